Context: an optimization exercise on an open-source flow, tuned for small area and a short achievable clock period. The choices shown serve that exercise and are no tape-out recipe.
At most, simulation tests tie the RTL to the original design; equivalence was not proved.
Runs are listed by start time; runs that overlapped did not see each other's results, and the first one shown may already differ from the original design.
Not every run is shown, and edits may drop behaviour that the tests do not exercise.
The RTL of runs 5, 6, 8, 10 to 12 and 20 was laid out without a check of its function.

--- design/flow/config.mk ---
export PLATFORM = sky130hd
export DESIGN_NAME = chipInterface
export DESIGN_NICKNAME = chipInterface
export VERILOG_FILES = /design/flow/design.v
export SDC_FILE = /design/flow/constraint.sdc
export NUM_CORES = 4
export LEC_CHECK = 0
export CAP_MARGIN = 20
export CORE_MARGIN = 2
export CORE_UTILIZATION = 40
export SLEW_MARGIN = 20
--- design/flow/constraint.sdc ---
create_clock -name core_clock -period 20.0 [get_ports {CLOCK_50}]
set_input_delay 4.0000 -clock core_clock [delete_from_list [all_inputs] [get_ports {CLOCK_50}]]
set_output_delay 4.0000 -clock core_clock [all_outputs]
set_load 0.01 [all_outputs]
--- design/flow/run.sh ---
#!/bin/bash
# synth_recipe.tcl (not shown) runs the flow's synth.tcl, then flattens the netlist and writes it again
# the make line also repeats each setting of config.mk as NAME=value (left out here)
make -C /OpenROAD-flow-scripts/flow DESIGN_CONFIG=/design/flow/config.mk WORK_HOME=/design/flow/orfs CLKGATE_MAP_FILE= SYNTH_SCRIPT=/design/flow/synth_recipe.tcl finish
--- design/flow/design.v ---
typedef enum logic [23:0] {
    RED      = {8'hFF, 8'h00, 8'h00},
    GREEN    = {8'h00, 8'hFF, 8'h00},
    BLUE     = {8'h00, 8'h00, 8'hFF},
    CYAN     = {8'h00, 8'hFF, 8'hCC},
    PURPLE   = {8'h99, 8'h00, 8'hFF},
    YELLOW   = {8'hFF, 8'hFF, 8'h00},
    BLACK    = {8'h00, 8'h00, 8'h00},
    WHITE    = {8'hFF, 8'hFF, 8'hFF}
} color_t;
typedef enum logic [2:0] {
    LEFTTOP  = 3'b001,   
    WALL     = 3'b010,   
    RIGHTTOP = 3'b011,   
    EQUAL    = 3'b100,   
    RIGHTBOT = 3'b101,   
    LEFTBOT  = 3'b110    
} shape_t;
module mastermindVGA (
    input  logic        CLOCK_50,
    output logic [7:0]  VGA_R, VGA_G, VGA_B,
    output logic        VGA_BLANK_N, VGA_SYNC_N,
    output logic        VGA_VS, VGA_HS,
    input  logic [3:0]  numGames,
    input  logic        loadNumGames,
    input  logic [3:0]  roundNumber,
    input  logic [11:0] guess,
    input  logic        loadGuess,
    input  logic [3:0]  znarly, zood,
    input  logic        loadZnarlyZood,
    input  logic        clearGame,
    input  logic [11:0] masterPattern,
    input  logic        displayMasterPattern,
    input  logic        reset
    );
    logic [7:0][3:0][2:0] memGuess;
    logic [7:0][3:0]      memZnarly;
    logic [7:0][3:0]      memZood;
    logic [3:0]           memNumGames;
    logic [3:0][2:0]      master;
    logic [9:0]           x, y;
    logic                 blank;
    logic [2:0]           shapeSel;
    logic [3:0]           numValue;
    logic [1:0]           masterIdx, guessIdxX;
    logic [2:0]           guessIdxY;
    logic [3:0]           gIdxX, gIdxY;
    logic                 inGameZoneX, inGameZoneY;
    logic                 isNum, isCredit, isRound;
    logic                 isMaster, isZZ, isShape;
    color_t               zzColor, shapeColor;
    color_t               color;
    integer               i, j;
    logic                 clk;
    localparam X0 = 10'd169;
    localparam X1 = 10'd481;
    localparam Y0 = 10'd10;
    localparam Y1 = 10'd468;
    localparam GSIDE = 10'd52;     
    localparam ZZ_X = 10'd429;     
    localparam MASTER_Y = 10'd426;  
    assign clk = CLOCK_50;
    assign master = masterPattern;
    vga vgaCounter (
            .row        (y),
            .col        (x),
            .HS         (VGA_HS),
            .VS         (VGA_VS),
            .*);
    assign VGA_BLANK_N           = ~blank;
    assign VGA_SYNC_N            = 1'b0;
    assign {VGA_R, VGA_G, VGA_B} = color;
    registerAZ #(4) numGamesReg (
            .Q      (memNumGames),
            .D      (numGames),
            .clr    (1'b0),
            .en     (loadNumGames),
            .*);
    always_ff @(posedge clk, posedge reset) begin
        if (reset)
            memGuess <= 96'b0;
        else if (clearGame)
            memGuess <= 96'b0;
        else if (loadGuess)
            for (i = 0; i < 8; i = i + 1)
                if (roundNumber == i)
                    memGuess[i] <= guess;
    end
    always_ff @(posedge clk, posedge reset) begin
        if (reset) begin
            memZnarly <= 32'b0;
            memZood <= 32'b0;
        end
        else if (clearGame) begin
            memZnarly <= 32'b0;
            memZood <= 32'b0;
        end
        else if (loadZnarlyZood) begin
            for (j = 0; j < 8; j = j + 1)
                if (roundNumber == j) begin
                    memZood[j]   <= zood;
                    memZnarly[j] <= znarly;
                end
        end
    end
    range_check gameFieldX (
            .val        (x),
            .low        (X0),
            .high       (X1),
            .is_between (inGameZoneX)
            );
    range_check gameFieldY (
            .val        (y),
            .low        (Y0),
            .high       (Y1),
            .is_between (inGameZoneY)
            );
    always_comb begin
        color = BLACK;
        if (inGameZoneX & inGameZoneY) begin
            if (isRound & isNum)
                color = WHITE;
            else if (isCredit & isNum)
                color = CYAN;
            else if (isZZ)
                color = zzColor;
            else if (isMaster & displayMasterPattern)
                color = shapeColor;
            else if (isShape)
                color = shapeColor;
        end
    end
    assign gIdxX     = (inGameZoneX ? ((x - X0) / GSIDE) : 4'b1111);
    assign gIdxY     = (inGameZoneY ? ((y - Y0) / GSIDE) : 4'b1111);
    assign isRound   = ((gIdxX == 4'd0) & (gIdxY < 4'd8));
    assign isZZ      = ((gIdxX == 4'd5) & (gIdxY < 4'd8));
    assign isCredit  = ((gIdxX == 4'd5) & (gIdxY == 4'd8));
    assign isMaster  = ((gIdxX > 4'd0) & (gIdxX < 4'd5) & (gIdxY == 4'd8));
    assign isShape   = ((gIdxX > 4'd0) & (gIdxX < 4'd5) & (gIdxY < 4'd8));
    assign numValue  = (isCredit ? memNumGames : gIdxY);
    assign shapeSel  = (isMaster ? master[masterIdx] : memGuess[guessIdxY][guessIdxX]);
    assign masterIdx = (isMaster ? ~(gIdxX - 1'b1) : 2'b0);
    assign guessIdxX = (isShape  ? ~(gIdxX - 1'b1) : 2'b0);
    assign guessIdxY = (isShape  ? gIdxY : 4'b0);
    drawNumber numDrawer (
            .inNum  (isNum),
            .x      (x),
            .y      (y),
            .posX   (X0 + (gIdxX * GSIDE)),
            .posY   (Y0 + (gIdxY * GSIDE)),
            .value  (numValue)
            );
    drawShape shapeDrawer (
            .color  (shapeColor),
            .x      (x),
            .y      (y),
            .posX   (X0 + (gIdxX * GSIDE)),
            .posY   (Y0 + (gIdxY * GSIDE)),
            .shape  (shapeSel)
            );
    drawZnarlyZood zzDrawer (
            .color  (zzColor),
            .znarly (memZnarly[gIdxY]),
            .zood   (memZood[gIdxY]),
            .x      (x),
            .y      (y),
            .posX   (ZZ_X),
            .posY   (Y0 + (gIdxY * GSIDE))
            );
endmodule
module drawNumber
    #(parameter LINEWIDTH = 10'd4, PADDING = 10'd10, SIDE = 10'd42) (
    output logic        inNum,
    input  logic [9:0]  x, y,
    input  logic [9:0]  posX, posY,
    input  logic [2:0]  value
    );
    logic   [6:0] isSegX, isSegY, isSeg;
    assign isSeg = (isSegX & isSegY);
    always_comb begin
        inNum = 1'b0;
        case (value)
            3'd0: begin
                if (isSeg[5:0])
                    inNum = 1'b1;
            end
            3'd1: begin
                if (isSeg[2:1])
                    inNum = 1'b1;
            end
            3'd2: begin
                if (isSeg[0] | isSeg[1] | isSeg[6] | isSeg[4] | isSeg[3])
                    inNum = 1'b1;
            end
            3'd3: begin
                if (isSeg[3:0] || isSeg[6])
                    inNum = 1'b1;
            end
            3'd4: begin
                if (isSeg[6:5] || isSeg[2:1])
                    inNum = 1'b1;
            end
            3'd5: begin
                if (isSeg[6:5] || isSeg[3:2] || isSeg[0])
                    inNum = 1'b1;
            end
            3'd6: begin
                if (isSeg[6:2] || isSeg[0])
                    inNum = 1'b1;
            end
            3'd7: begin
                if (isSeg[2:0])
                    inNum = 1'b1;
            end
        endcase
    end
    offset_check #(10) segCheckX0 (
            .val        (x),
            .low        (posX + PADDING),
            .delta      (SIDE - (2*PADDING)),
            .is_between (isSegX[0]));
    offset_check #(10) segCheckY0 (
            .val        (y),
            .low        (posY + PADDING),
            .delta      (LINEWIDTH),
            .is_between (isSegY[0]));
    offset_check #(10) segCheckX1 (
            .val        (x),
            .low        (posX + (SIDE - PADDING) - LINEWIDTH),
            .delta      (LINEWIDTH),
            .is_between (isSegX[1]));
    offset_check #(10) segCheckY1 (
            .val        (y),
            .low        (posY + PADDING),
            .delta      ((SIDE - (PADDING*2))/2),
            .is_between (isSegY[1]));
    offset_check #(10) segCheckX2 (
            .val        (x),
            .low        (posX + (SIDE - PADDING) - LINEWIDTH),
            .delta      (LINEWIDTH),
            .is_between (isSegX[2]));
    offset_check #(10) segCheckY2 (
            .val        (y),
            .low        (posY + PADDING + ((SIDE - (2*PADDING))/2)),
            .delta      ((SIDE - (PADDING*2))/2),
            .is_between (isSegY[2]));
    offset_check #(10) segCheckX3 (
            .val        (x),
            .low        (posX + PADDING),
            .delta      (SIDE - (2*PADDING)),
            .is_between (isSegX[3]));
    offset_check #(10) segCheckY3 (
            .val        (y),
            .low        (posY + (SIDE - PADDING) - LINEWIDTH),
            .delta      (LINEWIDTH),
            .is_between (isSegY[3]));
    offset_check #(10) segCheckX4 (
            .val        (x),
            .low        (posX + PADDING),
            .delta      (LINEWIDTH),
            .is_between (isSegX[4]));
    offset_check #(10) segCheckY4 (
            .val        (y),
            .low        (posY + PADDING + ((SIDE - (2*PADDING))/2)),
            .delta      ((SIDE - (PADDING*2))/2),
            .is_between (isSegY[4]));
    offset_check #(10) segCheckX5 (
            .val        (x),
            .low        (posX + PADDING),
            .delta      (LINEWIDTH),
            .is_between (isSegX[5]));
    offset_check #(10) segCheckY5 (
            .val        (y),
            .low        (posY + PADDING),
            .delta      ((SIDE - (PADDING*2))/2),
            .is_between (isSegY[5]));
    offset_check #(10) segCheckX6 (
            .val        (x),
            .low        (posX + PADDING),
            .delta      (SIDE - (2*PADDING)),
            .is_between (isSegX[6]));
    offset_check #(10) segCheckY6 (
            .val        (y),
            .low        (posY + (SIDE/2) - LINEWIDTH/2),
            .delta      (LINEWIDTH),
            .is_between (isSegY[6]));
endmodule
module drawZnarlyZood
    #(parameter WIDTH = 10'd26, PADDING = 10'd16) (
    output color_t        color,
    input  logic   [3:0]  znarly, zood,
    input  logic   [9:0]  x, y,
    input  logic   [9:0]  posX, posY
    );
    logic   [3:0] inBoxX, inBoxY;
    offset_check #(10) squareCheckX0 (
            .val        (x),
            .low        (posX),
            .delta      (PADDING),
            .is_between (inBoxX[0]));
    offset_check #(10) squareCheckY0 (
            .val        (y),
            .low        (posY),
            .delta      (PADDING),
            .is_between (inBoxY[0]));
    offset_check #(10) squareCheckX1 (
            .val        (x),
            .low        (posX + WIDTH),
            .delta      (PADDING),
            .is_between (inBoxX[1]));
    offset_check #(10) squareCheckY1 (
            .val        (y),
            .low        (posY),
            .delta      (PADDING),
            .is_between (inBoxY[1]));
    offset_check #(10) squareCheckX2 (
            .val        (x),
            .low        (posX),
            .delta      (PADDING),
            .is_between (inBoxX[2]));
    offset_check #(10) squareCheckY2 (
            .val        (y),
            .low        (posY + WIDTH),
            .delta      (PADDING),
            .is_between (inBoxY[2]));
    offset_check #(10) squareCheckX3 (
            .val        (x),
            .low        (posX + WIDTH),
            .delta      (PADDING),
            .is_between (inBoxX[3]));
    offset_check #(10) squareCheckY3 (
            .val        (y),
            .low        (posY + WIDTH),
            .delta      (PADDING),
            .is_between (inBoxY[3]));
    always_comb begin
        color = BLACK;
        if (inBoxX[0] & inBoxY[0]) begin
            if (znarly > 3'd0)
                color = RED;
            else if (zood > 3'd3)
                color = WHITE;
        end
        else if (inBoxX[1] & inBoxY[1]) begin
            if (znarly > 3'd1)
                color = RED;
            else if (zood > 3'd2)
                color = WHITE;
        end
        else if (inBoxX[2] & inBoxY[2]) begin
            if (znarly > 3'd2)
                color = RED;
            else if (zood > 3'd1)
                color = WHITE;
        end
        else if (inBoxX[3] & inBoxY[3]) begin
            if (znarly > 3'd3)
                color = RED;
            else if (zood > 3'd0)
                color = WHITE;
        end
    end
endmodule
module drawShape
    #(parameter LINEWIDTH = 10'd15, SIDE = 10'd42) (
    output color_t        color,
    input  logic   [9:0]  x, y,
    input  logic   [9:0]  posX, posY,
    input  logic   [2:0]  shape
    );
    color_t shapeColor;
    shape_t shapeType;
    logic   inBoxX, inBoxY;
    logic   inTopStick, inBottomStick, inLeftStick, inRightStick;
    offset_check #(10) squareCheckX (
            .val        (x),
            .low        (posX),
            .delta      (SIDE),
            .is_between (inBoxX));
    offset_check #(10) squareCheckY (
            .val        (y),
            .low        (posY),
            .delta      (SIDE),
            .is_between (inBoxY));
    offset_check #(10) topStick (
            .val        (y),
            .low        (posY),
            .delta      (LINEWIDTH),
            .is_between (inTopStick));
    offset_check #(10) bottomStick (
            .val        (y),
            .low        (posY + SIDE - LINEWIDTH),
            .delta      (LINEWIDTH),
            .is_between (inBottomStick));
    offset_check #(10) leftStick (
            .val        (x),
            .low        (posX),
            .delta      (LINEWIDTH),
            .is_between (inLeftStick));
    offset_check #(10) rightStick (
            .val        (x),
            .low        (posX + SIDE - LINEWIDTH),
            .delta      (LINEWIDTH),
            .is_between (inRightStick));
    assign color = shapeColor;
    assign shapeType = shape_t'(shape);
    always_comb begin
        shapeColor = BLACK;
        if (inBoxX & inBoxY) begin
            if ((shapeType == WALL) & (inLeftStick | inRightStick)) begin
                shapeColor = RED;
            end
            else if ((shapeType == LEFTTOP) & (inLeftStick | inTopStick)) begin
                shapeColor = BLUE;
            end
            else if ((shapeType == RIGHTTOP) & (inRightStick | inTopStick)) begin
                shapeColor = CYAN;
            end
            else if ((shapeType == RIGHTBOT) & (inRightStick | inBottomStick)) begin
                shapeColor = GREEN;
            end
            else if ((shapeType == LEFTBOT) & (inLeftStick | inBottomStick)) begin
                shapeColor = YELLOW;
            end
            else if ((shapeType == EQUAL) & (inBottomStick | inTopStick)) begin
                shapeColor = PURPLE;
            end
        end
    end
endmodule
module vga (
    output logic [9:0] row, col,
    output logic       HS, VS, blank,
    input  logic       CLOCK_50, reset
    );
    logic [10:0] col_count;
    logic        col_clear, col_enable;
    logic [9:0]  row_count;
    logic        row_clear, row_enable;
    logic        h_blank, v_blank;
    simple_counter #(10) row_counter(
            .Q      (row_count), 
            .en     (row_enable), 
            .clr    (row_clear),
            .clk    (CLOCK_50),
            .reset  (reset)
            );
    assign row        = row_count;
    assign row_clear  = (row_count >= 10'd520);
    assign row_enable = (col_count == 11'd1599);
    assign VS         = (row_count < 10'd490) | (row_count > 10'd491);
    assign v_blank    = (row_count >= 10'd480);
    simple_counter #(11) col_counter(
            .Q      (col_count), 
            .en     (col_enable), 
            .clr    (col_clear),
            .clk    (CLOCK_50),
            .reset  (reset)
            );
    assign col        = col_count[10:1];
    assign col_clear  = (col_count >= 11'd1599);
    assign col_enable = 1'b1;
    assign HS         = (col_count < 11'd1312) | (col_count > 11'd1503);
    assign h_blank    = col_count > 11'd1279;
    assign blank      = h_blank | v_blank;
endmodule
module range_check
    #(parameter WIDTH = 4'd10) (
    input  logic [WIDTH-1:0] val, low, high,
    output logic             is_between
    );
    assign is_between = (val >= low) & (val <= high);
endmodule
module offset_check
    #(parameter WIDTH = 4'd10) (
    input  logic [WIDTH-1:0] val, low, delta,
    output logic             is_between
    );
    assign is_between = ((val >= low) & (val < (low+delta)));
endmodule
module simple_counter
    #(parameter WIDTH = 4'd8) (
    output logic [WIDTH-1:0] Q,
    input  logic             clk, en, clr, reset
    );
    always_ff @(posedge clk, posedge reset)
        if (reset)
            Q <= 'b0;
        else if (clr)
            Q <= 'b0;
        else if (en)
            Q <= (Q + 1'b1);
endmodule
module registerAZ
    #(parameter WIDTH = 4'd8) (
    output logic [WIDTH-1:0] Q,
    input  logic [WIDTH-1:0] D,
    input  logic             clk, en, clr, reset
    );
    always_ff @(posedge clk, posedge reset) begin
        if (reset)
            Q <= 'b0;
        else if (clr)
            Q <= 'b0;
        else if (en)
            Q <= D;
    end
endmodule
module comparator
  #(parameter   WIDTH = 8)
  (output logic             AltB, AeqB, AgtB,
   input  logic [WIDTH-1:0] A, B);
  assign AeqB = (A == B);
  assign AltB = (A <  B);
  assign AgtB = (A >  B);
endmodule
module adder
  #(parameter WIDTH=8)
  (input  logic [WIDTH-1:0] A, B,
   input  logic             Cin,
   output logic [WIDTH-1:0] Sum,
   output logic             Cout);
   assign {Cout, Sum} = A + B + Cin;
endmodule
module decoder
  #(parameter WIDTH=8)
  (input  logic [$clog2(WIDTH)-1:0] I,
   input  logic                     en,
   output logic [WIDTH-1:0]         D);
  always_comb begin
    D = 0;
    if (en)
      D = 1'b1 << I;
  end
endmodule
module register
  #(parameter WIDTH=8)
  (input  logic [WIDTH-1:0] D,
   input  logic             en, clr, clk,
   output logic [WIDTH-1:0] Q,
   input  logic             reset);
  always_ff @(posedge clk, posedge reset)
    if (reset)
      Q <= 0;
    else if (en)
      Q <= D;
    else if (clr)
      Q <= 0;
endmodule
`default_nettype none
module topCoinAccept(
	input logic [1:0] CoinValue,
	input logic CoinInserted, reset, CLOCK_50, startGameNow, masterLoaded, gamePlaying,
	output logic ready,
	output logic [3:0] NumGames
	);
	logic drop, gt, lt, adderIn, en_reg;
	logic [3:0] numGamesIn;
	assign en_reg = startGameNow | drop;
	assign ready = gt&masterLoaded&(~gamePlaying);  
	assign numGamesIn = (startGameNow) ? NumGames - 1 : (drop & lt) ? NumGames + 1 : NumGames;
	coinAccept ca(.*);
	register #(4) r1(numGamesIn, en_reg, reset, CLOCK_50, NumGames, reset);
	comparator #(4) c1(, , gt, NumGames, 0);
	comparator #(4) c2(lt,,, NumGames, 7);
endmodule
module coinAccept(
    input logic reset, CoinInserted, CLOCK_50,
	 input logic [1:0] CoinValue,
	 output logic drop
	 );
	 logic [1:0] coin;
	 logic prevCoinInserted, prevPrevCoinInserted, goNow;
	 assign coin = CoinValue;
   enum logic [2:0] {d0ch0 = 3'd0, d0ch1 = 3'd1, d0ch2 = 3'd2, d0ch3 = 3'd3, 
                     d1ch0 = 3'd4, d1ch1 = 3'd5, d1ch2 = 3'd6, d1ch3 = 3'd7}
                     currState, nextState;
    always_comb
        case(currState)
            d0ch0, d1ch0: unique case(coin)
                2'd0: nextState = d0ch0;
                2'd1: nextState = goNow ? d0ch1 : d0ch0;
                2'd2: nextState = goNow ? d0ch3 : d0ch0;
                2'd3: nextState = goNow ? d1ch1 : d0ch0;
                endcase
            d0ch1, d1ch1: unique case(coin)
                2'd0: nextState = d0ch1; 
                2'd1: nextState = goNow ? d0ch2 : d0ch1;
                2'd2: nextState = goNow ? d1ch0 : d0ch1;
                2'd3: nextState = goNow ? d1ch2 : d0ch1;
                endcase
            d0ch2, d1ch2: unique case(coin)
                2'd0: nextState = d0ch2;
                2'd1: nextState = goNow ? d0ch3 : d0ch2;
                2'd2: nextState = goNow ? d1ch1 : d0ch2;
                2'd3: nextState = goNow ? d1ch3 : d0ch2;
                endcase
            d0ch3, d1ch3: unique case(coin)
                2'd0: nextState = d0ch3;
                2'd1: nextState = goNow ? d1ch0 : d0ch3;
                2'd2: nextState = goNow ? d1ch2 : d0ch3;
                2'd3: nextState = goNow ? d1ch0 : d0ch3;
                endcase
            default: nextState = d0ch0;
        endcase
    always_comb
        case(currState)
            d0ch0, d0ch1, d0ch2, d0ch3: drop = 0;
            d1ch0, d1ch1, d1ch2, d1ch3: drop = 1;
            default: drop = 0;
        endcase
    always_ff @(posedge CLOCK_50, posedge reset) begin
       if (reset == 1) begin
         currState <= d0ch0;
         prevCoinInserted <= 0;
         prevPrevCoinInserted <= 0;
         goNow <= 0;
       end
       else begin
         currState <= nextState;
			prevCoinInserted <= CoinInserted;
			prevPrevCoinInserted <= prevCoinInserted;
			goNow <= prevCoinInserted & ~prevPrevCoinInserted;
		end
	end
endmodule
`default_nettype none
module loadMaster(
	input logic [2:0] LoadShape,
	input logic [1:0] ShapeLocation,
	input logic LoadShapeNow, reset, CLOCK_50, gamePlaying, resetMaster,
	output logic [2:0] master0, master1, master2, master3,
	output logic masterLoaded, clearMaster
	);
	logic [3:0] decOut;
	logic load0, load1, load2, load3, timeToLoad, resetM, prevPrevReset, prevReset;
	assign resetM = clearMaster | resetMaster;
	assign timeToLoad = LSN & ~gamePlaying;
	assign load0 = timeToLoad&decOut[0]&(master0 == 3'd0);
	assign load1 = timeToLoad&decOut[1]&(master1 == 3'd0);
	assign load2 = timeToLoad&decOut[2]&(master2 == 3'd0);
	assign load3 = timeToLoad&decOut[3]&(master3 == 3'd0);
	assign masterLoaded = (master0 != 3'd0) & (master1 != 3'd0) & (master2 != 3'd0) & (master3 != 3'd0);
	register #(3) m0(LoadShape, load0, resetM, CLOCK_50, master0, reset);
	register #(3) m1(LoadShape, load1, resetM, CLOCK_50, master1, reset);
	register #(3) m2(LoadShape, load2, resetM, CLOCK_50, master2, reset);
	register #(3) m3(LoadShape, load3, resetM, CLOCK_50, master3, reset);
	decoder  #(4) d1(ShapeLocation, 1, decOut);
	logic prevLSN, prevPrevLSN, LSN;
	always_ff @(posedge CLOCK_50, posedge reset)
       if (reset) begin
         prevReset <= 1;
         prevPrevReset <= 0;
         clearMaster <= 0;
         prevLSN <= 0;
         prevPrevLSN <= 0;
         LSN <= 0;
       end
       else begin
			prevReset <= 0;
			prevPrevReset<= prevReset;
			clearMaster <= prevReset & ~prevPrevReset;
			prevLSN <= LoadShapeNow;
			prevPrevLSN <= prevLSN;
			LSN <= prevLSN & ~prevPrevLSN;
		end
endmodule
module GradeZnarly(
	input logic GradeZnarlyNow, CLOCK_50, reset, gamePlaying,
	input logic [2:0] guess0, guess1, guess2, guess3,
	input logic [2:0] master0, master1, master2, master3,
	input logic [3:0] RoundNumber,
	output logic [3:0] Znarly,
	output logic GameWonOut,
	output logic [3:0] seenOutZnarly
	);
	logic [3:0] rsrl, seen;
	logic eq0, eq1, eq2, eq3, eqgw;
	assign seen = {eq3, eq2, eq1, eq0};
	assign rsrl = (gamePlaying) ? eq0+eq1+eq2+eq3 : 0;
	comparator #(4) gm0(, eq0, , guess0, master0);
	comparator #(4) gm1(, eq1, , guess1, master1);
	comparator #(4) gm2(, eq2, , guess2, master2);
	comparator #(4) gm3(, eq3, , guess3, master3);
	comparator #(4) gw(, eqgw, , rsrl, 4);
	always @(posedge CLOCK_50, posedge reset) 
		if (reset)begin
			Znarly <= 0;
			GameWonOut <= 0;
			seenOutZnarly <= 0;
		end
		else if (GradeZnarlyNow)begin
			Znarly <= rsrl;
			GameWonOut <= eqgw;
			seenOutZnarly <= seen;
		end
		else if (~gamePlaying)begin
			Znarly <= 0;
			GameWonOut <= eqgw;
			seenOutZnarly <= 0;
		end
endmodule
module GradeZood(
	input logic GradeZoodNow, CLOCK_50, reset, clearMaster,
	input logic [2:0] master0, master1, master2, master3,
	input logic [2:0] guess0, guess1, guess2, guess3,
	input logic [3:0] seenOutZnarly,
	output logic [3:0] seenOutZood,
	output logic zoodDone
	);
	logic [3:0] seenOutZoodReg, zoodFinal;
	logic [2:0] guessAtIndex;
	logic [1:0] index;
	logic indexDone, gradeZoodIndexNow, changeSOZ, resetSeenOutZoodReg;
	GradeZoodIndex idg(.*);
	enum logic [2:0] {waiting = 3'd0, changeZ = 3'd5, done=3'd6,  check0 = 3'd1, check1 = 3'd2, check2 = 3'd3, check3 = 3'd4} currentState, nextState;
	always_comb
		case (currentState)
			waiting: nextState = (~GradeZoodNow) ? waiting : (seenOutZnarly[0] == 0) ? check0 : (seenOutZnarly[1] == 0) ? check1 : (seenOutZnarly[2] == 0) ? check2 : (seenOutZnarly[3] == 0) ? check3 : changeZ;
			check0: nextState = (~indexDone) ? check0 : (seenOutZnarly[1] == 0) ? check1 : (seenOutZnarly[2] == 0) ? check2 : (seenOutZnarly[3] == 0) ? check3 : changeZ;
			check1: nextState = (~indexDone) ? check1 : (seenOutZnarly[2] == 0) ? check2 : (seenOutZnarly[3] == 0) ? check3 : changeZ;
			check2: nextState = (~indexDone) ? check2 : (seenOutZnarly[3] == 0) ? check3 : changeZ;
			check3: nextState = (~indexDone) ? check3 : changeZ;
			changeZ: nextState = done;
			done: nextState = waiting;
			default: nextState = waiting;
		endcase
	always_comb begin
			changeSOZ = 0;
			index = 0;
			zoodDone = 0;
			gradeZoodIndexNow = 1;
			guessAtIndex = 0;
			resetSeenOutZoodReg = 0;
			case (currentState)
				waiting: begin
					resetSeenOutZoodReg = 1;
					index = 0;
					gradeZoodIndexNow = 0;
					end
				check0: begin 
					index = 0;
					guessAtIndex = guess0;
					end
				check1: begin 
					index = 1;
					guessAtIndex = guess1;
					end
				check2: begin 
					index = 2;
					guessAtIndex = guess2;
					end
				check3: begin 
					index = 3;
					guessAtIndex = guess3;
					end
				changeZ: begin
					changeSOZ = 1;
					gradeZoodIndexNow = 0;
					end
				done: begin 
					zoodDone = 1;
					gradeZoodIndexNow = 0;
					end
			endcase
		end
		always_ff @(posedge CLOCK_50, posedge reset)
        if (reset) begin
            currentState <= waiting;
            seenOutZood <= 0;
            zoodFinal <= 0;
        end
        else  begin 
		      if (changeSOZ) begin
					seenOutZood <= zoodFinal;
				end
				else if (resetSeenOutZoodReg)
					zoodFinal <= 0;
				currentState <= nextState;
				zoodFinal <= seenOutZoodReg;
		  end
endmodule
module GradeZoodIndex(
	input logic gradeZoodIndexNow, CLOCK_50, reset, clearMaster, resetSeenOutZoodReg,
	input logic [2:0] guessAtIndex,
	input logic [2:0] master0, master1, master2, master3,
	input logic [1:0] index,
	input logic [3:0] seenOutZood, zoodFinal, seenOutZnarly,
	output logic [3:0] seenOutZoodReg,
	output logic indexDone
	);
	logic seenMatch, seenMatchReg;  
	logic  resetZGT, timeToLoad;
	logic [1:0] updateIndex;
	logic [3:0] seenInternal;
	enum logic [2:0] {waiting = 3'd0, done=3'd5,  check0 = 3'd1, check1 = 3'd2, check2 = 3'd3, check3 = 3'd4} currentState, nextState;
	zoodGradeTracker zgt(.*);
	always_comb
		case (currentState)
			waiting: nextState = (~gradeZoodIndexNow) ? waiting : (index == 0 | zoodFinal[0]) ? check1 : check0;
			check0: nextState = (index == 1 | zoodFinal[1]) ? check2 : check1;
			check1: nextState = (index == 2 | zoodFinal[2]) ? check3 : check2;
			check2: nextState = (index == 3 | zoodFinal[3]) ? done : check3;
			check3: nextState = done;
			done: nextState = waiting;
			default: nextState = waiting;
		endcase
	always_comb begin
		seenMatch = 0;
		indexDone = 0;
		resetZGT = 0;
		updateIndex = 0;
		timeToLoad = 1;
		case (currentState)
			waiting: begin
				resetZGT = 1;
				timeToLoad = 0;
				end
			check0: begin 
				seenMatch = ((~seenMatchReg & (guessAtIndex == master0) & ~seenOutZnarly[0]) | seenOutZoodReg[0]) ? 1 : 0;
				updateIndex = 0;
				end
			check1: begin 
				seenMatch = ((~seenMatchReg & (guessAtIndex == master1) & ~seenOutZnarly[1]) | seenOutZoodReg[1]) ? 1 : 0;
				updateIndex = 1;
				end
			check2: begin 
				seenMatch = ((~seenMatchReg & (guessAtIndex == master2) & ~seenOutZnarly[2]) | seenOutZoodReg[2]) ? 1 : 0;
				updateIndex = 2;
				end
			check3: begin
				seenMatch = ((~seenMatchReg & (guessAtIndex == master3) & ~seenOutZnarly[3]) | seenOutZoodReg[3]) ? 1 : 0;
				updateIndex = 3;
				end
			done: begin 
				indexDone = 1;
				timeToLoad = 0;
				end
	   endcase
	end
		always_ff @(posedge CLOCK_50, posedge reset)
        if (reset) begin
            currentState <= waiting;
				seenMatchReg <= 0;
				end
        else begin 
				currentState <= nextState;
				if (resetZGT)
					seenMatchReg <= 0;
				else if (seenMatchReg == 0)
					seenMatchReg <= seenMatch;
		end
endmodule
module zoodGradeTracker(
	input logic CLOCK_50, reset, seenMatch, timeToLoad, resetSeenOutZoodReg, clearMaster,
	input logic [1:0] updateIndex,
	output logic [3:0] seenOutZoodReg);
	logic [3:0] decOut;
	logic l0, l1, l2, l3, so0, so1, so2, so3, resetM;
	assign resetM = clearMaster | resetSeenOutZoodReg;
	assign l0 = timeToLoad&decOut[0];
	assign l1 = timeToLoad&decOut[1];
	assign l2 = timeToLoad&decOut[2];
	assign l3 = timeToLoad&decOut[3];
	assign seenOutZoodReg = {so3, so2, so1, so0};
	register #(1) m0(seenMatch, l0, resetM, CLOCK_50, so0, reset);
	register #(1) m1(seenMatch, l1, resetM, CLOCK_50, so1, reset);
	register #(1) m2(seenMatch, l2, resetM, CLOCK_50, so2, reset);
	register #(1) m3(seenMatch, l3, resetM, CLOCK_50, so3, reset);
	decoder  #(4) d1(updateIndex, 1, decOut);
endmodule
module GradeGuessTop(
	input logic [11:0] Guess,
	input logic [2:0] master0, master1, master2, master3,
	input logic CLOCK_50, reset, GradeIt, gamePlaying, resetMaster, clearMaster,
	output logic [3:0] Znarly, Zood, RoundNumber,
	output logic GameWonOut, GameOver,
	output logic [3:0] seenOutZood,
	output logic [6:0] HEX7, HEX6, HEX5, HEX4
	);
	logic GradeZnarlyNow, GradeZoodNow, loadGuessNow, zoodDone, clr;
	logic [2:0] guess0, guess1, guess2, guess3;
	logic [3:0] seenOutZnarly, resetRegister;
	logic zn0, zn1, zn2, zn3, IncRoundNumber;
	logic [3:0] SOZood, sum;
	assign {zn3, zn2, zn1, zn0} = seenOutZood;
	assign SOZood = zn3+zn2+zn1+zn0;
	assign Zood = (gamePlaying) ? SOZood : 0;
	assign clr = clearMaster | resetMaster;
	BCDtoSevenSegment wtf234234(HEX6, seenOutZood);
	BCDtoSevenSegment fuckinA(HEX5, seenOutZnarly);
   BCDtoSevenSegment wtf2(HEX4, 0);
	BCDtoSevenSegment wtf3(HEX7, 0);
	GradeZnarly     gzn(.*);
	GradeZood       gz0(.*);
	guessControlFsm gcfsm(.*);
	loadGuess       lg(.*);
	register #(4)   rn(sum, IncRoundNumber, clr, CLOCK_50, RoundNumber, reset);
	adder #(4)      ad(1, RoundNumber, 0, sum, );
	assign GameOver = GameWonOut | (RoundNumber == 8);
endmodule
module guessControlFsm(
	input logic GradeIt, CLOCK_50, reset, gamePlaying, zoodDone,
	output logic loadGuessNow, GradeZnarlyNow, GradeZoodNow, IncRoundNumber
	);
	enum logic [2:0] {waitingS = 3'd0, loadGuessS = 3'd1, gradeZnarlyS = 3'd2, gradeZoodS = 3'd3, doneS = 3'd4}
                     currState, nextState;
	 logic prevGradeIt, prevPrevGradeIt, GradeItNow;
    always_comb begin
		  IncRoundNumber = 0;
        case(currState)
            waitingS: begin 
					nextState = (GradeItNow) ? loadGuessS : waitingS;
					loadGuessNow = 0;
					GradeZnarlyNow = 0;
					GradeZoodNow = 0;
					IncRoundNumber = 0;
				end
				loadGuessS: begin
					nextState = gradeZnarlyS;
					loadGuessNow = 1;
					GradeZnarlyNow = 0;
					GradeZoodNow = 0;
					IncRoundNumber = 0;
				end
				gradeZnarlyS: begin
					nextState = gradeZoodS;
					loadGuessNow = 0;
					GradeZnarlyNow = 1;
					GradeZoodNow = 0;
					IncRoundNumber = 0;
				end
				gradeZoodS: begin
					nextState = zoodDone ? doneS : gradeZoodS;
					loadGuessNow = 0;
					GradeZnarlyNow = 0;
					GradeZoodNow = 1;
					IncRoundNumber = 0;
				end
				doneS: begin
					nextState = waitingS;
					loadGuessNow = 0;
					GradeZnarlyNow = 0;
					GradeZoodNow = 0;
					IncRoundNumber = 1;
				end
				default: begin
					nextState = waitingS;
					loadGuessNow = 0;
					GradeZnarlyNow = 0;
					GradeZoodNow = 0;
					IncRoundNumber = 0;
				end
        endcase
	 end
    always_ff @(posedge CLOCK_50, posedge reset)
        if (reset) begin
            currState <= waitingS;
            prevGradeIt <= 0;
            prevPrevGradeIt <= 0;
            GradeItNow <= 0;
        end
        else begin
            currState <= nextState;
				prevGradeIt <= GradeIt;
				prevPrevGradeIt <= prevGradeIt;
				GradeItNow <= prevGradeIt & ~prevPrevGradeIt & gamePlaying;
			end
endmodule
module loadGuess(
	input logic [11:0] Guess,
	input logic loadGuessNow, clearMaster, CLOCK_50, resetMaster, reset,
	output logic [2:0] guess0, guess1, guess2, guess3
	);
	logic resetG;
	assign resetG = clearMaster | resetMaster;
	register #(3) g0(Guess[2:0],  loadGuessNow, resetG, CLOCK_50, guess0, reset);
	register #(3) g1(Guess[5:3],  loadGuessNow, resetG, CLOCK_50, guess1, reset);
	register #(3) g2(Guess[8:6],  loadGuessNow, resetG, CLOCK_50, guess2, reset);
	register #(3) g3(Guess[11:9], loadGuessNow, resetG, CLOCK_50, guess3, reset);
endmodule
`default_nettype none
module game_playing(
	input logic ready, StartGame, GameOver, CLOCK_50, reset, GameWonOut,
	output logic startGameNow, gamePlaying, resetMaster, GameWon
	);
	enum logic [1:0] {waitingtoplay = 2'd0, ingame = 2'd1, backtowaiting = 2'd2}
                     currState, nextState;
	 logic GameWonInt;
    always_comb
        case(currState)
            waitingtoplay: nextState = (startGameNow) ? ingame : waitingtoplay;
				ingame: nextState = (GameOver) ? backtowaiting : ingame;
				backtowaiting: nextState = waitingtoplay;
            default: nextState = waitingtoplay;
        endcase
    always_comb begin
        case(currState)
				waitingtoplay: begin gamePlaying = 0; resetMaster = 0; GameWonInt = GameWon; end
				ingame: begin gamePlaying = 1; resetMaster = 0; GameWonInt = 0; end
				backtowaiting: begin gamePlaying = 0; resetMaster = 1; GameWonInt = GameWonOut; end
            default: begin gamePlaying = 0; resetMaster = 0; GameWonInt = 0; end
        endcase
    end
	 logic prevstartGame, prevprevstartGame;
    always_ff @(posedge CLOCK_50, posedge reset) begin
       if (reset == 1) begin
         GameWon <= 0;
			currState <= waitingtoplay;
			prevstartGame <= 0;
			prevprevstartGame <= 0;
			startGameNow <= 0;
			end
       else begin
			GameWon <= GameWonInt;
         currState <= nextState;
			prevstartGame <= StartGame;
			prevprevstartGame <= prevstartGame;
			startGameNow <= prevstartGame & ~prevprevstartGame & ready;
		end
	end
endmodule
`default_nettype none
module chipInterface(
	input logic [17:0] SW,
	input logic [3:1] KEY,
	input logic KEY0,
	input logic CLOCK_50,
	output logic [6:0] HEX0, HEX1, HEX2, HEX3, HEX4, HEX5, HEX6, HEX7,
	output logic [7:0] LEDG,
	output logic [7:0] VGA_R, VGA_G, VGA_B,
	output logic VGA_BLANK_N, VGA_SYNC_N,
	output logic VGA_VS, VGA_HS
);
	logic CoinInserted, StartGame, GradeIt, LoadShapeNow, GameWon, reset, debug;
	logic LoadNumGames, LoadGuess, LoadZnarlyZood, clearGame, displayMasterPattern;
	logic [1:0] CoinValue, ShapeLocation;
	logic [2:0] LoadShape;
	logic [3:0] NumGames, RoundNumber, Znarly, Zood, seenOutZood;
	logic [11:0] Guess, masterPattern;
	logic masterLoaded, ready, GameOver, gamePlaying, startGameNow, resetMaster, clearMaster, GameWonOut;
	logic [2:0] master0, master1, master2, master3;
	assign CoinValue = SW[17:16];
	assign CoinInserted = ~KEY[1];
	assign StartGame = ~KEY[2];
	assign Guess = SW[11:0];
	assign GradeIt = ~KEY[3];
	assign LoadShape = SW[2:0];
	assign ShapeLocation = SW[4:3];
	assign LoadShapeNow = ~KEY[3];
	assign debug = SW[15];
	assign reset = ~KEY0;
	assign LEDG[0] = GameWon;
	assign LEDG[1] = GameOver;
	assign LEDG[2] = gamePlaying;
	assign LEDG[7:3] = 5'b0;
	assign LoadNumGames = 1;
	assign LoadGuess = gamePlaying;
	assign LoadZnarlyZood = gamePlaying;
	assign clearGame = resetMaster;
	assign masterPattern = {master3, master2, master1, master0};
	assign displayMasterPattern = debug;
	BCDtoSevenSegment zn(HEX3, Znarly);
	BCDtoSevenSegment zo(HEX2, Zood);
	BCDtoSevenSegment rn(HEX1, RoundNumber);
	BCDtoSevenSegment ng(HEX0, NumGames);
	topCoinAccept  tca(.*);
	loadMaster     lms(.*);
	GradeGuessTop  ggt(.*);
	game_playing   igp(.*);
	mastermindVGA mm(CLOCK_50, VGA_R, VGA_G, VGA_B, VGA_BLANK_N,
							VGA_SYNC_N, VGA_VS, VGA_HS,
							NumGames, LoadNumGames, RoundNumber, Guess,
							LoadGuess, Znarly, Zood, LoadZnarlyZood, 
							clearGame, masterPattern, displayMasterPattern, reset);
endmodule
module BCDtoSevenSegment
(output logic [6:0] segment,
input logic [3:0] bcd);
	logic w, x, y, z;
	assign {w, x, y, z} = bcd;
	assign segment[6] = ~w&~x&~y | ~w&x&y&z;
	assign segment[5] = w&x | y&z | w&y |  ~x&y | ~w&~x&z;
	assign segment[4] = z | w&y | x&~y;
	assign segment[3] = z&w | w&y | x&y&z | x&~y&~z | ~y&z&~x;
	assign segment[2] = w&x | w&y | ~x&y&~z;
	assign segment[1] = w&x | w&y | x&~y&z | x&y&~z;
	assign segment[0] = w&x | w&y | x&~y&~z | ~w&~x&~y&z;
endmodule
==> out/results.md, run 1 <==
* status: complete, no violations
* count of different cell masters after synthesis: 121
* count of endpoints failing setup in the final report: 0
* max incr delay on CP: 0.81 ns
* number of buffers on the longest clock path: 3
* total via count in the routed design: 23.11k
* Root Driver: sky130_fd_sc_hd__clkbuf_16
* antenna violations before repair: 2
* class of the tightest hold or removal check: flop to flop
* Max Fanout on Critical Path: 47
* share of the synthesized area in the top cell type: 0.2480
* total routed wirelength: 80.78 mm
* Post-CTS Setup Inserts: 0
* top-count cell post-synth: sky130_fd_sc_hd__nand2_1
* measured slew at the worst slew-check pin: 1.090 ns
* depth of the worst hold-timing path: 0
* synthesis warning total: 39
* final net count: 3319
* Layout Cell Area excl Fill: 27510 um^2
* sequential cell area fraction in the yosys report: 0.2491
* CP required: 16.00 ns
* hold path start: tca.ca.prevCoinInserted$_DFF_PN0_
* number of top-level pins: 115
* site row count: 91
* CTS tree: yes
* cells on worst reg2reg path: 8
* largest net degree at the start of global routing: 157
* Crit Path Class: flop to output port
* Num CTS Buffers: 34
* largest area contributor in the netlist: sky130_fd_sc_hd__dfrtp_1
* global-route wire length before repair: 128.2 mm
* area of the die: 64570 um^2
* average routed wire per standard cell: 20.70 um
* TNS Setup: 0 ns
* weighted congestion at the end of routability-driven global placement: 0.9481
* final worst clock skew: 0.02010 ns
* number of enable-type register cells in the synthesized netlist: 0
* number of iterations in the first detailed-routing pass: 5
* unrepaired setup endpoints after global routing: no
* fraction of the cycle the final worst path needs: 0.8438
* Die Span Y: 254.1 um
* via count of the first global-routing pass: 22.42k
* Worst R2R Start: mm.vgaCounter.col_counter.Q[4]$_DFF_PN0_
* clock transition at the registers of the reported paths: 0.05 ns
* die width: 254.1 um
* startpoint type of the worst setup path: flop
* cts hold-fix bufs: 0
* Synth async-reset ratio: 1.000
* number of clock sinks seen by CTS: 249
* H-Tree Level Count: 2
* Final min period: 16.88 ns
* count of port buffers added during placement: 91
* placement-stage cell area: 26400 um^2
* worst slew slack as a fraction of its limit: 0.2656
* number of design-rule violations left by the first detailed-router iteration: 1898
* Core Box Area: 61830 um^2
* Critical R2R Capture: mm.vgaCounter.row_counter.Q[7]$_DFFE_PN0P_
* total inserted antenna cells: 0
* Area growth, synth to finish: 9.956%
* critical path arrival: 12.88 ns
* initial cell density of the core: 0.4047
* Overflow after GRT: 0
* Detail Route Antenna Nets: 0
* DP Wirelength: 57.85 mm
* crit path capture type: output port
* # resized after CTS: 0
* Vias/cell: 5.923
* mean instance size in the synthesized netlist: 8.180 um^2
* Hold Violations, Final: 0
* worst hold endpoint: tca.ca.prevPrevCoinInserted$_DFF_PN0_
* top_reg_cell synth: sky130_fd_sc_hd__dfrtp_1
* Worst path slowest cell: sky130_fd_sc_hd__ha_2
* count of state elements after synthesis: 249
* minimum setup slack among reg-to-reg paths: 16.89 ns
* final max-slew violation count: 0
* source-to-sink clock delay at the later pin of the worst-skew pair: 0.55 ns
* share of post-route cells with drive strength above 1: 0.07047
* commonest cells in the synthesized netlist: sky130_fd_sc_hd__nand2_1 (358), sky130_fd_sc_hd__o21ai_0 (278), sky130_fd_sc_hd__dfrtp_1 (248)
* combined global-route utilization of all metal layers: 0.2499
* maximum achievable frequency: 59.26 MHz
* most prevalent standard cell on the critical path: sky130_fd_sc_hd__buf_4
* instance count of the mapped netlist: 3059
* mapped cell area: 25020 um^2
* top post-synthesis cells by area: sky130_fd_sc_hd__dfrtp_1 (25%), sky130_fd_sc_hd__ha_1 (12%), sky130_fd_sc_hd__o21ai_0 (5.6%), sky130_fd_sc_hd__nand2_1 (5.4%), sky130_fd_sc_hd__xnor2_1 (4.2%)
* max capacitance violation total: 0
* final worst hold slack: 0.3711 ns
* drc violations: 0
-- worst max-delay path, delay by kind of cell (launching register included) --
kind            cells  cell delay [ns]
buf+inv             7             2.78
simple gates        9             1.94
fa+ha+maj           4             1.69
flops               1             0.55
compound gates     14             4.80
mux                 2             0.49
-- flip-flops by register name, indices dropped and copies added (netlist names), 4 cells and up --
| name | cells |
|---|---|
| mm.memGuess | 96 |
| mm.memZnarly | 24 |
| mm.memZood | 24 |
| mm.vgaCounter.col_counter.Q | 11 |
| mm.vgaCounter.row_counter.Q | 10 |
| ggt.gz0.seenOutZood | 4 |
| ggt.gz0.zoodFinal | 4 |
| ggt.gzn.seenOutZnarly | 4 |
| ggt.rn.Q | 4 |
| tca.r1.Q | 4 |
-- cells by family (layout without fill, tap and decap cells) --
family,after synthesis,after routing,synth area share
and+or+nand+nor,1024,1024,0.1970
AOI/OAI and AO/OA,895,895,0.2419
buffers and inverters,331,318,0.06036
adders and majority gates,253,253,0.1285
DFF,249,249,0.2491
xor gates and xnor gates,199,199,0.07161
muxes,106,106,0.05130
other,2,21,0.0003001
-- placed cells by master, fill, tap and decap left out, types with 15 or more instances in the layout --
cell type,instances
sky130_fd_sc_hd__inv_1,116
sky130_fd_sc_hd__mux4_2,15
sky130_fd_sc_hd__a211oi_1,39
sky130_fd_sc_hd__o21ai_0,278
sky130_fd_sc_hd__or3_1,26
sky130_fd_sc_hd__xnor2_1,120
sky130_fd_sc_hd__a21oi_1,147
sky130_fd_sc_hd__mux2_2,24
sky130_fd_sc_hd__a21o_1,69
sky130_fd_sc_hd__nor2b_1,48
sky130_fd_sc_hd__nand2b_1,51
sky130_fd_sc_hd__xor2_1,74
sky130_fd_sc_hd__mux2i_1,63
sky130_fd_sc_hd__nor2_1,200
sky130_fd_sc_hd__o31ai_1,22
sky130_fd_sc_hd__nand4_1,23
sky130_fd_sc_hd__nor4_1,23
sky130_fd_sc_hd__conb_1,21
sky130_fd_sc_hd__nand3_1,81
sky130_fd_sc_hd__a31oi_1,23
sky130_fd_sc_hd__o21a_1,35
sky130_fd_sc_hd__o21ai_1,17
sky130_fd_sc_hd__o211ai_1,25
sky130_fd_sc_hd__nand2_1,357
sky130_fd_sc_hd__and3_1,21
sky130_fd_sc_hd__clkbuf_16,34
sky130_fd_sc_hd__clkdlybuf4s50_1,90
sky130_fd_sc_hd__nor3_1,100
sky130_fd_sc_hd__dfrtp_1,248
sky130_fd_sc_hd__a211o_1,21
sky130_fd_sc_hd__ha_1,244
sky130_fd_sc_hd__buf_4,47
sky130_fd_sc_hd__and2_1,15
-- worst max path at each step --
stage / from / end / slack, ns
after detailed placement: mm.vgaCounter.row_counter.Q[1]$_DFFE_PN0P_ / VGA_G[7] / 3.71
after global placement: mm.vgaCounter.row_counter.Q[1]$_DFFE_PN0P_ / VGA_G[0] / 3.94
after floorplan: mm.vgaCounter.row_counter.Q[1]$_DFFE_PN0P_ / VGA_G[1] / 6.15
after CTS: mm.vgaCounter.row_counter.Q[1]$_DFFE_PN0P_ / VGA_G[7] / 3.09
after global routing: mm.vgaCounter.row_counter.Q[1]$_DFFE_PN0P_ / VGA_G[4] / 2.09
final: mm.vgaCounter.col_counter.Q[2]$_DFF_PN0_ / VGA_R[0] / 3.12
-- per-layer routing --
metal	vias up	track usage	routed length, um
li1	11009	-	-
met1	11166	0.3466	36710
met2	791	0.4021	36630
met3	144	0.03278	5071
met4	0	0.08017	2362
met5	-	0	0
-- per-stage QoR --
stage                     cells  worst slack, ns  utilization
after floorplan            3078            6.153            -
after global placement     3845            3.942       0.4271
after detailed placement   3845            3.712       0.4271
after CTS                  3902            3.087       0.4448
after global routing       3902            2.091       0.4450
final                      3902            3.124       0.4450
-- layout make-up --
| type | count | area, um^2 |
|---|---|---|
| repair buffers | 139 | 1289 |
| inverters | 122 | 457.9 |
| fillers | 6129 | 34310 |
| well taps | 837 | 1047 |
| flip-flops and latches | 249 | 6232 |
| clock buffers | 45 | 952.2 |
| clock inverters | 12 | 147.6 |
| multi-input cells | 2498 | 17390 |
Power of run 1 is not shown: the default activity estimate is doubtful for this run.
==> inputs of run 2 (changes only) <==
==> design/flow/design.v (replaced) <==
`default_nettype none
module GradeZood(
	input logic GradeZoodNow, CLOCK_50, reset,
	input logic [2:0] master0, master1, master2, master3,
	input logic [2:0] guess0, guess1, guess2, guess3,
	input logic [3:0] seenOutZnarly,
	output logic [3:0] seenOutZood,
	output logic zoodDone
	);
	logic [3:0] seenOutZoodReg, zoodFinal;
	logic [2:0] guessAtIndex;
	logic [1:0] index;
	logic indexDone, gradeZoodIndexNow, changeSOZ, resetSeenOutZoodReg;
	GradeZoodIndex idg(.*);
	localparam logic [2:0] waiting = 3'd0, changeZ = 3'd5, done = 3'd6, check0 = 3'd1, check1 = 3'd2, check2 = 3'd3, check3 = 3'd4;
	logic [2:0] currentState, nextState;
	always_comb
		case (currentState)
			waiting: nextState = (~GradeZoodNow) ? waiting : (seenOutZnarly[0] == 0) ? check0 : (seenOutZnarly[1] == 0) ? check1 : (seenOutZnarly[2] == 0) ? check2 : (seenOutZnarly[3] == 0) ? check3 : changeZ;
			check0: nextState = (~indexDone) ? check0 : (seenOutZnarly[1] == 0) ? check1 : (seenOutZnarly[2] == 0) ? check2 : (seenOutZnarly[3] == 0) ? check3 : changeZ;
			check1: nextState = (~indexDone) ? check1 : (seenOutZnarly[2] == 0) ? check2 : (seenOutZnarly[3] == 0) ? check3 : changeZ;
			check2: nextState = (~indexDone) ? check2 : (seenOutZnarly[3] == 0) ? check3 : changeZ;
			check3: nextState = (~indexDone) ? check3 : changeZ;
			changeZ: nextState = done;
			done: nextState = waiting;
			default: nextState = waiting;
		endcase
	always_comb begin
		changeSOZ = 0;
		index = 0;
		zoodDone = 0;
		gradeZoodIndexNow = 1;
		guessAtIndex = 0;
		resetSeenOutZoodReg = 0;
		case (currentState)
			waiting: begin
				resetSeenOutZoodReg = 1;
				gradeZoodIndexNow = 0;
			end
			check0: begin index = 0; guessAtIndex = guess0; end
			check1: begin index = 1; guessAtIndex = guess1; end
			check2: begin index = 2; guessAtIndex = guess2; end
			check3: begin index = 3; guessAtIndex = guess3; end
			changeZ: begin changeSOZ = 1; gradeZoodIndexNow = 0; end
			done: begin zoodDone = 1; gradeZoodIndexNow = 0; end
			default: ;
		endcase
	end
	always_ff @(posedge CLOCK_50, posedge reset)
		if (reset) begin
			currentState <= waiting;
			seenOutZood <= 0;
			zoodFinal <= 0;
		end
		else begin
			if (changeSOZ)
				seenOutZood <= zoodFinal;
			currentState <= nextState;
			zoodFinal <= seenOutZoodReg;
		end
endmodule
module GradeZoodIndex(
	input logic gradeZoodIndexNow, CLOCK_50, reset, resetSeenOutZoodReg,
	input logic [2:0] guessAtIndex,
	input logic [2:0] master0, master1, master2, master3,
	input logic [1:0] index,
	input logic [3:0] zoodFinal, seenOutZnarly,
	output logic [3:0] seenOutZoodReg,
	output logic indexDone
	);
	logic seenMatch, seenMatchReg;
	logic resetZGT, timeToLoad;
	logic [1:0] updateIndex;
	localparam logic [2:0] waiting = 3'd0, done = 3'd5, check0 = 3'd1, check1 = 3'd2, check2 = 3'd3, check3 = 3'd4;
	logic [2:0] currentState, nextState;
	always_comb
		case (currentState)
			waiting: nextState = (~gradeZoodIndexNow) ? waiting : (index == 0 | zoodFinal[0]) ? check1 : check0;
			check0: nextState = (index == 1 | zoodFinal[1]) ? check2 : check1;
			check1: nextState = (index == 2 | zoodFinal[2]) ? check3 : check2;
			check2: nextState = (index == 3 | zoodFinal[3]) ? done : check3;
			check3: nextState = done;
			done: nextState = waiting;
			default: nextState = waiting;
		endcase
	always_comb begin
		seenMatch = 0;
		indexDone = 0;
		resetZGT = 0;
		updateIndex = 0;
		timeToLoad = 1;
		case (currentState)
			waiting: begin resetZGT = 1; timeToLoad = 0; end
			check0: begin
				seenMatch = (~seenMatchReg & (guessAtIndex == master0) & ~seenOutZnarly[0]) | seenOutZoodReg[0];
				updateIndex = 0;
			end
			check1: begin
				seenMatch = (~seenMatchReg & (guessAtIndex == master1) & ~seenOutZnarly[1]) | seenOutZoodReg[1];
				updateIndex = 1;
			end
			check2: begin
				seenMatch = (~seenMatchReg & (guessAtIndex == master2) & ~seenOutZnarly[2]) | seenOutZoodReg[2];
				updateIndex = 2;
			end
			check3: begin
				seenMatch = (~seenMatchReg & (guessAtIndex == master3) & ~seenOutZnarly[3]) | seenOutZoodReg[3];
				updateIndex = 3;
			end
			done: begin indexDone = 1; timeToLoad = 0; end
			default: ;
		endcase
	end
	always_ff @(posedge CLOCK_50, posedge reset)
		if (reset) begin
			currentState <= waiting;
			seenMatchReg <= 0;
			seenOutZoodReg <= 0;
		end
		else begin
			currentState <= nextState;
			if (resetZGT)
				seenMatchReg <= 0;
			else if (seenMatchReg == 0)
				seenMatchReg <= seenMatch;
			for (int k = 0; k < 4; k++)
				if (timeToLoad && updateIndex == k)
					seenOutZoodReg[k] <= seenMatch;
				else if (resetSeenOutZoodReg)
					seenOutZoodReg[k] <= 1'b0;
		end
endmodule
`default_nettype none
module chipInterface(
	input logic [17:0] SW,
	input logic [3:1] KEY,
	input logic KEY0,
	input logic CLOCK_50,
	output logic [6:0] HEX0, HEX1, HEX2, HEX3, HEX4, HEX5, HEX6, HEX7,
	output logic [7:0] LEDG,
	output logic [7:0] VGA_R, VGA_G, VGA_B,
	output logic VGA_BLANK_N, VGA_SYNC_N,
	output logic VGA_VS, VGA_HS
);
	logic clk, reset;
	assign clk = CLOCK_50;
	assign reset = ~KEY0;
	function automatic logic [6:0] bcd7(input logic [3:0] bcd);
		logic w, x, y, z;
		{w, x, y, z} = bcd;
		bcd7[6] = ~w&~x&~y | ~w&x&y&z;
		bcd7[5] = w&x | y&z | w&y | ~x&y | ~w&~x&z;
		bcd7[4] = z | w&y | x&~y;
		bcd7[3] = z&w | w&y | x&y&z | x&~y&~z | ~y&z&~x;
		bcd7[2] = w&x | w&y | ~x&y&~z;
		bcd7[1] = w&x | w&y | x&~y&z | x&y&~z;
		bcd7[0] = w&x | w&y | x&~y&~z | ~w&~x&~y&z;
	endfunction
	function automatic logic [2:0] popc(input logic [3:0] v);
		popc = {2'b0, v[0]} + {2'b0, v[1]} + {2'b0, v[2]} + {2'b0, v[3]};
	endfunction
	logic c1, c2, goNow;
	logic s1, s2, startGameNow;
	logic k1, k2, LSN, GradeItNow;
	logic gamePlaying, resetMaster, GameWon, GameOver, GameWonOut, ready, masterLoaded;
	always_ff @(posedge clk, posedge reset)
		if (reset) begin
			c1 <= 0; c2 <= 0; goNow <= 0;
			s1 <= 0; s2 <= 0; startGameNow <= 0;
			k1 <= 0; k2 <= 0; LSN <= 0; GradeItNow <= 0;
		end
		else begin
			c1 <= ~KEY[1]; c2 <= c1; goNow <= c1 & ~c2;
			s1 <= ~KEY[2]; s2 <= s1; startGameNow <= s1 & ~s2 & ready;
			k1 <= ~KEY[3]; k2 <= k1; LSN <= k1 & ~k2;
			GradeItNow <= k1 & ~k2 & gamePlaying;
		end
	always_ff @(posedge clk, posedge reset)
		if (reset) begin
			gamePlaying <= 0;
			resetMaster <= 0;
			GameWon <= 0;
		end
		else begin
			gamePlaying <= (~gamePlaying & ~resetMaster & startGameNow) | (gamePlaying & ~GameOver);
			resetMaster <= gamePlaying & GameOver;
			GameWon <= (~gamePlaying & ~resetMaster & GameWon) | (resetMaster & GameWonOut);
		end
	logic [2:0] cs, csNext;
	logic [2:0] NumGames;
	logic drop;
	assign drop = cs[2];
	always_comb begin
		csNext = {1'b0, cs[1:0]};
		if (goNow)
			case ({cs[1:0], SW[17:16]})
				4'b00_01: csNext = 3'd1;
				4'b00_10: csNext = 3'd3;
				4'b00_11: csNext = 3'd5;
				4'b01_01: csNext = 3'd2;
				4'b01_10: csNext = 3'd4;
				4'b01_11: csNext = 3'd6;
				4'b10_01: csNext = 3'd3;
				4'b10_10: csNext = 3'd5;
				4'b10_11: csNext = 3'd7;
				4'b11_01: csNext = 3'd4;
				4'b11_10: csNext = 3'd6;
				4'b11_11: csNext = 3'd4;
				default: ;
			endcase
	end
	always_ff @(posedge clk, posedge reset)
		if (reset) begin
			cs <= 0;
			NumGames <= 0;
		end
		else begin
			cs <= csNext;
			if (startGameNow)
				NumGames <= NumGames - 3'd1;
			else if (drop & (NumGames != 3'd7))
				NumGames <= NumGames + 3'd1;
		end
	assign ready = (NumGames != 3'd0) & masterLoaded & ~gamePlaying;
	logic [3:0][2:0] master, masterD;
	assign masterLoaded = (master[0] != 0) & (master[1] != 0) & (master[2] != 0) & (master[3] != 0);
	always_comb
		for (int k = 0; k < 4; k++)
			if (LSN & ~gamePlaying & (SW[4:3] == k) & (master[k] == 0))
				masterD[k] = SW[2:0];
			else if (resetMaster)
				masterD[k] = 3'd0;
			else
				masterD[k] = master[k];
	always_ff @(posedge clk, posedge reset)
		if (reset) master <= 0;
		else master <= masterD;
	logic loadGuessNow, GradeZnarlyNow, GradeZoodNow, IncRoundNumber, zoodDone;
	logic [2:0] gst, gstNext;
	localparam logic [2:0] G_WAIT = 3'd0, G_LOAD = 3'd1, G_ZN = 3'd2, G_ZO = 3'd3, G_DONE = 3'd4;
	always_comb begin
		case (gst)
			G_WAIT: gstNext = GradeItNow ? G_LOAD : G_WAIT;
			G_LOAD: gstNext = G_ZN;
			G_ZN:   gstNext = G_ZO;
			G_ZO:   gstNext = zoodDone ? G_DONE : G_ZO;
			default: gstNext = G_WAIT;
		endcase
		loadGuessNow   = (gst == G_LOAD);
		GradeZnarlyNow = (gst == G_ZN);
		GradeZoodNow   = (gst == G_ZO);
		IncRoundNumber = (gst == G_DONE);
	end
	logic [3:0][2:0] guess;
	logic [3:0] RoundNumber;
	logic [2:0] Znarly;
	logic [3:0] seenOutZnarly, seenOutZood, eq;
	logic [2:0] rsrl;
	always_comb
		for (int k = 0; k < 4; k++)
			eq[k] = (guess[k] == master[k]);
	assign rsrl = gamePlaying ? popc(eq) : 3'd0;
	always_ff @(posedge clk, posedge reset)
		if (reset) begin
			gst <= G_WAIT;
			guess <= 0;
			RoundNumber <= 0;
			Znarly <= 0;
			GameWonOut <= 0;
			seenOutZnarly <= 0;
		end
		else begin
			gst <= gstNext;
			if (loadGuessNow) guess <= SW[11:0];
			else if (resetMaster) guess <= 0;
			if (IncRoundNumber) RoundNumber <= RoundNumber + 4'd1;
			else if (resetMaster) RoundNumber <= 0;
			if (GradeZnarlyNow) begin
				Znarly <= rsrl;
				GameWonOut <= (rsrl == 3'd4);
				seenOutZnarly <= eq;
			end
			else if (~gamePlaying) begin
				Znarly <= 0;
				GameWonOut <= 0;
				seenOutZnarly <= 0;
			end
		end
	assign GameOver = GameWonOut | (RoundNumber == 4'd8);
	GradeZood gz0(
		.GradeZoodNow (GradeZoodNow), .CLOCK_50 (clk), .reset (reset),
		.master0 (master[0]), .master1 (master[1]), .master2 (master[2]), .master3 (master[3]),
		.guess0 (guess[0]), .guess1 (guess[1]), .guess2 (guess[2]), .guess3 (guess[3]),
		.seenOutZnarly (seenOutZnarly), .seenOutZood (seenOutZood), .zoodDone (zoodDone));
	logic [2:0] zoodCount, Zood;
	assign zoodCount = popc(seenOutZood);
	assign Zood = gamePlaying ? zoodCount : 3'd0;
	assign HEX0 = bcd7({1'b0, NumGames});
	assign HEX1 = bcd7(RoundNumber);
	assign HEX2 = bcd7({1'b0, Zood});
	assign HEX3 = bcd7({1'b0, Znarly});
	assign HEX4 = bcd7(4'd0);
	assign HEX5 = bcd7(seenOutZnarly);
	assign HEX6 = bcd7(seenOutZood);
	assign HEX7 = bcd7(4'd0);
	assign LEDG = {5'b0, gamePlaying, GameOver, GameWon};
	mastermindVGA vga(
		.clk (clk), .reset (reset),
		.SW (SW), .gamePlaying (gamePlaying), .clearGame (resetMaster),
		.RoundNumber (RoundNumber), .Znarly (Znarly), .zoodCount (zoodCount),
		.NumGames (NumGames), .masterD (masterD),
		.VGA_R (VGA_R), .VGA_G (VGA_G), .VGA_B (VGA_B),
		.VGA_BLANK_N (VGA_BLANK_N), .VGA_SYNC_N (VGA_SYNC_N),
		.VGA_VS (VGA_VS), .VGA_HS (VGA_HS));
endmodule
module mastermindVGA(
	input logic clk, reset,
	input logic [17:0] SW,
	input logic gamePlaying, clearGame,
	input logic [3:0] RoundNumber,
	input logic [2:0] Znarly, zoodCount,
	input logic [2:0] NumGames,
	input logic [3:0][2:0] masterD,
	output logic [7:0] VGA_R, VGA_G, VGA_B,
	output logic VGA_BLANK_N, VGA_SYNC_N,
	output logic VGA_VS, VGA_HS
	);
	localparam logic [4:0] C_BLACK = 5'b00000, C_RED = 5'b11000, C_BLUE = 5'b00011,
		C_CYAN = 5'b00101, C_GREEN = 5'b00100, C_YELLOW = 5'b11100,
		C_PURPLE = 5'b01011, C_WHITE = 5'b11111;
	function automatic logic [4:0] shapeColor(input logic [2:0] shape,
		input logic top, bottom, left, right);
		shapeColor = C_BLACK;
		case (shape)
			3'd2: if (left | right) shapeColor = C_RED;
			3'd1: if (left | top) shapeColor = C_BLUE;
			3'd3: if (right | top) shapeColor = C_CYAN;
			3'd5: if (right | bottom) shapeColor = C_GREEN;
			3'd6: if (left | bottom) shapeColor = C_YELLOW;
			3'd4: if (bottom | top) shapeColor = C_PURPLE;
			default: ;
		endcase
	endfunction
	function automatic logic [3:0] zzEncode(input logic [2:0] n, z);
		logic [2:0] w;
		w = (z < 3'd4 - n) ? z : 3'd4 - n;
		case (n)
			3'd0: zzEncode = {1'b0, w};
			3'd1: zzEncode = 4'd5 + {1'b0, w};
			3'd2: zzEncode = 4'd9 + {1'b0, w};
			3'd3: zzEncode = 4'd12 + {1'b0, w};
			default: zzEncode = 4'd14;
		endcase
	endfunction
	function automatic logic [7:0] zzDecode(input logic [3:0] c);
		case (c)
			4'd0:  zzDecode = 8'b0000_0000;
			4'd1:  zzDecode = 8'b1000_0000;
			4'd2:  zzDecode = 8'b1100_0000;
			4'd3:  zzDecode = 8'b1110_0000;
			4'd4:  zzDecode = 8'b1111_0000;
			4'd5:  zzDecode = 8'b0000_0001;
			4'd6:  zzDecode = 8'b1000_0001;
			4'd7:  zzDecode = 8'b1100_0001;
			4'd8:  zzDecode = 8'b1110_0001;
			4'd9:  zzDecode = 8'b0000_0011;
			4'd10: zzDecode = 8'b1000_0011;
			4'd11: zzDecode = 8'b1100_0011;
			4'd12: zzDecode = 8'b0000_0111;
			4'd13: zzDecode = 8'b1000_0111;
			default: zzDecode = 8'b0000_1111;
		endcase
	endfunction
	logic       ph;
	logic [3:0] gx, gy;
	logic [5:0] dx, dy;
	logic       lineEnd, rowAdv;
	assign lineEnd = ph & (gx == 4'd12) & (dx == 6'd6);             
	assign rowAdv  = lineEnd | ((gy == 4'd9) & (dy == 6'd42));      
	always_ff @(posedge clk, posedge reset)
		if (reset) begin
			ph <= 1'b1; gx <= 4'd12; dx <= 6'd7;     
			gy <= 4'd9; dy <= 6'd43;                 
		end
		else begin
			ph <= ~ph;
			if (ph) begin
				if ((gx == 4'd15) & (dx == 6'd19)) begin gx <= 4'd0; dx <= 6'd0; end
				else if (dx == 6'd51) begin gx <= gx + 4'd1; dx <= 6'd0; end
				else dx <= dx + 6'd1;
			end
			if (rowAdv) begin
				if ((gy == 4'd10) & (dy == 6'd0)) begin gy <= 4'd0; dy <= 6'd0; end
				else if (dy == 6'd51) begin gy <= gy + 4'd1; dy <= 6'd0; end
				else dy <= dy + 6'd1;
			end
		end
	logic [7:0]       rowValid;
	logic [7:0][15:0] rowData;
	logic [3:0]       zzIn;
	assign zzIn = zzEncode(Znarly, zoodCount);
	always_ff @(posedge clk, posedge reset)
		if (reset) rowValid <= 8'd0;
		else if (clearGame) rowValid <= 8'd0;
		else if (gamePlaying)
			for (int r = 0; r < 8; r++)
				if (RoundNumber == r) rowValid[r] <= 1'b1;
	always_ff @(posedge clk)
		if (gamePlaying)
			for (int r = 0; r < 8; r++)
				if (RoundNumber == r) rowData[r] <= {SW[11:0], zzIn};
	logic [15:0] rowNext;
	logic [2:0]  shapeG, shapeM, numValue;
	logic [7:0]  zzSq;
	logic        zoneX, zoneY;
	logic        segXa, segXr, segXl, segY0, segYup, segYlo, segY3, segY6;
	logic [6:0]  isSeg;
	logic        isNum, inBox, top, bottom, left, right;
	logic [3:0]  boxX, boxY;
	logic [4:0]  zzColor, nmColor, msColor;
	always_comb begin
		if (clearGame) rowNext = 16'd0;
		else if (gamePlaying & (RoundNumber == gy)) rowNext = {SW[11:0], zzIn};
		else if (rowValid[gy[2:0]]) rowNext = rowData[gy[2:0]];
		else rowNext = 16'd0;
	end
	always_comb begin
		case (gx[1:0])
			2'd1: begin shapeG = rowNext[15:13]; shapeM = masterD[3]; end
			2'd2: begin shapeG = rowNext[12:10]; shapeM = masterD[2]; end
			2'd3: begin shapeG = rowNext[9:7];   shapeM = masterD[1]; end
			default: begin shapeG = rowNext[6:4]; shapeM = masterD[0]; end
		endcase
	end
	assign zoneX = (gx <= 4'd5);
	assign zoneY = (gy <= 4'd8);
	assign segXa  = (dx >= 6'd10) & (dx < 6'd32);
	assign segXr  = (dx >= 6'd28) & (dx < 6'd32);
	assign segXl  = (dx >= 6'd10) & (dx < 6'd14);
	assign segY0  = (dy >= 6'd10) & (dy < 6'd14);
	assign segYup = (dy >= 6'd10) & (dy < 6'd21);
	assign segYlo = (dy >= 6'd21) & (dy < 6'd32);
	assign segY3  = (dy >= 6'd28) & (dy < 6'd32);
	assign segY6  = (dy >= 6'd19) & (dy < 6'd23);
	assign isSeg  = {segXa & segY6, segXl & segYup, segXl & segYlo, segXa & segY3,
	                 segXr & segYlo, segXr & segYup, segXa & segY0};
	assign numValue = (gx == 4'd5) ? NumGames : gy[2:0];
	always_comb
		case (numValue)
			3'd0: isNum = |isSeg[5:0];
			3'd1: isNum = |isSeg[2:1];
			3'd2: isNum = isSeg[0] | isSeg[1] | isSeg[6] | isSeg[4] | isSeg[3];
			3'd3: isNum = (|isSeg[3:0]) | isSeg[6];
			3'd4: isNum = (|isSeg[6:5]) | (|isSeg[2:1]);
			3'd5: isNum = (|isSeg[6:5]) | (|isSeg[3:2]) | isSeg[0];
			3'd6: isNum = (|isSeg[6:2]) | isSeg[0];
			default: isNum = |isSeg[2:0];
		endcase
	assign inBox  = (dx < 6'd42) & (dy < 6'd42);
	assign top    = (dy < 6'd15);
	assign bottom = (dy >= 6'd27);
	assign left   = (dx < 6'd15);
	assign right  = (dx >= 6'd27);
	assign boxX = {dx >= 6'd26, dx < 6'd16, dx >= 6'd26, dx < 6'd16};
	assign boxY = {dy >= 6'd26, dy >= 6'd26, dy < 6'd16, dy < 6'd16};
	assign zzSq = zzDecode(rowNext[3:0]);
	always_comb begin
		zzColor = C_BLACK;
		for (int k = 3; k >= 0; k--)
			if (boxX[k] & boxY[k] & inBox)
				zzColor = zzSq[k] ? C_RED : zzSq[k+4] ? C_WHITE : C_BLACK;
	end
	always_comb begin
		nmColor = C_BLACK;
		msColor = C_BLACK;
		if (zoneX & zoneY) begin
			if (gy == 4'd8) begin
				if ((gx == 4'd5) & isNum) nmColor = C_CYAN;
				else if ((gx != 4'd0) & (gx != 4'd5) & inBox)
					msColor = shapeColor(shapeM, top, bottom, left, right);
			end
			else begin
				if (gx == 4'd0) begin
					if (isNum) nmColor = C_WHITE;
				end
				else if (gx == 4'd5) nmColor = zzColor;
				else if (inBox) nmColor = shapeColor(shapeG, top, bottom, left, right);
			end
		end
	end
	logic [4:0] nmReg, msReg, col;
	logic       hsReg, vsReg, blankReg;
	always_ff @(posedge clk, posedge reset)
		if (reset) begin
			nmReg <= 0; msReg <= 0;
			hsReg <= 1'b1; vsReg <= 1'b1; blankReg <= 1'b0;
		end
		else begin
			nmReg <= nmColor;
			msReg <= msColor;
			hsReg <= ~(((gx == 4'd9) & (dx >= 6'd19)) | (gx == 4'd10) | ((gx == 4'd11) & (dx <= 6'd10)));
			vsReg <= ~((gy == 4'd9) & ((dy == 6'd12) | (dy == 6'd13)));
			blankReg <= ((gx == 4'd9) & (dx >= 6'd3)) | (gx == 4'd10) | (gx == 4'd11) |
			            ((gx == 4'd12) & (dx <= 6'd6)) |
			            ((gy == 4'd9) & (dy >= 6'd2) & (dy <= 6'd42));
		end
	assign col = nmReg | (SW[15] ? msReg : 5'd0);
	assign VGA_R = {col[3], col[4], col[4], col[3], col[3], col[4], col[4], col[3]};
	assign VGA_G = {8{col[2]}};
	assign VGA_B = {col[0], col[0], col[1], col[1], col[0], col[0], col[1], col[1]};
	assign VGA_HS = hsReg;
	assign VGA_VS = vsReg;
	assign VGA_BLANK_N = ~blankReg;
	assign VGA_SYNC_N = 1'b0;
endmodule
==> run 2 against run 1 <==
Against the previous run:
- still clean on timing, DRC and antenna
- wire length is 58% lower
- sequential share of layout area up 21 points
- first-iteration DRC count down 54%
- flip-flop and latch count down 2
- area after synthesis down 45%
- critical path type is now primary input to output port
- highest routed layer unchanged
==> out/results.md, run 2 <==
* biggest regs: vga.rowData (128), guess (12), master (12)
* mean instance size in the synthesized netlist: 10.70 um^2
* total via count in the routed design: 9964
* critical path arrival: 5.41 ns
* combined global-route utilization of all metal layers: 0.1891
* TNS Setup: 0 ns
* final max-slew violation count: 0
* initial cell density of the core: 0.4091
* global-route wire length before repair: 53.73 mm
* fraction of the cycle the final worst path needs: 0.4705
* number of enable-type register cells in the synthesized netlist: 128
* placement-stage cell area: 14740 um^2
* die width: 189.7 um
* top_reg_cell synth: sky130_fd_sc_hd__edfxtp_1
* area of the die: 35970 um^2
* Hold Violations, Final: 0
* max capacitance violation total: 0
* number of design-rule violations left by the first detailed-router iteration: 880
* largest area contributor in the netlist: sky130_fd_sc_hd__edfxtp_1
* count of different cell masters after synthesis: 90
* Area growth, synth to finish: 14.21%
* dominant combinational cell family by area after synthesis: compound AO/OA/AOI/OAI gates
* average routed wire per standard cell: 18.83 um
* Vias/cell: 5.560
* Core Box Area: 33700 um^2
* class of the tightest hold or removal check: flop to flop
* Final min period: 9.410 ns
* instance count of the mapped netlist: 1289
* count of state elements after synthesis: 247
* multiplexer share of the synthesized area: 0.08386
* mapped cell area: 13790 um^2
* Root Driver: sky130_fd_sc_hd__clkbuf_16
* CTS tree: yes
* measured slew at the worst slew-check pin: 1.099 ns
* Crit Path Class: primary input to output port
* commonest cells in the synthesized netlist: sky130_fd_sc_hd__edfxtp_1 (128), sky130_fd_sc_hd__nand2_1 (125), sky130_fd_sc_hd__dfrtp_1 (105)
* via count of the first global-routing pass: 9594
* Top reg by flops: vga.rowData
* total routed wirelength: 33.75 mm
* Num CTS Buffers: 27
* synthesis warning total: 4
* unrepaired setup endpoints after global routing: no
* most common cell after layout, fill and taps aside: sky130_fd_sc_hd__edfxtp_1
* weighted congestion at the end of routability-driven global placement: 0.8711
* worst slew slack as a fraction of its limit: 0.2675
* top post-synthesis cells by area: sky130_fd_sc_hd__edfxtp_1 (28%), sky130_fd_sc_hd__dfrtp_1 (19%), sky130_fd_sc_hd__mux4_2 (4.4%), sky130_fd_sc_hd__nand2_1 (3.4%), sky130_fd_sc_hd__ha_1 (3.1%)
* source-to-sink clock delay at the later pin of the worst-skew pair: 0.56 ns
* share of the synthesized area in the top cell type: 0.2788
* # resized after CTS: 0
* number of buffers on the longest clock path: 3
* final net count: 1383
* CP required: 16.00 ns
* antenna violations before repair: 0
* total inserted antenna cells: 0
* crit path capture type: output port
* share of post-route cells with drive strength above 1: 0.1057
* number of clock sinks seen by CTS: 247
* most frequent cells in the layout: sky130_fd_sc_hd__edfxtp_1 (128), sky130_fd_sc_hd__nand2_1 (125), sky130_fd_sc_hd__dfrtp_1 (104), sky130_fd_sc_hd__nor2_1 (92), sky130_fd_sc_hd__clkdlybuf4s50_1 (90)
* number of flip-flops under the largest register name: 128
* Overflow after GRT: 0
* status: complete, no violations
* final worst clock skew: 0.01483 ns
* Detail Route Antenna Nets: 0
* startpoint type of the worst setup path: primary input
* number of iterations in the first detailed-routing pass: 7
* DP Wirelength: 23.01 mm
* XOR/XNOR share of the synthesized area: 0.03031
* Die Span Y: 189.7 um
* Place WS: 10.56 ns
* Final WS setup: 10.59 ns
* Max Fanout on Critical Path: 8
* maximum achievable frequency: 106.3 MHz
* top-count cell post-synth: sky130_fd_sc_hd__edfxtp_1
* Synth async-reset ratio: 0.4818
* clock transition at the registers of the reported paths: 0.06 ns
* H-Tree Level Count: 1
* count of endpoints failing setup in the final report: 0
* fraction of the mapped netlist area in compound gates: 0.1487
* sequential cell area fraction in the yosys report: 0.4961
* Post-Synth Adder-Cell Area: 0.03521
* simple-gate portion of the synthesized area: 0.1418
* drc violations: 0
* site row count: 67
* Layout Cell Area excl Fill: 15750 um^2
* largest net degree at the start of global routing: 74
* cts hold-fix bufs: 0
* count of port buffers added during placement: 91
* number of top-level pins: 115
* Post-CTS Setup Inserts: 0
## run 2: metal layers
metal | vias up | track usage | share of wire
met3 | 44 | 0.02767 | 0.056
met5 | - | 0 | 0
met1 | 4909 | 0.2673 | 0.45
met2 | 319 | 0.3091 | 0.47
li1 | 4692 | - | -
met4 | 0 | 0.04353 | 0.018
## run 2: final timing paths
kind / endpoint / depth (start not counted) / start / slack [ns]
min reg2reg: k2$_DFF_PN0_ / 0 / k1$_DFF_PN0_ / 0.37
min: k2$_DFF_PN0_ / 0 / k1$_DFF_PN0_ / 0.37
min in group asynchronous: vga.dy[4]$_DFFE_PN0P_ / 1 / KEY0 / 3.47
max: VGA_G[7] / 3 / SW[15] / 10.59
max in group asynchronous: GameWon$_DFF_PN0_ / 2 / KEY0 / 15.15
max reg2reg: vga.nmReg[4]$_DFF_PN0_ / 18 / gz0.seenOutZood[0]$_DFFE_PN0N_ / 14.74
## run 2: critical path: stages
cell and delay, ns:
sky130_fd_sc_hd__clkdlybuf4s50_1 0.57, sky130_fd_sc_hd__a21o_1 0.26, sky130_fd_sc_hd__clkdlybuf4s50_1 0.58
## run 2: metrics by stage
stage | std cells | hold WS, ns | utilization
after floorplan | 1307 | 0.3463 | -
after global placement | 1741 | 0.3536 | 0.4374
after detailed placement | 1741 | 0.3616 | 0.4374
after CTS | 1791 | 0.3760 | 0.4661
after global routing | 1792 | 0.3852 | 0.4673
final | 1792 | 0.3739 | 0.4673
## run 2: cells by family after synthesis
family / after synthesis
DFF: 247
xor gates and xnor gates: 46
muxes: 76
buffers and inverters: 173
adders and majority gates: 37
other: 2
AOI/OAI and AO/OA: 302
and+or+nand+nor: 406
## run 2: area by class of cell
type                       count  area (um^2)
tap                          448        560.5
sequential                   247         6840
multi-input combinational    887         6155
fill                        3059        17950
timing repair buffer         101         1003
inverter                      59        221.5
clock buffer                  29        683.2
clock inverter                21        282.8
Power of run 2 is not shown: the default activity estimate is doubtful for this run.
==> inputs of run 3 (changes only) <==
==> design/flow/flow/run.sh (new file) <==
#!/bin/bash
set -euo pipefail
bash standard.sh 'BUFFER_PORTS_ARGS=-buffer_cell sky130_fd_sc_hd__buf_1' finish > standard_flow.log 2>&1
==> design/flow/standard.sh (new file) <==
#!/bin/bash
# synth_recipe.tcl (not shown) runs the flow's synth.tcl, then flattens the netlist and writes it again
# the make line also repeats each setting of config.mk as NAME=value (left out here)
make -C /OpenROAD-flow-scripts/flow DESIGN_CONFIG=/design/flow/config.mk WORK_HOME=/design/flow/orfs CLKGATE_MAP_FILE= SYNTH_SCRIPT=/design/flow/synth_recipe.tcl "${@:-finish}"
--- a/design/flow/config.mk
+++ b/design/flow/config.mk
@@ -6,6 +6,8 @@
 export NUM_CORES = 4
 export LEC_CHECK = 0
+export ABC_AREA = 1
 export CAP_MARGIN = 20
 export CORE_MARGIN = 2
 export CORE_UTILIZATION = 40
+export CTS_BUF_LIST = sky130_fd_sc_hd__clkbuf_8
 export SLEW_MARGIN = 20
removed: design/flow/run.sh
==> run 3 against run 2 <==
Against the previous run:
- non-clock buffer count increased by 5
- wire length increased by 2.5%
- cell area shrank 5.6%
- critical path type unchanged
==> out/results.md, run 3 <==
* crit path capture type: output port
* top post-synthesis cells by area: sky130_fd_sc_hd__edfxtp_1 (28%), sky130_fd_sc_hd__dfrtp_1 (19%), sky130_fd_sc_hd__nand2_1 (6.5%), sky130_fd_sc_hd__nor2_1 (6.2%), sky130_fd_sc_hd__inv_1 (5.4%)
* Top reg by flops: vga.rowData
* most common cell after layout, fill and taps aside: sky130_fd_sc_hd__nand2_1
* number of buffers on the longest clock path: 3
* count of endpoints failing setup in the final report: 0
* max capacitance violation total: 0
* mean instance size in the synthesized netlist: 8.704 um^2
* share of the synthesized area in the top cell type: 0.2840
* die width: 187.9 um
* antenna violations before repair: 0
* most frequent cells in the layout: sky130_fd_sc_hd__nand2_1 (235), sky130_fd_sc_hd__nor2_1 (224), sky130_fd_sc_hd__inv_1 (214), sky130_fd_sc_hd__edfxtp_1 (128), sky130_fd_sc_hd__o21ai_0 (122)
* global-route wire length before repair: 54.91 mm
* top-count cell post-synth: sky130_fd_sc_hd__nand2_1
* class of the tightest hold or removal check: flop to flop
* cts hold-fix bufs: 0
* biggest regs: vga.rowData (128), guess (12), master (12)
* sequential cell area fraction in the yosys report: 0.5053
* TNS Setup: 0 ns
* Core Box Area: 33450 um^2
* measured slew at the worst slew-check pin: 0.9168 ns
* number of iterations in the first detailed-routing pass: 6
* Area growth, synth to finish: 9.883%
* share of post-route cells with drive strength above 1: 0.08144
* Met1 Wirelength: 15.88 mm
* unrepaired setup endpoints after global routing: no
* number of enable-type register cells in the synthesized netlist: 128
* # resized after CTS: 0
* top_reg_cell synth: sky130_fd_sc_hd__edfxtp_1
* Crit Path Class: primary input to output port
* fraction of the cycle the final worst path needs: 0.4327
* largest area contributor in the netlist: sky130_fd_sc_hd__edfxtp_1
* total via count in the routed design: 10.97k
* H-Tree Level Count: 2
* startpoint type of the worst setup path: primary input
* number of top-level pins: 115
* area of the die: 35320 um^2
* count of state elements after synthesis: 247
* number of design-rule violations left by the first detailed-router iteration: 883
* uppermost metal layer occupied by signal nets: met4
* Vias/cell: 5.177
* number of flip-flops under the largest register name: 128
* Max Fanout on Critical Path: 8
* site row count: 67
* drc violations: 0
* Num CTS Buffers: 43
* number of clock sinks seen by CTS: 247
* Overflow after GRT: 0
* Detail Route Antenna Nets: 0
* average routed wire per standard cell: 16.33 um
* synthesis warning total: 4
* met3 layer wire length in the routed design: 2.141 mm
* status: complete, no violations
* instance count of the mapped netlist: 1555
* initial cell density of the core: 0.4046
* CTS tree: yes
* maximum achievable frequency: 115.6 MHz
* via count of the first global-routing pass: 10.36k
* commonest cells in the synthesized netlist: sky130_fd_sc_hd__nand2_1 (235), sky130_fd_sc_hd__nor2_1 (224), sky130_fd_sc_hd__inv_1 (193)
* Synth async-reset ratio: 0.4818
* largest net degree at the start of global routing: 75
* count of port buffers added during placement: 91
* Root Driver: sky130_fd_sc_hd__clkbuf_8
* final max-slew violation count: 0
* critical path arrival: 4.65 ns
* minimum setup slack among reg-to-reg paths: 15.61 ns
* DP Wirelength: 23.36 mm
* total inserted antenna cells: 0
* count of different cell masters after synthesis: 62
* worst slew slack as a fraction of its limit: 0.3855
* Final min period: 8.653 ns
* clock transition at the registers of the reported paths: 0.06 ns
* combined global-route utilization of all metal layers: 0.1945
* Hold Violations, Final: 0
* mapped cell area: 13530 um^2
* final net count: 1695
* weighted congestion at the end of routability-driven global placement: 0.8815
* total routed wirelength: 34.58 mm
* final worst clock skew: 0.03657 ns
* length of routed met2 wiring: 15.78 mm
* Die Span Y: 187.9 um
* Post-CTS Setup Inserts: 0
* source-to-sink clock delay at the later pin of the worst-skew pair: 0.59 ns
* CP required: 16.00 ns
## run 3: changes by cell type after synthesis, sizes merged, moves of 20 or more
cell,before,now
o21ai,79,140
mux2i,27,0
nor2b,26,0
mux4,29,0
nor2,92,229
nand2,125,245
xnor2,34,13
mux2,20,0
inv,58,205
nand3,39,103
o22ai,13,40
clkbuf,49,20
o211ai,6,32
## run 3: metrics by stage
step / utilization / setup slack, ns / instances / area, um^2 / hold slack, ns
CTS: 0.4446 / 11.30 / 2118 / 14870 / 0.3737
floorplan: - / 11.60 / 1573 / 13600 / 0.3537
finish: 0.4446 / 11.35 / 2118 / 14870 / 0.3712
global placement: 0.4208 / 11.33 / 2038 / 14070 / 0.3574
global route: 0.4446 / 11.25 / 2118 / 14870 / 0.3814
detailed placement: 0.4208 / 11.31 / 2038 / 14070 / 0.3604
## run 3: path summary, 6_finish.rpt
kind                                     endpoint  cells after the start                           start
min in group asynchronous  vga.blankReg$_DFF_PN0_                      1                            KEY0
setup reg to reg           vga.nmReg[3]$_DFF_PN0_                     28  gz0.seenOutZood[0]$_DFFE_PN0N_
hold reg to reg                      k2$_DFF_PN0_                      0                    k1$_DFF_PN0_
setup / recovery                         VGA_G[2]                      3                          SW[15]
max in group asynchronous     master[8]$_DFF_PN0_                      3                            KEY0
hold / removal                       k2$_DFF_PN0_                      0                    k1$_DFF_PN0_
## run 3: critical path, cell delays in order
cell	delay, ns
sky130_fd_sc_hd__buf_1	0.20
sky130_fd_sc_hd__a21o_1	0.27
sky130_fd_sc_hd__buf_1	0.18
## run 3: cells by family (layout without fill, tap and decap cells)
| group | count (synthesis) | count (layout) | synth area share |
|---|---|---|---|
| AO/OA/AOI/OAI | 302 | 302 | 0.1366 |
| XOR/XNOR | 29 | 29 | 0.01877 |
| adder cells (fa/ha/maj) | 37 | 37 | 0.03587 |
| buffers and inverters | 297 | 394 | 0.1018 |
| flip-flops | 247 | 247 | 0.5053 |
| other | 2 | 20 | 0.0005549 |
| AND/OR/NAND/NOR | 641 | 641 | 0.2011 |
## run 3: layout make-up
cell class	instances	area (um^2)
well taps	448	560.5
inverters	208	792.0
fillers	3298	18580
flip-flops and latches	247	6839
multi-input cells	1029	5425
clock buffers	46	633.1
clock inverters	34	163.9
repair buffers	106	457.9
## run 3: per-layer routing
metal,vias up,global-route usage
met3,53,0.03612
met2,378,0.3142
met1,5187,0.2667
met5,-,0
met4,0,0.05815
li1,5347,-
Power of run 3 is not shown: the default activity estimate is doubtful for this run.
==> inputs of run 4 (changes only) <==
--- a/design/flow/config.mk
+++ b/design/flow/config.mk
@@ -10,4 +10,4 @@
 export CORE_MARGIN = 2
 export CORE_UTILIZATION = 40
-export CTS_BUF_LIST = sky130_fd_sc_hd__clkbuf_8
+export CTS_BUF_LIST = sky130_fd_sc_hd__clkbuf_4
 export SLEW_MARGIN = 20
==> run 4 against run 3 <==
Against the previous run:
- register-to-register slack improved by 0.02 ns
- die area did not move
- non-clock buffer count did not move
- via count rose by 0.62%
- sequential share of layout area fell by 0.10 points
- global-route usage rose by 0.27 points
- wire length fell by 0.15%
- utilization rose by 0.10 points
- clock skew rose by 0.0049 ns
==> out/results.md, run 4 <==
* Root Driver: sky130_fd_sc_hd__clkbuf_4
* instance count of the mapped netlist: 1555
* CTS tree: yes
* Vias/cell: 5.117
* count of state elements after synthesis: 247
* via count of the first global-routing pass: 10.58k
* final net count: 1718
* DP Wirelength: 23.36 mm
* source-to-sink clock delay at the later pin of the worst-skew pair: 0.68 ns
* crit path capture type: output port
* share of post-route cells with drive strength above 1: 0.1043
* number of buffers on the longest clock path: 3
* TNS Setup: 0 ns
* initial cell density of the core: 0.4046
* number of iterations in the first detailed-routing pass: 6
* H-Tree Level Count: 3
* Area growth, synth to finish: 10.13%
* Synth async-reset ratio: 0.4818
* most common cell after layout, fill and taps aside: sky130_fd_sc_hd__nand2_1
* top_reg_cell synth: sky130_fd_sc_hd__edfxtp_1
* number of enable-type register cells in the synthesized netlist: 128
* clock transition at the registers of the reported paths: 0.06 ns
* largest area contributor in the netlist: sky130_fd_sc_hd__edfxtp_1
* maximum achievable frequency: 115.6 MHz
* cts hold-fix bufs: 0
* top post-synthesis cells by area: sky130_fd_sc_hd__edfxtp_1 (28%), sky130_fd_sc_hd__dfrtp_1 (19%), sky130_fd_sc_hd__nand2_1 (6.5%), sky130_fd_sc_hd__nor2_1 (6.2%), sky130_fd_sc_hd__inv_1 (5.4%)
* sequential cell area fraction in the yosys report: 0.5053
* global-route wire length before repair: 55.43 mm
* average routed wire per standard cell: 16.01 um
* area of the die: 35320 um^2
* unrepaired setup endpoints after global routing: no
* largest net degree at the start of global routing: 75
* Hold Violations, Final: 0
* Top reg by flops: vga.rowData
* utilization of the core after routing: 0.4456
* count of port buffers added during placement: 91
* # resized after CTS: 0
* number of top-level pins: 115
* weighted congestion at the end of routability-driven global placement: 0.8815
* number of design-rule violations left by the first detailed-router iteration: 832
* class of the tightest hold or removal check: flop to flop
* fraction of the cycle the final worst path needs: 0.4327
* measured slew at the worst slew-check pin: 0.9212 ns
* Num CTS Buffers: 66
* biggest regs: vga.rowData (128), guess (12), master (12)
* startpoint type of the worst setup path: primary input
* count of different cell masters after synthesis: 62
* share of the synthesized area in the top cell type: 0.2840
* Overflow after GRT: 0
* critical path arrival: 4.65 ns
* number of flip-flops under the largest register name: 128
* total via count in the routed design: 11.03k
* max capacitance violation total: 0
* mapped cell area: 13530 um^2
* count of endpoints failing setup in the final report: 0
* mean instance size in the synthesized netlist: 8.704 um^2
* Detail Route Antenna Nets: 0
* commonest cells in the synthesized netlist: sky130_fd_sc_hd__nand2_1 (235), sky130_fd_sc_hd__nor2_1 (224), sky130_fd_sc_hd__inv_1 (193)
* total routed wirelength: 34.52 mm
* Crit Path Class: primary input to output port
* worst slew slack as a fraction of its limit: 0.3826
* site row count: 67
* Core Box Area: 33450 um^2
* Final min period: 8.653 ns
* placement-stage cell area: 14070 um^2
* number of clock sinks seen by CTS: 247
* CP required: 16.00 ns
* combined global-route utilization of all metal layers: 0.1972
* Filler Cell Count: 3319
* Layout Cell Area excl Fill: 14910 um^2
* Die Span Y: 187.9 um
* status: complete, no violations
* top-count cell post-synth: sky130_fd_sc_hd__nand2_1
* Post-CTS Setup Inserts: 0
* Max Fanout on Critical Path: 8
* antenna violations before repair: 2
* synthesis warning total: 4
* final max-slew violation count: 0
* most frequent cells in the layout: sky130_fd_sc_hd__nand2_1 (235), sky130_fd_sc_hd__nor2_1 (224), sky130_fd_sc_hd__inv_1 (193), sky130_fd_sc_hd__edfxtp_1 (128), sky130_fd_sc_hd__o21ai_0 (122)
* die width: 187.9 um
* final worst clock skew: 0.04148 ns
* drc violations: 0
run 4: cell counts after synthesis:
Identical to the previous run, type by type.
run 4: area by class of cell:
class,instances,area (um^2),area share
tap,448,560.5,0.03761
multi-input combinational,1029,5425,0.3640
inverter,208,792.0,0.05314
sequential,247,6839,0.4588
antenna,2,5.005,0.0003358
timing repair buffer,106,457.9,0.03072
clock buffer,88,660.6,0.04432
clock inverter,28,165.2,0.01108
run 4: critical path, stage by stage:
cell	delay, ns
sky130_fd_sc_hd__buf_1	0.20
sky130_fd_sc_hd__a21o_1	0.27
sky130_fd_sc_hd__buf_1	0.18
run 4: path summary, 6_finish.rpt:
path / start / endpoint / slack [ns] / cells after the start
setup / recovery: SW[15] / VGA_G[2] / 11.35 / 3
max in group asynchronous: KEY0 / k1$_DFF_PN0_ / 15.20 / 3
hold reg to reg: k1$_DFF_PN0_ / k2$_DFF_PN0_ / 0.37 / 0
min in group asynchronous: KEY0 / vga.nmReg[2]$_DFF_PN0_ / 3.24 / 1
setup reg to reg: gz0.seenOutZood[0]$_DFFE_PN0N_ / vga.nmReg[3]$_DFF_PN0_ / 15.63 / 28
hold / removal: k1$_DFF_PN0_ / k2$_DFF_PN0_ / 0.37 / 0
run 4: metrics by stage:
| step | hold slack, ns | setup WS [ns] | std cells |
|---|---|---|---|
| after floorplan | 0.3537 | 11.60 | 1573 |
| after global placement | 0.3574 | 11.33 | 2038 |
| after detailed placement | 0.3604 | 11.31 | 2038 |
| after CTS | 0.3742 | 11.30 | 2154 |
| after global routing | 0.3810 | 11.25 | 2156 |
| final | 0.3712 | 11.35 | 2156 |
run 4: per-layer routing:
layer / vias to the layer above / track usage / part of all wire
met5: - / 0 / 0
met4: 0 / 0.06451 / 0.020
met3: 59 / 0.04230 / 0.069
met2: 396 / 0.3175 / 0.46
met1: 5145 / 0.2656 / 0.45
li1: 5433 / - / -
run 4: logic make-up after synthesis:
logic type | count (synthesis) | share of synthesized area
adder cells (fa/ha/maj) | 37 | 0.03587
XOR/XNOR | 29 | 0.01877
other | 2 | 0.0005549
buffers and inverters | 297 | 0.1018
AO/OA/AOI/OAI | 302 | 0.1366
AND/OR/NAND/NOR | 641 | 0.2011
flip-flops | 247 | 0.5053
Power of run 4 is not shown: the default activity estimate is doubtful for this run.
==> inputs of run 5 (changes only) <==
--- a/design/flow/design.v
+++ b/design/flow/design.v
@@ -307,5 +307,5 @@
 	mastermindVGA vga(
 		.clk (clk), .reset (reset),
-		.SW (SW), .gamePlaying (gamePlaying), .clearGame (resetMaster),
+		.SW (SW), .gamePlaying (gamePlaying), .clearGame (resetMaster), .IncRoundNumber (IncRoundNumber),
 		.RoundNumber (RoundNumber), .Znarly (Znarly), .zoodCount (zoodCount),
 		.NumGames (NumGames), .masterD (masterD),
@@ -317,5 +317,5 @@
 	input logic clk, reset,
 	input logic [17:0] SW,
-	input logic gamePlaying, clearGame,
+	input logic gamePlaying, clearGame, IncRoundNumber,
 	input logic [3:0] RoundNumber,
 	input logic [2:0] Znarly, zoodCount,
@@ -396,8 +396,24 @@
 			end
 		end
+	function automatic logic [3:0] cellBits(input logic [15:0] r16, input logic [2:0] idx);
+		case (idx)
+			3'd1: cellBits = {1'b0, r16[15:13]};
+			3'd2: cellBits = {1'b0, r16[12:10]};
+			3'd3: cellBits = {1'b0, r16[9:7]};
+			3'd4: cellBits = {1'b0, r16[6:4]};
+			default: cellBits = r16[3:0];
+		endcase
+	endfunction
 	logic [7:0]       rowValid;
-	logic [7:0][15:0] rowData;
-	logic [3:0]       zzIn;
+	logic [7:0][15:0] ring;
+	logic [2:0]       p, pendRow, tgt;
+	logic [15:0]      L, portIn, rowIn;
+	logic             pending, commitNow;
+	logic [3:0]       zzIn, C;
 	assign zzIn = zzEncode(Znarly, zoodCount);
+	assign rowIn = {SW[11:0], zzIn};
+	assign commitNow = pending & (p == pendRow);
+	assign portIn = commitNow ? L : ring[0];
+	assign tgt = (dx >= 6'd42) ? gx[2:0] + 3'd1 : gx[2:0];
 	always_ff @(posedge clk, posedge reset)
 		if (reset) rowValid <= 8'd0;
@@ -406,9 +422,23 @@
 			for (int r = 0; r < 8; r++)
 				if (RoundNumber == r) rowValid[r] <= 1'b1;
-	always_ff @(posedge clk)
-		if (gamePlaying)
-			for (int r = 0; r < 8; r++)
-				if (RoundNumber == r) rowData[r] <= {SW[11:0], zzIn};
-	logic [15:0] rowNext;
+	always_ff @(posedge clk, posedge reset)
+		if (reset) begin
+			p <= 3'd0;
+			pending <= 1'b0;
+		end
+		else begin
+			p <= p + 3'd1;
+			if (clearGame) pending <= 1'b0;
+			else if (IncRoundNumber & gamePlaying & ~RoundNumber[3]) pending <= 1'b1;
+			else if (commitNow) pending <= 1'b0;
+		end
+	always_ff @(posedge clk) begin
+		ring[6:0] <= ring[7:1];
+		ring[7] <= portIn;
+		if (IncRoundNumber & gamePlaying) pendRow <= RoundNumber[2:0];
+		if (gamePlaying & (~pending | commitNow)) L <= rowIn;
+		if (p == gy[2:0]) C <= cellBits(portIn, tgt);
+	end
+	logic [3:0]  cbits;
 	logic [2:0]  shapeG, shapeM, numValue;
 	logic [7:0]  zzSq;
@@ -420,15 +450,17 @@
 	logic [4:0]  zzColor, nmColor, msColor;
 	always_comb begin
-		if (clearGame) rowNext = 16'd0;
-		else if (gamePlaying & (RoundNumber == gy)) rowNext = {SW[11:0], zzIn};
-		else if (rowValid[gy[2:0]]) rowNext = rowData[gy[2:0]];
-		else rowNext = 16'd0;
+		if (clearGame) cbits = 4'd0;
+		else if (gamePlaying & (RoundNumber == gy)) cbits = cellBits(rowIn, gx[2:0]);
+		else if (~rowValid[gy[2:0]]) cbits = 4'd0;
+		else if (pending & (pendRow == gy[2:0])) cbits = cellBits(L, gx[2:0]);
+		else cbits = C;
 	end
+	assign shapeG = cbits[2:0];
 	always_comb begin
 		case (gx[1:0])
-			2'd1: begin shapeG = rowNext[15:13]; shapeM = masterD[3]; end
-			2'd2: begin shapeG = rowNext[12:10]; shapeM = masterD[2]; end
-			2'd3: begin shapeG = rowNext[9:7];   shapeM = masterD[1]; end
-			default: begin shapeG = rowNext[6:4]; shapeM = masterD[0]; end
+			2'd1: shapeM = masterD[3];
+			2'd2: shapeM = masterD[2];
+			2'd3: shapeM = masterD[1];
+			default: shapeM = masterD[0];
 		endcase
 	end
@@ -464,5 +496,5 @@
 	assign boxX = {dx >= 6'd26, dx < 6'd16, dx >= 6'd26, dx < 6'd16};
 	assign boxY = {dy >= 6'd26, dy >= 6'd26, dy < 6'd16, dy < 6'd16};
-	assign zzSq = zzDecode(rowNext[3:0]);
+	assign zzSq = zzDecode(cbits);
 	always_comb begin
 		zzColor = C_BLACK;
==> design/flow/flow/run.sh (replaced) <==
#!/bin/bash
set -euo pipefail
CTS="-sink_clustering_enable -repair_clock_nets -buf_list sky130_fd_sc_hd__clkbuf_8 -sink_clustering_size 20 -sink_clustering_max_diameter 80 -dont_use_dummy_load"
bash standard.sh 'BUFFER_PORTS_ARGS=-buffer_cell sky130_fd_sc_hd__buf_1' "CTS_ARGS=$CTS" finish > standard_flow.log 2>&1
--- a/design/flow/config.mk
+++ b/design/flow/config.mk
@@ -10,4 +10,3 @@
 export CORE_MARGIN = 2
 export CORE_UTILIZATION = 40
-export CTS_BUF_LIST = sky130_fd_sc_hd__clkbuf_4
 export SLEW_MARGIN = 20
==> run 5 against run 4 <==
Against the previous run:
- utilization is 1.9 points lower
- non-clock buffer count fell by 12
- wire length is 18% lower
- worst setup slack improved by 0.061 ns
- first-iteration DRC count decreased by 25%
- count of clock-buffer cells in the layout fell by 69
- highest routed layer unchanged
==> out/results.md, run 5 <==
* FF/Latch Area: 6349 um^2
* dominant combinational cell family by area after synthesis: simple AND/OR/NAND/NOR gates
* Final min period: 8.592 ns
* antenna violations before repair: 0
* average routed wire per standard cell: 14.58 um
* final net count: 1599
* fraction of the cycle the final worst path needs: 0.4296
* number of top-level pins: 115
* top post-synthesis cells by area: sky130_fd_sc_hd__dfrtp_1 (22%), sky130_fd_sc_hd__dfxtp_1 (20%), sky130_fd_sc_hd__nand2_1 (7.1%), sky130_fd_sc_hd__inv_1 (6.4%), sky130_fd_sc_hd__edfxtp_1 (5.5%)
* weighted congestion at the end of routability-driven global placement: 0.9101
* Area growth, synth to finish: 5.846%
* number of buffers on the longest clock path: 3
* Crit Path Class: primary input to output port
* status: complete, no violations
* unrepaired setup endpoints after global routing: no
* source-to-sink clock delay at the later pin of the worst-skew pair: 0.55 ns
* max capacitance violation total: 0
* total via count in the routed design: 9669
* Hold Violations, Final: 0
* crit path capture type: output port
* top_reg_cell synth: sky130_fd_sc_hd__dfxtp_1
* combined global-route utilization of all metal layers: 0.1713
* commonest cells in the synthesized netlist: sky130_fd_sc_hd__nand2_1 (237), sky130_fd_sc_hd__inv_1 (214), sky130_fd_sc_hd__dfxtp_1 (128)
* final max-slew violation count: 0
* Worst path slowest cell: sky130_fd_sc_hd__a21o_1
* clock transition at the registers of the reported paths: 0.10 ns
* Vias/cell: 5.007
* count of state elements after synthesis: 274
* Detail Route Antenna Nets: 0
* largest area contributor in the netlist: sky130_fd_sc_hd__dfrtp_1
* area used by multi-input combinational logic: 4999 um^2
* cts hold-fix bufs: 0
* H-Tree Level Count: 1
* share of the synthesized area in the top cell type: 0.2164
* synthesis warning total: 4
* TNS Setup: 0 ns
* # resized after CTS: 0
* most common cell after layout, fill and taps aside: sky130_fd_sc_hd__nand2_1
* Top reg by flops: vga.ring
* number of design-rule violations left by the first detailed-router iteration: 620
* fraction of the mapped netlist area in compound gates: 0.1165
* count of endpoints failing setup in the final report: 0
* Overflow after GRT: 0
* count of port buffers added during placement: 91
* biggest regs: vga.ring (128), vga.L (16)
* global-route wire length before repair: 46.23 mm
* Post-Synth Adder-Cell Area: 0.04645
* Filler Cell Count: 3118
* site row count: 65
* largest net degree at the start of global routing: 66
* number of enable-type register cells in the synthesized netlist: 23
* top-count cell post-synth: sky130_fd_sc_hd__nand2_1
* Post-CTS Setup Inserts: 0
* total inserted antenna cells: 0
* Die Span Y: 181.5 um
* number of clock sinks seen by CTS: 274
* total routed wirelength: 28.16 mm
* sequential cell area fraction in the yosys report: 0.5036
* CP required: 16.00 ns
* mapped cell area: 12610 um^2
* Max Fanout on Critical Path: 8
* critical path arrival: 4.59 ns
* die width: 181.5 um
* maximum achievable frequency: 116.4 MHz
* Core Box Area: 31310 um^2
* number of iterations in the first detailed-routing pass: 5
* worst slew slack as a fraction of its limit: 0.3360
* drc violations: 0
* most prevalent standard cell on the critical path: sky130_fd_sc_hd__buf_1
* simple-gate portion of the synthesized area: 0.2012
* DP Wirelength: 21.45 mm
* startpoint type of the worst setup path: primary input
* multiplexer share of the synthesized area: 0
* XOR/XNOR share of the synthesized area: 0.02640
* area of the die: 32950 um^2
* via count of the first global-routing pass: 9111
* instance count of the mapped netlist: 1465
* Synth async-reset ratio: 0.4489
* class of the tightest hold or removal check: flop to flop
* number of flip-flops under the largest register name: 128
* initial cell density of the core: 0.4026
* max incr delay on CP: 0.25 ns
* Root Driver: sky130_fd_sc_hd__clkbuf_8
* CTS tree: yes
* count of different cell masters after synthesis: 62
* measured slew at the worst slew-check pin: 0.9960 ns
* final worst clock skew: 0.04685 ns
* most frequent cells in the layout: sky130_fd_sc_hd__nand2_1 (237), sky130_fd_sc_hd__inv_1 (214), sky130_fd_sc_hd__dfxtp_1 (128), sky130_fd_sc_hd__nor2_1 (117), sky130_fd_sc_hd__dfrtp_1 (109)
* share of post-route cells with drive strength above 1: 0.05886
* Num CTS Buffers: 19
* cells along the critical path: buf_1 -> a21o_1 -> buf_1
* mean instance size in the synthesized netlist: 8.605 um^2
==> run 5: critical path: cells and delay by family <==
family	cells	cell delay, ns
AOI/OAI and AO/OA	1	0.25
buffers and inverters	2	0.35
==> run 5: area by class of cell <==
type / count / area share
clock buffers: 19 / 0.01960
inverters: 228 / 0.06470
multi-input cells: 914 / 0.3746
flip-flops and latches: 274 / 0.4758
well taps: 402 / 0.03770
repair buffers: 94 / 0.02757
==> run 5: stage by stage <==
| step | util | instances | worst slack (ns) | hold slack (ns) | instance area [um^2] |
|---|---|---|---|---|---|
| floorplan | - | 1483 | 11.58 | 0.3096 | 12670 |
| global placement | 0.4178 | 1912 | 11.43 | 0.3095 | 13080 |
| detailed placement | 0.4178 | 1912 | 11.39 | 0.3121 | 13080 |
| CTS | 0.4261 | 1931 | 11.39 | 0.3380 | 13340 |
| global route | 0.4261 | 1931 | 11.31 | 0.3420 | 13340 |
| finish | 0.4261 | 1931 | 11.41 | 0.3358 | 13340 |
==> run 5: final timing paths <==
path                                                  to                           start  slack [ns]  cells past startpoint
hold / removal                      vga.ring[33]$_DFF_P_            vga.ring[49]$_DFF_P_        0.34                      0
setup / recovery                                VGA_G[5]                          SW[15]       11.41                      3
max in group asynchronous  gz0.currentState[1]$_DFF_PN0_                            KEY0       15.01                      2
setup reg to reg                  vga.nmReg[4]$_DFF_PN0_  gz0.seenOutZood[0]$_DFFE_PN0P_       15.42                     27
min in group asynchronous         vga.msReg[3]$_DFF_PN0_                            KEY0        3.57                      1
hold reg to reg                     vga.ring[33]$_DFF_P_            vga.ring[49]$_DFF_P_        0.34                      0
==> run 5: routing by layer <==
metal,part of all wire,routed length [um],track usage,vias to the layer above
met2,0.47,13150,0.2861,175
met3,0.034,962,0.02086,49
li1,-,-,-,4864
met1,0.48,13410,0.2369,4581
met5,0,0,0,-
met4,0.023,635,0.04293,0
==> run 5: cell families (layout without fill, tap and decap cells) <==
family	after synthesis	count (layout)
simple gates	564	564
buf+inv	295	341
flops	274	274
compound gates	247	247
fa+ha+maj	45	45
xor+xnor	38	38
other cells	2	20
Power of run 5 is not shown: the default activity estimate is doubtful for this run.
==> inputs of run 6 (changes only) <==
==> design/flow/flow/run.sh (replaced) <==
#!/bin/bash
set -euo pipefail
CTS="-sink_clustering_enable -repair_clock_nets -buf_list sky130_fd_sc_hd__clkbuf_16 -sink_clustering_size 40 -sink_clustering_max_diameter 80 -dont_use_dummy_load"
bash standard.sh 'BUFFER_PORTS_ARGS=-buffer_cell sky130_fd_sc_hd__buf_1' "CTS_ARGS=$CTS" finish > standard_flow.log 2>&1
==> run 6 against run 5 <==
Against the previous run:
- still clean on timing, DRC and antenna
- register-to-register slack improved by 0.05 ns
- critical path depth stayed put
- flip-flop and latch count is the same
- final cell count fell by 0.21%
- largest cell class unchanged
==> out/results.md, run 6 <==
* filler-free cell count of the finished design: 1927
* final max-slew violation count: 0
* measured slew at the worst slew-check pin: 0.9821 ns
* top post-synthesis cells by area: sky130_fd_sc_hd__dfrtp_1 (22%), sky130_fd_sc_hd__dfxtp_1 (20%), sky130_fd_sc_hd__nand2_1 (7.1%), sky130_fd_sc_hd__inv_1 (6.4%), sky130_fd_sc_hd__edfxtp_1 (5.5%)
* number of top-level pins: 115
* Layout Cell Area excl Fill: 13460 um^2
* drc violations: 0
* crit path capture type: output port
* count of port buffers added during placement: 91
* Core Box Area: 31310 um^2
* class of the tightest hold or removal check: flop to flop
* Top reg by flops: vga.ring
* worst slew slack as a fraction of its limit: 0.3452
* Crit Path Class: primary input to output port
* TNS Setup: 0 ns
* Vias/cell: 4.996
* placed instance count: 1912
* total inserted antenna cells: 0
* source-to-sink clock delay at the later pin of the worst-skew pair: 0.52 ns
* site row count: 65
* final net count: 1595
* Num CTS Buffers: 15
* number of iterations in the first detailed-routing pass: 5
* antenna violations before repair: 0
* average routed wire per standard cell: 14.65 um
* startpoint type of the worst setup path: primary input
* mapped cell area: 12610 um^2
* mean instance size in the synthesized netlist: 8.605 um^2
* number of clock sinks seen by CTS: 274
* number of design-rule violations left by the first detailed-router iteration: 617
* count of endpoints failing setup in the final report: 0
* top-count cell post-synth: sky130_fd_sc_hd__nand2_1
* instance count of the mapped netlist: 1465
* cts hold-fix bufs: 0
* fraction of the cycle the final worst path needs: 0.4296
* Synth async-reset ratio: 0.4489
* max capacitance violation total: 0
* sequential cell area fraction in the yosys report: 0.5036
* most common cell after layout, fill and taps aside: sky130_fd_sc_hd__nand2_1
* Final min period: 8.592 ns
* H-Tree Level Count: 1
* total routed wirelength: 28.23 mm
* CP required: 16.00 ns
* global-route wire length before repair: 46.25 mm
* largest area contributor in the netlist: sky130_fd_sc_hd__dfrtp_1
* clock transition at the registers of the reported paths: 0.11 ns
* share of the synthesized area in the top cell type: 0.2164
* maximum achievable frequency: 116.4 MHz
* weighted congestion at the end of routability-driven global placement: 0.9101
* count of state elements after synthesis: 274
* commonest cells in the synthesized netlist: sky130_fd_sc_hd__nand2_1 (237), sky130_fd_sc_hd__inv_1 (214), sky130_fd_sc_hd__dfxtp_1 (128)
* Detail Route Antenna Nets: 0
* synthesis warning total: 4
* utilization of the core after routing: 0.4298
* unrepaired setup endpoints after global routing: no
* # resized after CTS: 0
* CTS tree: yes
* placement-stage cell area: 13080 um^2
* area of the die: 32950 um^2
* critical path arrival: 4.59 ns
* total via count in the routed design: 9627
* DP Wirelength: 21.45 mm
* share of post-route cells with drive strength above 1: 0.05639
* count of different cell masters after synthesis: 62
* Die Span Y: 181.5 um
* Root Driver: sky130_fd_sc_hd__clkbuf_16
* Post-CTS Setup Inserts: 0
* initial cell density of the core: 0.4026
* Area growth, synth to finish: 6.750%
* Max Fanout on Critical Path: 8
* Hold Violations, Final: 0
* most frequent cells in the layout: sky130_fd_sc_hd__nand2_1 (237), sky130_fd_sc_hd__inv_1 (214), sky130_fd_sc_hd__dfxtp_1 (128), sky130_fd_sc_hd__nor2_1 (117), sky130_fd_sc_hd__dfrtp_1 (109)
* combined global-route utilization of all metal layers: 0.1717
* biggest regs: vga.ring (128), vga.L (16)
* die width: 181.5 um
* final worst clock skew: 0.07020 ns
* top_reg_cell synth: sky130_fd_sc_hd__dfxtp_1
* largest net degree at the start of global routing: 66
* number of buffers on the longest clock path: 3
* status: complete, no violations
* number of flip-flops under the largest register name: 128
* Overflow after GRT: 0
* via count of the first global-routing pass: 9033
* number of enable-type register cells in the synthesized netlist: 23
## run 6: cell counts after synthesis
Identical to the previous run, type by type.
## run 6: metrics by stage
step                      worst slack, ns  hold slack, ns
final                               11.41          0.3172
after global routing                11.31          0.3226
after CTS                           11.39          0.3195
after detailed placement            11.39          0.3121
after global placement              11.43          0.3095
after floorplan                     11.58          0.3096
## run 6: kinds of logic (layout without fill, tap and decap cells)
| group | after synthesis | in the layout | share of synthesized area |
|---|---|---|---|
| flip-flops | 274 | 274 | 0.5036 |
| other | 2 | 20 | 0.0005958 |
| buffers and inverters | 295 | 337 | 0.1052 |
| AND/OR/NAND/NOR | 564 | 564 | 0.2012 |
| AO/OA/AOI/OAI | 247 | 247 | 0.1165 |
| adder cells (fa/ha/maj) | 45 | 45 | 0.04645 |
| XOR/XNOR | 38 | 38 | 0.02640 |
## run 6: final cells by class
class / instances / area, um^2
multi-input combinational: 914 / 4999
clock buffer: 15 / 375.4
timing repair buffer: 94 / 367.9
tap: 402 / 503.0
inverter: 228 / 863.3
fill: 3112 / 17850
sequential: 274 / 6349
## run 6: final timing paths
check | from | to | slack [ns] | depth (start not counted)
worst min register to register | vga.ring[113]$_DFF_P_ | vga.ring[97]$_DFF_P_ | 0.32 | 0
worst max register to register | gz0.seenOutZood[0]$_DFFE_PN0P_ | vga.nmReg[4]$_DFF_PN0_ | 15.47 | 27
max in group asynchronous | KEY0 | gz0.seenOutZood[0]$_DFFE_PN0P_ | 14.96 | 2
worst min-delay path | vga.ring[113]$_DFF_P_ | vga.ring[97]$_DFF_P_ | 0.32 | 0
min in group asynchronous | KEY0 | vga.msReg[3]$_DFF_PN0_ | 3.62 | 1
worst max-delay path | SW[15] | VGA_G[5] | 11.41 | 3
## run 6: critical path, cell delays in order
cell                     delay [ns]
sky130_fd_sc_hd__buf_1         0.17
sky130_fd_sc_hd__a21o_1        0.25
sky130_fd_sc_hd__buf_1         0.18
## run 6: per-layer routing
layer	up-vias	track usage	wire, um
met5	-	0	0
met4	0	0.04195	583
met3	40	0.02026	995
met2	180	0.2866	13110
met1	4544	0.2387	13550
li1	4863	-	-
Power of run 6 is not shown: the default activity estimate is doubtful for this run.
==> inputs of run 7 (changes only) <==
--- a/design/flow/design.v
+++ b/design/flow/design.v
@@ -157,4 +157,9 @@
 		bcd7[0] = w&x | w&y | x&~y&~z | ~w&~x&~y&z;
 	endfunction
+	function automatic logic [6:0] bcd7to4(input logic [2:0] v);
+		logic x, y, z;
+		{x, y, z} = v;
+		bcd7to4 = {~x & ~y, y | z, x | z, x | (z & ~y), y & ~z, 1'b0, x | (z & ~y)};
+	endfunction
 	function automatic logic [2:0] popc(input logic [3:0] v);
 		popc = {2'b0, v[0]} + {2'b0, v[1]} + {2'b0, v[2]} + {2'b0, v[3]};
@@ -287,5 +292,5 @@
 			end
 		end
-	assign GameOver = GameWonOut | (RoundNumber == 4'd8);
+	assign GameOver = GameWonOut | RoundNumber[3];    
 	GradeZood gz0(
 		.GradeZoodNow (GradeZoodNow), .CLOCK_50 (clk), .reset (reset),
@@ -297,7 +302,7 @@
 	assign Zood = gamePlaying ? zoodCount : 3'd0;
 	assign HEX0 = bcd7({1'b0, NumGames});
-	assign HEX1 = bcd7(RoundNumber);
-	assign HEX2 = bcd7({1'b0, Zood});
-	assign HEX3 = bcd7({1'b0, Znarly});
+	assign HEX1 = RoundNumber[3] ? 7'b0 : bcd7({1'b0, RoundNumber[2:0]});
+	assign HEX2 = bcd7to4(Zood);
+	assign HEX3 = bcd7to4(Znarly);
 	assign HEX4 = bcd7(4'd0);
 	assign HEX5 = bcd7(seenOutZnarly);
==> design/flow/flow/run.sh (replaced) <==
#!/bin/bash
set -euo pipefail
MARGIN=11.8
CTS="-sink_clustering_enable -repair_clock_nets -buf_list sky130_fd_sc_hd__clkbuf_8 -sink_clustering_size 15 -sink_clustering_max_diameter 60 -dont_use_dummy_load"
bash standard.sh 'BUFFER_PORTS_ARGS=-buffer_cell sky130_fd_sc_hd__buf_1' "CTS_ARGS=$CTS" "SETUP_SLACK_MARGIN=$MARGIN" finish > standard_flow.log 2>&1
==> run 7 against run 6 <==
Against the previous run:
- area after synthesis shrank 0.12%
- sequential share of layout area shrank 0.59 points
- hold slack lost 0.0027 ns
- clock skew shrank 0.0097 ns
- highest routed layer unchanged
==> out/results.md, run 7 <==
* cts hold-fix bufs: 0
* Crit Path Class: primary input to output port
* Vias/cell: 5.078
* Filler Cell Count: 3064
* weighted congestion at the end of routability-driven global placement: 0.9051
* global-route wire length before repair: 47.53 mm
* clock transition at the registers of the reported paths: 0.08 ns
* worst slew slack as a fraction of its limit: 0.3599
* maximum achievable frequency: 117.8 MHz
* worst hold endpoint: vga.ring[22]$_DFF_P_
* Max Fanout on Critical Path: 8
* minimum setup slack among reg-to-reg paths: 15.30 ns
* count of endpoints failing setup in the final report: 0
* synthesis warning total: 4
* count of port buffers added during placement: 89
* combined global-route utilization of all metal layers: 0.1777
* count of different cell masters after synthesis: 66
* Root Driver: sky130_fd_sc_hd__clkbuf_8
* fraction of the cycle the final worst path needs: 0.4244
* measured slew at the worst slew-check pin: 0.9602 ns
* Num CTS Buffers: 26
* total routed wirelength: 29.31 mm
* instance count of the mapped netlist: 1432
* max incr delay on CP: 0.24 ns
* most common cell after layout, fill and taps aside: sky130_fd_sc_hd__nand2_1
* mean instance size in the synthesized netlist: 8.792 um^2
* top_reg_cell synth: sky130_fd_sc_hd__dfxtp_1
* area of the die: 32910 um^2
* die width: 181.4 um
* initial cell density of the core: 0.4084
* commonest cells in the synthesized netlist: sky130_fd_sc_hd__nand2_1 (228), sky130_fd_sc_hd__inv_1 (204), sky130_fd_sc_hd__dfxtp_1 (128)
* max capacitance violation total: 0
* Overflow after GRT: 0
* Area growth, synth to finish: 8.238%
* share of the synthesized area in the top cell type: 0.2166
* crit path capture type: output port
* final max-slew violation count: 0
* share of post-route cells with drive strength above 1: 0.1020
* DP Wirelength: 21.86 mm
* number of enable-type register cells in the synthesized netlist: 23
* total via count in the routed design: 9627
* critical path arrival: 4.49 ns
* H-Tree Level Count: 1
* number of clock sinks seen by CTS: 274
* number of buffers on the longest clock path: 3
* count of state elements after synthesis: 274
* CP Launch Point: SW[15]
* Worst path slowest cell: sky130_fd_sc_hd__a21o_4
* sequential cell area fraction in the yosys report: 0.5042
* hold path start: vga.ring[38]$_DFF_P_
* top post-synthesis cells by area: sky130_fd_sc_hd__dfrtp_1 (22%), sky130_fd_sc_hd__dfxtp_1 (20%), sky130_fd_sc_hd__nand2_1 (6.8%), sky130_fd_sc_hd__inv_1 (6.1%), sky130_fd_sc_hd__edfxtp_1 (5.5%)
* Die Span Y: 181.4 um
* TNS Setup: 0 ns
* class of the tightest hold or removal check: flop to flop
* status: complete, no violations
* final worst hold slack: 0.3145 ns
* startpoint type of the worst setup path: primary input
* top-count cell post-synth: sky130_fd_sc_hd__nand2_1
* Final min period: 8.489 ns
* mapped cell area: 12590 um^2
* CTS tree: yes
* Worst R2R Start: gz0.seenOutZood[0]$_DFFE_PN0P_
* largest net degree at the start of global routing: 76
* Synth async-reset ratio: 0.4489
* Critical R2R Capture: vga.nmReg[1]$_DFF_PN0_
* Hold Violations, Final: 0
* antenna violations before repair: 0
* number of top-level pins: 115
* final worst clock skew: 0.06051 ns
* Detail Route Antenna Nets: 0
* source-to-sink clock delay at the later pin of the worst-skew pair: 0.57 ns
* cells on worst reg2reg path: 27
* number of design-rule violations left by the first detailed-router iteration: 610
* site row count: 64
* via count of the first global-routing pass: 9374
* biggest regs: vga.ring (128), vga.L (16)
* depth of the worst hold-timing path: 0
* number of flip-flops under the largest register name: 128
* final net count: 1569
* most frequent cells in the layout: sky130_fd_sc_hd__nand2_1 (228), sky130_fd_sc_hd__inv_1 (204), sky130_fd_sc_hd__dfxtp_1 (128), sky130_fd_sc_hd__nor2_1 (120), sky130_fd_sc_hd__dfrtp_1 (109)
* Top reg by flops: vga.ring
* CP required: 16.00 ns
* unrepaired setup endpoints after global routing: yes
* drc violations: 0
* cells along the critical path: buf_12 -> a21o_4 -> buf_6
* Core Box Area: 30830 um^2
* total inserted antenna cells: 0
* average routed wire per standard cell: 15.46 um
* number of iterations in the first detailed-routing pass: 5
* largest area contributor in the netlist: sky130_fd_sc_hd__dfrtp_1
[run 7: changes by cell type in the layout (fill, tap and decap cells not counted), moves of 10 or more]
cell	previous run	this run
sky130_fd_sc_hd__o21ai_0	88	77
sky130_fd_sc_hd__o22ai_1	48	34
sky130_fd_sc_hd__buf_6	0	24
sky130_fd_sc_hd__clkbuf_8	0	26
sky130_fd_sc_hd__buf_1	90	63
sky130_fd_sc_hd__inv_1	214	204
sky130_fd_sc_hd__clkbuf_16	15	0
sky130_fd_sc_hd__nand3_1	105	81
[run 7: layer usage]
| layer | track usage | up-vias | part of all wire |
|---|---|---|---|
| li1 | - | 4758 | - |
| met1 | 0.2444 | 4608 | 0.47 |
| met2 | 0.2966 | 224 | 0.46 |
| met3 | 0.02246 | 37 | 0.047 |
| met4 | 0.04780 | 0 | 0.021 |
| met5 | 0 | - | 0 |
[run 7: kinds of logic after synthesis]
kind of cell | count (synthesis) | synth area share
buf+inv | 287 | 0.1035
flops | 274 | 0.5042
other cells | 2 | 0.0005965
compound gates | 253 | 0.1250
simple gates | 533 | 0.1940
xor+xnor | 39 | 0.02713
fa+ha+maj | 44 | 0.04551
[run 7: worst max path at each step]
stage                    end  slack [ns]  cells after the start
floorplan           VGA_G[1]       11.64                      2
global placement    VGA_G[7]       11.39                      3
detailed placement  VGA_G[3]       11.37                      3
CTS                 VGA_G[3]       11.50                      3
global route        VGA_G[7]       11.50                      3
finish              VGA_G[5]       11.51                      3
[run 7: stage by stage]
step | util | instance area (um^2) | setup slack (ns) | std cells
finish | 0.4420 | 13630 | 11.51 | 1896
global placement | 0.4241 | 13070 | 11.39 | 1870
CTS | 0.4419 | 13620 | 11.50 | 1896
floorplan | - | 12750 | 11.64 | 1452
global route | 0.4420 | 13630 | 11.50 | 1896
detailed placement | 0.4241 | 13070 | 11.37 | 1870
[run 7: cell type report]
type | instances | area [um^2] | share of cell area
Timing Repair Buffer | 92 | 556.8 | 0.04086
Clock buffer | 26 | 357.8 | 0.02626
Inverter | 217 | 818.3 | 0.06004
Multi-Input combinational cell | 891 | 5051 | 0.3706
Tap cell | 396 | 495.5 | 0.03636
Sequential cell | 274 | 6349 | 0.4658
[run 7: what timing repair did]
item / CTS / global route
pin swaps: 1 / 1
setup endpoints to repair: 24 / 24
gates resized for setup: 52 / 1
setup buffers: 0 / 0
[run 7: worst max-delay path, delay by kind of cell]
kind	cells	cell delay, ns
buffers and inverters	2	0.24
AO/OA/AOI/OAI	1	0.24
Power of run 7 is not shown: the default activity estimate is doubtful for this run.
==> inputs of run 8 (changes only) <==
--- a/design/flow/design.v
+++ b/design/flow/design.v
@@ -377,27 +377,33 @@
 		endcase
 	endfunction
-	logic       ph;
-	logic [3:0] gx, gy;
-	logic [5:0] dx, dy;
+	logic       ph, nph;
+	logic [3:0] gx, gy, ngx, ngy;
+	logic [5:0] dx, dy, ndx, ndy;
 	logic       lineEnd, rowAdv;
 	assign lineEnd = ph & (gx == 4'd12) & (dx == 6'd6);             
 	assign rowAdv  = lineEnd | ((gy == 4'd9) & (dy == 6'd42));      
+	always_comb begin
+		nph = ~ph;
+		ngx = gx; ndx = dx;
+		ngy = gy; ndy = dy;
+		if (ph) begin
+			if ((gx == 4'd15) & (dx == 6'd19)) begin ngx = 4'd0; ndx = 6'd0; end
+			else if (dx == 6'd51) begin ngx = gx + 4'd1; ndx = 6'd0; end
+			else ndx = dx + 6'd1;
+		end
+		if (rowAdv) begin
+			if ((gy == 4'd10) & (dy == 6'd0)) begin ngy = 4'd0; ndy = 6'd0; end
+			else if (dy == 6'd51) begin ngy = gy + 4'd1; ndy = 6'd0; end
+			else ndy = dy + 6'd1;
+		end
+	end
 	always_ff @(posedge clk, posedge reset)
 		if (reset) begin
-			ph <= 1'b1; gx <= 4'd12; dx <= 6'd7;     
+			ph <= 1'b0; gx <= 4'd12; dx <= 6'd7;     
 			gy <= 4'd9; dy <= 6'd43;                 
 		end
 		else begin
-			ph <= ~ph;
-			if (ph) begin
-				if ((gx == 4'd15) & (dx == 6'd19)) begin gx <= 4'd0; dx <= 6'd0; end
-				else if (dx == 6'd51) begin gx <= gx + 4'd1; dx <= 6'd0; end
-				else dx <= dx + 6'd1;
-			end
-			if (rowAdv) begin
-				if ((gy == 4'd10) & (dy == 6'd0)) begin gy <= 4'd0; dy <= 6'd0; end
-				else if (dy == 6'd51) begin gy <= gy + 4'd1; dy <= 6'd0; end
-				else dy <= dy + 6'd1;
-			end
+			ph <= nph; gx <= ngx; dx <= ndx;
+			gy <= ngy; dy <= ndy;
 		end
 	function automatic logic [3:0] cellBits(input logic [15:0] r16, input logic [2:0] idx);
@@ -420,5 +426,5 @@
 	assign commitNow = pending & (p == pendRow);
 	assign portIn = commitNow ? L : ring[0];
-	assign tgt = (dx >= 6'd42) ? gx[2:0] + 3'd1 : gx[2:0];
+	assign tgt = (ndx >= 6'd42) ? ngx[2:0] + 3'd1 : ngx[2:0];
 	always_ff @(posedge clk, posedge reset)
 		if (reset) rowValid <= 8'd0;
@@ -443,5 +449,5 @@
 		if (IncRoundNumber & gamePlaying) pendRow <= RoundNumber[2:0];
 		if (gamePlaying & (~pending | commitNow)) L <= rowIn;
-		if (p == gy[2:0]) C <= cellBits(portIn, tgt);
+		if (p == ngy[2:0]) C <= cellBits(portIn, tgt);
 	end
 	logic [3:0]  cbits;
@@ -453,15 +459,16 @@
 	logic        isNum, inBox, top, bottom, left, right;
 	logic [3:0]  boxX, boxY;
-	logic [4:0]  zzColor, nmColor, msColor;
+	logic [4:0]  zzColor, shapeColorNext, colorNext;
+	logic        masterNext;
 	always_comb begin
 		if (clearGame) cbits = 4'd0;
-		else if (gamePlaying & (RoundNumber == gy)) cbits = cellBits(rowIn, gx[2:0]);
-		else if (~rowValid[gy[2:0]]) cbits = 4'd0;
-		else if (pending & (pendRow == gy[2:0])) cbits = cellBits(L, gx[2:0]);
+		else if (gamePlaying & (RoundNumber == ngy)) cbits = cellBits(rowIn, ngx[2:0]);
+		else if (~rowValid[ngy[2:0]]) cbits = 4'd0;
+		else if (pending & (pendRow == ngy[2:0])) cbits = cellBits(L, ngx[2:0]);
 		else cbits = C;
 	end
 	assign shapeG = cbits[2:0];
 	always_comb begin
-		case (gx[1:0])
+		case (ngx[1:0])
 			2'd1: shapeM = masterD[3];
 			2'd2: shapeM = masterD[2];
@@ -470,17 +477,17 @@
 		endcase
 	end
-	assign zoneX = (gx <= 4'd5);
-	assign zoneY = (gy <= 4'd8);
-	assign segXa  = (dx >= 6'd10) & (dx < 6'd32);
-	assign segXr  = (dx >= 6'd28) & (dx < 6'd32);
-	assign segXl  = (dx >= 6'd10) & (dx < 6'd14);
-	assign segY0  = (dy >= 6'd10) & (dy < 6'd14);
-	assign segYup = (dy >= 6'd10) & (dy < 6'd21);
-	assign segYlo = (dy >= 6'd21) & (dy < 6'd32);
-	assign segY3  = (dy >= 6'd28) & (dy < 6'd32);
-	assign segY6  = (dy >= 6'd19) & (dy < 6'd23);
+	assign zoneX = (ngx <= 4'd5);
+	assign zoneY = (ngy <= 4'd8);
+	assign segXa  = (ndx >= 6'd10) & (ndx < 6'd32);
+	assign segXr  = (ndx >= 6'd28) & (ndx < 6'd32);
+	assign segXl  = (ndx >= 6'd10) & (ndx < 6'd14);
+	assign segY0  = (ndy >= 6'd10) & (ndy < 6'd14);
+	assign segYup = (ndy >= 6'd10) & (ndy < 6'd21);
+	assign segYlo = (ndy >= 6'd21) & (ndy < 6'd32);
+	assign segY3  = (ndy >= 6'd28) & (ndy < 6'd32);
+	assign segY6  = (ndy >= 6'd19) & (ndy < 6'd23);
 	assign isSeg  = {segXa & segY6, segXl & segYup, segXl & segYlo, segXa & segY3,
 	                 segXr & segYlo, segXr & segYup, segXa & segY0};
-	assign numValue = (gx == 4'd5) ? NumGames : gy[2:0];
+	assign numValue = (ngx == 4'd5) ? NumGames : ngy[2:0];
 	always_comb
 		case (numValue)
@@ -494,11 +501,11 @@
 			default: isNum = |isSeg[2:0];
 		endcase
-	assign inBox  = (dx < 6'd42) & (dy < 6'd42);
-	assign top    = (dy < 6'd15);
-	assign bottom = (dy >= 6'd27);
-	assign left   = (dx < 6'd15);
-	assign right  = (dx >= 6'd27);
-	assign boxX = {dx >= 6'd26, dx < 6'd16, dx >= 6'd26, dx < 6'd16};
-	assign boxY = {dy >= 6'd26, dy >= 6'd26, dy < 6'd16, dy < 6'd16};
+	assign inBox  = (ndx < 6'd42) & (ndy < 6'd42);
+	assign top    = (ndy < 6'd15);
+	assign bottom = (ndy >= 6'd27);
+	assign left   = (ndx < 6'd15);
+	assign right  = (ndx >= 6'd27);
+	assign boxX = {ndx >= 6'd26, ndx < 6'd16, ndx >= 6'd26, ndx < 6'd16};
+	assign boxY = {ndy >= 6'd26, ndy >= 6'd26, ndy < 6'd16, ndy < 6'd16};
 	assign zzSq = zzDecode(cbits);
 	always_comb begin
@@ -508,45 +515,39 @@
 				zzColor = zzSq[k] ? C_RED : zzSq[k+4] ? C_WHITE : C_BLACK;
 	end
+	assign shapeColorNext = inBox ? shapeColor((ngy == 4'd8) ? shapeM : shapeG, top, bottom, left, right) : C_BLACK;
+	assign masterNext = zoneX & (ngy == 4'd8) & (ngx != 4'd0) & (ngx != 4'd5);
 	always_comb begin
-		nmColor = C_BLACK;
-		msColor = C_BLACK;
+		colorNext = C_BLACK;
 		if (zoneX & zoneY) begin
-			if (gy == 4'd8) begin
-				if ((gx == 4'd5) & isNum) nmColor = C_CYAN;
-				else if ((gx != 4'd0) & (gx != 4'd5) & inBox)
-					msColor = shapeColor(shapeM, top, bottom, left, right);
+			if (ngx == 4'd5) begin
+				if (ngy == 4'd8) colorNext = isNum ? C_CYAN : C_BLACK;
+				else colorNext = zzColor;
 			end
-			else begin
-				if (gx == 4'd0) begin
-					if (isNum) nmColor = C_WHITE;
-				end
-				else if (gx == 4'd5) nmColor = zzColor;
-				else if (inBox) nmColor = shapeColor(shapeG, top, bottom, left, right);
+			else if (ngx == 4'd0) begin
+				if ((ngy != 4'd8) & isNum) colorNext = C_WHITE;
 			end
+			else colorNext = shapeColorNext;
 		end
 	end
-	logic [4:0] nmReg, msReg, col;
-	logic       hsReg, vsReg, blankReg;
+	logic [4:0] colorReg, col;
+	logic       notMaster;
 	always_ff @(posedge clk, posedge reset)
 		if (reset) begin
-			nmReg <= 0; msReg <= 0;
-			hsReg <= 1'b1; vsReg <= 1'b1; blankReg <= 1'b0;
+			colorReg <= C_BLACK;
+			notMaster <= 1'b1;
 		end
 		else begin
-			nmReg <= nmColor;
-			msReg <= msColor;
-			hsReg <= ~(((gx == 4'd9) & (dx >= 6'd19)) | (gx == 4'd10) | ((gx == 4'd11) & (dx <= 6'd10)));
-			vsReg <= ~((gy == 4'd9) & ((dy == 6'd12) | (dy == 6'd13)));
-			blankReg <= ((gx == 4'd9) & (dx >= 6'd3)) | (gx == 4'd10) | (gx == 4'd11) |
-			            ((gx == 4'd12) & (dx <= 6'd6)) |
-			            ((gy == 4'd9) & (dy >= 6'd2) & (dy <= 6'd42));
+			colorReg <= colorNext;
+			notMaster <= ~masterNext;
 		end
-	assign col = nmReg | (SW[15] ? msReg : 5'd0);
+	assign col = colorReg & {5{notMaster | SW[15]}};
 	assign VGA_R = {col[3], col[4], col[4], col[3], col[3], col[4], col[4], col[3]};
 	assign VGA_G = {8{col[2]}};
 	assign VGA_B = {col[0], col[0], col[1], col[1], col[0], col[0], col[1], col[1]};
-	assign VGA_HS = hsReg;
-	assign VGA_VS = vsReg;
-	assign VGA_BLANK_N = ~blankReg;
+	assign VGA_HS = ~(((gx == 4'd9) & (dx >= 6'd19)) | (gx == 4'd10) | ((gx == 4'd11) & (dx <= 6'd10)));
+	assign VGA_VS = ~((gy == 4'd9) & ((dy == 6'd12) | (dy == 6'd13)));
+	assign VGA_BLANK_N = ~(((gx == 4'd9) & (dx >= 6'd3)) | (gx == 4'd10) | (gx == 4'd11) |
+	                       ((gx == 4'd12) & (dx <= 6'd6)) |
+	                       ((gy == 4'd9) & (dy >= 6'd2) & (dy <= 6'd42)));
 	assign VGA_SYNC_N = 1'b0;
 endmodule
==> design/flow/flow/run.sh (replaced) <==
#!/bin/bash
set -euo pipefail
MARGIN=0
CTS="-sink_clustering_enable -repair_clock_nets -buf_list sky130_fd_sc_hd__clkbuf_8 -sink_clustering_size 18 -sink_clustering_max_diameter 60 -dont_use_dummy_load"
bash standard.sh 'BUFFER_PORTS_ARGS=-buffer_cell sky130_fd_sc_hd__buf_1' "CTS_ARGS=$CTS" "SETUP_SLACK_MARGIN=$MARGIN" finish > standard_flow.log 2>&1
==> run 8 against run 7 <==
Against the previous run:
- die area grew 1.5%
- cell area decreased by 0.14%
- worst setup slack worse by 0.18 ns
- clock skew grew 0.018 ns
- register-to-register slack better by 0.05 ns
- critical path depth grew 1
- via count rose by 3.0%
- flip-flop and latch count decreased by 7
- count of clock-buffer cells in the layout down 4
- non-clock buffer count increased by 3
- fmax down 2.1%
- first-iteration DRC count rose by 2.1%
- largest cell class unchanged
- highest routed layer unchanged
==> out/results.md, run 8 <==
* synthesis warning total: 4
* Final WS setup: 11.33 ns
* TNS Setup: 0 ns
* number of iterations in the first detailed-routing pass: 5
* weighted congestion at the end of routability-driven global placement: 0.8992
* Place WS: 11.32 ns
* final max-slew violation count: 0
* total inserted antenna cells: 0
* unrepaired setup endpoints after global routing: no
* number of top-level pins: 115
* CTS tree: yes
* startpoint type of the worst setup path: primary input
* count of state elements after synthesis: 267
* crit path capture type: output port
* Core Box Area: 31560 um^2
* commonest cells in the synthesized netlist: sky130_fd_sc_hd__nand2_1 (291), sky130_fd_sc_hd__inv_1 (191), sky130_fd_sc_hd__dfxtp_1 (128)
* Detail Route Antenna Nets: 0
* # resized after CTS: 0
* Top reg by flops: vga.ring
* total via count in the routed design: 9912
* cts hold-fix bufs: 0
* number of flip-flops under the largest register name: 128
* most frequent cells in the layout: sky130_fd_sc_hd__nand2_1 (291), sky130_fd_sc_hd__inv_1 (191), sky130_fd_sc_hd__dfxtp_1 (128), sky130_fd_sc_hd__nor2_1 (123), sky130_fd_sc_hd__nand3_1 (108)
* max capacitance violation total: 0
* count of port buffers added during placement: 89
* combined global-route utilization of all metal layers: 0.1751
* number of enable-type register cells in the synthesized netlist: 23
* count of different cell masters after synthesis: 63
* global-route wire length before repair: 47.71 mm
* measured slew at the worst slew-check pin: 0.9169 ns
* Post-CTS Setup Inserts: 0
* Die Span Y: 182.8 um
* number of clock sinks seen by CTS: 267
* critical path arrival: 4.67 ns
* share of the synthesized area in the top cell type: 0.2035
* DP Wirelength: 22.23 mm
* Synth async-reset ratio: 0.4345
* top post-synthesis cells by area: sky130_fd_sc_hd__dfrtp_1 (20%), sky130_fd_sc_hd__dfxtp_1 (20%), sky130_fd_sc_hd__nand2_1 (8.5%), sky130_fd_sc_hd__inv_1 (5.6%), sky130_fd_sc_hd__edfxtp_1 (5.4%)
* clock transition at the registers of the reported paths: 0.10 ns
* CP required: 16.00 ns
* number of design-rule violations left by the first detailed-router iteration: 623
* largest net degree at the start of global routing: 78
* count of endpoints failing setup in the final report: 0
* largest area contributor in the netlist: sky130_fd_sc_hd__dfrtp_1
* Hold Violations, Final: 0
* Num CTS Buffers: 22
* total routed wirelength: 29.27 mm
* top-count cell post-synth: sky130_fd_sc_hd__nand2_1
* most common cell after layout, fill and taps aside: sky130_fd_sc_hd__nand2_1
* Root Driver: sky130_fd_sc_hd__clkbuf_8
* Crit Path Class: primary input to output port
* final worst clock skew: 0.07818 ns
* Max Fanout on Critical Path: 8
* share of post-route cells with drive strength above 1: 0.09824
* area of the die: 33420 um^2
* worst slew slack as a fraction of its limit: 0.3887
* initial cell density of the core: 0.4053
* site row count: 65
* source-to-sink clock delay at the later pin of the worst-skew pair: 0.57 ns
* die width: 182.8 um
* class of the tightest hold or removal check: flop to flop
* mapped cell area: 12790 um^2
* sequential cell area fraction in the yosys report: 0.4825
* Area growth, synth to finish: 6.418%
* status: complete, no violations
* maximum achievable frequency: 115.3 MHz
* drc violations: 0
* final net count: 1659
* number of buffers on the longest clock path: 3
* via count of the first global-routing pass: 9444
* Overflow after GRT: 0
* top_reg_cell synth: sky130_fd_sc_hd__dfxtp_1
* antenna violations before repair: 0
* biggest regs: vga.ring (128), vga.L (16)
* Vias/cell: 4.981
* Final min period: 8.671 ns
* instance count of the mapped netlist: 1515
* average routed wire per standard cell: 14.71 um
* fraction of the cycle the final worst path needs: 0.4336
* H-Tree Level Count: 1
* mean instance size in the synthesized netlist: 8.441 um^2
## run 8: cell types whose count changed in the layout (fill, tap and decap cells not counted), sizes merged, moves of 4 or more
cell,change
nand2,+75
nand3,+33
a21oi,-28
nor2,+13
o22ai,+10
nor4,+6
dfrtp,-5
xor2,-5
a21o,-4
clkbuf,-4
o2111ai,-4
o211ai,-4
o31ai,-4
## run 8: per-stage QoR
stage	util	cells	hold WS, ns	instance area (um^2)
floorplan	-	1535	0.3096	12860
global placement	0.4214	1968	0.3097	13300
detailed placement	0.4214	1968	0.3121	13300
CTS	0.4310	1990	0.2933	13600
global route	0.4313	1990	0.3117	13610
finish	0.4313	1990	0.3013	13610
## run 8: metal layers
layer | wire length [um] | GRT usage
met1 | 13990 | 0.2437
met2 | 12960 | 0.2827
met3 | 1358 | 0.02303
met4 | 953 | 0.05920
met5 | 0 | 0
## run 8: final timing paths
path	startpoint	end	slack (ns)	depth (start not counted)
min in group asynchronous	KEY0	gz0.currentState[1]$_DFF_PN0_	3.43	1
setup / recovery	SW[15]	VGA_G[1]	11.33	4
hold / removal	vga.ring[48]$_DFF_P_	vga.ring[32]$_DFF_P_	0.30	0
hold reg to reg	vga.ring[48]$_DFF_P_	vga.ring[32]$_DFF_P_	0.30	0
setup reg to reg	gz0.seenOutZood[0]$_DFFE_PN0N_	vga.colorReg[4]$_DFF_PN0_	15.35	24
max in group asynchronous	KEY0	vga.dx[4]$_DFF_PN0_	15.35	2
## run 8: cell families after synthesis
| kind of cell | Yosys count | share of synthesized area |
|---|---|---|
| simple gates | 662 | 0.2428 |
| buf+inv | 287 | 0.1012 |
| flops | 267 | 0.4825 |
| compound gates | 215 | 0.1003 |
| fa+ha+maj | 46 | 0.04677 |
| xor+xnor | 36 | 0.02583 |
| other cells | 2 | 0.0005872 |
## run 8: layout make-up
type,count,area [um^2]
Fill cell,3198,17950
Timing Repair Buffer,95,386.6
Inverter,223,840.8
Multi-Input combinational cell,981,5405
Tap cell,402,503.0
Sequential cell,267,6171
Clock buffer,22,302.8
## run 8: critical path, cell delays in order
cell,delay (ns)
sky130_fd_sc_hd__buf_1,0.07
sky130_fd_sc_hd__nor2_1,0.08
sky130_fd_sc_hd__nor2_1,0.33
sky130_fd_sc_hd__buf_1,0.20
Power of run 8 is not shown: the default activity estimate is doubtful for this run.
==> inputs of run 9 (changes only) <==
==> design/flow/design.v: back to that of run 7 <==
==> design/flow/flow/run.sh (replaced) <==
#!/bin/bash
set -euo pipefail
MARGIN=0
CTS="-sink_clustering_enable -repair_clock_nets -buf_list sky130_fd_sc_hd__clkbuf_8 -sink_clustering_size 15 -sink_clustering_max_diameter 60 -dont_use_dummy_load"
bash standard.sh 'BUFFER_PORTS_ARGS=-buffer_cell sky130_fd_sc_hd__buf_1' "CTS_ARGS=$CTS" "SETUP_SLACK_MARGIN=$MARGIN" finish > standard_flow.log 2>&1
==> run 9 against run 8 <==
Against the previous run:
- global-route usage fell by 0.23 points
- first-iteration DRC count fell by 17%
- final cell count decreased by 4.6%
- flip-flop and latch count up 7
- utilization is 0.39 points higher
- clock skew is 0.027 ns lower
- via count decreased by 4.6%
- cell area shrank 1.4%
- die area down 1.5%
- worst setup slack improved by 0.054 ns
- non-clock buffer count decreased by 2
- sequential share of layout area up 2.0 points
- highest routed layer unchanged
==> out/results.md, run 9 <==
* source-to-sink clock delay at the later pin of the worst-skew pair: 0.57 ns
* top_reg_cell synth: sky130_fd_sc_hd__dfxtp_1
* max capacitance violation total: 0
* total via count in the routed design: 9458
* count of endpoints failing setup in the final report: 0
* top-count cell post-synth: sky130_fd_sc_hd__nand2_1
* crit path capture type: output port
* most crowded layer after global routing: met2
* Top reg by flops: vga.ring
* most frequent cells in the layout: sky130_fd_sc_hd__nand2_1 (228), sky130_fd_sc_hd__inv_1 (204), sky130_fd_sc_hd__dfxtp_1 (128), sky130_fd_sc_hd__nor2_1 (120), sky130_fd_sc_hd__dfrtp_1 (109)
* sequential cell area fraction in the yosys report: 0.5042
* biggest regs: vga.ring (128), vga.L (16)
* synthesis warning total: 4
* weighted congestion at the end of routability-driven global placement: 0.8936
* largest net degree at the start of global routing: 76
* fraction of the cycle the final worst path needs: 0.4309
* via count of the first global-routing pass: 9107
* number of design-rule violations left by the first detailed-router iteration: 520
* average routed wire per standard cell: 14.79 um
* Crit Path Class: primary input to output port
* area of the die: 32910 um^2
* critical path arrival: 4.62 ns
* Root Driver: sky130_fd_sc_hd__clkbuf_8
* number of buffers on the longest clock path: 3
* number of flip-flops under the largest register name: 128
* Worst path slowest cell: sky130_fd_sc_hd__a21o_1
* maximum achievable frequency: 116.0 MHz
* largest area contributor in the netlist: sky130_fd_sc_hd__dfrtp_1
* most common cell after layout, fill and taps aside: sky130_fd_sc_hd__nand2_1
* cells along the critical path: buf_1 -> a21o_1 -> buf_1
* final net count: 1571
* count of state elements after synthesis: 274
* site row count: 64
* Die Span Y: 181.4 um
* initial cell density of the core: 0.4084
* startpoint type of the worst setup path: primary input
* class of the tightest hold or removal check: flop to flop
* measured slew at the worst slew-check pin: 0.9462 ns
* CTS tree: yes
* number of top-level pins: 115
* combined global-route utilization of all metal layers: 0.1727
* Synth async-reset ratio: 0.4489
* antenna violations before repair: 0
* global-route met2 utilization: 0.2786
* count of port buffers added during placement: 89
* final worst clock skew: 0.05118 ns
* DP Wirelength: 21.39 mm
* final worst hold slack: 0.3009 ns
* Num CTS Buffers: 27
* worst path buffer plus inverter count: 2
* share of post-route cells with drive strength above 1: 0.08322
* die width: 181.4 um
* clock transition at the registers of the reported paths: 0.09 ns
* instance count of the mapped netlist: 1432
* unrepaired setup endpoints after global routing: no
* Vias/cell: 4.981
* max incr delay on CP: 0.26 ns
* CP delay by family, top: buffers and inverters
* # resized after CTS: 0
* cts hold-fix bufs: 0
* count of different cell masters after synthesis: 66
* Core Box Area: 30830 um^2
* filler-free cell count of the finished design: 1899
* worst slew slack as a fraction of its limit: 0.3692
* utilization of the core after routing: 0.4352
* number of iterations in the first detailed-routing pass: 5
* number of enable-type register cells in the synthesized netlist: 23
* top post-synthesis cells by area: sky130_fd_sc_hd__dfrtp_1 (22%), sky130_fd_sc_hd__dfxtp_1 (20%), sky130_fd_sc_hd__nand2_1 (6.8%), sky130_fd_sc_hd__inv_1 (6.1%), sky130_fd_sc_hd__edfxtp_1 (5.5%)
* most prevalent standard cell on the critical path: sky130_fd_sc_hd__buf_1
* Final min period: 8.617 ns
* Filler Cell Count: 3037
* commonest cells in the synthesized netlist: sky130_fd_sc_hd__nand2_1 (228), sky130_fd_sc_hd__inv_1 (204), sky130_fd_sc_hd__dfxtp_1 (128)
* total routed wirelength: 28.10 mm
* met3 track demand over resource: 0.02547
* mapped cell area: 12590 um^2
* status: complete, no violations
* final max-slew violation count: 0
* CP required: 16.00 ns
* Post-CTS Setup Inserts: 0
* placed instance count: 1871
* share of the synthesized area in the top cell type: 0.2166
* number of clock sinks seen by CTS: 274
* H-Tree Level Count: 1
* Max Fanout on Critical Path: 8
* drc violations: 0
* mean instance size in the synthesized netlist: 8.792 um^2
* Overflow after GRT: 0
* M1 GR Usage: 0.2393
* TNS Setup: 0 ns
* global-route wire length before repair: 46.43 mm
* Area growth, synth to finish: 6.569%
* Hold Violations, Final: 0
* Detail Route Antenna Nets: 0
## run 9: area by class of cell
class | count | area, um^2 | area share
multi-input cells | 891 | 5014 | 0.3736
inverters | 217 | 818.3 | 0.06098
well taps | 396 | 495.5 | 0.03693
diodes | 1 | 2.502 | 0.0001865
repair buffers | 93 | 367.9 | 0.02742
flip-flops and latches | 274 | 6349 | 0.4731
clock buffers | 27 | 371.6 | 0.02769
## run 9: final timing paths
check | start | to | slack (ns) | cells past startpoint
hold / removal | vga.ring[113]$_DFF_P_ | vga.ring[97]$_DFF_P_ | 0.30 | 0
setup / recovery | SW[15] | VGA_G[6] | 11.38 | 3
setup reg to reg | gz0.seenOutZood[0]$_DFFE_PN0P_ | vga.nmReg[1]$_DFF_PN0_ | 15.34 | 27
max in group asynchronous | KEY0 | vga.nmReg[4]$_DFF_PN0_ | 15.04 | 3
hold reg to reg | vga.ring[113]$_DFF_P_ | vga.ring[97]$_DFF_P_ | 0.30 | 0
min in group asynchronous | KEY0 | gz0.seenOutZood[2]$_DFFE_PN0P_ | 3.66 | 2
## run 9: stage by stage
step	setup WS [ns]	instance area (um^2)
after global routing	11.31	13420
after CTS	11.38	13420
after floorplan	11.60	12670
final	11.38	13420
after detailed placement	11.38	13040
after global placement	11.42	13040
## run 9: kinds of logic after synthesis
logic type               Yosys count  share of synthesized area
AND/OR/NAND/NOR                  533                     0.1940
buffers and inverters            287                     0.1035
flip-flops                       274                     0.5042
AO/OA/AOI/OAI                    253                     0.1250
adder cells (fa/ha/maj)           44                    0.04551
XOR/XNOR                          39                    0.02713
other                              2                  0.0005965
## run 9: metal layers
metal | up-vias | wire length, um | share of wire
met2 | 252 | 12670 | 0.45
met3 | 56 | 1395 | 0.050
met4 | 0 | 799 | 0.028
met1 | 4384 | 13230 | 0.47
met5 | - | 0 | 0
li1 | 4766 | - | -
## run 9: worst reg2reg max path: stages (launching register included)
cell and delay (ns):
sky130_fd_sc_hd__dfrtp_1 0.51, sky130_fd_sc_hd__fa_1 0.52, sky130_fd_sc_hd__ha_1 0.21, sky130_fd_sc_hd__ha_1 0.35, sky130_fd_sc_hd__ha_1 0.30, sky130_fd_sc_hd__inv_1 0.03
sky130_fd_sc_hd__nor2_1 0.10, sky130_fd_sc_hd__nand2_2 0.08, sky130_fd_sc_hd__nand2_2 0.08, sky130_fd_sc_hd__nand2_1 0.06, sky130_fd_sc_hd__nand2_2 0.11, sky130_fd_sc_hd__nor2_1 0.05
sky130_fd_sc_hd__a31oi_1 0.33, sky130_fd_sc_hd__or2_2 0.18, sky130_fd_sc_hd__a21oi_1 0.06, sky130_fd_sc_hd__nor2_1 0.28, sky130_fd_sc_hd__inv_1 0.14, sky130_fd_sc_hd__ha_1 0.32
sky130_fd_sc_hd__nand3_1 0.08, sky130_fd_sc_hd__nand2_1 0.07, sky130_fd_sc_hd__inv_1 0.03, sky130_fd_sc_hd__a21oi_1 0.14, sky130_fd_sc_hd__nor2_1 0.07, sky130_fd_sc_hd__nor2_1 0.08
sky130_fd_sc_hd__nand2_1 0.05, sky130_fd_sc_hd__nand2_1 0.08, sky130_fd_sc_hd__nand2_2 0.06, sky130_fd_sc_hd__nor3b_2 0.15
Power of run 9 is not shown: the default activity estimate is doubtful for this run.
==> inputs of run 10 (changes only) <==
--- a/design/flow/design.v
+++ b/design/flow/design.v
@@ -378,7 +378,11 @@
 	endfunction
 	logic       ph;
-	logic [3:0] gx, gy;
-	logic [5:0] dx, dy;
+	logic [3:0] gx, gy, ngx, ngy;
+	logic [5:0] dx, dy, ndx, ndy;
 	logic       lineEnd, rowAdv;
+	assign ngx = gx;
+	assign ndx = dx;
+	assign ngy = gy;
+	assign ndy = dy;
 	assign lineEnd = ph & (gx == 4'd12) & (dx == 6'd6);             
 	assign rowAdv  = lineEnd | ((gy == 4'd9) & (dy == 6'd42));      
@@ -410,28 +414,24 @@
 		endcase
 	endfunction
-	logic [7:0]       rowValid;
 	logic [7:0][15:0] ring;
 	logic [2:0]       p, pendRow, tgt;
 	logic [15:0]      L, portIn, rowIn;
-	logic             pending, commitNow;
+	logic             pending, commitNow, w0, rowValid;
 	logic [3:0]       zzIn, C;
 	assign zzIn = zzEncode(Znarly, zoodCount);
 	assign rowIn = {SW[11:0], zzIn};
+	assign p = {dx[1:0], ph};
+	assign pendRow = RoundNumber[2:0] - 3'd1;
 	assign commitNow = pending & (p == pendRow);
 	assign portIn = commitNow ? L : ring[0];
-	assign tgt = (dx >= 6'd42) ? gx[2:0] + 3'd1 : gx[2:0];
-	always_ff @(posedge clk, posedge reset)
-		if (reset) rowValid <= 8'd0;
-		else if (clearGame) rowValid <= 8'd0;
-		else if (gamePlaying)
-			for (int r = 0; r < 8; r++)
-				if (RoundNumber == r) rowValid[r] <= 1'b1;
+	assign tgt = (ndx >= 6'd42) ? ngx[2:0] + 3'd1 : ngx[2:0];
+	assign rowValid = gamePlaying & (ngy < RoundNumber) & (w0 | (ngy != 4'd0));
 	always_ff @(posedge clk, posedge reset)
 		if (reset) begin
-			p <= 3'd0;
+			w0 <= 1'b0;
 			pending <= 1'b0;
 		end
 		else begin
-			p <= p + 3'd1;
+			w0 <= gamePlaying & (w0 | (RoundNumber == 4'd0));
 			if (clearGame) pending <= 1'b0;
 			else if (IncRoundNumber & gamePlaying & ~RoundNumber[3]) pending <= 1'b1;
@@ -441,7 +441,6 @@
 		ring[6:0] <= ring[7:1];
 		ring[7] <= portIn;
-		if (IncRoundNumber & gamePlaying) pendRow <= RoundNumber[2:0];
 		if (gamePlaying & (~pending | commitNow)) L <= rowIn;
-		if (p == gy[2:0]) C <= cellBits(portIn, tgt);
+		if (p == ngy[2:0]) C <= cellBits(portIn, tgt);
 	end
 	logic [3:0]  cbits;
@@ -453,15 +452,16 @@
 	logic        isNum, inBox, top, bottom, left, right;
 	logic [3:0]  boxX, boxY;
-	logic [4:0]  zzColor, nmColor, msColor;
+	logic [4:0]  zzColor, shapeColorNext, colorNext;
+	logic        masterNext;
 	always_comb begin
 		if (clearGame) cbits = 4'd0;
-		else if (gamePlaying & (RoundNumber == gy)) cbits = cellBits(rowIn, gx[2:0]);
-		else if (~rowValid[gy[2:0]]) cbits = 4'd0;
-		else if (pending & (pendRow == gy[2:0])) cbits = cellBits(L, gx[2:0]);
+		else if (gamePlaying & (RoundNumber == ngy)) cbits = cellBits(rowIn, ngx[2:0]);
+		else if (~rowValid) cbits = 4'd0;
+		else if (pending & (pendRow == ngy[2:0])) cbits = cellBits(L, ngx[2:0]);
 		else cbits = C;
 	end
 	assign shapeG = cbits[2:0];
 	always_comb begin
-		case (gx[1:0])
+		case (ngx[1:0])
 			2'd1: shapeM = masterD[3];
 			2'd2: shapeM = masterD[2];
@@ -470,17 +470,17 @@
 		endcase
 	end
-	assign zoneX = (gx <= 4'd5);
-	assign zoneY = (gy <= 4'd8);
-	assign segXa  = (dx >= 6'd10) & (dx < 6'd32);
-	assign segXr  = (dx >= 6'd28) & (dx < 6'd32);
-	assign segXl  = (dx >= 6'd10) & (dx < 6'd14);
-	assign segY0  = (dy >= 6'd10) & (dy < 6'd14);
-	assign segYup = (dy >= 6'd10) & (dy < 6'd21);
-	assign segYlo = (dy >= 6'd21) & (dy < 6'd32);
-	assign segY3  = (dy >= 6'd28) & (dy < 6'd32);
-	assign segY6  = (dy >= 6'd19) & (dy < 6'd23);
+	assign zoneX = (ngx <= 4'd5);
+	assign zoneY = (ngy <= 4'd8);
+	assign segXa  = (ndx >= 6'd10) & (ndx < 6'd32);
+	assign segXr  = (ndx >= 6'd28) & (ndx < 6'd32);
+	assign segXl  = (ndx >= 6'd10) & (ndx < 6'd14);
+	assign segY0  = (ndy >= 6'd10) & (ndy < 6'd14);
+	assign segYup = (ndy >= 6'd10) & (ndy < 6'd21);
+	assign segYlo = (ndy >= 6'd21) & (ndy < 6'd32);
+	assign segY3  = (ndy >= 6'd28) & (ndy < 6'd32);
+	assign segY6  = (ndy >= 6'd19) & (ndy < 6'd23);
 	assign isSeg  = {segXa & segY6, segXl & segYup, segXl & segYlo, segXa & segY3,
 	                 segXr & segYlo, segXr & segYup, segXa & segY0};
-	assign numValue = (gx == 4'd5) ? NumGames : gy[2:0];
+	assign numValue = (ngx == 4'd5) ? NumGames : ngy[2:0];
 	always_comb
 		case (numValue)
@@ -494,11 +494,11 @@
 			default: isNum = |isSeg[2:0];
 		endcase
-	assign inBox  = (dx < 6'd42) & (dy < 6'd42);
-	assign top    = (dy < 6'd15);
-	assign bottom = (dy >= 6'd27);
-	assign left   = (dx < 6'd15);
-	assign right  = (dx >= 6'd27);
-	assign boxX = {dx >= 6'd26, dx < 6'd16, dx >= 6'd26, dx < 6'd16};
-	assign boxY = {dy >= 6'd26, dy >= 6'd26, dy < 6'd16, dy < 6'd16};
+	assign inBox  = (ndx < 6'd42) & (ndy < 6'd42);
+	assign top    = (ndy < 6'd15);
+	assign bottom = (ndy >= 6'd27);
+	assign left   = (ndx < 6'd15);
+	assign right  = (ndx >= 6'd27);
+	assign boxX = {ndx >= 6'd26, ndx < 6'd16, ndx >= 6'd26, ndx < 6'd16};
+	assign boxY = {ndy >= 6'd26, ndy >= 6'd26, ndy < 6'd16, ndy < 6'd16};
 	assign zzSq = zzDecode(cbits);
 	always_comb begin
@@ -508,32 +508,30 @@
 				zzColor = zzSq[k] ? C_RED : zzSq[k+4] ? C_WHITE : C_BLACK;
 	end
+	assign shapeColorNext = inBox ? shapeColor((ngy == 4'd8) ? shapeM : shapeG, top, bottom, left, right) : C_BLACK;
+	assign masterNext = zoneX & (ngy == 4'd8) & (ngx != 4'd0) & (ngx != 4'd5);
 	always_comb begin
-		nmColor = C_BLACK;
-		msColor = C_BLACK;
+		colorNext = C_BLACK;
 		if (zoneX & zoneY) begin
-			if (gy == 4'd8) begin
-				if ((gx == 4'd5) & isNum) nmColor = C_CYAN;
-				else if ((gx != 4'd0) & (gx != 4'd5) & inBox)
-					msColor = shapeColor(shapeM, top, bottom, left, right);
+			if (ngx == 4'd5) begin
+				if (ngy == 4'd8) colorNext = isNum ? C_CYAN : C_BLACK;
+				else colorNext = zzColor;
 			end
-			else begin
-				if (gx == 4'd0) begin
-					if (isNum) nmColor = C_WHITE;
-				end
-				else if (gx == 4'd5) nmColor = zzColor;
-				else if (inBox) nmColor = shapeColor(shapeG, top, bottom, left, right);
+			else if (ngx == 4'd0) begin
+				if ((ngy != 4'd8) & isNum) colorNext = C_WHITE;
 			end
+			else colorNext = shapeColorNext;
 		end
 	end
-	logic [4:0] nmReg, msReg, col;
-	logic       hsReg, vsReg, blankReg;
+	logic [4:0] colorReg, col;
+	logic       notMaster, hsReg, vsReg, blankReg;
 	always_ff @(posedge clk, posedge reset)
 		if (reset) begin
-			nmReg <= 0; msReg <= 0;
+			colorReg <= C_BLACK;
+			notMaster <= 1'b1;
 			hsReg <= 1'b1; vsReg <= 1'b1; blankReg <= 1'b0;
 		end
 		else begin
-			nmReg <= nmColor;
-			msReg <= msColor;
+			colorReg <= colorNext;
+			notMaster <= ~masterNext;
 			hsReg <= ~(((gx == 4'd9) & (dx >= 6'd19)) | (gx == 4'd10) | ((gx == 4'd11) & (dx <= 6'd10)));
 			vsReg <= ~((gy == 4'd9) & ((dy == 6'd12) | (dy == 6'd13)));
@@ -542,5 +540,5 @@
 			            ((gy == 4'd9) & (dy >= 6'd2) & (dy <= 6'd42));
 		end
-	assign col = nmReg | (SW[15] ? msReg : 5'd0);
+	assign col = colorReg & {5{notMaster | SW[15]}};
 	assign VGA_R = {col[3], col[4], col[4], col[3], col[3], col[4], col[4], col[3]};
 	assign VGA_G = {8{col[2]}};
==> design/flow/flow/run.sh (replaced) <==
#!/bin/bash
set -euo pipefail
MARGIN=0
CTS="-sink_clustering_enable -repair_clock_nets -buf_list sky130_fd_sc_hd__clkbuf_8 -sink_clustering_size 18 -sink_clustering_max_diameter 60 -dont_use_dummy_load"
bash standard.sh 'BUFFER_PORTS_ARGS=-buffer_cell sky130_fd_sc_hd__buf_1' "CTS_ARGS=$CTS" "SETUP_SLACK_MARGIN=$MARGIN" finish > standard_flow.log 2>&1
==> run 10 against run 9 <==
Against the previous run:
- count of clock-buffer cells in the layout shrank 3
- sequential share of layout area shrank 1.2 points
- fmax shrank 0.47%
- via count shrank 3.3%
- synthesized cell count shrank 2.0%
- flip-flop and latch count shrank 17
- die area shrank 4.4%
- global-route usage grew 0.20 points
- area after synthesis shrank 4.5%
- cell area shrank 4.5%
- critical path depth grew 1
- first-iteration DRC count grew 16%
- critical path type unchanged
==> out/results.md, run 10 <==
* status: complete, no violations
* Vias/cell: 4.916
* top post-synthesis cells by area: sky130_fd_sc_hd__dfxtp_1 (21%), sky130_fd_sc_hd__dfrtp_1 (20%), sky130_fd_sc_hd__nand2_1 (7.6%), sky130_fd_sc_hd__inv_1 (6.4%), sky130_fd_sc_hd__edfxtp_1 (5.0%)
* commonest cells in the synthesized netlist: sky130_fd_sc_hd__nand2_1 (244), sky130_fd_sc_hd__inv_1 (205), sky130_fd_sc_hd__dfxtp_1 (128)
* number of top-level pins: 115
* startpoint type of the worst setup path: primary input
* number of iterations in the first detailed-routing pass: 5
* number of clock sinks seen by CTS: 257
* class of the tightest hold or removal check: flop to flop
* average routed wire per standard cell: 14.52 um
* sequential cell area fraction in the yosys report: 0.4915
* Worst R2R Start: gz0.seenOutZood[0]$_DFFE_PN0P_
* die width: 177.4 um
* synthesis warning total: 4
* largest net degree at the start of global routing: 61
* largest area contributor in the netlist: sky130_fd_sc_hd__dfxtp_1
* hold path start: vga.ring[86]$_DFF_P_
* total via count in the routed design: 9149
* Crit Path Class: primary input to output port
* critical path arrival: 4.66 ns
* Max Fanout on Critical Path: 8
* combined global-route utilization of all metal layers: 0.1747
* cells along the critical path: buf_1 -> nor2_1 -> nor2_1 -> buf_1
* count of state elements after synthesis: 257
* initial cell density of the core: 0.4056
* measured slew at the worst slew-check pin: 0.8496 ns
* weighted congestion at the end of routability-driven global placement: 0.9268
* final net count: 1543
* depth of the worst hold-timing path: 0
* Worst path slowest cell: sky130_fd_sc_hd__nor2_1
* share of post-route cells with drive strength above 1: 0.07954
* count of different cell masters after synthesis: 64
* CP required: 16.00 ns
* mapped cell area: 12020 um^2
* DP Wirelength: 20.93 mm
* biggest regs: vga.ring (128), vga.L (16)
* via count of the first global-routing pass: 8738
* Layout Cell Area excl Fill: 12820 um^2
* Critical R2R Capture: vga.colorReg[2]$_DFF_PN0_
* drc violations: 0
* clock transition at the registers of the reported paths: 0.10 ns
* most common cell after layout, fill and taps aside: sky130_fd_sc_hd__nand2_1
* fraction of the cycle the final worst path needs: 0.4329
* number of enable-type register cells in the synthesized netlist: 20
* unrepaired setup endpoints after global routing: no
* source-to-sink clock delay at the later pin of the worst-skew pair: 0.57 ns
* Final WS setup: 11.34 ns
* instance count of the mapped netlist: 1403
* Met1 Wirelength: 12.68 mm
* maximum achievable frequency: 115.5 MHz
* worst hold endpoint: vga.ring[70]$_DFF_P_
* count of endpoints failing setup in the final report: 0
* Place WS: 11.34 ns
* top_reg_cell synth: sky130_fd_sc_hd__dfxtp_1
* final worst clock skew: 0.05822 ns
* worst slew slack as a fraction of its limit: 0.4292
* CTS tree: yes
* Final min period: 8.658 ns
* global-route wire length before repair: 44.15 mm
* TNS Setup: 0 ns
* final worst hold slack: 0.3292 ns
* Post-CTS Setup Inserts: 0
* Area growth, synth to finish: 6.598%
* Synth async-reset ratio: 0.4241
* length of routed met2 wiring: 12.45 mm
* top-count cell post-synth: sky130_fd_sc_hd__nand2_1
* Filler Cell Count: 3006
* Hold Violations, Final: 0
* cts hold-fix bufs: 0
* mean instance size in the synthesized netlist: 8.569 um^2
* count of port buffers added during placement: 89
* Top reg by flops: vga.ring
* Core Box Area: 29640 um^2
* Root Driver: sky130_fd_sc_hd__clkbuf_8
* number of design-rule violations left by the first detailed-router iteration: 604
* most frequent cells in the layout: sky130_fd_sc_hd__nand2_1 (244), sky130_fd_sc_hd__inv_1 (205), sky130_fd_sc_hd__dfxtp_1 (128), sky130_fd_sc_hd__nor2_1 (114), sky130_fd_sc_hd__dfrtp_1 (94)
* max capacitance violation total: 0
* final max-slew violation count: 0
* Overflow after GRT: 0
* total routed wirelength: 27.03 mm
* share of the synthesized area in the top cell type: 0.2131
* Die Span Y: 177.4 um
* placement-stage cell area: 12490 um^2
* site row count: 63
* max incr delay on CP: 0.32 ns
* # resized after CTS: 0
* H-Tree Level Count: 1
* Detail Route Antenna Nets: 0
* number of flip-flops under the largest register name: 128
* uppermost metal layer occupied by signal nets: met4
* antenna violations before repair: 0
* cells on worst reg2reg path: 29
* Num CTS Buffers: 24
* minimum setup slack among reg-to-reg paths: 15.65 ns
* met3 layer wire length in the routed design: 1.182 mm
* area of the die: 31460 um^2
* number of buffers on the longest clock path: 3
* total inserted antenna cells: 0
* crit path capture type: output port
==> run 10: cell count changes in the layout (fill, tap and decap cells not counted), sizes merged, moves of 4 or more <==
| cell | delta |
|---|---|
| nand4 | +7 |
| dfrtp | -15 |
| nor4 | +4 |
| a31oi | -7 |
| a21oi | -19 |
| o22ai | +14 |
| nand3 | -19 |
| inv | +7 |
| o211ai | -6 |
| a21o | -5 |
| nand2 | +9 |
==> run 10: worst max path at each step <==
| stage | from | end | slack (ns) | depth (start not counted) |
|---|---|---|---|---|
| finish | SW[15] | VGA_G[7] | 11.34 | 4 |
| global route | SW[15] | VGA_G[3] | 11.21 | 4 |
| CTS | SW[15] | VGA_G[7] | 11.34 | 4 |
| detailed placement | SW[15] | VGA_G[7] | 11.34 | 4 |
| global placement | SW[15] | VGA_G[1] | 11.35 | 4 |
| floorplan | SW[15] | VGA_G[1] | 11.35 | 3 |
==> run 10: logic make-up after synthesis <==
logic type                 Yosys count  share of synthesized area
adders and majority gates           47                    0.05079
DFF                                257                     0.4915
xor gates and xnor gates            41                    0.03049
and+or+nand+nor                    539                     0.2061
other                                2                  0.0006246
buffers and inverters              295                     0.1096
AOI/OAI and AO/OA                  222                     0.1109
==> run 10: cell type report <==
cell class	count	area, um^2	share of cell area
clock buffer	24	330.3	0.02577
tap	390	488.0	0.03807
inverter	227	857.1	0.06688
multi-input combinational	871	4871	0.3801
timing repair buffer	92	360.3	0.02812
sequential	257	5909	0.4611
==> run 10: routing by layer <==
layer	GRT usage	vias up
li1	-	4628
met1	0.2423	4251
met2	0.2873	222
met3	0.02207	48
met4	0.04918	0
met5	0	-
==> run 10: critical path, delay by kind of cell <==
| kind | cells | cell delay (ns) |
|---|---|---|
| buffers and inverters | 2 | 0.27 |
| AND/OR/NAND/NOR | 2 | 0.39 |
==> run 10: metrics by stage <==
step / cells / utilization
floorplan: 1423 / -
global placement: 1837 / 0.4213
detailed placement: 1837 / 0.4213
CTS: 1861 / 0.4324
global route: 1861 / 0.4324
finish: 1861 / 0.4324
Power of run 10 is not shown: the default activity estimate is doubtful for this run.
==> inputs of run 11 (changes only) <==
--- a/design/flow/design.v
+++ b/design/flow/design.v
@@ -9,4 +9,5 @@
 	);
 	logic [3:0] seenOutZoodReg, zoodFinal;
+	assign zoodFinal = seenOutZoodReg;
 	logic [2:0] guessAtIndex;
 	logic [1:0] index;
@@ -51,5 +52,4 @@
 			currentState <= waiting;
 			seenOutZood <= 0;
-			zoodFinal <= 0;
 		end
 		else begin
@@ -57,5 +57,4 @@
 				seenOutZood <= zoodFinal;
 			currentState <= nextState;
-			zoodFinal <= seenOutZoodReg;
 		end
 endmodule
==> run 11 against run 10 <==
Against the previous run:
- still clean
- die area decreased by 0.56%
- sequential share of layout area fell by 0.60 points
- first-iteration DRC count is 2.8% lower
- final cell count increased by 0.97%
==> out/results.md, run 11 <==
* commonest cells in the synthesized netlist: sky130_fd_sc_hd__nand2_1 (274), sky130_fd_sc_hd__inv_1 (193), sky130_fd_sc_hd__dfxtp_1 (128)
* number of design-rule violations left by the first detailed-router iteration: 587
* # resized after CTS: 0
* Worst R2R Start: gz0.seenOutZood[0]$_DFFE_PN0P_
* number of enable-type register cells in the synthesized netlist: 20
* Die Span Y: 176.9 um
* most common cell after layout, fill and taps aside: sky130_fd_sc_hd__nand2_1
* Synth async-reset ratio: 0.4150
* final worst clock skew: 0.05735 ns
* count of different cell masters after synthesis: 60
* Area growth, synth to finish: 6.793%
* source-to-sink clock delay at the later pin of the worst-skew pair: 0.54 ns
* Filler Cell Count: 2946
* die width: 176.9 um
* Post-CTS Setup Inserts: 0
* largest area contributor in the netlist: sky130_fd_sc_hd__dfxtp_1
* measured slew at the worst slew-check pin: 0.8931 ns
* biggest regs: vga.ring (128), vga.L (16)
* minimum setup slack among reg-to-reg paths: 15.78 ns
* startpoint type of the worst setup path: primary input
* placed instance count: 1855
* most frequent cells in the layout: sky130_fd_sc_hd__nand2_1 (274), sky130_fd_sc_hd__inv_1 (193), sky130_fd_sc_hd__dfxtp_1 (128), sky130_fd_sc_hd__nor2_1 (120), sky130_fd_sc_hd__dfrtp_1 (90)
* Detail Route Antenna Nets: 0
* Root Driver: sky130_fd_sc_hd__clkbuf_8
* cells on worst reg2reg path: 25
* filler-free cell count of the finished design: 1879
* instance count of the mapped netlist: 1418
* Final min period: 8.650 ns
* share of the synthesized area in the top cell type: 0.2144
* DP Wirelength: 20.86 mm
* CTS tree: yes
* Hold Violations, Final: 0
* number of clock sinks seen by CTS: 253
* number of iterations in the first detailed-routing pass: 7
* clock transition at the registers of the reported paths: 0.10 ns
* count of endpoints failing setup in the final report: 0
* final max-slew violation count: 0
* hold path start: vga.ring[51]$_DFF_P_
* worst hold endpoint: vga.ring[35]$_DFF_P_
* number of top-level pins: 115
* total via count in the routed design: 9281
* fraction of the cycle the final worst path needs: 0.4325
* synthesis warning total: 4
* H-Tree Level Count: 1
* Critical R2R Capture: vga.colorReg[3]$_DFF_PN0_
* average routed wire per standard cell: 14.55 um
* top-count cell post-synth: sky130_fd_sc_hd__nand2_1
* Final WS setup: 11.35 ns
* via count of the first global-routing pass: 8906
* top_reg_cell synth: sky130_fd_sc_hd__dfxtp_1
* count of port buffers added during placement: 89
* drc violations: 0
* mean instance size in the synthesized netlist: 8.430 um^2
* unrepaired setup endpoints after global routing: no
* Max Fanout on Critical Path: 8
* top post-synthesis cells by area: sky130_fd_sc_hd__dfxtp_1 (21%), sky130_fd_sc_hd__dfrtp_1 (19%), sky130_fd_sc_hd__nand2_1 (8.6%), sky130_fd_sc_hd__inv_1 (6.1%), sky130_fd_sc_hd__edfxtp_1 (5.0%)
* Num CTS Buffers: 24
* sequential cell area fraction in the yosys report: 0.4860
* largest net degree at the start of global routing: 66
* antenna violations before repair: 0
* number of flip-flops under the largest register name: 128
* final net count: 1561
* Core Box Area: 29560 um^2
* CP required: 16.00 ns
* combined global-route utilization of all metal layers: 0.1779
* status: complete, no violations
* worst slew slack as a fraction of its limit: 0.4024
* site row count: 63
* depth of the worst hold-timing path: 0
* number of buffers on the longest clock path: 3
* Crit Path Class: primary input to output port
* TNS Setup: 0 ns
* cts hold-fix bufs: 0
* share of post-route cells with drive strength above 1: 0.09268
* weighted congestion at the end of routability-driven global placement: 0.9141
* count of state elements after synthesis: 253
* initial cell density of the core: 0.4044
* crit path capture type: output port
* total inserted antenna cells: 0
* utilization of the core after routing: 0.4319
* critical path arrival: 4.65 ns
* class of the tightest hold or removal check: flop to flop
* total routed wirelength: 27.34 mm
* cells along the critical path: buf_1 -> nor2_1 -> nor2_1 -> buf_1
* max incr delay on CP: 0.31 ns
* Place WS: 11.33 ns
* Vias/cell: 4.939
* maximum achievable frequency: 115.6 MHz
* area of the die: 31280 um^2
* worst path buffer plus inverter count: 2
* Top reg by flops: vga.ring
* Worst path slowest cell: sky130_fd_sc_hd__nor2_1
* max capacitance violation total: 0
* global-route wire length before repair: 44.94 mm
* CP delay by family, top: simple AND/OR/NAND/NOR gates
* Overflow after GRT: 0
* mapped cell area: 11950 um^2
==> run 11: how the worst max path moves through the flow <==
stage / slack (ns) / end / start / depth (start not counted)
CTS: 11.33 / VGA_G[4] / SW[15] / 4
global route: 11.18 / VGA_G[2] / SW[15] / 4
detailed placement: 11.33 / VGA_G[4] / SW[15] / 4
finish: 11.35 / VGA_G[4] / SW[15] / 4
floorplan: 11.35 / VGA_G[1] / SW[15] / 3
global placement: 11.35 / VGA_G[1] / SW[15] / 4
==> run 11: through the flow <==
step                hold slack, ns  cell area, um^2
floorplan                   0.3096            12030
global placement            0.3098            12440
detailed placement          0.3121            12440
CTS                         0.2753            12770
global route                0.2690            12770
finish                      0.2737            12770
==> run 11: layer usage <==
metal	routed length, um	global-route usage	up-vias
met5	0	0	-
met4	656	0.04959	0
met3	1266	0.02320	42
met2	12310	0.2835	236
met1	13110	0.2537	4359
li1	-	-	4644
==> run 11: cell type report <==
cell class	instances	area, um^2	share of cell area
inverters	221	832.0	0.06518
well taps	390	488.0	0.03822
repair buffers	93	367.9	0.02882
flip-flops and latches	253	5809	0.4551
clock buffers	24	330.3	0.02587
multi-input cells	898	4938	0.3868
==> run 11: logic make-up (layout without fill, tap and decap cells) <==
logic type      count (synthesis)  after routing  synth area share
fa+ha+maj                      47             47           0.05108
compound gates                206            206            0.1027
buf+inv                       287            338            0.1072
other cells                     2             22         0.0006282
simple gates                  589            589            0.2276
xor+xnor                       34             34           0.02491
flops                         253            253            0.4860
Power of run 11 is not shown: the default activity estimate is doubtful for this run.
==> inputs of run 12 (changes only) <==
==> design/flow/flow/run.sh (replaced) <==
#!/bin/bash
set -euo pipefail
MARGIN=0
CTS="-sink_clustering_enable -repair_clock_nets -buf_list sky130_fd_sc_hd__clkbuf_8 -sink_clustering_size 18 -sink_clustering_max_diameter 60 -dont_use_dummy_load"
bash standard.sh 'BUFFER_PORTS_ARGS=-buffer_cell sky130_fd_sc_hd__buf_1' "CTS_ARGS=$CTS" "SETUP_SLACK_MARGIN=$MARGIN" RECOVER_POWER=100 finish > standard_flow.log 2>&1
==> run 12 against run 11 <==
Against the previous run:
- the layout now fails its checks (max-capacitance violations, max-slew violations)
- area after synthesis unchanged
- count of clock-buffer cells in the layout did not move
- flip-flop and latch count did not move
- fmax about the same
- first-iteration DRC count decreased by 4.8%
- die area unchanged
- critical path depth unchanged
- cell area down 0.45%
- sequential share of layout area up 0.21 points
- critical endpoint unchanged
==> out/results.md, run 12 <==
* top_reg_cell synth: sky130_fd_sc_hd__dfxtp_1
* largest net degree at the start of global routing: 66
* number of design-rule violations left by the first detailed-router iteration: 559
* Vias/cell: 4.951
* DP Wirelength: 20.86 mm
* CP required: 16.00 ns
* final max-slew violation count: 108
* measured slew at the worst slew-check pin: 3.517 ns
* placed instance count: 1855
* mean instance size in the synthesized netlist: 8.430 um^2
* Die Span Y: 176.9 um
* # resized after CTS: 0
* Overflow after GRT: 0
* top post-synthesis cells by area: sky130_fd_sc_hd__dfxtp_1 (21%), sky130_fd_sc_hd__dfrtp_1 (19%), sky130_fd_sc_hd__nand2_1 (8.6%), sky130_fd_sc_hd__inv_1 (6.1%), sky130_fd_sc_hd__edfxtp_1 (5.0%)
* number of top-level pins: 115
* instance count of the mapped netlist: 1418
* Core Box Area: 29560 um^2
* H-Tree Level Count: 1
* number of clock sinks seen by CTS: 253
* antenna violations before repair: 0
* via count of the first global-routing pass: 8906
* Final min period: 8.650 ns
* initial cell density of the core: 0.4044
* commonest cells in the synthesized netlist: sky130_fd_sc_hd__nand2_1 (274), sky130_fd_sc_hd__inv_1 (193), sky130_fd_sc_hd__dfxtp_1 (128)
* count of state elements after synthesis: 253
* number of flip-flops under the largest register name: 128
* area used by multi-input combinational logic: 4901 um^2
* met3 track demand over resource: 0.02320
* count of port buffers added during placement: 89
* unrepaired setup endpoints after global routing: no
* share of post-route cells with drive strength above 1: 0.08059
* maximum achievable frequency: 115.6 MHz
* share of the synthesized area in the top cell type: 0.2144
* number of buffers on the longest clock path: 3
* clock transition at the registers of the reported paths: 0.10 ns
* Crit Path Class: primary input to output port
* Worst R2R Start: gz0.seenOutZood[0]$_DFFE_PN0P_
* most frequent cells in the layout: sky130_fd_sc_hd__nand2_1 (278), sky130_fd_sc_hd__inv_1 (195), sky130_fd_sc_hd__dfxtp_1 (128), sky130_fd_sc_hd__nor2_1 (121), sky130_fd_sc_hd__dfrtp_1 (90)
* most crowded layer after global routing: met2
* Num CTS Buffers: 24
* Max Fanout on Critical Path: 8
* top-count cell post-synth: sky130_fd_sc_hd__nand2_1
* FF/Latch Area: 5809 um^2
* critical path arrival: 4.65 ns
* CTS tree: yes
* Root Driver: sky130_fd_sc_hd__clkbuf_8
* source-to-sink clock delay at the later pin of the worst-skew pair: 0.54 ns
* Post-CTS Setup Inserts: 0
* Top reg by flops: vga.ring
* count of endpoints failing setup in the final report: 0
* Area growth, synth to finish: 6.311%
* Synth async-reset ratio: 0.4150
* cts hold-fix bufs: 0
* status: complete, but fails checks
* Filler Cell Count: 2959
* class of the tightest hold or removal check: flop to flop
* max capacitance violation total: 2
* set of violated layout checks: max-capacitance violations, max-slew violations
* Hold Violations, Final: 0
* most common cell after layout, fill and taps aside: sky130_fd_sc_hd__nand2_1
* sequential cell area fraction in the yosys report: 0.4860
* weighted congestion at the end of routability-driven global placement: 0.9141
* placement-stage cell area: 12440 um^2
* largest area contributor in the netlist: sky130_fd_sc_hd__dfxtp_1
* total via count in the routed design: 9302
* total inserted antenna cells: 0
* M1 GR Usage: 0.2537
* fraction of the cycle the final worst path needs: 0.4325
* filler-free cell count of the finished design: 1879
* average routed wire per standard cell: 14.52 um
* hold path start: vga.ring[51]$_DFF_P_
* area of the die: 31280 um^2
* Layout Cell Area excl Fill: 12710 um^2
* total routed wirelength: 27.28 mm
* CP Launch Point: SW[15]
* final net count: 1561
* drc violations: 0
* final worst clock skew: 0.05782 ns
* biggest regs: vga.ring (128), vga.L (16)
* crit path capture type: output port
* count of different cell masters after synthesis: 60
* number of enable-type register cells in the synthesized netlist: 20
* combined global-route utilization of all metal layers: 0.1779
* mapped cell area: 11950 um^2
* number of iterations in the first detailed-routing pass: 5
* global-route wire length before repair: 44.94 mm
* die width: 176.9 um
* synthesis warning total: 4
* TNS Setup: 0 ns
* site row count: 63
* Detail Route Antenna Nets: 0
* global-route met2 utilization: 0.2835
* startpoint type of the worst setup path: primary input
* worst slew slack as a fraction of its limit: -1.345
==> run 12: cell families (layout without fill, tap and decap cells) <==
family	count (synthesis)	count (layout)	share of synthesized area
AO/OA/AOI/OAI	206	206	0.1027
XOR/XNOR	34	34	0.02491
adder cells (fa/ha/maj)	47	47	0.05108
buffers and inverters	287	338	0.1072
flip-flops	253	253	0.4860
other	2	22	0.0006282
AND/OR/NAND/NOR	589	589	0.2276
==> run 12: path summary, 6_finish.rpt <==
kind	end	slack [ns]	depth (start not counted)
max	VGA_G[4]	11.35	4
min	vga.ring[35]$_DFF_P_	0.28	0
max reg2reg	vga.colorReg[2]$_DFF_PN0_	15.61	30
min reg2reg	vga.ring[35]$_DFF_P_	0.28	0
max in group asynchronous	gz0.currentState[0]$_DFF_PN0_	11.62	2
min in group asynchronous	NumGames[2]$_DFFE_PN0P_	4.13	1
==> run 12: critical path: stages <==
cell and delay, ns:
sky130_fd_sc_hd__buf_1 0.07, sky130_fd_sc_hd__nor2_1 0.08, sky130_fd_sc_hd__nor2_1 0.31, sky130_fd_sc_hd__buf_1 0.19
==> run 12: layout make-up <==
cell class,instances,area share
Clock buffer,24,0.02599
Inverter,221,0.06537
Multi-Input combinational cell,898,0.3856
Sequential cell,253,0.4571
Tap cell,390,0.03840
Timing Repair Buffer,93,0.02747
==> run 12: routing by layer <==
metal | vias up | wire length (um)
met5 | - | 0
met4 | 0 | 704
met3 | 45 | 1260
met2 | 238 | 12280
met1 | 4368 | 13040
li1 | 4651 | -
==> run 12: through the flow <==
step,setup WS (ns),utilization,hold slack [ns]
floorplan,11.35,-,0.3096
global placement,11.35,0.4207,0.3098
detailed placement,11.33,0.4207,0.3121
CTS,11.33,0.4319,0.2753
global route,10.48,0.4299,0.2690
finish,11.35,0.4299,0.2769
Power of run 12 is not shown: the default activity estimate is doubtful for this run.
==> inputs of run 13 (changes only) <==
--- a/design/flow/design.v
+++ b/design/flow/design.v
@@ -413,5 +413,5 @@
 		endcase
 	endfunction
-	logic [7:0][15:0] ring;
+	logic [6:0][15:0] ring;
 	logic [2:0]       p, pendRow, tgt;
 	logic [15:0]      L, portIn, rowIn;
@@ -420,5 +420,4 @@
 	assign zzIn = zzEncode(Znarly, zoodCount);
 	assign rowIn = {SW[11:0], zzIn};
-	assign p = {dx[1:0], ph};
 	assign pendRow = RoundNumber[2:0] - 3'd1;
 	assign commitNow = pending & (p == pendRow);
@@ -430,7 +429,9 @@
 			w0 <= 1'b0;
 			pending <= 1'b0;
+			p <= 3'd0;
 		end
 		else begin
 			w0 <= gamePlaying & (w0 | (RoundNumber == 4'd0));
+			p <= (p == 3'd6) ? 3'd0 : p + 3'd1;
 			if (clearGame) pending <= 1'b0;
 			else if (IncRoundNumber & gamePlaying & ~RoundNumber[3]) pending <= 1'b1;
@@ -438,6 +439,6 @@
 		end
 	always_ff @(posedge clk) begin
-		ring[6:0] <= ring[7:1];
-		ring[7] <= portIn;
+		ring[5:0] <= ring[6:1];
+		ring[6] <= portIn;
 		if (gamePlaying & (~pending | commitNow)) L <= rowIn;
 		if (p == ngy[2:0]) C <= cellBits(portIn, tgt);
==> design/flow/flow/run.sh (replaced) <==
#!/bin/bash
set -euo pipefail
MARGIN=0
CTS="-sink_clustering_enable -repair_clock_nets -buf_list sky130_fd_sc_hd__clkbuf_8 -sink_clustering_size 18 -sink_clustering_max_diameter 60 -dont_use_dummy_load"
bash standard.sh 'BUFFER_PORTS_ARGS=-buffer_cell sky130_fd_sc_hd__buf_1' "CTS_ARGS=$CTS" "SETUP_SLACK_MARGIN=$MARGIN" finish > standard_flow.log 2>&1
==> run 13 against run 12 <==
Against the previous run:
- the run now finishes clean
- highest routed layer unchanged
- non-clock buffer count shrank 1
- die area shrank 3.5%
- clock skew shrank 0.0014 ns
- first-iteration DRC count grew 6.8%
- hold slack gained 0.013 ns
- critical endpoint is now VGA_G[6]
- sequential share of layout area shrank 0.61 points
- global-route usage shrank 0.14 points
- wire length shrank 2.2%
- flip-flop and latch count shrank 13
- synthesized cell count shrank 3.1%
- area after synthesis shrank 3.6%
==> out/results.md, run 13 <==
* status: complete, no violations
* unrepaired setup endpoints after global routing: no
* cts hold-fix bufs: 0
* filler-free cell count of the finished design: 1832
* instance count of the mapped netlist: 1374
* die width: 173.7 um
* commonest cells in the synthesized netlist: sky130_fd_sc_hd__nand2_1 (227), sky130_fd_sc_hd__inv_1 (219), sky130_fd_sc_hd__nor2_1 (127)
* dominant combinational cell family by area after synthesis: simple AND/OR/NAND/NOR gates
* XOR/XNOR share of the synthesized area: 0.02585
* Post-Synth Adder-Cell Area: 0.05192
* antenna violations before repair: 0
* area of the die: 30170 um^2
* Crit Path Class: primary input to output port
* DP Wirelength: 20.58 mm
* critical path arrival: 4.67 ns
* Max Fanout on Critical Path: 8
* drc violations: 0
* biggest regs: vga.ring (112), vga.L (16)
* most frequent cells in the layout: sky130_fd_sc_hd__nand2_1 (227), sky130_fd_sc_hd__inv_1 (219), sky130_fd_sc_hd__nor2_1 (127), sky130_fd_sc_hd__dfxtp_1 (112), sky130_fd_sc_hd__dfrtp_1 (93)
* measured slew at the worst slew-check pin: 0.9042 ns
* number of top-level pins: 115
* mean instance size in the synthesized netlist: 8.384 um^2
* final net count: 1519
* Worst path slowest cell: sky130_fd_sc_hd__nor2_1
* crit path capture type: output port
* H-Tree Level Count: 1
* Root Driver: sky130_fd_sc_hd__clkbuf_8
* combined global-route utilization of all metal layers: 0.1765
* count of different cell masters after synthesis: 58
* number of buffers on the longest clock path: 3
* fraction of the mapped netlist area in compound gates: 0.1188
* CP required: 16.00 ns
* initial cell density of the core: 0.4035
* simple-gate portion of the synthesized area: 0.2077
* via count of the first global-routing pass: 8614
* placed instance count: 1809
* cells along the critical path: buf_1 -> nor2_1 -> nor2_1 -> buf_1
* multiplexer share of the synthesized area: 0
* max incr delay on CP: 0.27 ns
* Num CTS Buffers: 23
* total via count in the routed design: 9112
* Synth async-reset ratio: 0.4500
* global-route wire length before repair: 43.60 mm
* number of design-rule violations left by the first detailed-router iteration: 597
* synthesis warning total: 4
* clock transition at the registers of the reported paths: 0.10 ns
* site row count: 62
* number of iterations in the first detailed-routing pass: 5
* TNS Setup: 0 ns
* Final min period: 8.668 ns
* Vias/cell: 4.974
* # resized after CTS: 0
* total inserted antenna cells: 0
* Die Span Y: 173.7 um
* fraction of the cycle the final worst path needs: 0.4334
* largest net degree at the start of global routing: 72
* sequential cell area fraction in the yosys report: 0.4830
* final max-slew violation count: 0
* Top reg by flops: vga.ring
* utilization of the core after routing: 0.4321
* Post-CTS Setup Inserts: 0
* Area growth, synth to finish: 7.082%
* count of endpoints failing setup in the final report: 0
* share of the synthesized area in the top cell type: 0.2020
* largest area contributor in the netlist: sky130_fd_sc_hd__dfrtp_1
* maximum achievable frequency: 115.4 MHz
* top_reg_cell synth: sky130_fd_sc_hd__dfxtp_1
* most common cell after layout, fill and taps aside: sky130_fd_sc_hd__nand2_1
* CTS tree: yes
* share of post-route cells with drive strength above 1: 0.06768
* weighted congestion at the end of routability-driven global placement: 0.9079
* number of enable-type register cells in the synthesized netlist: 20
* top-count cell post-synth: sky130_fd_sc_hd__nand2_1
* worst slew slack as a fraction of its limit: 0.3926
* class of the tightest hold or removal check: flop to flop
* source-to-sink clock delay at the later pin of the worst-skew pair: 0.55 ns
* count of port buffers added during placement: 89
* Filler Cell Count: 2931
* mapped cell area: 11520 um^2
* Overflow after GRT: 0
* count of state elements after synthesis: 240
* startpoint type of the worst setup path: primary input
* average routed wire per standard cell: 14.57 um
* Hold Violations, Final: 0
* number of clock sinks seen by CTS: 240
* number of flip-flops under the largest register name: 112
* final worst clock skew: 0.05646 ns
* total routed wirelength: 26.69 mm
* Detail Route Antenna Nets: 0
* max capacitance violation total: 0
* top post-synthesis cells by area: sky130_fd_sc_hd__dfrtp_1 (20%), sky130_fd_sc_hd__dfxtp_1 (19%), sky130_fd_sc_hd__nand2_1 (7.4%), sky130_fd_sc_hd__inv_1 (7.1%), sky130_fd_sc_hd__edfxtp_1 (5.2%)
* Core Box Area: 28550 um^2
[run 13: cell count changes in the layout (fill, tap and decap cells not counted), sizes merged, moves of 3 or more]
cell | before | now
nand4 | 27 | 24
dfrtp | 90 | 93
inv | 219 | 228
o22ai | 42 | 47
o221ai | 2 | 5
a211oi | 2 | 7
clkbuf | 31 | 24
o21ai | 77 | 84
o2111ai | 4 | 7
nand2 | 298 | 240
or2 | 5 | 12
buf | 86 | 91
dfxtp | 128 | 112
[run 13: cells by family (layout without fill, tap and decap cells)]
kind of cell               Yosys count  in the layout
AOI/OAI and AO/OA                  228            228
and+or+nand+nor                    532            532
other                                2             22
adders and majority gates           46             46
buffers and inverters              292            346
DFF                                240            240
xor gates and xnor gates            34             34
[run 13: critical path: cells and delay by family]
family | cells | cell delay (ns)
buffers and inverters | 2 | 0.23
and+or+nand+nor | 2 | 0.44
[run 13: through the flow]
step | cell area [um^2] | setup slack [ns] | hold WS [ns]
2_1_floorplan | 11590 | 11.35 | 0.3096
3_3_place_gp | 12020 | 11.34 | 0.3100
3_5_place_dp | 12020 | 11.31 | 0.3121
4_1_cts | 12340 | 11.31 | 0.2982
5_1_grt | 12340 | 11.16 | 0.2953
6_report | 12340 | 11.33 | 0.2900
[run 13: final timing paths]
check	from	endpoint	slack [ns]	cells past startpoint
worst min-delay path	vga.ring[33]$_DFF_P_	vga.ring[17]$_DFF_P_	0.29	0
worst min register to register	vga.ring[33]$_DFF_P_	vga.ring[17]$_DFF_P_	0.29	0
worst max register to register	gz0.seenOutZood[0]$_DFFE_PN0N_	vga.colorReg[3]$_DFF_PN0_	15.56	32
max in group asynchronous	KEY0	master[9]$_DFF_PN0_	15.22	2
worst max-delay path	SW[15]	VGA_G[6]	11.33	4
min in group asynchronous	KEY0	c2$_DFF_PN0_	3.45	1
[run 13: cell type report]
class | count | area (um^2) | area share
Sequential cell | 240 | 5564 | 0.4511
Multi-Input combinational cell | 862 | 4740 | 0.3842
Inverter | 231 | 874.6 | 0.07090
Tap cell | 384 | 480.5 | 0.03895
Timing Repair Buffer | 92 | 360.3 | 0.02921
Clock buffer | 23 | 316.6 | 0.02566
[run 13: layer usage]
layer	vias to the layer above	wire length (um)	global-route usage
li1	4559	-	-
met1	4309	12970	0.2505
met2	212	11960	0.2865
met3	32	1194	0.02412
met4	0	554	0.04237
met5	-	0	0
Power of run 13 is not shown: the default activity estimate is doubtful for this run.
==> inputs of run 14 (changes only) <==
--- a/design/flow/config.mk
+++ b/design/flow/config.mk
@@ -9,4 +9,4 @@
 export CAP_MARGIN = 20
 export CORE_MARGIN = 2
-export CORE_UTILIZATION = 40
+export CORE_UTILIZATION = 60
 export SLEW_MARGIN = 20
==> run 14 against run 13 <==
Against the previous run:
- via count down 0.95%
- still clean on timing, DRC and antenna
- largest cell class unchanged
- critical path depth unchanged
- clock skew down 0.0099 ns
- sequential share of layout area up 0.80 points
- non-clock buffer count unchanged
- hold slack about the same
- final cell count down 8.3%
- count of clock-buffer cells in the layout down 2
==> out/results.md, run 14 <==
* status: complete, no violations
* Final WS setup: 11.35 ns
* global-route wire length before repair: 41.79 mm
* mapped cell area: 11520 um^2
* biggest regs: vga.ring (112), vga.L (16)
* final max-slew violation count: 0
* Final min period: 8.653 ns
* Core Box Area: 18770 um^2
* via count of the first global-routing pass: 8368
* Post-CTS Setup Inserts: 0
* mean instance size in the synthesized netlist: 8.384 um^2
* count of different cell masters after synthesis: 58
* critical path arrival: 4.65 ns
* Worst R2R Start: gz0.seenOutZood[0]$_DFFE_PN0N_
* Overflow after GRT: 0
* final net count: 1517
* TNS Setup: 0 ns
* multiplexer share of the synthesized area: 0
* M1 GR Usage: 0.3718
* Top reg by flops: vga.ring
* Vias/cell: 5.372
* largest area contributor in the netlist: sky130_fd_sc_hd__dfrtp_1
* Area growth, synth to finish: 5.214%
* unrepaired setup endpoints after global routing: no
* Crit Path Class: primary input to output port
* largest net degree at the start of global routing: 56
* fraction of the cycle the final worst path needs: 0.4327
* share of the synthesized area in the top cell type: 0.2020
* top post-synthesis cells by area: sky130_fd_sc_hd__dfrtp_1 (20%), sky130_fd_sc_hd__dfxtp_1 (19%), sky130_fd_sc_hd__nand2_1 (7.4%), sky130_fd_sc_hd__inv_1 (7.1%), sky130_fd_sc_hd__edfxtp_1 (5.2%)
* top-count cell post-synth: sky130_fd_sc_hd__nand2_1
* Synth async-reset ratio: 0.4500
* XOR/XNOR share of the synthesized area: 0.02585
* most crowded layer after global routing: met2
* number of iterations in the first detailed-routing pass: 5
* Root Driver: sky130_fd_sc_hd__clkbuf_8
* number of design-rule violations left by the first detailed-router iteration: 749
* total routed wirelength: 25.88 mm
* top_reg_cell synth: sky130_fd_sc_hd__dfxtp_1
* worst slew slack as a fraction of its limit: 0.4168
* simple-gate portion of the synthesized area: 0.2077
* commonest cells in the synthesized netlist: sky130_fd_sc_hd__nand2_1 (227), sky130_fd_sc_hd__inv_1 (219), sky130_fd_sc_hd__nor2_1 (127)
* count of endpoints failing setup in the final report: 0
* Num CTS Buffers: 21
* most common cell after layout, fill and taps aside: sky130_fd_sc_hd__nand2_1
* startpoint type of the worst setup path: primary input
* most frequent cells in the layout: sky130_fd_sc_hd__nand2_1 (227), sky130_fd_sc_hd__inv_1 (219), sky130_fd_sc_hd__nor2_1 (127), sky130_fd_sc_hd__dfxtp_1 (112), sky130_fd_sc_hd__dfrtp_1 (93)
* combined global-route utilization of all metal layers: 0.2579
* average routed wire per standard cell: 15.40 um
* met3 track demand over resource: 0.03937
* maximum achievable frequency: 115.6 MHz
* global-route met2 utilization: 0.4049
* weighted congestion at the end of routability-driven global placement: 0.9448
* crit path capture type: output port
* Detail Route Antenna Nets: 0
* total via count in the routed design: 9025
* clock transition at the registers of the reported paths: 0.10 ns
* count of state elements after synthesis: 240
* fraction of the mapped netlist area in compound gates: 0.1188
* initial cell density of the core: 0.6138
* dominant combinational cell family by area after synthesis: simple AND/OR/NAND/NOR gates
* H-Tree Level Count: 1
* sequential cell area fraction in the yosys report: 0.4830
* site row count: 50
* Max Fanout on Critical Path: 8
* drc violations: 0
* Post-Synth Adder-Cell Area: 0.05192
* number of buffers on the longest clock path: 3
* Place WS: 11.34 ns
* source-to-sink clock delay at the later pin of the worst-skew pair: 0.54 ns
* number of flip-flops under the largest register name: 112
* hold path start: vga.ring[31]$_DFF_P_
* Die Span Y: 142.6 um
* final worst clock skew: 0.04653 ns
* area of the die: 20320 um^2
* measured slew at the worst slew-check pin: 0.8681 ns
* class of the tightest hold or removal check: flop to flop
* antenna violations before repair: 0
* share of post-route cells with drive strength above 1: 0.06639
* Hold Violations, Final: 0
* number of clock sinks seen by CTS: 240
* CP required: 16.00 ns
* # resized after CTS: 0
* DP Wirelength: 19.79 mm
* number of enable-type register cells in the synthesized netlist: 20
* number of top-level pins: 115
* instance count of the mapped netlist: 1374
* synthesis warning total: 4
* total inserted antenna cells: 0
* CTS tree: yes
* max capacitance violation total: 0
* die width: 142.6 um
* count of port buffers added during placement: 89
* cts hold-fix bufs: 0
* CP Launch Point: SW[15]
run 14: through the flow:
step           std cells  area (um^2)    util  hold slack, ns
2_1_floorplan       1394        11590       -          0.3096
3_3_place_gp        1659        11830  0.6304          0.3103
3_5_place_dp        1659        11830  0.6304          0.3121
4_1_cts             1680        12120  0.6458          0.2904
5_1_grt             1680        12120  0.6458          0.2999
6_report            1680        12120  0.6458          0.2896
run 14: critical path, cell delays in order:
cell and delay (ns):
sky130_fd_sc_hd__buf_1 0.07, sky130_fd_sc_hd__nor2_1 0.08, sky130_fd_sc_hd__nor2_1 0.31, sky130_fd_sc_hd__buf_1 0.20
run 14: cell type report:
cell class | instances | area (um^2)
Fill cell | 1654 | 6648
Timing Repair Buffer | 92 | 360.3
Clock buffer | 21 | 289.0
Tap cell | 234 | 292.8
Sequential cell | 240 | 5564
Multi-Input combinational cell | 862 | 4740
Inverter | 231 | 874.6
run 14: path summary, 6_finish.rpt:
| kind | endpoint | slack (ns) | cells after the start |
|---|---|---|---|
| hold reg to reg | vga.ring[15]$_DFF_P_ | 0.29 | 0 |
| max in group asynchronous | master[7]$_DFF_PN0_ | 15.25 | 2 |
| setup reg to reg | vga.colorReg[3]$_DFF_PN0_ | 15.58 | 32 |
| hold / removal | vga.ring[15]$_DFF_P_ | 0.29 | 0 |
| setup / recovery | VGA_G[5] | 11.35 | 4 |
| min in group asynchronous | NumGames[2]$_DFFE_PN0P_ | 3.53 | 1 |
run 14: cells by family after synthesis:
group	Yosys count
and+or+nand+nor	532
xor gates and xnor gates	34
adders and majority gates	46
other	2
buffers and inverters	292
AOI/OAI and AO/OA	228
DFF	240
run 14: metal layers:
metal,share of wire,vias up
li1,-,4554
met1,0.47,4171
met2,0.45,253
met3,0.056,47
met4,0.028,0
met5,0,-
Power of run 14 is not shown: the default activity estimate is doubtful for this run.
==> inputs of run 15 (changes only) <==
--- a/design/flow/config.mk
+++ b/design/flow/config.mk
@@ -9,4 +9,4 @@
 export CAP_MARGIN = 20
 export CORE_MARGIN = 2
-export CORE_UTILIZATION = 60
+export CORE_UTILIZATION = 75
 export SLEW_MARGIN = 20
==> run 15 against run 14 <==
Against the previous run:
- still clean
- flip-flop and latch count stayed put
- critical path depth unchanged
- clock skew up 0.011 ns
==> out/results.md, run 15 <==
* length of routed met2 wiring: 12.52 mm
* # resized after CTS: 0
* Post-Synth Adder-Cell Area: 0.05192
* Final min period: 8.715 ns
* top_reg_cell synth: sky130_fd_sc_hd__dfxtp_1
* total routed wirelength: 26.24 mm
* simple-gate portion of the synthesized area: 0.2077
* Max Fanout on Critical Path: 8
* count of different cell masters after synthesis: 58
* Hold Violations, Final: 0
* number of clock sinks seen by CTS: 240
* Top reg by flops: vga.ring
* number of iterations in the first detailed-routing pass: 7
* synthesis warning total: 4
* total via count in the routed design: 9471
* uppermost metal layer occupied by signal nets: met4
* average routed wire per standard cell: 16.09 um
* mapped cell area: 11520 um^2
* DP Wirelength: 19.68 mm
* mean instance size in the synthesized netlist: 8.384 um^2
* top post-synthesis cells by area: sky130_fd_sc_hd__dfrtp_1 (20%), sky130_fd_sc_hd__dfxtp_1 (19%), sky130_fd_sc_hd__nand2_1 (7.4%), sky130_fd_sc_hd__inv_1 (7.1%), sky130_fd_sc_hd__edfxtp_1 (5.2%)
* commonest cells in the synthesized netlist: sky130_fd_sc_hd__nand2_1 (227), sky130_fd_sc_hd__inv_1 (219), sky130_fd_sc_hd__nor2_1 (127)
* number of design-rule violations left by the first detailed-router iteration: 1224
* Overflow after GRT: 0
* number of enable-type register cells in the synthesized netlist: 20
* worst slew slack as a fraction of its limit: 0.3831
* global-route wire length before repair: 42.74 mm
* TNS Setup: 0 ns
* CP required: 16.00 ns
* XOR/XNOR share of the synthesized area: 0.02585
* Area growth, synth to finish: 4.410%
* count of endpoints failing setup in the final report: 0
* site row count: 45
* top-count cell post-synth: sky130_fd_sc_hd__nand2_1
* drc violations: 0
* via count of the first global-routing pass: 8879
* initial cell density of the core: 0.7634
* FF/Latch Area: 5564 um^2
* final net count: 1514
* Crit Path Class: primary input to output port
* Core Box Area: 15090 um^2
* Root Driver: sky130_fd_sc_hd__clkbuf_8
* depth of the worst hold-timing path: 0
* dominant combinational cell family by area after synthesis: simple AND/OR/NAND/NOR gates
* biggest regs: vga.ring (112), vga.L (16)
* share of post-route cells with drive strength above 1: 0.06445
* final max-slew violation count: 0
* combined global-route utilization of all metal layers: 0.3231
* Die Span Y: 127.9 um
* maximum achievable frequency: 114.7 MHz
* fraction of the cycle the final worst path needs: 0.4358
* largest area contributor in the netlist: sky130_fd_sc_hd__dfrtp_1
* Post-CTS Setup Inserts: 0
* number of flip-flops under the largest register name: 112
* met3 layer wire length in the routed design: 1.957 mm
* area used by multi-input combinational logic: 4740 um^2
* cells on worst reg2reg path: 32
* startpoint type of the worst setup path: primary input
* count of state elements after synthesis: 240
* crit path capture type: output port
* max capacitance violation total: 0
* weighted congestion at the end of routability-driven global placement: 1.025
* final worst clock skew: 0.05712 ns
* cts hold-fix bufs: 0
* die width: 127.9 um
* unrepaired setup endpoints after global routing: no
* Synth async-reset ratio: 0.4500
* total inserted antenna cells: 0
* count of port buffers added during placement: 89
* CTS tree: yes
* antenna violations before repair: 0
* Vias/cell: 5.807
* multiplexer share of the synthesized area: 0
* source-to-sink clock delay at the later pin of the worst-skew pair: 0.53 ns
* number of buffers on the longest clock path: 3
* Num CTS Buffers: 19
* number of top-level pins: 115
* Met1 Wirelength: 11.11 mm
* share of the synthesized area in the top cell type: 0.2020
* critical path arrival: 4.72 ns
* most common cell after layout, fill and taps aside: sky130_fd_sc_hd__nand2_1
* most frequent cells in the layout: sky130_fd_sc_hd__nand2_1 (227), sky130_fd_sc_hd__inv_1 (219), sky130_fd_sc_hd__nor2_1 (127), sky130_fd_sc_hd__dfxtp_1 (112), sky130_fd_sc_hd__dfrtp_1 (93)
* H-Tree Level Count: 1
* Detail Route Antenna Nets: 0
* fraction of the mapped netlist area in compound gates: 0.1188
* measured slew at the worst slew-check pin: 0.9183 ns
* instance count of the mapped netlist: 1374
* status: complete, no violations
* clock transition at the registers of the reported paths: 0.09 ns
* largest net degree at the start of global routing: 57
* Filler Cell Count: 1066
* class of the tightest hold or removal check: flop to flop
* sequential cell area fraction in the yosys report: 0.4830
* area of the die: 16370 um^2
run 15: cell count changes in the layout (fill, tap and decap cells not counted):
cell | previous run | this run
sky130_fd_sc_hd__buf_4 | 3 | 2
sky130_fd_sc_hd__clkbuf_8 | 21 | 19
run 15: cell type report:
cell class              count  share of cell area
flip-flops and latches    240              0.4626
multi-input cells         862              0.3940
inverters                 231             0.07271
repair buffers             91             0.02934
clock buffers              19             0.02174
well taps                 188             0.01956
run 15: worst max-delay path: stages:
cell	delay, ns
sky130_fd_sc_hd__buf_1	0.07
sky130_fd_sc_hd__nor2_1	0.29
sky130_fd_sc_hd__nor2_1	0.19
sky130_fd_sc_hd__buf_1	0.17
run 15: layer usage:
metal | global-route usage | up-vias
li1 | - | 4553
met1 | 0.4327 | 4445
met2 | 0.5502 | 403
met3 | 0.05593 | 70
met4 | 0.08468 | 0
met5 | 0 | -
run 15: path summary, 6_finish.rpt:
| check | from | end | slack [ns] |
|---|---|---|---|
| setup / recovery | SW[15] | VGA_G[5] | 11.28 |
| hold / removal | vga.ring[76]$_DFF_P_ | vga.ring[60]$_DFF_P_ | 0.30 |
| setup reg to reg | gz0.seenOutZood[1]$_DFFE_PN0N_ | vga.colorReg[3]$_DFF_PN0_ | 15.59 |
| hold reg to reg | vga.ring[76]$_DFF_P_ | vga.ring[60]$_DFF_P_ | 0.30 |
| max in group asynchronous | KEY0 | vga.colorReg[2]$_DFF_PN0_ | 15.23 |
| min in group asynchronous | KEY0 | guess[5]$_DFFE_PN0P_ | 3.54 |
run 15: through the flow:
stage          std cells  setup WS (ns)  hold WS, ns  cell area (um^2)  utilization
2_1_floorplan       1394          11.35       0.3096             11590            -
5_1_grt             1631          11.22       0.2954             12030       0.7971
4_1_cts             1631          11.29       0.3003             12030       0.7971
6_report            1631          11.28       0.3025             12030       0.7971
3_5_place_dp        1612          11.29       0.3121             11770       0.7798
3_3_place_gp        1612          11.37       0.3105             11770       0.7798
run 15: kinds of logic after synthesis:
group,Yosys count
xor gates and xnor gates,34
other,2
and+or+nand+nor,532
adders and majority gates,46
buffers and inverters,292
AOI/OAI and AO/OA,228
DFF,240
Power of run 15 is not shown: the default activity estimate is doubtful for this run.
==> inputs of run 16 (changes only) <==
--- a/design/flow/design.v
+++ b/design/flow/design.v
@@ -112,21 +112,17 @@
 	end
 	always_ff @(posedge CLOCK_50, posedge reset)
-		if (reset) begin
-			currentState <= waiting;
+		if (reset) currentState <= waiting;
+		else currentState <= nextState;
+	always_ff @(posedge CLOCK_50) begin
+		if (resetZGT)
 			seenMatchReg <= 0;
-			seenOutZoodReg <= 0;
-		end
-		else begin
-			currentState <= nextState;
-			if (resetZGT)
-				seenMatchReg <= 0;
-			else if (seenMatchReg == 0)
-				seenMatchReg <= seenMatch;
-			for (int k = 0; k < 4; k++)
-				if (timeToLoad && updateIndex == k)
-					seenOutZoodReg[k] <= seenMatch;
-				else if (resetSeenOutZoodReg)
-					seenOutZoodReg[k] <= 1'b0;
-		end
+		else if (seenMatchReg == 0)
+			seenMatchReg <= seenMatch;
+		for (int k = 0; k < 4; k++)
+			if (timeToLoad && updateIndex == k)
+				seenOutZoodReg[k] <= seenMatch;
+			else if (resetSeenOutZoodReg)
+				seenOutZoodReg[k] <= 1'b0;
+	end
 endmodule
 `default_nettype none
@@ -260,35 +256,32 @@
 	logic [2:0] Znarly;
 	logic [3:0] seenOutZnarly, seenOutZood, eq;
-	logic [2:0] rsrl;
+	logic       graded;
 	always_comb
 		for (int k = 0; k < 4; k++)
 			eq[k] = (guess[k] == master[k]);
-	assign rsrl = gamePlaying ? popc(eq) : 3'd0;
+	assign Znarly = graded ? popc(seenOutZnarly) : 3'd0;
+	assign GameWonOut = graded & (&seenOutZnarly);
 	always_ff @(posedge clk, posedge reset)
 		if (reset) begin
 			gst <= G_WAIT;
-			guess <= 0;
 			RoundNumber <= 0;
-			Znarly <= 0;
-			GameWonOut <= 0;
+			graded <= 0;
 			seenOutZnarly <= 0;
 		end
 		else begin
 			gst <= gstNext;
-			if (loadGuessNow) guess <= SW[11:0];
-			else if (resetMaster) guess <= 0;
 			if (IncRoundNumber) RoundNumber <= RoundNumber + 4'd1;
 			else if (resetMaster) RoundNumber <= 0;
 			if (GradeZnarlyNow) begin
-				Znarly <= rsrl;
-				GameWonOut <= (rsrl == 3'd4);
+				graded <= gamePlaying;
 				seenOutZnarly <= eq;
 			end
 			else if (~gamePlaying) begin
-				Znarly <= 0;
-				GameWonOut <= 0;
+				graded <= 0;
 				seenOutZnarly <= 0;
 			end
 		end
+	always_ff @(posedge clk)
+		if (loadGuessNow) guess <= SW[11:0];
 	assign GameOver = GameWonOut | RoundNumber[3];    
 	GradeZood gz0(
@@ -333,17 +326,4 @@
 		C_CYAN = 5'b00101, C_GREEN = 5'b00100, C_YELLOW = 5'b11100,
 		C_PURPLE = 5'b01011, C_WHITE = 5'b11111;
-	function automatic logic [4:0] shapeColor(input logic [2:0] shape,
-		input logic top, bottom, left, right);
-		shapeColor = C_BLACK;
-		case (shape)
-			3'd2: if (left | right) shapeColor = C_RED;
-			3'd1: if (left | top) shapeColor = C_BLUE;
-			3'd3: if (right | top) shapeColor = C_CYAN;
-			3'd5: if (right | bottom) shapeColor = C_GREEN;
-			3'd6: if (left | bottom) shapeColor = C_YELLOW;
-			3'd4: if (bottom | top) shapeColor = C_PURPLE;
-			default: ;
-		endcase
-	endfunction
 	function automatic logic [3:0] zzEncode(input logic [2:0] n, z);
 		logic [2:0] w;
@@ -357,23 +337,4 @@
 		endcase
 	endfunction
-	function automatic logic [7:0] zzDecode(input logic [3:0] c);
-		case (c)
-			4'd0:  zzDecode = 8'b0000_0000;
-			4'd1:  zzDecode = 8'b1000_0000;
-			4'd2:  zzDecode = 8'b1100_0000;
-			4'd3:  zzDecode = 8'b1110_0000;
-			4'd4:  zzDecode = 8'b1111_0000;
-			4'd5:  zzDecode = 8'b0000_0001;
-			4'd6:  zzDecode = 8'b1000_0001;
-			4'd7:  zzDecode = 8'b1100_0001;
-			4'd8:  zzDecode = 8'b1110_0001;
-			4'd9:  zzDecode = 8'b0000_0011;
-			4'd10: zzDecode = 8'b1000_0011;
-			4'd11: zzDecode = 8'b1100_0011;
-			4'd12: zzDecode = 8'b0000_0111;
-			4'd13: zzDecode = 8'b1000_0111;
-			default: zzDecode = 8'b0000_1111;
-		endcase
-	endfunction
 	logic       ph;
 	logic [3:0] gx, gy, ngx, ngy;
@@ -445,12 +406,6 @@
 	end
 	logic [3:0]  cbits;
-	logic [2:0]  shapeG, shapeM, numValue;
-	logic [7:0]  zzSq;
-	logic        zoneX, zoneY;
-	logic        segXa, segXr, segXl, segY0, segYup, segYlo, segY3, segY6;
-	logic [6:0]  isSeg;
-	logic        isNum, inBox, top, bottom, left, right;
-	logic [3:0]  boxX, boxY;
-	logic [4:0]  zzColor, shapeColorNext, colorNext;
+	logic [2:0]  shapeM;
+	logic [4:0]  colorNext;
 	logic        masterNext;
 	always_comb begin
@@ -461,5 +416,4 @@
 		else cbits = C;
 	end
-	assign shapeG = cbits[2:0];
 	always_comb begin
 		case (ngx[1:0])
@@ -470,57 +424,84 @@
 		endcase
 	end
-	assign zoneX = (ngx <= 4'd5);
-	assign zoneY = (ngy <= 4'd8);
-	assign segXa  = (ndx >= 6'd10) & (ndx < 6'd32);
-	assign segXr  = (ndx >= 6'd28) & (ndx < 6'd32);
-	assign segXl  = (ndx >= 6'd10) & (ndx < 6'd14);
-	assign segY0  = (ndy >= 6'd10) & (ndy < 6'd14);
-	assign segYup = (ndy >= 6'd10) & (ndy < 6'd21);
-	assign segYlo = (ndy >= 6'd21) & (ndy < 6'd32);
-	assign segY3  = (ndy >= 6'd28) & (ndy < 6'd32);
-	assign segY6  = (ndy >= 6'd19) & (ndy < 6'd23);
-	assign isSeg  = {segXa & segY6, segXl & segYup, segXl & segYlo, segXa & segY3,
-	                 segXr & segYlo, segXr & segYup, segXa & segY0};
-	assign numValue = (ngx == 4'd5) ? NumGames : ngy[2:0];
+	logic xa, xr, xl, y0, yup, ylo, y3, y6, inBox, top, bottom, left, right, zx0, zx1, zy0, zy1;
+	assign xa = (ndx >= 6'd10) & (ndx < 6'd32);
+	assign xr = (ndx >= 6'd28) & (ndx < 6'd32);
+	assign xl = (ndx >= 6'd10) & (ndx < 6'd14);
+	assign y0 = (ndy >= 6'd10) & (ndy < 6'd14);
+	assign yup = (ndy >= 6'd10) & (ndy < 6'd21);
+	assign ylo = (ndy >= 6'd21) & (ndy < 6'd32);
+	assign y3 = (ndy >= 6'd28) & (ndy < 6'd32);
+	assign y6 = (ndy >= 6'd19) & (ndy < 6'd23);
+	assign inBox = (ndx < 6'd42) & (ndy < 6'd42);
+	assign top = ndy < 6'd15;
+	assign bottom = ndy >= 6'd27;
+	assign left = ndx < 6'd15;
+	assign right = ndx >= 6'd27;
+	assign zx0 = ndx < 6'd16;
+	assign zx1 = ndx >= 6'd26;
+	assign zy0 = ndy < 6'd16;
+	assign zy1 = ndy >= 6'd26;
+	logic rowG, row8, cRound, cZZ, cCred, cShape;
+	assign rowG = ngy < 4'd8;
+	assign row8 = ngy == 4'd8;
+	assign cRound = (ngx == 4'd0) & rowG;
+	assign cZZ = (ngx == 4'd5) & rowG;
+	assign cCred = (ngx == 4'd5) & row8;
+	assign cShape = (ngx != 4'd0) & (ngx <= 4'd4) & (rowG | row8);
+	assign masterNext = (ngx != 4'd0) & (ngx <= 4'd4) & row8;
+	logic [2:0] v; logic [6:0] seg, mask; logic isNum;
+	assign v = ngx[0] ? NumGames : ngy[2:0];    
+	assign seg = {xa & y6, xl & yup, xl & ylo, xa & y3, xr & ylo, xr & yup, xa & y0};
 	always_comb
-		case (numValue)
-			3'd0: isNum = |isSeg[5:0];
-			3'd1: isNum = |isSeg[2:1];
-			3'd2: isNum = isSeg[0] | isSeg[1] | isSeg[6] | isSeg[4] | isSeg[3];
-			3'd3: isNum = (|isSeg[3:0]) | isSeg[6];
-			3'd4: isNum = (|isSeg[6:5]) | (|isSeg[2:1]);
-			3'd5: isNum = (|isSeg[6:5]) | (|isSeg[3:2]) | isSeg[0];
-			3'd6: isNum = (|isSeg[6:2]) | isSeg[0];
-			default: isNum = |isSeg[2:0];
+		case (v)
+			3'd0: mask = 7'b0111111;
+			3'd1: mask = 7'b0000110;
+			3'd2: mask = 7'b1011011;
+			3'd3: mask = 7'b1001111;
+			3'd4: mask = 7'b1100110;
+			3'd5: mask = 7'b1101101;
+			3'd6: mask = 7'b1111101;
+			default: mask = 7'b0000111;
 		endcase
-	assign inBox  = (ndx < 6'd42) & (ndy < 6'd42);
-	assign top    = (ndy < 6'd15);
-	assign bottom = (ndy >= 6'd27);
-	assign left   = (ndx < 6'd15);
-	assign right  = (ndx >= 6'd27);
-	assign boxX = {ndx >= 6'd26, ndx < 6'd16, ndx >= 6'd26, ndx < 6'd16};
-	assign boxY = {ndy >= 6'd26, ndy >= 6'd26, ndy < 6'd16, ndy < 6'd16};
-	assign zzSq = zzDecode(cbits);
-	always_comb begin
-		zzColor = C_BLACK;
-		for (int k = 3; k >= 0; k--)
-			if (boxX[k] & boxY[k] & inBox)
-				zzColor = zzSq[k] ? C_RED : zzSq[k+4] ? C_WHITE : C_BLACK;
-	end
-	assign shapeColorNext = inBox ? shapeColor((ngy == 4'd8) ? shapeM : shapeG, top, bottom, left, right) : C_BLACK;
-	assign masterNext = zoneX & (ngy == 4'd8) & (ngx != 4'd0) & (ngx != 4'd5);
+	assign isNum = |(seg & mask);
+	logic [2:0] s; logic act; logic [4:0] sc;
+	assign s = row8 ? shapeM : cbits[2:0];
 	always_comb begin
-		colorNext = C_BLACK;
-		if (zoneX & zoneY) begin
-			if (ngx == 4'd5) begin
-				if (ngy == 4'd8) colorNext = isNum ? C_CYAN : C_BLACK;
-				else colorNext = zzColor;
-			end
-			else if (ngx == 4'd0) begin
-				if ((ngy != 4'd8) & isNum) colorNext = C_WHITE;
-			end
-			else colorNext = shapeColorNext;
-		end
+		case (s)
+			3'd1: begin act = left | top;     sc = 5'b00011; end
+			3'd2: begin act = left | right;   sc = 5'b11000; end
+			3'd3: begin act = right | top;    sc = 5'b00101; end
+			3'd4: begin act = bottom | top;   sc = 5'b01011; end
+			3'd5: begin act = right | bottom; sc = 5'b00100; end
+			3'd6: begin act = left | bottom;  sc = 5'b11100; end
+			default: begin act = 1'b0; sc = 5'b00000; end
+		endcase
 	end
+	logic [3:0] red, white; logic [1:0] q; logic inSq, isRed, isWhite;
+	always_comb
+		case (cbits)
+			4'd0:  {white, red} = 8'b0000_0000;
+			4'd1:  {white, red} = 8'b1000_0000;
+			4'd2:  {white, red} = 8'b1100_0000;
+			4'd3:  {white, red} = 8'b1110_0000;
+			4'd4:  {white, red} = 8'b1111_0000;
+			4'd5:  {white, red} = 8'b0000_0001;
+			4'd6:  {white, red} = 8'b1000_0001;
+			4'd7:  {white, red} = 8'b1100_0001;
+			4'd8:  {white, red} = 8'b1110_0001;
+			4'd9:  {white, red} = 8'b0000_0011;
+			4'd10: {white, red} = 8'b1000_0011;
+			4'd11: {white, red} = 8'b1100_0011;
+			4'd12: {white, red} = 8'b0000_0111;
+			4'd13: {white, red} = 8'b1000_0111;
+			default: {white, red} = 8'b0000_1111;
+		endcase
+	assign q = {zy1, zx1};
+	assign inSq = (zx0 | zx1) & (zy0 | zy1) & inBox;
+	assign isRed = inSq & red[q];
+	assign isWhite = inSq & white[q];
+	assign colorNext = ({5{cRound & isNum}} & 5'b11111) | ({5{cCred & isNum}} & 5'b00101)
+		| ({5{cZZ & isRed}} & 5'b11000) | ({5{cZZ & isWhite}} & 5'b11111)
+		| ({5{cShape & inBox & act}} & sc);
 	logic [4:0] colorReg, col;
 	logic       notMaster, hsReg, vsReg, blankReg;
--- a/design/flow/config.mk
+++ b/design/flow/config.mk
@@ -9,4 +9,4 @@
 export CAP_MARGIN = 20
 export CORE_MARGIN = 2
-export CORE_UTILIZATION = 75
+export CORE_UTILIZATION = 60
 export SLEW_MARGIN = 20
==> run 16 against run 15 <==
Against the previous run:
- fmax hardly changed
- via count is 5.0% lower
- cell area hardly changed
- final cell count is 2.1% higher
- worst setup slack better by 0.0013 ns
- utilization is 15 points lower
- critical path depth stayed put
- sequential share of layout area hardly changed
- still clean
- synthesized cell count is 0.87% lower
- global-route usage is 6.7 points lower
==> out/results.md, run 16 <==
* maximum achievable frequency: 114.8 MHz
* Top reg by flops: vga.ring
* count of state elements after synthesis: 237
* most common cell after layout, fill and taps aside: sky130_fd_sc_hd__nand2_1
* max incr delay on CP: 0.30 ns
* class of the tightest hold or removal check: flop to flop
* minimum setup slack among reg-to-reg paths: 14.75 ns
* cts hold-fix bufs: 0
* XOR/XNOR share of the synthesized area: 0.02301
* worst hold endpoint: vga.ring[83]$_DFF_P_
* top post-synthesis cells by area: sky130_fd_sc_hd__dfxtp_1 (20%), sky130_fd_sc_hd__dfrtp_1 (16%), sky130_fd_sc_hd__edfxtp_1 (9.5%), sky130_fd_sc_hd__nand2_1 (9.2%), sky130_fd_sc_hd__inv_1 (6.1%)
* Overflow after GRT: 0
* Critical R2R Capture: vga.colorReg[2]$_DFF_PN0_
* fraction of the cycle the final worst path needs: 0.4357
* cells along the critical path: buf_1 -> nor2_1 -> nor2_1 -> buf_1
* sequential cell area fraction in the yosys report: 0.4872
* largest net degree at the start of global routing: 78
* count of endpoints failing setup in the final report: 0
* synthesis warning total: 4
* worst slew slack as a fraction of its limit: 0.3221
* Final min period: 8.714 ns
* unrepaired setup endpoints after global routing: no
* crit path capture type: output port
* fraction of the mapped netlist area in compound gates: 0.1036
* Vias/cell: 5.399
* Hold Violations, Final: 0
* startpoint type of the worst setup path: primary input
* via count of the first global-routing pass: 8375
* multiplexer share of the synthesized area: 0
* clock transition at the registers of the reported paths: 0.10 ns
* CTS tree: yes
* combined global-route utilization of all metal layers: 0.2557
* simple-gate portion of the synthesized area: 0.2263
* biggest regs: vga.ring (112), vga.L (16)
* max capacitance violation total: 0
* mean instance size in the synthesized netlist: 8.385 um^2
* Num CTS Buffers: 21
* final worst clock skew: 0.04505 ns
* count of port buffers added during placement: 89
* final net count: 1507
* antenna violations before repair: 0
* placement-stage cell area: 11720 um^2
* top-count cell post-synth: sky130_fd_sc_hd__nand2_1
* Core Box Area: 18710 um^2
* critical path arrival: 4.71 ns
* drc violations: 0
* total routed wirelength: 25.58 mm
* DP Wirelength: 19.65 mm
* number of clock sinks seen by CTS: 237
* number of top-level pins: 115
* TNS Setup: 0 ns
* number of buffers on the longest clock path: 3
* final max-slew violation count: 0
* Synth async-reset ratio: 0.3713
* die width: 142.0 um
* commonest cells in the synthesized netlist: sky130_fd_sc_hd__nand2_1 (279), sky130_fd_sc_hd__inv_1 (186), sky130_fd_sc_hd__dfxtp_1 (113)
* Crit Path Class: primary input to output port
* most frequent cells in the layout: sky130_fd_sc_hd__nand2_1 (279), sky130_fd_sc_hd__inv_1 (186), sky130_fd_sc_hd__dfxtp_1 (113), sky130_fd_sc_hd__nor2_1 (111), sky130_fd_sc_hd__nand3_1 (98)
* dominant combinational cell family by area after synthesis: simple AND/OR/NAND/NOR gates
* measured slew at the worst slew-check pin: 1.013 ns
* Die Span Y: 142.0 um
* total inserted antenna cells: 0
* Post-Synth Adder-Cell Area: 0.05675
* Worst path slowest cell: sky130_fd_sc_hd__nor2_1
* initial cell density of the core: 0.6105
* mapped cell area: 11420 um^2
* Area growth, synth to finish: 5.226%
* total via count in the routed design: 8995
* instance count of the mapped netlist: 1362
* area of the die: 20150 um^2
* depth of the worst hold-timing path: 0
* share of the synthesized area in the top cell type: 0.1981
* Root Driver: sky130_fd_sc_hd__clkbuf_8
* site row count: 50
* Worst R2R Start: seenOutZnarly[3]$_DFFE_PN0P_
* Detail Route Antenna Nets: 0
* number of iterations in the first detailed-routing pass: 5
* weighted congestion at the end of routability-driven global placement: 0.9206
* number of enable-type register cells in the synthesized netlist: 36
* status: complete, no violations
* share of post-route cells with drive strength above 1: 0.05936
* Layout Cell Area excl Fill: 12020 um^2
* CP required: 16.00 ns
* # resized after CTS: 0
* Post-CTS Setup Inserts: 0
* number of flip-flops under the largest register name: 112
* source-to-sink clock delay at the later pin of the worst-skew pair: 0.54 ns
* average routed wire per standard cell: 15.35 um
* H-Tree Level Count: 1
* top_reg_cell synth: sky130_fd_sc_hd__dfxtp_1
* cells on worst reg2reg path: 29
* Max Fanout on Critical Path: 8
* number of design-rule violations left by the first detailed-router iteration: 650
* hold path start: vga.ring[99]$_DFF_P_
* global-route wire length before repair: 41.17 mm
* count of different cell masters after synthesis: 59
* largest area contributor in the netlist: sky130_fd_sc_hd__dfxtp_1
[run 16: changes by cell type after synthesis, sizes merged, moves of 9 or more]
| cell | before | now |
|---|---|---|
| a21oi | 47 | 56 |
| nand3 | 79 | 100 |
| nand2 | 240 | 292 |
| inv | 228 | 194 |
| dfrtp | 93 | 73 |
| nor2 | 133 | 116 |
| o22ai | 47 | 10 |
| edfxtp | 20 | 36 |
[run 16: cell families (layout without fill, tap and decap cells)]
logic type	Yosys count	after routing
AOI/OAI and AO/OA	199	199
xor gates and xnor gates	30	30
adders and majority gates	50	50
buffers and inverters	257	307
DFF	237	237
other	2	22
and+or+nand+nor	587	587
[run 16: worst max-delay path by stage]
stage	from	to	slack, ns	cells past startpoint
2_1_floorplan	SW[15]	VGA_G[1]	11.35	3
3_3_place_gp	SW[15]	VGA_G[0]	11.31	4
3_5_place_dp	SW[15]	VGA_G[5]	11.26	4
4_1_cts	SW[15]	VGA_G[5]	11.28	4
5_1_grt	SW[15]	VGA_G[2]	11.20	4
6_report	SW[15]	VGA_G[6]	11.29	4
[run 16: worst max-delay path: cells and delay by family]
family	cells	cell delay, ns
AND/OR/NAND/NOR	2	0.48
buffers and inverters	2	0.23
[run 16: through the flow]
step / setup slack (ns) / utilization / hold slack, ns / instances
floorplan: 11.35 / - / 0.3096 / 1382
global placement: 11.31 / 0.6265 / 0.3098 / 1645
detailed placement: 11.26 / 0.6265 / 0.3121 / 1645
CTS: 11.28 / 0.6419 / 0.3133 / 1666
global route: 11.20 / 0.6424 / 0.3163 / 1666
finish: 11.29 / 0.6424 / 0.3056 / 1666
[run 16: layout make-up]
cell class / instances / area (um^2)
Multi-Input combinational cell: 888 / 4766
Clock buffer: 21 / 289.0
Inverter: 194 / 740.7
Timing Repair Buffer: 92 / 364.1
Tap cell: 234 / 292.8
Fill cell: 1702 / 6689
Sequential cell: 237 / 5564
[run 16: routing by layer]
layer  track usage  routed length [um]  share of wire  vias up
met5             0                   0              0        -
met4       0.09053                 818          0.032        0
met3       0.03533                1336          0.052       57
met2        0.4159               11810           0.46      253
met1        0.3536               11610           0.45     4165
li1              -                   -              -     4520
Power of run 16 is not shown: the default activity estimate is doubtful for this run.
==> inputs of run 17 (changes only) <==
==> design/flow/flow/run.sh (replaced) <==
#!/bin/bash
set -euo pipefail
MARGIN=0
CTS="-sink_clustering_enable -repair_clock_nets -buf_list sky130_fd_sc_hd__clkbuf_16 -sink_clustering_size 30 -sink_clustering_max_diameter 90 -dont_use_dummy_load"
bash standard.sh 'BUFFER_PORTS_ARGS=-buffer_cell sky130_fd_sc_hd__buf_1' "CTS_ARGS=$CTS" "SETUP_SLACK_MARGIN=$MARGIN" finish > standard_flow.log 2>&1
==> run 17 against run 16 <==
Against the previous run:
- area after synthesis stayed put
- highest routed layer unchanged
- cell area rose by 0.30%
- register-to-register slack worse by 0.03 ns
- critical path type unchanged
- sequential share of layout area shrank 0.14 points
- utilization grew 0.19 points
- first-iteration DRC count down 3.4%
- via count decreased by 0.39%
- fmax is 0.16% higher
- largest cell class unchanged
- hold slack gained 0.024 ns
==> out/results.md, run 17 <==
* fraction of the cycle the final worst path needs: 0.4350
* Critical R2R Capture: vga.colorReg[2]$_DFF_PN0_
* hold path start: vga.ring[48]$_DFF_P_
* synthesis warning total: 4
* Die Span Y: 142.0 um
* worst slew slack as a fraction of its limit: 0.3191
* Num CTS Buffers: 13
* Worst R2R Start: seenOutZnarly[3]$_DFFE_PN0P_
* final max-slew violation count: 0
* number of flip-flops under the largest register name: 112
* unrepaired setup endpoints after global routing: no
* mean instance size in the synthesized netlist: 8.385 um^2
* simple-gate portion of the synthesized area: 0.2263
* combined global-route utilization of all metal layers: 0.2546
* maximum achievable frequency: 114.9 MHz
* global-route wire length before repair: 41.06 mm
* class of the tightest hold or removal check: flop to flop
* die width: 142.0 um
* Area growth, synth to finish: 5.544%
* Synth async-reset ratio: 0.3713
* measured slew at the worst slew-check pin: 1.018 ns
* biggest regs: vga.ring (112), vga.L (16)
* count of endpoints failing setup in the final report: 0
* number of clock sinks seen by CTS: 237
* share of post-route cells with drive strength above 1: 0.05407
* source-to-sink clock delay at the later pin of the worst-skew pair: 0.49 ns
* area of the die: 20150 um^2
* Top reg by flops: vga.ring
* count of port buffers added during placement: 89
* Core Box Area: 18710 um^2
* clock transition at the registers of the reported paths: 0.10 ns
* total inserted antenna cells: 0
* fraction of the mapped netlist area in compound gates: 0.1036
* most frequent cells in the layout: sky130_fd_sc_hd__nand2_1 (279), sky130_fd_sc_hd__inv_1 (186), sky130_fd_sc_hd__dfxtp_1 (113), sky130_fd_sc_hd__nor2_1 (111), sky130_fd_sc_hd__nand3_1 (98)
* commonest cells in the synthesized netlist: sky130_fd_sc_hd__nand2_1 (279), sky130_fd_sc_hd__inv_1 (186), sky130_fd_sc_hd__dfxtp_1 (113)
* Final min period: 8.700 ns
* instance count of the mapped netlist: 1362
* via count of the first global-routing pass: 8293
* share of the synthesized area in the top cell type: 0.1981
* length of routed met2 wiring: 11.79 mm
* max capacitance violation total: 0
* uppermost metal layer occupied by signal nets: met4
* Post-CTS Setup Inserts: 0
* number of enable-type register cells in the synthesized netlist: 36
* met3 layer wire length in the routed design: 1.301 mm
* most common cell after layout, fill and taps aside: sky130_fd_sc_hd__nand2_1
* top-count cell post-synth: sky130_fd_sc_hd__nand2_1
* top post-synthesis cells by area: sky130_fd_sc_hd__dfxtp_1 (20%), sky130_fd_sc_hd__dfrtp_1 (16%), sky130_fd_sc_hd__edfxtp_1 (9.5%), sky130_fd_sc_hd__nand2_1 (9.2%), sky130_fd_sc_hd__inv_1 (6.1%)
* site row count: 50
* Overflow after GRT: 0
* antenna violations before repair: 0
* depth of the worst hold-timing path: 0
* weighted congestion at the end of routability-driven global placement: 0.9206
* average routed wire per standard cell: 15.45 um
* sequential cell area fraction in the yosys report: 0.4872
* multiplexer share of the synthesized area: 0
* Met1 Wirelength: 11.71 mm
* Detail Route Antenna Nets: 0
* CP required: 16.00 ns
* TNS Setup: 0 ns
* initial cell density of the core: 0.6105
* cells on worst reg2reg path: 29
* Crit Path Class: primary input to output port
* Vias/cell: 5.404
* total via count in the routed design: 8960
* dominant combinational cell family by area after synthesis: simple AND/OR/NAND/NOR gates
* final net count: 1499
* count of state elements after synthesis: 237
* number of iterations in the first detailed-routing pass: 5
* total routed wirelength: 25.62 mm
* critical path arrival: 4.70 ns
* Post-Synth Adder-Cell Area: 0.05675
* count of different cell masters after synthesis: 59
* mapped cell area: 11420 um^2
* cts hold-fix bufs: 0
* DP Wirelength: 19.65 mm
* final worst clock skew: 0.05758 ns
* status: complete, no violations
* XOR/XNOR share of the synthesized area: 0.02301
* largest net degree at the start of global routing: 78
* startpoint type of the worst setup path: primary input
* worst hold endpoint: vga.ring[32]$_DFF_P_
* number of buffers on the longest clock path: 3
* CTS tree: yes
* Root Driver: sky130_fd_sc_hd__clkbuf_16
* top_reg_cell synth: sky130_fd_sc_hd__dfxtp_1
* # resized after CTS: 0
* Max Fanout on Critical Path: 8
* number of design-rule violations left by the first detailed-router iteration: 628
* Hold Violations, Final: 0
* H-Tree Level Count: 1
* minimum setup slack among reg-to-reg paths: 14.72 ns
* number of top-level pins: 115
* crit path capture type: output port
* largest area contributor in the netlist: sky130_fd_sc_hd__dfxtp_1
* drc violations: 0
run 17: cell counts after synthesis:
No cell type changed its count.
run 17: area by class of cell:
| type | instances | area, um^2 |
|---|---|---|
| well taps | 234 | 292.8 |
| inverters | 194 | 740.7 |
| fillers | 1676 | 6653 |
| clock buffers | 13 | 325.3 |
| repair buffers | 92 | 364.1 |
| flip-flops and latches | 237 | 5564 |
| multi-input cells | 888 | 4766 |
run 17: critical path: stages:
cell and delay (ns):
sky130_fd_sc_hd__buf_1 0.07, sky130_fd_sc_hd__nor2_1 0.29, sky130_fd_sc_hd__nor2_1 0.18, sky130_fd_sc_hd__buf_1 0.16
run 17: stage by stage:
| step | instances | util | cell area (um^2) | setup WS [ns] | hold WS, ns |
|---|---|---|---|---|---|
| after floorplan | 1382 | - | 11490 | 11.35 | 0.3096 |
| after global placement | 1645 | 0.6265 | 11720 | 11.31 | 0.3098 |
| after detailed placement | 1645 | 0.6265 | 11720 | 11.26 | 0.3121 |
| after CTS | 1658 | 0.6439 | 12040 | 11.28 | 0.3351 |
| after global routing | 1658 | 0.6443 | 12050 | 11.20 | 0.3416 |
| final | 1658 | 0.6443 | 12050 | 11.30 | 0.3299 |
run 17: metal layers:
| layer | vias up | global-route usage |
|---|---|---|
| li1 | 4506 | - |
| met1 | 4140 | 0.3555 |
| met2 | 264 | 0.4172 |
| met3 | 50 | 0.02927 |
| met4 | 0 | 0.08474 |
| met5 | - | 0 |
run 17: cell families (layout without fill, tap and decap cells):
logic type,after synthesis,in the layout
other,2,22
adders and majority gates,50,50
xor gates and xnor gates,30,30
buffers and inverters,257,299
and+or+nand+nor,587,587
AOI/OAI and AO/OA,199,199
DFF,237,237
run 17: worst max-delay path by stage:
stage	start	endpoint	depth (start not counted)
floorplan	SW[15]	VGA_G[1]	3
global placement	SW[15]	VGA_G[0]	4
detailed placement	SW[15]	VGA_G[5]	4
CTS	SW[15]	VGA_G[5]	4
global route	SW[15]	VGA_G[2]	4
finish	SW[15]	VGA_G[6]	4
Power of run 17 is not shown: the default activity estimate is doubtful for this run.
==> inputs of run 18 (changes only) <==
==> design/flow/flow/run.sh (replaced) <==
#!/bin/bash
set -euo pipefail
MARGIN=11.5
CTS="-sink_clustering_enable -repair_clock_nets -buf_list sky130_fd_sc_hd__clkbuf_8 -sink_clustering_size 18 -sink_clustering_max_diameter 60 -dont_use_dummy_load"
bash standard.sh 'BUFFER_PORTS_ARGS=-buffer_cell sky130_fd_sc_hd__buf_1' "CTS_ARGS=$CTS" "SETUP_SLACK_MARGIN=$MARGIN" finish > standard_flow.log 2>&1
==> run 18 against run 17 <==
Against the previous run:
- hold slack got worse by 0.022 ns
- utilization rose by 0.053 points
- critical endpoint is now VGA_G[2]
- worst setup slack improved by 0.17 ns
- via count rose by 0.52%
- fmax rose by 2.0%
- largest cell class unchanged
- synthesized cell count did not move
- first-iteration DRC count fell by 5.6%
- global-route usage rose by 0.51 points
- non-clock buffer count did not move
- critical path depth did not move
==> out/results.md, run 18 <==
* DP Wirelength: 19.55 mm
* top post-synthesis cells by area: sky130_fd_sc_hd__dfxtp_1 (20%), sky130_fd_sc_hd__dfrtp_1 (16%), sky130_fd_sc_hd__edfxtp_1 (9.5%), sky130_fd_sc_hd__nand2_1 (9.2%), sky130_fd_sc_hd__inv_1 (6.1%)
* largest net degree at the start of global routing: 71
* initial cell density of the core: 0.6105
* most prevalent standard cell on the critical path: sky130_fd_sc_hd__nor2_4
* Critical R2R Capture: vga.colorReg[2]$_DFF_PN0_
* top_reg_cell synth: sky130_fd_sc_hd__dfxtp_1
* Final min period: 8.533 ns
* class of the tightest hold or removal check: flop to flop
* global-route wire length before repair: 41.88 mm
* Hold Violations, Final: 0
* TNS Setup: 0 ns
* CP Launch Point: SW[15]
* average routed wire per standard cell: 15.52 um
* Num CTS Buffers: 20
* measured slew at the worst slew-check pin: 1.148 ns
* count of port buffers added during placement: 89
* most frequent cells in the layout: sky130_fd_sc_hd__nand2_1 (279), sky130_fd_sc_hd__inv_1 (186), sky130_fd_sc_hd__dfxtp_1 (113), sky130_fd_sc_hd__nor2_1 (105), sky130_fd_sc_hd__nand3_1 (98)
* count of endpoints failing setup in the final report: 0
* clock transition at the registers of the reported paths: 0.11 ns
* Worst path slowest cell: sky130_fd_sc_hd__nor2_4
* number of flip-flops under the largest register name: 112
* synthesis warning total: 4
* FF/Latch Area: 5564 um^2
* crit path to: VGA_G[2]
* unrepaired setup endpoints after global routing: yes
* Overflow after GRT: 0
* startpoint type of the worst setup path: primary input
* Root Driver: sky130_fd_sc_hd__clkbuf_8
* die width: 142.0 um
* Crit Path Class: primary input to output port
* crit path capture type: output port
* total inserted antenna cells: 0
* worst slew slack as a fraction of its limit: 0.2286
* area of the die: 20150 um^2
* status: complete, no violations
* CP delay by family, top: simple AND/OR/NAND/NOR gates
* critical path arrival: 4.53 ns
* minimum setup slack among reg-to-reg paths: 14.70 ns
* Max Fanout on Critical Path: 8
* sequential cell area fraction in the yosys report: 0.4872
* worst path buffer plus inverter count: 2
* Area growth, synth to finish: 5.631%
* Filler Cell Count: 1677
* area used by multi-input combinational logic: 4786 um^2
* share of post-route cells with drive strength above 1: 0.07617
* drc violations: 0
* weighted congestion at the end of routability-driven global placement: 0.9308
* H-Tree Level Count: 1
* Synth async-reset ratio: 0.3713
* count of state elements after synthesis: 237
* site row count: 50
* CTS tree: yes
* final max-slew violation count: 0
* Core Box Area: 18710 um^2
* Post-CTS Setup Inserts: 0
* fraction of the cycle the final worst path needs: 0.4266
* biggest regs: vga.ring (112), vga.L (16)
* number of iterations in the first detailed-routing pass: 5
* cells along the critical path: buf_6 -> nor2_4 -> nor2_4 -> buf_1
* placement-stage cell area: 11720 um^2
* Worst R2R Start: seenOutZnarly[3]$_DFFE_PN0P_
* mean instance size in the synthesized netlist: 8.385 um^2
* count of different cell masters after synthesis: 59
* cells on worst reg2reg path: 29
* share of the synthesized area in the top cell type: 0.1981
* number of buffers on the longest clock path: 3
* CP required: 16.00 ns
* number of design-rule violations left by the first detailed-router iteration: 593
* total via count in the routed design: 9007
* number of enable-type register cells in the synthesized netlist: 36
* instance count of the mapped netlist: 1362
* combined global-route utilization of all metal layers: 0.2597
* maximum achievable frequency: 117.2 MHz
* commonest cells in the synthesized netlist: sky130_fd_sc_hd__nand2_1 (279), sky130_fd_sc_hd__inv_1 (186), sky130_fd_sc_hd__dfxtp_1 (113)
* Top reg by flops: vga.ring
* Die Span Y: 142.0 um
* final net count: 1506
* antenna violations before repair: 0
* final worst clock skew: 0.06426 ns
* most common cell after layout, fill and taps aside: sky130_fd_sc_hd__nand2_1
* cts hold-fix bufs: 0
* Detail Route Antenna Nets: 0
* largest area contributor in the netlist: sky130_fd_sc_hd__dfxtp_1
* number of top-level pins: 115
* max incr delay on CP: 0.20 ns
* Layout Cell Area excl Fill: 12060 um^2
* via count of the first global-routing pass: 8233
* total routed wirelength: 25.85 mm
* Vias/cell: 5.410
* number of clock sinks seen by CTS: 237
* top-count cell post-synth: sky130_fd_sc_hd__nand2_1
* max capacitance violation total: 0
* source-to-sink clock delay at the later pin of the worst-skew pair: 0.55 ns
* number of gates on the worst path with buffers counted: 4
* mapped cell area: 11420 um^2
==> run 18: cell count changes in the layout (fill, tap and decap cells not counted), sizes merged <==
cell    before  now
buf         91   74
clkbuf      14   38
==> run 18: layout make-up <==
type | instances | share of cell area
Timing Repair Buffer | 92 | 0.03350
Clock buffer | 20 | 0.02282
Tap cell | 234 | 0.02427
Inverter | 194 | 0.06140
Multi-Input combinational cell | 888 | 0.3967
Sequential cell | 237 | 0.4613
==> run 18: routing by layer <==
metal | wire length (um) | track usage | vias to the layer above
li1 | - | - | 4515
met1 | 12020 | 0.3709 | 4207
met2 | 11940 | 0.4223 | 237
met3 | 1162 | 0.02793 | 48
met4 | 726 | 0.07632 | 0
met5 | 0 | 0 | -
==> run 18: per-stage QoR <==
step                        util  worst slack [ns]  hold WS, ns  std cells
final                     0.6449             11.47       0.3078       1665
after global routing      0.6449             11.43       0.3256       1665
after CTS                 0.6437             11.48       0.3156       1665
after detailed placement  0.6268             11.42       0.3121       1645
after global placement    0.6268             11.45       0.3095       1645
after floorplan                -             11.52       0.3096       1382
==> run 18: kinds of logic (layout without fill, tap and decap cells) <==
family / after synthesis / in the layout / share of synthesized area
simple gates: 587 / 587 / 0.2263
other cells: 2 / 22 / 0.0006576
xor+xnor: 30 / 30 / 0.02301
compound gates: 199 / 199 / 0.1037
fa+ha+maj: 50 / 50 / 0.05675
flops: 237 / 237 / 0.4872
buf+inv: 257 / 306 / 0.1024
==> run 18: how the worst min path moves through the flow <==
stage,to,startpoint,depth (start not counted)
after floorplan,vga.ring[0]$_DFF_P_,vga.ring[16]$_DFF_P_,0
after global placement,vga.ring[95]$_DFF_P_,vga.ring[111]$_DFF_P_,0
after detailed placement,vga.ring[35]$_DFF_P_,vga.ring[51]$_DFF_P_,0
after CTS,vga.ring[37]$_DFF_P_,vga.ring[53]$_DFF_P_,0
after global routing,vga.ring[37]$_DFF_P_,vga.ring[53]$_DFF_P_,0
final,vga.ring[37]$_DFF_P_,vga.ring[53]$_DFF_P_,0
==> run 18: timing repair <==
action	CTS	global route
setup endpoints to repair	24	24
hold endpoints to repair	0	0
pin swaps	1	0
resized for setup	12	17
Power of run 18 is not shown: the default activity estimate is doubtful for this run.
==> inputs of run 19 (changes only) <==
==> design/flow/flow/run.sh (replaced) <==
#!/bin/bash
set -euo pipefail
MARGIN=11.4
CTS="-sink_clustering_enable -repair_clock_nets -buf_list sky130_fd_sc_hd__clkbuf_8 -sink_clustering_size 18 -sink_clustering_max_diameter 60 -dont_use_dummy_load"
bash standard.sh 'BUFFER_PORTS_ARGS=-buffer_cell sky130_fd_sc_hd__buf_1' "CTS_ARGS=$CTS" "SETUP_SLACK_MARGIN=$MARGIN" finish > standard_flow.log 2>&1
==> run 19 against run 18 <==
Against the previous run:
- count of clock-buffer cells in the layout did not move
- utilization fell by 0.34 points
- die area did not move
- first-iteration DRC count rose by 5.4%
- area after synthesis did not move
- hold slack got worse by 0.021 ns
- wire length fell by 0.80%
- fmax fell by 0.40%
- synthesized cell count did not move
- worst setup slack got worse by 0.034 ns
- register-to-register slack barely moved
- cell area fell by 0.53%
- still clean on timing, DRC and antenna
- critical path type unchanged
==> out/results.md, run 19 <==
* max incr delay on CP: 0.22 ns
* status: complete, no violations
* share of the synthesized area in the top cell type: 0.1981
* max capacitance violation total: 0
* critical path arrival: 4.57 ns
* biggest regs: vga.ring (112), vga.L (16)
* global-route wire length before repair: 41.77 mm
* cts hold-fix bufs: 0
* top_reg_cell synth: sky130_fd_sc_hd__dfxtp_1
* count of port buffers added during placement: 89
* average routed wire per standard cell: 15.40 um
* mapped cell area: 11420 um^2
* cells on worst reg2reg path: 29
* site row count: 50
* Post-CTS Setup Inserts: 0
* antenna violations before repair: 0
* final net count: 1506
* maximum achievable frequency: 116.7 MHz
* Filler Cell Count: 1672
* Max Fanout on Critical Path: 5
* Top reg by flops: vga.ring
* number of flip-flops under the largest register name: 112
* Synth async-reset ratio: 0.3713
* Hold Violations, Final: 0
* top post-synthesis cells by area: sky130_fd_sc_hd__dfxtp_1 (20%), sky130_fd_sc_hd__dfrtp_1 (16%), sky130_fd_sc_hd__edfxtp_1 (9.5%), sky130_fd_sc_hd__nand2_1 (9.2%), sky130_fd_sc_hd__inv_1 (6.1%)
* mean instance size in the synthesized netlist: 8.385 um^2
* weighted congestion at the end of routability-driven global placement: 0.9046
* class of the tightest hold or removal check: flop to flop
* largest net degree at the start of global routing: 72
* area of the die: 20150 um^2
* DP Wirelength: 19.76 mm
* CP required: 16.00 ns
* TNS Setup: 0 ns
* count of different cell masters after synthesis: 59
* drc violations: 0
* most common cell after layout, fill and taps aside: sky130_fd_sc_hd__nand2_1
* Detail Route Antenna Nets: 0
* cells along the critical path: buf_1 -> nor2_2 -> nor2_1 -> buf_1
* number of design-rule violations left by the first detailed-router iteration: 625
* count of state elements after synthesis: 237
* # resized after CTS: 1
* most frequent cells in the layout: sky130_fd_sc_hd__nand2_1 (279), sky130_fd_sc_hd__inv_1 (186), sky130_fd_sc_hd__dfxtp_1 (113), sky130_fd_sc_hd__nor2_1 (109), sky130_fd_sc_hd__nand3_1 (98)
* total inserted antenna cells: 0
* Crit Path Class: primary input to output port
* measured slew at the worst slew-check pin: 1.071 ns
* commonest cells in the synthesized netlist: sky130_fd_sc_hd__nand2_1 (279), sky130_fd_sc_hd__inv_1 (186), sky130_fd_sc_hd__dfxtp_1 (113)
* count of endpoints failing setup in the final report: 0
* final max-slew violation count: 0
* Num CTS Buffers: 20
* number of enable-type register cells in the synthesized netlist: 36
* Vias/cell: 5.461
* Final min period: 8.567 ns
* via count of the first global-routing pass: 8386
* most prevalent standard cell on the critical path: sky130_fd_sc_hd__buf_1
* total via count in the routed design: 9092
* depth of the worst hold-timing path: 0
* Root Driver: sky130_fd_sc_hd__clkbuf_8
* total routed wirelength: 25.64 mm
* Die Span Y: 142.0 um
* Worst path slowest cell: sky130_fd_sc_hd__nor2_2
* top-count cell post-synth: sky130_fd_sc_hd__nand2_1
* share of post-route cells with drive strength above 1: 0.05940
* utilization of the core after routing: 0.6415
* H-Tree Level Count: 1
* crit path capture type: output port
* synthesis warning total: 4
* number of top-level pins: 115
* unrepaired setup endpoints after global routing: yes
* fraction of the cycle the final worst path needs: 0.4283
* initial cell density of the core: 0.6105
* Core Box Area: 18710 um^2
* final worst clock skew: 0.06563 ns
* combined global-route utilization of all metal layers: 0.2581
* largest area contributor in the netlist: sky130_fd_sc_hd__dfxtp_1
* sequential cell area fraction in the yosys report: 0.4872
* die width: 142.0 um
* number of iterations in the first detailed-routing pass: 6
* number of buffers on the longest clock path: 3
* worst slew slack as a fraction of its limit: 0.2808
* instance count of the mapped netlist: 1362
* number of clock sinks seen by CTS: 237
* startpoint type of the worst setup path: primary input
* clock transition at the registers of the reported paths: 0.10 ns
* source-to-sink clock delay at the later pin of the worst-skew pair: 0.54 ns
* Area growth, synth to finish: 5.073%
* Overflow after GRT: 0
* CTS tree: yes
-- run 19: cell types whose count changed in the layout (fill, tap and decap cells not counted), sizes merged --
| cell | change |
|---|---|
| buf | +17 |
| clkbuf | -17 |
-- run 19: layout make-up --
cell class              count  area, um^2  share of cell area
flip-flops and latches    237        5564              0.4637
multi-input cells         888        4766              0.3972
well taps                 234       292.8             0.02440
repair buffers             92       360.3             0.03003
inverters                 194       740.7             0.06173
clock buffers              20       275.3             0.02294
-- run 19: path summary, 6_finish.rpt --
kind / slack [ns] / end / from
hold / removal: 0.29 / vga.ring[66]$_DFF_P_ / vga.ring[82]$_DFF_P_
max in group asynchronous: 15.39 / vga.dx[5]$_DFFE_PN0P_ / KEY0
hold reg to reg: 0.29 / vga.ring[66]$_DFF_P_ / vga.ring[82]$_DFF_P_
setup / recovery: 11.43 / VGA_B[6] / SW[15]
min in group asynchronous: 3.34 / seenOutZnarly[1]$_DFFE_PN0P_ / KEY0
setup reg to reg: 14.70 / vga.colorReg[2]$_DFF_PN0_ / seenOutZnarly[0]$_DFFE_PN0P_
-- run 19: cell families (layout without fill, tap and decap cells) --
family                   count (synthesis)  after routing  synth area share
buffers and inverters                  257            306            0.1024
flip-flops                             237            237            0.4872
AND/OR/NAND/NOR                        587            587            0.2263
adder cells (fa/ha/maj)                 50             50           0.05675
AO/OA/AOI/OAI                          199            199            0.1037
XOR/XNOR                                30             30           0.02301
other                                    2             22         0.0006576
-- run 19: routing by layer --
metal  part of all wire  track usage  routed length [um]  vias up
met5                  0            0                   0        -
met4              0.024      0.06895                 619        0
met3              0.056      0.02995                1434       43
met2               0.48       0.4405               12310      282
met1               0.44       0.3523               11280     4246
li1                   -            -                   -     4521
-- run 19: metrics by stage --
step	hold slack, ns	instance area, um^2	setup slack [ns]	std cells
after global routing	0.2836	12000	11.38	1665
final	0.2870	12000	11.43	1665
after floorplan	0.3096	11500	11.44	1382
after detailed placement	0.3121	11720	11.31	1645
after CTS	0.2782	12000	11.42	1665
after global placement	0.3098	11720	11.34	1645
-- run 19: worst max-delay path: cells and delay by family --
kind          cells  cell delay (ns)
simple gates      2             0.34
buf+inv           2             0.23
Power of run 19 is not shown: the default activity estimate is doubtful for this run.
==> inputs of run 20 (changes only) <==
--- a/design/flow/design.v
+++ b/design/flow/design.v
@@ -504,15 +504,15 @@
 		| ({5{cZZ & isRed}} & 5'b11000) | ({5{cZZ & isWhite}} & 5'b11111)
 		| ({5{cShape & inBox & act}} & sc);
-	logic [4:0] colorReg, col;
-	logic       notMaster, hsReg, vsReg, blankReg;
+	logic [4:0] nmReg, msReg, col;
+	logic       hsReg, vsReg, blankReg;
 	always_ff @(posedge clk, posedge reset)
 		if (reset) begin
-			colorReg <= C_BLACK;
-			notMaster <= 1'b1;
+			nmReg <= C_BLACK;
+			msReg <= C_BLACK;
 			hsReg <= 1'b1; vsReg <= 1'b1; blankReg <= 1'b0;
 		end
 		else begin
-			colorReg <= colorNext;
-			notMaster <= ~masterNext;
+			nmReg <= masterNext ? C_BLACK : colorNext;
+			msReg <= masterNext ? colorNext : C_BLACK;
 			hsReg <= ~(((gx == 4'd9) & (dx >= 6'd19)) | (gx == 4'd10) | ((gx == 4'd11) & (dx <= 6'd10)));
 			vsReg <= ~((gy == 4'd9) & ((dy == 6'd12) | (dy == 6'd13)));
@@ -521,5 +521,5 @@
 			            ((gy == 4'd9) & (dy >= 6'd2) & (dy <= 6'd42));
 		end
-	assign col = colorReg & {5{notMaster | SW[15]}};
+	assign col = nmReg | (msReg & {5{SW[15]}});
 	assign VGA_R = {col[3], col[4], col[4], col[3], col[3], col[4], col[4], col[3]};
 	assign VGA_G = {8{col[2]}};
==> run 20 against run 19 <==
Against the previous run:
- sequential share of layout area decreased by 0.48 points
- hold slack improved by 0.024 ns
- still clean on timing, DRC and antenna
- critical endpoint is now VGA_G[6]
- area after synthesis increased by 2.6%
- highest routed layer unchanged
- first-iteration DRC count decreased by 9.8%
- register-to-register slack got worse by 0.15 ns
- final cell count increased by 3.8%
- flip-flop and latch count increased by 4
==> out/results.md, run 20 <==
* length of routed met2 wiring: 12.29 mm
* Vias/cell: 5.345
* mean instance size in the synthesized netlist: 8.408 um^2
* Worst path slowest cell: sky130_fd_sc_hd__a21o_4
* largest area contributor in the netlist: sky130_fd_sc_hd__dfxtp_1
* maximum achievable frequency: 117.6 MHz
* measured slew at the worst slew-check pin: 1.027 ns
* dominant combinational cell family by area after synthesis: simple AND/OR/NAND/NOR gates
* Post-CTS Setup Inserts: 0
* count of state elements after synthesis: 241
* site row count: 51
* count of port buffers added during placement: 89
* total inserted antenna cells: 0
* area used by multi-input combinational logic: 4959 um^2
* share of post-route cells with drive strength above 1: 0.07177
* Hold Violations, Final: 0
* share of the synthesized area in the top cell type: 0.1931
* area of the die: 20650 um^2
* met3 layer wire length in the routed design: 1.268 mm
* CP delay by family, top: buffers and inverters
* number of iterations in the first detailed-routing pass: 6
* combined global-route utilization of all metal layers: 0.2579
* multiplexer share of the synthesized area: 0
* Met1 Wirelength: 11.72 mm
* number of top-level pins: 115
* Filler Cell Count: 1717
* fraction of the cycle the final worst path needs: 0.4251
* Crit Path Class: primary input to output port
* Top reg by flops: vga.ring
* drc violations: 0
* synthesis warning total: 4
* count of endpoints failing setup in the final report: 0
* startpoint type of the worst setup path: primary input
* number of flip-flops under the largest register name: 112
* crit path capture type: output port
* top post-synthesis cells by area: sky130_fd_sc_hd__dfxtp_1 (19%), sky130_fd_sc_hd__dfrtp_1 (17%), sky130_fd_sc_hd__edfxtp_1 (9.2%), sky130_fd_sc_hd__nand2_1 (8.7%), sky130_fd_sc_hd__inv_1 (5.9%)
* Max Fanout on Critical Path: 8
* Area growth, synth to finish: 5.363%
* number of enable-type register cells in the synthesized netlist: 36
* Num CTS Buffers: 21
* XOR/XNOR share of the synthesized area: 0.01944
* number of clock sinks seen by CTS: 241
* source-to-sink clock delay at the later pin of the worst-skew pair: 0.54 ns
* total routed wirelength: 26.19 mm
* cells along the critical path: buf_2 -> a21o_4 -> buf_1
* final net count: 1538
* number of design-rule violations left by the first detailed-router iteration: 564
* DP Wirelength: 20.20 mm
* top-count cell post-synth: sky130_fd_sc_hd__nand2_1
* Detail Route Antenna Nets: 0
* number of buffers on the longest clock path: 3
* final max-slew violation count: 0
* critical path arrival: 4.50 ns
* uppermost metal layer occupied by signal nets: met4
* largest net degree at the start of global routing: 75
* hold path start: vga.ring[83]$_DFF_P_
* CP required: 16.00 ns
* most common cell after layout, fill and taps aside: sky130_fd_sc_hd__nand2_1
* Final min period: 8.502 ns
* clock transition at the registers of the reported paths: 0.10 ns
* biggest regs: vga.ring (112), vga.L (16)
* via count of the first global-routing pass: 8510
* FF/Latch Area: 5663 um^2
* antenna violations before repair: 0
* unrepaired setup endpoints after global routing: no
* class of the tightest hold or removal check: flop to flop
* global-route wire length before repair: 42.49 mm
* average routed wire per standard cell: 15.15 um
* top_reg_cell synth: sky130_fd_sc_hd__dfxtp_1
* initial cell density of the core: 0.6058
* H-Tree Level Count: 1
* die width: 143.7 um
* weighted congestion at the end of routability-driven global placement: 0.9245
* commonest cells in the synthesized netlist: sky130_fd_sc_hd__nand2_1 (270), sky130_fd_sc_hd__inv_1 (184), sky130_fd_sc_hd__nor2_1 (115)
* total via count in the routed design: 9236
* instance count of the mapped netlist: 1393
* Synth async-reset ratio: 0.3817
* max capacitance violation total: 0
* Overflow after GRT: 0
* max incr delay on CP: 0.24 ns
* simple-gate portion of the synthesized area: 0.2397
* mapped cell area: 11710 um^2
* Worst R2R Start: seenOutZnarly[0]$_DFFE_PN0P_
* Die Span Y: 143.7 um
* worst path buffer plus inverter count: 2
* most frequent cells in the layout: sky130_fd_sc_hd__nand2_1 (270), sky130_fd_sc_hd__inv_1 (184), sky130_fd_sc_hd__nor2_1 (115), sky130_fd_sc_hd__dfxtp_1 (113), sky130_fd_sc_hd__nand3_1 (108)
* CTS tree: yes
* status: complete, no violations
* sequential cell area fraction in the yosys report: 0.4835
* CP Launch Point: SW[15]
* fraction of the mapped netlist area in compound gates: 0.1012
* Root Driver: sky130_fd_sc_hd__clkbuf_8
* count of different cell masters after synthesis: 58
* Post-Synth Adder-Cell Area: 0.05534
* Core Box Area: 19330 um^2
* worst slew slack as a fraction of its limit: 0.3125
* final worst clock skew: 0.05983 ns
* TNS Setup: 0 ns
==> run 20: per-layer routing <==
metal / global-route usage / vias to the layer above
met5: 0 / -
met4: 0.09133 / 0
met3: 0.02999 / 61
met2: 0.4338 / 256
met1: 0.3464 / 4277
li1: - / 4642
==> run 20: through the flow <==
step / instances / hold slack, ns / utilization / area [um^2] / setup slack, ns
global placement: 1707 / 0.3095 / 0.6229 / 12040 / 11.38
CTS: 1728 / 0.3097 / 0.6379 / 12330 / 11.46
finish: 1728 / 0.3107 / 0.6383 / 12340 / 11.50
detailed placement: 1707 / 0.3121 / 0.6229 / 12040 / 11.36
global route: 1728 / 0.3127 / 0.6383 / 12340 / 11.45
floorplan: 1413 / 0.3096 / - / 11790 / 11.60
==> run 20: logic make-up after synthesis <==
logic type      after synthesis
simple gates                615
fa+ha+maj                    50
flops                       241
other cells                   2
buf+inv                     258
xor+xnor                     26
compound gates              201
==> run 20: repair_timing <==
action	CTS	global route
pin swaps	1	0
gates resized for setup	1	1
setup endpoints to repair	8	1
hold buffers	0	0
==> run 20: path summary, 6_finish.rpt <==
path                                           endpoint  slack [ns]  depth (start not counted)
max                                            VGA_G[6]       11.50                          3
min                                vga.ring[67]$_DFF_P_        0.31                          0
max reg2reg                      vga.nmReg[2]$_DFF_PN0_       14.55                         30
min reg2reg                        vga.ring[67]$_DFF_P_        0.31                          0
max in group asynchronous        vga.msReg[2]$_DFF_PN0_       15.39                          2
min in group asynchronous  seenOutZnarly[1]$_DFFE_PN0P_        3.34                          1
==> run 20: cell type report <==
type | count | share of cell area
Multi-Input combinational cell | 914 | 0.4018
Sequential cell | 241 | 0.4589
Inverter | 195 | 0.05972
Clock buffer | 21 | 0.02342
Timing Repair Buffer | 92 | 0.02930
Tap cell | 265 | 0.02687
Power of run 20 is not shown: the default activity estimate is doubtful for this run.
==> inputs of run 21 (changes only) <==
--- a/design/flow/design.v
+++ b/design/flow/design.v
@@ -504,15 +504,15 @@
 		| ({5{cZZ & isRed}} & 5'b11000) | ({5{cZZ & isWhite}} & 5'b11111)
 		| ({5{cShape & inBox & act}} & sc);
-	logic [4:0] nmReg, msReg, col;
-	logic       hsReg, vsReg, blankReg;
+	logic [4:0] colorReg, col;
+	logic       notMaster, hsReg, vsReg, blankReg;
 	always_ff @(posedge clk, posedge reset)
 		if (reset) begin
-			nmReg <= C_BLACK;
-			msReg <= C_BLACK;
+			colorReg <= C_BLACK;
+			notMaster <= 1'b1;
 			hsReg <= 1'b1; vsReg <= 1'b1; blankReg <= 1'b0;
 		end
 		else begin
-			nmReg <= masterNext ? C_BLACK : colorNext;
-			msReg <= masterNext ? colorNext : C_BLACK;
+			colorReg <= colorNext;
+			notMaster <= ~masterNext;
 			hsReg <= ~(((gx == 4'd9) & (dx >= 6'd19)) | (gx == 4'd10) | ((gx == 4'd11) & (dx <= 6'd10)));
 			vsReg <= ~((gy == 4'd9) & ((dy == 6'd12) | (dy == 6'd13)));
@@ -521,5 +521,5 @@
 			            ((gy == 4'd9) & (dy >= 6'd2) & (dy <= 6'd42));
 		end
-	assign col = nmReg | (msReg & {5{SW[15]}});
+	assign col = colorReg & {5{notMaster | SW[15]}};
 	assign VGA_R = {col[3], col[4], col[4], col[3], col[3], col[4], col[4], col[3]};
 	assign VGA_G = {8{col[2]}};
--- a/design/flow/config.mk
+++ b/design/flow/config.mk
@@ -9,4 +9,4 @@
 export CAP_MARGIN = 20
 export CORE_MARGIN = 2
-export CORE_UTILIZATION = 60
+export CORE_UTILIZATION = 70
 export SLEW_MARGIN = 20
==> run 21 against run 20 <==
Against the previous run:
- fmax is 0.85% lower
- global-route usage is 3.7 points higher
- hold slack worse by 0.0098 ns
- critical path type unchanged
==> out/results.md, run 21 <==
* crit path capture type: output port
* initial cell density of the core: 0.7163
* largest net degree at the start of global routing: 77
* Post-Synth Adder-Cell Area: 0.05675
* Crit Path Class: primary input to output port
* final worst clock skew: 0.04286 ns
* Final min period: 8.575 ns
* Vias/cell: 5.653
* cts hold-fix bufs: 0
* Detail Route Antenna Nets: 0
* dominant combinational cell family by area after synthesis: simple AND/OR/NAND/NOR gates
* class of the tightest hold or removal check: flop to flop
* global-route wire length before repair: 41.91 mm
* combined global-route utilization of all metal layers: 0.2945
* site row count: 46
* Area growth, synth to finish: 5.182%
* antenna violations before repair: 0
* startpoint type of the worst setup path: primary input
* via count of the first global-routing pass: 8697
* average routed wire per standard cell: 15.60 um
* fraction of the cycle the final worst path needs: 0.4287
* Post-CTS Setup Inserts: 0
* total inserted antenna cells: 0
* multiplexer share of the synthesized area: 0
* Synth async-reset ratio: 0.3713
* final net count: 1506
* Overflow after GRT: 0
* measured slew at the worst slew-check pin: 1.068 ns
* count of different cell masters after synthesis: 59
* synthesis warning total: 4
* die width: 131.7 um
* share of the synthesized area in the top cell type: 0.1981
* count of endpoints failing setup in the final report: 0
* number of clock sinks seen by CTS: 237
* depth of the worst hold-timing path: 0
* number of top-level pins: 115
* count of port buffers added during placement: 89
* mapped cell area: 11420 um^2
* weighted congestion at the end of routability-driven global placement: 1.004
* mean instance size in the synthesized netlist: 8.385 um^2
* Max Fanout on Critical Path: 5
* largest area contributor in the netlist: sky130_fd_sc_hd__dfxtp_1
* area of the die: 17350 um^2
* number of flip-flops under the largest register name: 112
* TNS Setup: 0 ns
* number of enable-type register cells in the synthesized netlist: 36
* CP required: 16.00 ns
* worst slew slack as a fraction of its limit: 0.2827
* instance count of the mapped netlist: 1362
* Top reg by flops: vga.ring
* Root Driver: sky130_fd_sc_hd__clkbuf_8
* critical path arrival: 4.58 ns
* total via count in the routed design: 9311
* total routed wirelength: 25.69 mm
* Hold Violations, Final: 0
* number of iterations in the first detailed-routing pass: 5
* minimum setup slack among reg-to-reg paths: 14.72 ns
* Core Box Area: 15940 um^2
* drc violations: 0
* most frequent cells in the layout: sky130_fd_sc_hd__nand2_1 (279), sky130_fd_sc_hd__inv_1 (186), sky130_fd_sc_hd__dfxtp_1 (113), sky130_fd_sc_hd__nor2_1 (108), sky130_fd_sc_hd__nand3_1 (98)
* commonest cells in the synthesized netlist: sky130_fd_sc_hd__nand2_1 (279), sky130_fd_sc_hd__inv_1 (186), sky130_fd_sc_hd__dfxtp_1 (113)
* XOR/XNOR share of the synthesized area: 0.02301
* CTS tree: yes
* count of state elements after synthesis: 237
* status: complete, no violations
* max capacitance violation total: 0
* most common cell after layout, fill and taps aside: sky130_fd_sc_hd__nand2_1
* top-count cell post-synth: sky130_fd_sc_hd__nand2_1
* share of post-route cells with drive strength above 1: 0.06499
* top post-synthesis cells by area: sky130_fd_sc_hd__dfxtp_1 (20%), sky130_fd_sc_hd__dfrtp_1 (16%), sky130_fd_sc_hd__edfxtp_1 (9.5%), sky130_fd_sc_hd__nand2_1 (9.2%), sky130_fd_sc_hd__inv_1 (6.1%)
* simple-gate portion of the synthesized area: 0.2263
* fraction of the mapped netlist area in compound gates: 0.1036
* unrepaired setup endpoints after global routing: yes
* top_reg_cell synth: sky130_fd_sc_hd__dfxtp_1
* source-to-sink clock delay at the later pin of the worst-skew pair: 0.50 ns
* Die Span Y: 131.7 um
* number of buffers on the longest clock path: 3
* maximum achievable frequency: 116.6 MHz
* biggest regs: vga.ring (112), vga.L (16)
* number of design-rule violations left by the first detailed-router iteration: 810
* sequential cell area fraction in the yosys report: 0.4872
* cells on worst reg2reg path: 29
* final max-slew violation count: 0
* H-Tree Level Count: 1
* DP Wirelength: 19.49 mm
* clock transition at the registers of the reported paths: 0.11 ns
* Num CTS Buffers: 19
[run 21: changes by cell type after synthesis, sizes merged, moves of 4 or more]
cell / before / now
nand3: 115 / 100
nor2: 128 / 116
nand4: 32 / 22
a21o: 5 / 0
dfrtp: 78 / 73
nor3: 26 / 31
a211oi: 1 / 5
o2111ai: 6 / 10
[run 21: final cells by class]
class / count / area (um^2)
Sequential cell: 237 / 5564
Multi-Input combinational cell: 888 / 4778
Fill cell: 1222 / 3931
Inverter: 194 / 740.7
Timing Repair Buffer: 93 / 396.6
Tap cell: 216 / 270.3
Clock buffer: 19 / 261.5
[run 21: metal layers]
metal  vias up  global-route usage  wire (um)
met5         -                   0          0
met4         0              0.1057        811
met3        61             0.03627       1624
met2       381              0.4991      12480
met1      4350              0.3934      10770
li1       4519                   -          -
[run 21: stage by stage]
stage | setup slack, ns | hold slack, ns | instances | utilization | area, um^2
floorplan | 11.44 | 0.3096 | 1382 | - | 11500
global placement | 11.37 | 0.3095 | 1627 | 0.7338 | 11700
detailed placement | 11.36 | 0.3121 | 1627 | 0.7338 | 11700
CTS | 11.41 | 0.3134 | 1646 | 0.7504 | 11960
global route | 11.34 | 0.3006 | 1647 | 0.7534 | 12010
finish | 11.43 | 0.3009 | 1647 | 0.7534 | 12010
[run 21: worst max-delay path: stages]
cell	delay [ns]
sky130_fd_sc_hd__buf_1	0.14
sky130_fd_sc_hd__nor2_4	0.08
sky130_fd_sc_hd__nor2_1	0.18
sky130_fd_sc_hd__buf_1	0.18
[run 21: repair_timing]
| item | in CTS | in global routing |
|---|---|---|
| resized for setup | 1 | 11 |
| pin swaps | 0 | 0 |
| gates cloned | 0 | 0 |
| setup endpoints to repair | 24 | 24 |
[run 21: cell families after synthesis]
| kind of cell | Yosys count |
|---|---|
| simple gates | 587 |
| buf+inv | 257 |
| flops | 237 |
| compound gates | 199 |
| fa+ha+maj | 50 |
| xor+xnor | 30 |
| other cells | 2 |
[run 21: worst paths after layout]
kind | from | endpoint
worst max-delay path | SW[15] | VGA_B[7]
worst min-delay path | vga.ring[83]$_DFF_P_ | vga.ring[67]$_DFF_P_
worst max register to register | seenOutZnarly[3]$_DFFE_PN0P_ | vga.colorReg[2]$_DFF_PN0_
worst min register to register | vga.ring[83]$_DFF_P_ | vga.ring[67]$_DFF_P_
max in group asynchronous | KEY0 | vga.gx[2]$_DFFE_PN1P_
min in group asynchronous | KEY0 | goNow$_DFF_PN0_
Power of run 21 is not shown: the default activity estimate is doubtful for this run.

separate check: timing with driven ports:
The results above use ideal ports. As a check the final layouts listed here were re-extracted and re-timed, cells and wires unchanged.
Step 1, drivers: a clkbuf_16 drives CLOCK_50 and a buf_2 each remaining input, both assumed.
Step 2 adds t to the input delays and takes it off the output delays; t is the mean of the earliest and latest rising clock arrival at the registers after step 1. Input paths then give back, and output paths get back, about the clock's delay inside the block.
a / b / c = no drivers / after step 1 / after step 2; a / b = the first two.
run	t (ns)	slack for setup (ns)	clock arrival spread, ns	pins driven straight from the clock port
run 1	0.607	3.124 / 3.063 / 3.670	0.026 / 0.027	1
run 2	0.597	10.590 / 10.558 / 10.558	0.015 / 0.015	1
run 3	0.613	11.347 / 11.326 / 11.326	0.037 / 0.037	1
run 4	0.708	11.347 / 11.326 / 11.326	0.042 / 0.041	1
run 5	0.570	11.408 / 11.383 / 11.383	0.053 / 0.054	1
run 6	0.538	11.408 / 11.383 / 11.383	0.085 / 0.085	1
run 7	0.583	11.511 / 11.462 / 11.462	0.063 / 0.064	1
run 8	0.577	11.329 / 11.302 / 11.302	0.088 / 0.088	1
run 9	0.586	11.383 / 11.360 / 11.360	0.052 / 0.051	1
run 10	0.575	11.342 / 11.317 / 11.317	0.064 / 0.064	1
run 11	0.566	11.350 / 11.327 / 11.327	0.070 / 0.070	1
run 12	0.567	11.351 / 11.327 / 11.060	0.073 / 0.074	1
run 13	0.570	11.332 / 11.311 / 11.311	0.058 / 0.058	1
run 14	0.565	11.347 / 11.314 / 11.314	0.047 / 0.047	1
run 15	0.545	11.285 / 11.265 / 11.265	0.057 / 0.057	1
run 16	0.557	11.286 / 11.266 / 11.266	0.045 / 0.045	1
run 17	0.504	11.300 / 11.280 / 11.280	0.058 / 0.058	1
run 18	0.560	11.468 / 11.437 / 11.437	0.065 / 0.064	1
run 19	0.551	11.433 / 11.411 / 11.411	0.066 / 0.066	1
run 20	0.552	11.498 / 11.478 / 11.478	0.060 / 0.060	1
run 21	0.530	11.425 / 11.401 / 11.401	0.065 / 0.065	1
The setup slack of run 12, which loses most, moves by -0.024 ns with the drivers and by -0.291 ns with both steps. Setup slack includes reset recovery checks.
